This design comes from an exercise in tuning for small area on the open sky130 flow, not from production work.
The RTL was checked by simulation tests, not by an equivalence proof against the original design.
Order is by start time. A run may have started before the one above it ended, and the first run may already hold edits.
The series may have gaps, and a smaller design here may also do less where the tests do not look.
In runs 5, 6, 8 and 10 to 17 the design's own scripts or RTL, not TritonCTS, make the clock network.
No driver is modelled on the clock port, so clock power and skew are understated where the tree is cut down; a real chip needs a root buffer or a tree.
No activity file was given, so power comes from the tool's default toggle rates.

## flow/run.sh

```bash
#!/bin/bash
# synth_recipe.tcl (not shown) runs the flow's synth.tcl, then flattens the netlist and writes it again
# the make line also repeats each setting of config.mk as NAME=value (left out here)
make -C /OpenROAD-flow-scripts/flow DESIGN_CONFIG=/design/flow/config.mk WORK_HOME=/design/flow/orfs CLKGATE_MAP_FILE= SYNTH_SCRIPT=/design/flow/synth_recipe.tcl finish
```

## flow/config.mk

```make
export PLATFORM = sky130hd
export DESIGN_NAME = pdl
export DESIGN_NICKNAME = pdl
export VERILOG_FILES = /design/flow/design.v
export SDC_FILE = /design/flow/constraint.sdc
export NUM_CORES = 4
export LEC_CHECK = 0
export CAP_MARGIN = 20
export CORE_MARGIN = 2
export CORE_UTILIZATION = 40
export SLEW_MARGIN = 20
```

## flow/constraint.sdc

```tcl
create_clock -name core_clock -period 10.0 [get_ports {clk}]
set_input_delay 2.0000 -clock core_clock [delete_from_list [all_inputs] [get_ports {clk}]]
set_output_delay 2.0000 -clock core_clock [all_outputs]
set_load 0.01 [all_outputs]
```

## flow/design.v

```verilog
module pdl  
#(
          parameter N = 20,
          parameter OUT_NUM = 8 
)   
(   
      input [N-1:0] wb,  
      input [N-1:0] dl,  
      input clk,  
      input reset,  
      input trigger,  
      output reg delay_out  
);
 reg [2:0] fsm_clk;
 reg [N-1:0] DL ;  
 reg [N-1:0] TH;  
 reg [N-1:0] counter;  
 reg trigger_sync_1,trigger_sync_2;  
 reg timer_delay_enable, timer_width_enable;
 wire trigger_rising,trigger_falling;  
 reg reset_det1,reset_det2; 
 reg TimerEn;
 reg LoadEnReg;
always @(posedge clk)  
 begin  
           trigger_sync_1 <= trigger;            
           trigger_sync_2 <= trigger_sync_1;     
           reset_det1 <= reset;  
           reset_det2 <= reset_det1;
 end 
 assign trigger_rising = trigger_sync_1 & (~trigger_sync_2);   
 assign trigger_falling = trigger_sync_2 & (~trigger_sync_1);   
always @(posedge clk or negedge reset)
if ( ~reset ) begin  
    counter <= {N{1'b0}};
 end
else
 begin
     begin
         if(LoadEnReg == 1'b1)
         begin
             counter <= {N{1'b0}};
         end
     else if (TimerEn == 1'b1)
     begin
         counter <= counter + 1'b1;
     end
 end
end
always @( posedge clk)
 begin
     case(fsm_clk)
         3'b000: delay_out <= 0; 
         3'b001: delay_out <= 0;
         3'b011: delay_out <= 1;
         default: ;
    endcase
 end
 always@(posedge clk or negedge reset)
 if (~ reset)
 begin
     fsm_clk <= 3'b000;
     TH <= {N{1'b0}};
     DL <= {N{1'b0}};
     LoadEnReg <= 1'b1;
     TimerEn <= 1'b0;
 end
 else
 begin
     case (fsm_clk)
         3'b000: begin
             if ( trigger_rising == 1 ) 
             begin
                LoadEnReg <= 1'b1;
                TimerEn <= 1'b0;
                DL <= dl;
                fsm_clk <= 3'b001;
            end
         end
         3'b001: begin
             LoadEnReg <= 1'b0;
             TimerEn <= 1'b1;
             if ( counter == DL )
             begin
                TH <= dl + wb;
                fsm_clk <= 3'b011;
            end
         end
         3'b011: begin
             if ( counter == TH )
             begin
                 fsm_clk <= 3'b000;
             end
         end
         default: ;
    endcase
end
endmodule
```

==> results of run 1 <==
## layout make-up
type                       instances  area, um^2  share of cell area
timing repair buffer              46         448              0.0920
multi-input combinational        331        2350               0.482
inverter                           9        33.8             0.00694
tap                              136         170              0.0349
clock buffer                      14         163              0.0334
sequential                        67        1670               0.344
clock inverter                     2        35.0             0.00719
## state kept, by name, summed over array words and instances, names as in the netlist
name            flops
DL                 20
TH                 20
counter            20
fsm_clk             2
LoadEnReg           1
TimerEn             1
delay_out           1
trigger_sync_1      1
trigger_sync_2      1
## worst reg2reg max path, stage by stage (launching register included)
cell,delay [ns]
sky130_fd_sc_hd__dfrtp_1,0.48
sky130_fd_sc_hd__xor2_1,0.20
sky130_fd_sc_hd__nor4_1,0.54
sky130_fd_sc_hd__nand4_1,0.38
sky130_fd_sc_hd__nor2_1,0.75
sky130_fd_sc_hd__mux2_2,0.41
## per-stage QoR
stage / cells / power, mW / hold slack, ns
2_1_floorplan: 428 / 0.465 / 0.345
3_3_place_gp: 589 / 0.525 / 0.359
3_5_place_dp: 589 / 0.529 / 0.364
4_1_cts: 605 / 0.763 / 0.378
5_1_grt: 605 / 0.802 / 0.390
6_report: 605 / 0.758 / 0.380
## path summary, 6_finish.rpt
kind	start	endpoint	slack, ns	depth (start not counted)
setup / recovery	dl[0]	TH[18]$_DFFE_PN0P_	5.65	9
hold / removal	trigger_sync_1$_DFF_P_	trigger_sync_2$_DFF_P_	0.38	0
setup reg to reg	counter[12]$_DFFE_PN0P_	TH[11]$_DFFE_PN0P_	7.12	5
hold reg to reg	trigger_sync_1$_DFF_P_	trigger_sync_2$_DFF_P_	0.38	0
max in group asynchronous	reset	DL[16]$_DFFE_PN0P_	7.61	2
min in group asynchronous	reset	counter[5]$_DFFE_PN0P_	1.84	2
## placed cells by master, fill, tap and decap left out, types with 12 or more instances in the layout
master / instances
sky130_fd_sc_hd__nor2_1: 27
sky130_fd_sc_hd__a21oi_1: 23
sky130_fd_sc_hd__mux2_2: 21
sky130_fd_sc_hd__xor2_1: 40
sky130_fd_sc_hd__nand2_1: 43
sky130_fd_sc_hd__o21ai_0: 20
sky130_fd_sc_hd__ha_1: 20
sky130_fd_sc_hd__nand4_1: 12
sky130_fd_sc_hd__xnor2_1: 25
sky130_fd_sc_hd__dfrtp_1: 63
sky130_fd_sc_hd__clkdlybuf4s50_1: 42
## layer usage
metal / share of wire / global-route usage / up-vias / wire length (um)
li1: - / - / 1606 / -
met1: 0.46 / 0.255 / 1584 / 4770
met2: 0.47 / 0.319 / 70 / 4860
met3: 0.034 / 0.0423 / 27 / 351
met4: 0.029 / 0.0761 / 0 / 301
met5: 0 / 0 / - / 0
## logic make-up after synthesis
family                   share of synthesized area
multiplexers                                0.0593
buffers and inverters                       0.0337
AO/OA/AOI/OAI                                0.145
adder cells (fa/ha/maj)                     0.0651
AND/OR/NAND/NOR                              0.157
flip-flops                                   0.403
XOR/XNOR                                     0.137
## power by group through the flow
stage / logic [mW] / registers, mW / clock network, mW
floorplan: 0.136 / 0.329 / 0
global placement: 0.174 / 0.351 / 0
detailed placement: 0.177 / 0.352 / 0
CTS: 0.178 / 0.347 / 0.237
global route: 0.199 / 0.352 / 0.251
finish: 0.178 / 0.347 / 0.232
==> qor.tcl, run 1 <==
set qor(slew_headroom) 0.435
set qor(number_of_antenna_violations_at_the_first_check_in_global_routing) 0
set qor(power.ir.vdd_worst_mv) 0.0827
set qor(boundaryPins) 44
set qor(die_x_um) 106
set qor(synth_area_per_cell_um2) 9.71
set qor(cts_sinks) 67
set qor(cts_setup_buffers) 0
set qor(dp_hpwl_um) 7740
set qor(end_kind) {flip-flop}
set qor(max_freq_mhz) 230
set qor(drt_iter0_drc) 127
set qor(initial_standard_cell_utilization_of_the_core) 0.408
set qor(power_density_mw_per_mm2) 156
set qor(post_cts_resize_count) 0
set qor(post_drt_wl_per_cell_um) 17.0
set qor(power.switching_fraction) 0.314
set qor(timing.critical_path.cells) {clkdlybuf4s50_1 -> ha_1 -> fa_1 -> a21oi_1 -> o21ai_0 -> a31o_2 -> a211o_1 -> a2111o_1 -> o211ai_1}
set qor(detail_route.drc_violations) 0
set qor(synth_warnings) 1
set qor(antenna_cells) 0
set qor(ys_ff_latch) 67
set qor(layout.core_utilization) 0.478
set qor(detailedPlace.worstSlack_ns) 5.31
set qor(hold_violations) 0
set qor(detail_route.wirelength_um) 10300
set qor(synthDominantAreaCellType) {sky130_fd_sc_hd__dfrtp_1}
set qor(finalSetupViolCount) 0
set qor(area_of_the_core_mm2) 0.0102
set qor(critical_path_arrival_ns) 4.61
set qor(internal_power_mw) 0.520
set qor(floorplan.die_area_mm2) 0.0112
set qor(required_ns) 10.26
set qor(synthesis.instances) 428
set qor(critical_path.max_stage_delay_ns) 0.44
set qor(synth.cell_area_mm2) 0.00415
set qor(rsz0062_at_grt) {no}
set qor(power_switching_mw) 0.238
set qor(power.leakage_nw) 2.13
set qor(grt_pass1_wl_um) 16900
set qor(startpoint_type) {input port}
set qor(antenna_left) 0
set qor(fin_area_mm2) 0.00487
set qor(layout_worst_path_cycle_share) 0.435
set qor(cts_buffers) 9
set qor(max_cap_violations) 0
set qor(detail_route.first_pass.iterations) 4
set qor(finClkSkew_ns) 0.00866
set qor(fin_crit_ns) 4.35
set qor(clk_pin_slew_ns) 0.07
set qor(synth_enable_flop_cells) 1
set qor(cp.buffers_inverters) 1
set qor(worst_slack_ns) 5.65
set qor(drive_above_1_share) 0.0896
set qor(globalRouteOverflowTotal) 0
set qor(cts_tree) {yes}
set qor(vias) 3287
set qor(pwr-share-clk) 0.307
set qor(fp-row-count) 37
set qor(yosysTopAreaCellShare) 0.380
set qor(synth_seq_area_share) 0.403
set qor(fp.dieH_um) 106
set qor(synth_unique_cells) 50
set qor(cts_hold_buf) 0
set qor(post_synth_main_area_contributors) {sky130_fd_sc_hd__dfrtp_1, sky130_fd_sc_hd__xor2_1, sky130_fd_sc_hd__ha_1, sky130_fd_sc_hd__mux2_2, sky130_fd_sc_hd__xnor2_1}
set qor(worst-path-max-fanout) 5
set qor(worstSetupPathType) {input port to flip-flop}
set qor(synthTopCellsByCount) {sky130_fd_sc_hd__dfrtp_1, sky130_fd_sc_hd__nand2_1, sky130_fd_sc_hd__xor2_1}
set qor(power.combinational.fraction) 0.235
set qor(setup_total_negative_slack_ns) 0
set qor(power.sequential.fraction) 0.459
set qor(grtUsageTotal) 0.196
set qor(worst_path_max_delay_cell) {sky130_fd_sc_hd__fa_1}
set qor(first_global_vias) 3399
set qor(place_congestion) 0.885
set qor(place.port_buffers) 43
set qor(postSynthNetCount) 492
set qor(postPlaceCellArea_mm2) 0.00467
set qor(primary_ff_master_synth) {sky130_fd_sc_hd__dfrtp_1}
set qor(finish.net_count) 528
set qor(nFillCells) 1022
set qor(final_max_tran_viols) 0
set qor(flow.area_growth_from_synthesis_pct) 17.2
set qor(clkLatencyLatePin_ns) 0.35
set qor(hp-class) {flip-flop to flip-flop}
set qor(status) {timing/DRC/antenna clean}
set qor(detail_route.vias_per_cell) 5.43
set qor(cts_root_buffer) {sky130_fd_sc_hd__clkbuf_8}
set qor(async_flop_share) 0.955
set qor(grt_start_max_net_pins) 65
set qor(critPathTopFamily) {compound AO/OA/AOI/OAI gates}
set qor(clock_tree.buffer_depth) 2
set qor(synth.most_common_cell) {sky130_fd_sc_hd__dfrtp_1}
set qor(worst_pin_slew_ns) 0.845
set qor(cts-htree-levels) 3
==> run 2, diff against run 1 <==
==> flow/design.v (replaced) <==
module pdl
#(
          parameter N = 20,
          parameter OUT_NUM = 8
)
(
      input [N-1:0] wb,
      input [N-1:0] dl,
      input clk,
      input reset,
      input trigger,
      output reg delay_out
);
 reg s1, s2;
 reg [N-1:0] cnt;
 reg [N-1:0] tgt;
 reg in_dly, in_wid, load;
 wire rise  = s1 & ~s2;
 wire match = (cnt == tgt);
 wire idle  = ~in_dly & ~in_wid;
 wire [N-1:0] wg = wb & {N{in_dly}};
 wire [N:0] c;
 wire [N-1:0] sum;
 assign c[0] = 1'b0;
 genvar i;
 generate for (i = 0; i < N; i = i + 1) begin : g_add
     assign sum[i] = dl[i] ^ wg[i] ^ c[i];
     assign c[i+1] = (dl[i] & wg[i]) | (c[i] & (dl[i] ^ wg[i]));
 end endgenerate
 always @(posedge clk) begin
     s1 <= trigger;
     s2 <= s1;
     delay_out <= in_wid;
     cnt <= load ? {N{1'b0}} : cnt + 1'b1;
     if ((idle & rise) | (in_dly & match))
         tgt <= sum;
 end
 always @(posedge clk or negedge reset)
     if (~reset) begin
         in_dly <= 1'b0;
         in_wid <= 1'b0;
         load   <= 1'b1;
     end else if (idle) begin
         if (rise) begin
             load   <= 1'b1;
             in_dly <= 1'b1;
         end
     end else if (in_dly) begin
         load <= 1'b0;
         if (match) begin
             in_dly <= 1'b0;
             in_wid <= 1'b1;
         end
     end else begin
         if (match)
             in_wid <= 1'b0;
     end
endmodule
==> run 2 against run 1 <==
  * Routed wire length is 61% lower
  * Critical path depth up 16
  * Still clean on timing, DRC and antenna
  * Synthesized cell count decreased by 53%
  * First-iteration DRC count down 43%
  * Total power down 34%
  * Sequential power is 25% lower
  * Clock power shrank about 40%
  * Combinational power down 42%
==> qor.tcl, run 2 <==
set qor(worst_pin_slew_ns) 0.605
set qor(worst_slack_ns) 0.258
set qor(end_kind) {flip-flop}
set qor(initial_standard_cell_utilization_of_the_core) 0.411
set qor(global_route.usage.met3) 0.0308
set qor(finClkSkew_ns) 0.00930
set qor(clk_pin_slew_ns) 0.08
set qor(cts_sinks) 46
set qor(reg2reg_slack_ns) 1.63
set qor(worst-path-max-fanout) 1
set qor(detailedPlace.worstSlack_ns) -0.257
set qor(synth_area_per_cell_um2) 12.0
set qor(cts-htree-levels) 2
set qor(detail_route.first_pass.iterations) 4
set qor(grt-busiest-layer) {met2}
set qor(postSynthNetCount) 263
set qor(synth.most_common_cell) {sky130_fd_sc_hd__xnor2_1}
set qor(post_synth_main_area_contributors) {sky130_fd_sc_hd__edfxtp_1, sky130_fd_sc_hd__dfxtp_1, sky130_fd_sc_hd__fa_1, sky130_fd_sc_hd__xnor2_1, sky130_fd_sc_hd__and2_1}
set qor(required_ns) 10.04
set qor(first_global_vias) 1462
set qor(number_of_antenna_violations_at_the_first_check_in_global_routing) 0
set qor(max_cap_violations) 0
set qor(worstSetupPathType) {input port to flip-flop}
set qor(multi_input_gate_area_mm2) 0.00123
set qor(slew_headroom) 0.597
set qor(postPlaceCellArea_mm2) 0.00292
set qor(cts_tree) {yes}
set qor(synthesis.instances) 200
set qor(place_congestion) 0.740
set qor(layout.cells.most_common_list) {sky130_fd_sc_hd__clkdlybuf4s50_1, sky130_fd_sc_hd__xnor2_1, sky130_fd_sc_hd__nor2_1, sky130_fd_sc_hd__dfxtp_1, sky130_fd_sc_hd__edfxtp_1}
set qor(power.leakage_nw) 1.08
set qor(synth_unique_cells) 31
set qor(antenna_cells) 0
set qor(clkLatencyLatePin_ns) 0.29
set qor(clock_tree.buffer_depth) 2
set qor(drt_iter0_drc) 72
set qor(grtUsageTotal) 0.137
set qor(flow.area_growth_from_synthesis_pct) 26.6
set qor(drive_above_1_share) 0.0887
set qor(detail_route.wirelength_um) 4050
set qor(startpoint_type) {input port}
set qor(synthDominantAreaCellType) {sky130_fd_sc_hd__edfxtp_1}
set qor(synthTopCellsByCount) {sky130_fd_sc_hd__xnor2_1, sky130_fd_sc_hd__nor2_1, sky130_fd_sc_hd__dfxtp_1}
set qor(async_flop_share) 0.0652
set qor(cts_buffers) 5
set qor(gr-usage-met2) 0.214
set qor(globalRouteOverflowTotal) 0
set qor(vias) 1457
set qor(primary_ff_master_synth) {sky130_fd_sc_hd__dfxtp_1}
set qor(fin_total_pwr_mw) 0.503
set qor(setup_total_negative_slack_ns) 0
set qor(max_freq_mhz) 103
set qor(power.ir.vdd_worst_mv) 0.0659
set qor(yosysTopAreaCellShare) 0.249
set qor(gr-usage-met1) 0.183
set qor(grt_pass1_wl_um) 6760
set qor(boundaryPins) 44
set qor(area_of_the_core_mm2) 0.00585
set qor(final_common_cell) {sky130_fd_sc_hd__clkdlybuf4s50_1}
set qor(synth_enable_flop_cells) 20
set qor(seq_area_mm2) 0.00114
set qor(cts_hold_buf) 0
set qor(layout_worst_path_cycle_share) 0.974
set qor(fin_crit_ns) 9.74
set qor(critical_path_arrival_ns) 9.78
set qor(detail_route.vias_per_cell) 4.51
set qor(rsz0062_at_grt) {no}
set qor(synth_seq_area_share) 0.472
set qor(synth.cell_area_mm2) 0.00241
set qor(finalSetupViolCount) 0
set qor(fp-row-count) 28
set qor(finish.net_count) 310
set qor(cts_root_buffer) {sky130_fd_sc_hd__clkbuf_8}
set qor(hold_violations) 0
set qor(dp_hpwl_um) 3190
set qor(antenna_left) 0
set qor(post_drt_wl_per_cell_um) 12.5
set qor(die_x_um) 81.6
set qor(detail_route.drc_violations) 0
set qor(hp-class) {flip-flop to flip-flop}
set qor(reg_top3) {cnt x20, tgt x20}
set qor(nFillCells) 517
set qor(cts_setup_buffers) 0
set qor(fp.dieH_um) 81.6
set qor(place.port_buffers) 43
set qor(fin_area_mm2) 0.00305
set qor(power_density_mw_per_mm2) 165
set qor(status) {timing/DRC/antenna clean}
set qor(final_max_tran_viols) 0
set qor(synth_warnings) 1
set qor(floorplan.die_area_mm2) 0.00665
set qor(grt_start_max_net_pins) 26
set qor(ys_ff_latch) 46
==> run 2: through the flow <==
step / hold slack, ns / util / instances
floorplan: 0.343 / - / 200
global placement: 0.352 / 0.499 / 315
detailed placement: 0.360 / 0.499 / 315
CTS: 0.372 / 0.519 / 323
global route: 0.392 / 0.521 / 323
finish: 0.370 / 0.521 / 323
==> run 2: timing repair <==
item / 4_1_cts / 5_1_grt
gates resized for setup: 0 / 4
endpoints found under the setup margin: 0 / 1
hold endpoints to repair: 0 / 0
==> run 2: kinds of logic (layout without fill, tap and decap cells) <==
logic type / count (synthesis) / in the layout / share of synthesized area
DFF: 46 / 46 / 0.472
buffers and inverters: 11 / 59 / 0.0187
and+or+nand+nor: 78 / 78 / 0.191
AOI/OAI and AO/OA: 6 / 6 / 0.0161
xor gates and xnor gates: 39 / 39 / 0.142
adders and majority gates: 20 / 20 / 0.160
==> run 2: where the power goes <==
part	total [mW]	internal, mW	switching [mW]
logic	0.103	0.0618	0.0416
registers	0.260	0.222	0.0382
clock network	0.140	0.0814	0.0583
==> run 2: worst paths after layout <==
path,endpoint,cells after the start,startpoint
setup / recovery,tgt[19]$_DFFE_PP_,25,wb[0]
hold / removal,s2$_DFF_P_,0,s1$_DFF_P_
max in group asynchronous,load$_DFFE_PN1P_,1,reset
min in group asynchronous,in_dly$_DFFE_PN0P_,1,reset
setup reg to reg,tgt[19]$_DFFE_PP_,24,in_dly$_DFFE_PN0P_
hold reg to reg,s2$_DFF_P_,0,s1$_DFF_P_
==> run 2: metal layers <==
layer | share of wire | wire length (um)
met1 | 0.46 | 1860
met2 | 0.49 | 1970
met4 | 0.019 | 78
met3 | 0.035 | 143
met5 | 0 | 0
==> run 2: final cells by class <==
cell class | count | share of cell area
repair buffers | 44 | 0.144
flip-flops and latches | 46 | 0.373
inverters | 7 | 0.00862
clock buffers | 7 | 0.0283
clock inverters | 1 | 0.00986
multi-input cells | 143 | 0.405
well taps | 75 | 0.0308
==> run 2: critical path: stages <==
cell	delay, ns
sky130_fd_sc_hd__clkdlybuf4s50_1	0.39
sky130_fd_sc_hd__and2_1	0.15
sky130_fd_sc_hd__ha_1	0.17
sky130_fd_sc_hd__inv_1	0.06
sky130_fd_sc_hd__fa_1	0.16
sky130_fd_sc_hd__inv_1	0.05
sky130_fd_sc_hd__fa_1	0.38
sky130_fd_sc_hd__fa_1	0.40
sky130_fd_sc_hd__fa_1	0.39
sky130_fd_sc_hd__fa_1	0.40
sky130_fd_sc_hd__fa_2	0.36
sky130_fd_sc_hd__fa_2	0.36
sky130_fd_sc_hd__fa_2	0.36
sky130_fd_sc_hd__fa_1	0.38
sky130_fd_sc_hd__fa_1	0.38
sky130_fd_sc_hd__fa_1	0.40
sky130_fd_sc_hd__fa_2	0.37
sky130_fd_sc_hd__fa_1	0.39
sky130_fd_sc_hd__fa_1	0.39
sky130_fd_sc_hd__fa_1	0.38
sky130_fd_sc_hd__fa_1	0.39
sky130_fd_sc_hd__fa_1	0.38
sky130_fd_sc_hd__fa_1	0.38
sky130_fd_sc_hd__xor2_1	0.18
sky130_fd_sc_hd__xnor2_1	0.13
==> run 3, diff against run 2 <==
==> flow/flow/run.sh (new file) <==
#!/bin/bash
# Standard ORFS flow, with the port buffers made from the smallest buffer cell.
set -e
cp standard.sh standard_sh.log
cp config.mk config_orig.log
cat >> config.mk <<'EOT'
export BUFFER_PORTS_ARGS = -buffer_cell sky130_fd_sc_hd__buf_1
EOT
bash standard.sh > standard.log 2>&1
==> flow/standard.sh (new file) <==
#!/bin/bash
# synth_recipe.tcl (not shown) runs the flow's synth.tcl, then flattens the netlist and writes it again
# the make line also repeats each setting of config.mk as NAME=value (left out here)
make -C /OpenROAD-flow-scripts/flow DESIGN_CONFIG=/design/flow/config.mk WORK_HOME=/design/flow/orfs CLKGATE_MAP_FILE= SYNTH_SCRIPT=/design/flow/synth_recipe.tcl "${@:-finish}"
--- a/flow/config.mk
+++ b/flow/config.mk
@@ -10,2 +10,3 @@
 export CORE_UTILIZATION = 40
 export SLEW_MARGIN = 20
+export BUFFER_PORTS_ARGS = -buffer_cell sky130_fd_sc_hd__buf_1
removed: flow/run.sh
==> run 3 against run 2 <==
  * Still clean
  * Total power is 8.7% lower
  * Register-to-register slack worse by 0.08 ns
  * Die area unchanged
  * Worst hold slack lost 0.00096 ns
  * Critical path depth is the same
  * Clock skew shrank 0.0049 ns
  * Highest routed layer unchanged
==> qor.tcl, run 3 <==
set qor(critical_path.max_stage_delay_ns) 0.41
set qor(synth_unique_cells) 31
set qor(dp_hpwl_um) 2920
set qor(top_cell_by_count_worst_path) {sky130_fd_sc_hd__fa_1}
set qor(detail_route.first_pass.iterations) 4
set qor(synth_area_per_cell_um2) 12.0
set qor(max_cap_violations) 0
set qor(setup_total_negative_slack_ns) 0
set qor(instances_no_fill) 323
set qor(detail_route.drc_violations) 0
set qor(synth_warnings) 1
set qor(antenna_cells) 0
set qor(finClkSkew_ns) 0.00439
set qor(cts_buffers) 5
set qor(vias) 1463
set qor(power_density_mw_per_mm2) 168
set qor(critical_path_arrival_ns) 9.57
set qor(max_freq_mhz) 105
set qor(end_kind) {flip-flop}
set qor(regToRegStartpoint) {in_dly$_DFFE_PN0P_}
set qor(synth_seq_area_share) 0.472
set qor(cts_setup_buffers) 0
set qor(hold_slack_ns) 0.370
set qor(drive_above_1_share) 0.0685
set qor(synth_enable_flop_cells) 20
set qor(critPathLaunch) {wb[0]}
set qor(worstSetupPathType) {input port to flip-flop}
set qor(status) {timing/DRC/antenna clean}
set qor(yosysTopAreaCellShare) 0.249
set qor(clock_tree.buffer_depth) 2
set qor(antenna_left) 0
set qor(area_of_the_core_mm2) 0.00585
set qor(place.port_buffers) 43
set qor(finalSetupViolCount) 0
set qor(cts_tree) {yes}
set qor(detail_route.vias_per_cell) 4.53
set qor(grt_start_max_net_pins) 26
set qor(rsz0062_at_grt) {no}
set qor(worst_setup_path_endpoint) {tgt[19]$_DFFE_PP_}
set qor(hp-class) {flip-flop to flip-flop}
set qor(reg2reg_slack_ns) 1.55
set qor(hold_violations) 0
set qor(fin_crit_ns) 9.51
set qor(reg2regPathDepth) 24
set qor(post_drt_wl_per_cell_um) 11.5
set qor(final_common_cell) {sky130_fd_sc_hd__buf_1}
set qor(floorplan.die_area_mm2) 0.00665
set qor(first_global_vias) 1415
set qor(worst_path_max_delay_cell) {sky130_fd_sc_hd__fa_1}
set qor(dpl.cell_count) 315
set qor(drt_iter0_drc) 74
set qor(synthesis.instances) 200
set qor(required_ns) 10.05
set qor(worst-path-max-fanout) 1
set qor(postSynthNetCount) 263
set qor(final_max_tran_viols) 0
set qor(die_x_um) 81.6
set qor(async_flop_share) 0.0652
set qor(layout_worst_path_cycle_share) 0.951
set qor(cts-htree-levels) 2
set qor(slew_headroom) 0.615
set qor(post_cts_resize_count) 0
set qor(synth.most_common_cell) {sky130_fd_sc_hd__xnor2_1}
set qor(reg_top3) {cnt x20, tgt x20}
set qor(globalRouteOverflowTotal) 0
set qor(layout.cells.most_common_list) {sky130_fd_sc_hd__buf_1, sky130_fd_sc_hd__xnor2_1, sky130_fd_sc_hd__nor2_1, sky130_fd_sc_hd__dfxtp_1, sky130_fd_sc_hd__edfxtp_1}
set qor(synthDominantAreaCellType) {sky130_fd_sc_hd__edfxtp_1}
set qor(power.ir.vdd_worst_mv) 0.0725
set qor(synth.cell_area_mm2) 0.00241
set qor(flow.area_growth_from_synthesis_pct) 13.5
set qor(startpoint_type) {input port}
set qor(power.leakage_nw) 0.945
set qor(detail_route.wirelength_um) 3720
set qor(primary_ff_master_synth) {sky130_fd_sc_hd__dfxtp_1}
set qor(ys_ff_latch) 46
set qor(fp-row-count) 28
set qor(initial_standard_cell_utilization_of_the_core) 0.411
set qor(cts_root_buffer) {sky130_fd_sc_hd__clkbuf_8}
set qor(synthTopCellsByCount) {sky130_fd_sc_hd__xnor2_1, sky130_fd_sc_hd__nor2_1, sky130_fd_sc_hd__dfxtp_1}
set qor(cts_hold_buf) 0
set qor(grt_pass1_wl_um) 6400
set qor(fp.dieH_um) 81.6
set qor(place_congestion) 0.707
set qor(fin_area_mm2) 0.00273
set qor(finish.net_count) 310
set qor(cts_sinks) 46
set qor(grtUsageTotal) 0.130
set qor(worst_pin_slew_ns) 0.578
set qor(clk_pin_slew_ns) 0.08
set qor(r2r-end) {tgt[19]$_DFFE_PP_}
set qor(postPlaceCellArea_mm2) 0.00265
set qor(number_of_antenna_violations_at_the_first_check_in_global_routing) 0
set qor(post_synth_main_area_contributors) {sky130_fd_sc_hd__edfxtp_1, sky130_fd_sc_hd__dfxtp_1, sky130_fd_sc_hd__fa_1, sky130_fd_sc_hd__xnor2_1, sky130_fd_sc_hd__and2_1}
set qor(clkLatencyLatePin_ns) 0.30
set qor(boundaryPins) 44
## run 3: cell types whose count changed in the layout (fill, tap and decap cells not counted), sizes merged
| cell | before | now |
|---|---|---|
| buf | 1 | 44 |
| clkdlybuf4s50 | 43 | 0 |
| bufinv | 1 | 0 |
| clkbuf | 7 | 8 |
## run 3: kinds of logic (layout without fill, tap and decap cells)
logic type               count (synthesis)  after routing  share of synthesized area
AO/OA/AOI/OAI                            6              6                     0.0161
AND/OR/NAND/NOR                         78             78                      0.191
XOR/XNOR                                39             39                      0.142
flip-flops                              46             46                      0.472
buffers and inverters                   11             59                     0.0187
adder cells (fa/ha/maj)                 20             20                      0.160
## run 3: final cells by class
type	instances	area, um^2
Clock buffer	8	81.3
Fill cell	546	3120
Inverter	7	26.3
Multi-Input combinational cell	143	1220
Sequential cell	46	1140
Tap cell	75	93.8
Timing Repair Buffer	44	169
## run 3: critical path, delay by kind of cell
family        cells  cell delay, ns
buf+inv           3            0.18
fa+ha+maj        19            6.93
xor+xnor          2            0.30
simple gates      1            0.15
## run 3: routing by layer
layer	routed length, um	GRT usage
met3	140	0.0231
met1	1730	0.171
met2	1760	0.204
met5	0	0
met4	88	0.0700
## run 3: worst min-delay path by stage
stage / to / start / depth (start not counted)
after detailed placement: s2$_DFF_P_ / s1$_DFF_P_ / 0
after CTS: s2$_DFF_P_ / s1$_DFF_P_ / 0
final: s2$_DFF_P_ / s1$_DFF_P_ / 0
after global routing: s2$_DFF_P_ / s1$_DFF_P_ / 0
after floorplan: s2$_DFF_P_ / s1$_DFF_P_ / 0
after global placement: s2$_DFF_P_ / s1$_DFF_P_ / 0
## run 3: where the power goes
group | internal, mW | total (mW) | switching, mW
sequential | 0.222 | 0.260 | 0.0377
clock | 0.0506 | 0.109 | 0.0583
combinational | 0.0502 | 0.0908 | 0.0407
total | 0.323 | 0.460 | 0.137
## run 3: through the flow
stage	power, mW	utilization	setup WS [ns]
2_1_floorplan	0.328	-	0.473
3_3_place_gp	0.354	0.453	0.185
3_5_place_dp	0.356	0.453	0.145
4_1_cts	0.464	0.467	0.462
5_1_grt	0.490	0.467	0.219
6_report	0.460	0.467	0.487
==> run 4, diff against run 3 <==
--- a/flow/design.v
+++ b/flow/design.v
@@ -31,10 +31,10 @@
      s1 <= trigger;
      s2 <= s1;
-     delay_out <= in_wid;
+     delay_out <= in_wid & reset;
      cnt <= load ? {N{1'b0}} : cnt + 1'b1;
      if ((idle & rise) | (in_dly & match))
          tgt <= sum;
  end
- always @(posedge clk or negedge reset)
+ always @(posedge clk)
      if (~reset) begin
          in_dly <= 1'b0;
--- a/flow/config.mk
+++ b/flow/config.mk
@@ -9,4 +9,7 @@
 export CORE_MARGIN = 2
 export CORE_UTILIZATION = 40
+export CTS_BUF_LIST = sky130_fd_sc_hd__clkbuf_16
+export CTS_CLUSTER_DIAMETER = 200
+export CTS_CLUSTER_SIZE = 50
 export SLEW_MARGIN = 20
 export BUFFER_PORTS_ARGS = -buffer_cell sky130_fd_sc_hd__buf_1
==> run 4 against run 3 <==
  * Routed wire length increased by 5.2%
  * Final cell count decreased by 0.62%
  * Critical endpoint unchanged
  * Combinational power is 65% lower
  * Register-to-register slack better by 0.32 ns
  * Synthesized area down 2.3%
  * Fmax fell by 0.72%
  * Clock-buffer cell count is 3 lower
  * Global-route usage grew 1.4 points
  * Core utilization is 2.0 points higher
==> qor.tcl, run 4 <==
set qor(slew_headroom) 0.522
set qor(fp.dieH_um) 80.7
set qor(grt_start_max_net_pins) 25
set qor(finClkSkew_ns) 0.00540
set qor(post_drt_wl_per_cell_um) 12.2
set qor(dp_hpwl_um) 2950
set qor(finish.net_count) 311
set qor(globalRouteOverflowTotal) 0
set qor(cts_hold_buf) 0
set qor(power_density_mw_per_mm2) 146
set qor(post_synth_main_area_contributors) {sky130_fd_sc_hd__edfxtp_1, sky130_fd_sc_hd__dfxtp_1, sky130_fd_sc_hd__fa_1, sky130_fd_sc_hd__xor2_1, sky130_fd_sc_hd__xnor2_1}
set qor(synthesis.instances) 202
set qor(detail_route.vias_per_cell) 4.51
set qor(reg_top3) {cnt x20, tgt x20}
set qor(max_cap_violations) 0
set qor(power.leakage_nw) 1.00
set qor(antenna_cells) 0
set qor(initial_standard_cell_utilization_of_the_core) 0.419
set qor(grtUsageTotal) 0.144
set qor(hp-class) {flip-flop to flip-flop}
set qor(async_flop_share) 0
set qor(rsz0062_at_grt) {no}
set qor(clkLatencyLatePin_ns) 0.29
set qor(vias) 1449
set qor(synth_warnings) 1
set qor(synth.cell_area_mm2) 0.00235
set qor(critical_path_arrival_ns) 9.61
set qor(cts_tree) {yes}
set qor(detail_route.first_pass.iterations) 4
set qor(clock_tree.buffer_depth) 2
set qor(worstSetupPathType) {input port to flip-flop}
set qor(fin_crit_ns) 9.58
set qor(cts-htree-levels) 2
set qor(synth_enable_flop_cells) 20
set qor(finalSetupViolCount) 0
set qor(flow.area_growth_from_synthesis_pct) 16.0
set qor(cts_sinks) 46
set qor(max_freq_mhz) 104
set qor(worst_pin_slew_ns) 0.716
set qor(postSynthNetCount) 265
set qor(yosysTopAreaCellShare) 0.255
set qor(end_kind) {flip-flop}
set qor(synth_unique_cells) 27
set qor(antenna_left) 0
set qor(nFillCells) 550
set qor(place_congestion) 0.721
set qor(fp-row-count) 27
set qor(detail_route.drc_violations) 0
set qor(layout.cells.most_common_list) {sky130_fd_sc_hd__buf_1, sky130_fd_sc_hd__dfxtp_1, sky130_fd_sc_hd__xor2_1, sky130_fd_sc_hd__nor2_1, sky130_fd_sc_hd__edfxtp_1}
set qor(final_max_tran_viols) 0
set qor(power.ir.vdd_worst_mv) 0.0651
set qor(detail_route.wirelength_um) 3910
set qor(post_cts_resize_count) 0
set qor(place.port_buffers) 43
set qor(cts_setup_buffers) 0
set qor(die_x_um) 80.7
set qor(number_of_antenna_violations_at_the_first_check_in_global_routing) 0
set qor(fin_total_pwr_mw) 0.398
set qor(ys_ff_latch) 46
set qor(worst-path-max-fanout) 1
set qor(floorplan.die_area_mm2) 0.00651
set qor(startpoint_type) {input port}
set qor(drt_iter0_drc) 111
set qor(synth_area_per_cell_um2) 11.6
set qor(status) {timing/DRC/antenna clean}
set qor(clk_pin_slew_ns) 0.06
set qor(boundaryPins) 44
set qor(synthTopCellsByCount) {sky130_fd_sc_hd__dfxtp_1, sky130_fd_sc_hd__xor2_1, sky130_fd_sc_hd__edfxtp_1, sky130_fd_sc_hd__nor2_1}
set qor(synthDominantAreaCellType) {sky130_fd_sc_hd__edfxtp_1}
set qor(area_of_the_core_mm2) 0.00561
set qor(setup_total_negative_slack_ns) 0
set qor(grt_pass1_wl_um) 6930
set qor(synth_seq_area_share) 0.477
set qor(layout_worst_path_cycle_share) 0.958
set qor(final_common_cell) {sky130_fd_sc_hd__buf_1}
set qor(cts_buffers) 5
set qor(primary_ff_master_synth) {sky130_fd_sc_hd__dfxtp_1}
set qor(cts_root_buffer) {sky130_fd_sc_hd__clkbuf_16}
set qor(drive_above_1_share) 0.0442
set qor(hold_violations) 0
set qor(first_global_vias) 1488
set qor(synth.most_common_cell) {sky130_fd_sc_hd__dfxtp_1}
set qor(required_ns) 10.03
-- run 4: cell type report --
cell class                      count  area [um^2]  share of cell area
Clock buffer                        5          125              0.0459
Inverter                            6         22.5             0.00825
Multi-Input combinational cell    145         1190               0.436
Sequential cell                    46         1120               0.411
Clock inverter                      3         12.5             0.00459
Timing Repair Buffer               44          169              0.0619
Tap cell                           72         90.1              0.0330
-- run 4: through the flow --
step / util / hold slack, ns / instance area, um^2 / cells / setup WS [ns]
6_report: 0.487 / 0.350 / 2730 / 321 / 0.418
5_1_grt: 0.487 / 0.361 / 2730 / 321 / 0.0860
4_1_cts: 0.487 / 0.353 / 2730 / 321 / 0.419
3_5_place_dp: 0.462 / 0.338 / 2590 / 313 / 0.136
3_3_place_gp: 0.462 / 0.333 / 2590 / 313 / 0.192
2_1_floorplan: - / 0.323 / 2350 / 202 / 0.473
-- run 4: worst max-delay path: stages --
cell	delay [ns]
sky130_fd_sc_hd__buf_1	0.06
sky130_fd_sc_hd__and2_1	0.14
sky130_fd_sc_hd__ha_1	0.17
sky130_fd_sc_hd__inv_1	0.06
sky130_fd_sc_hd__fa_1	0.15
sky130_fd_sc_hd__inv_1	0.05
sky130_fd_sc_hd__fa_1	0.40
sky130_fd_sc_hd__fa_1	0.40
sky130_fd_sc_hd__fa_1	0.39
sky130_fd_sc_hd__fa_1	0.39
sky130_fd_sc_hd__fa_1	0.40
sky130_fd_sc_hd__fa_1	0.39
sky130_fd_sc_hd__fa_1	0.40
sky130_fd_sc_hd__fa_1	0.39
sky130_fd_sc_hd__fa_1	0.39
sky130_fd_sc_hd__fa_1	0.39
sky130_fd_sc_hd__fa_1	0.39
sky130_fd_sc_hd__fa_1	0.39
sky130_fd_sc_hd__fa_1	0.39
sky130_fd_sc_hd__fa_1	0.39
sky130_fd_sc_hd__fa_1	0.39
sky130_fd_sc_hd__fa_1	0.39
sky130_fd_sc_hd__fa_1	0.38
sky130_fd_sc_hd__xor2_1	0.22
sky130_fd_sc_hd__xnor2_1	0.10
-- run 4: cell families after synthesis --
group                    after synthesis  share of synthesized area
adder cells (fa/ha/maj)               20                      0.164
XOR/XNOR                              38                      0.141
flip-flops                            46                      0.477
AO/OA/AOI/OAI                          7                     0.0149
multiplexers                           2                    0.00904
buffers and inverters                 11                     0.0181
AND/OR/NAND/NOR                       78                      0.176
-- run 4: final timing paths --
path / start / endpoint / slack (ns) / cells after the start
worst max-delay path: wb[0] / tgt[19]$_DFFE_PP_ / 0.42 / 25
worst min-delay path: s1$_DFF_P_ / s2$_DFF_P_ / 0.35 / 0
worst max register to register: in_dly$_SDFFE_PN0P_ / tgt[19]$_DFFE_PP_ / 1.87 / 24
worst min register to register: s1$_DFF_P_ / s2$_DFF_P_ / 0.35 / 0
-- run 4: power by group --
| group | total, mW | switching, mW | internal [mW] | leakage (nW) |
|---|---|---|---|---|
| logic | 0.0315 | 0.0162 | 0.0153 | 0.532 |
| registers | 0.211 | 0.00476 | 0.206 | 0.397 |
| clock network | 0.156 | 0.0653 | 0.0905 | 0.0751 |
| total | 0.398 | 0.0862 | 0.312 | 1.00 |
-- run 4: routing by layer --
layer	global-route usage	wire, um	part of all wire
met5	0	0	0
met1	0.197	1900	0.48
met3	0.0315	146	0.037
met2	0.217	1780	0.45
met4	0.0661	91	0.023
==> run 5, diff against run 4 <==
==> flow/flow/run.sh (replaced) <==
#!/bin/bash
# Standard ORFS flow with two changes:
#  - port buffers use the smallest buffer cell (buf_1);
#  - after CTS, the clock tree is rebuilt as KB_K leaf buffers fed directly
#    from the clock port (flow/kbuf.tcl), without TritonCTS's dummy loads.
set -e
HERE=$(pwd)
cp config.mk config_orig.log
cat >> config.mk <<EOT
export BUFFER_PORTS_ARGS = -buffer_cell sky130_fd_sc_hd__buf_1
export POST_CTS_TCL = $HERE/flow/post_cts.tcl
EOT
export KB_LEAF=sky130_fd_sc_hd__clkbuf_8 KB_K=3 KB_ROOT=none
bash standard.sh > standard.log 2>&1
==> flow/flow/kbuf.tcl (new file) <==
# Rebuild the clock tree: the clock port drives an optional root buffer, which
# drives K leaf buffers; the registers are split among the leaves by position
# (k-means). Settings: KB_LEAF (cell), KB_K, KB_ROOT (cell or "none").
proc kb_env {n d} { if {[info exists ::env($n)]} { return $::env($n) } ; return $d }
set leaf_master [kb_env KB_LEAF sky130_fd_sc_hd__clkbuf_8]
set K [kb_env KB_K 2]
set root_master [kb_env KB_ROOT none]
set block [ord::get_db_block]
set db [ord::get_db]
set root_net [[$block findBTerm clk] getNet]
set sinks {}; set bufs {}; set nets {}; set loads {}
set todo [list $root_net]
while {[llength $todo]} {
  set n [lindex $todo 0]; set todo [lrange $todo 1 end]
  foreach it [$n getITerms] {
    if {[$it isOutputSignal]} continue
    set inst [$it getInst]
    set m [[$inst getMaster] getName]
    if {[string match "clkload*" [$inst getName]]} { lappend loads $inst; continue }
    if {[string match "*clkbuf*" $m] || [string match "*__buf_*" $m]} {
      lappend bufs $inst
      foreach o [$inst getITerms] { if {[$o isOutputSignal] && [$o getNet] ne "NULL"} { lappend todo [$o getNet]; lappend nets [$o getNet] } }
    } elseif {[string match "*inv*" $m]} {
      error "inverter in clock tree: [$inst getName]"
    } else {
      lappend sinks $it
    }
  }
}
puts "kbuf: [llength $sinks] sinks; removing [llength $bufs] buffers, [llength $loads] dummy loads"
set pts {}
foreach it $sinks { set b [[$it getInst] getBBox]; lappend pts [list [expr {([$b xMin]+[$b xMax])/2}] [expr {([$b yMin]+[$b yMax])/2}]]; $it disconnect }
foreach inst [concat $bufs $loads] { foreach o [$inst getITerms] { $o disconnect }; odb::dbInst_destroy $inst }
foreach n $nets { odb::dbNet_destroy $n }
# k-means, seeded by spreading along x
set N [llength $pts]
set sorted [lsort -integer -index 0 $pts]
set cents {}
for {set k 0} {$k < $K} {incr k} { lappend cents [lindex $sorted [expr {int(($k+0.5)*$N/$K)}]] }
for {set iter 0} {$iter < 50} {incr iter} {
  set asg {}
  foreach p $pts {
    set best 0; set bd 1e18
    for {set k 0} {$k < $K} {incr k} { set c [lindex $cents $k]; set d [expr {abs([lindex $p 0]-[lindex $c 0]) + abs([lindex $p 1]-[lindex $c 1])}]; if {$d < $bd} { set bd $d; set best $k } }
    lappend asg $best
  }
  set nc {}
  for {set k 0} {$k < $K} {incr k} {
    set sx 0; set sy 0; set c 0
    foreach p $pts a $asg { if {$a == $k} { incr sx [lindex $p 0]; incr sy [lindex $p 1]; incr c } }
    if {$c} { lappend nc [list [expr {$sx / $c}] [expr {$sy / $c}]] } else { lappend nc [lindex $cents $k] }
  }
  set cents $nc
}
if {$root_master ne "none"} {
  set top_net [odb::dbNet_create $block clknet_root]
  $top_net setSigType CLOCK
  set r [odb::dbInst_create $block [$db findMaster $root_master] clkbuf_root]
  [$r findITerm A] connect $root_net
  [$r findITerm X] connect $top_net
  set sx 0; set sy 0; foreach c $cents { incr sx [lindex $c 0]; incr sy [lindex $c 1] }
  $r setLocation [expr {$sx / $K}] [expr {$sy / $K}]
  $r setPlacementStatus PLACED
} else {
  set top_net $root_net
}
for {set k 0} {$k < $K} {incr k} {
  set ln [odb::dbNet_create $block clknet_leaf_$k]
  $ln setSigType CLOCK
  set b [odb::dbInst_create $block [$db findMaster $leaf_master] clkbuf_leaf_$k]
  [$b findITerm A] connect $top_net
  [$b findITerm X] connect $ln
  set c 0
  foreach it $sinks a $asg { if {$a == $k} { $it connect $ln; incr c } }
  puts "kbuf: leaf $k: $c sinks"
  $b setLocation [lindex $cents $k 0] [lindex $cents $k 1]
  $b setPlacementStatus PLACED
}
==> flow/flow/post_cts.tcl (new file) <==
# Runs at the end of ORFS's CTS step: replace TritonCTS's tree with a flat
# one (see kbuf.tcl), then legalize and re-estimate.
source [file join [file dirname [info script]] kbuf.tcl]
detailed_placement
check_placement -verbose
estimate_parasitics -placement
report_worst_slack -max
report_worst_slack -min
--- a/flow/config.mk
+++ b/flow/config.mk
@@ -9,7 +9,5 @@
 export CORE_MARGIN = 2
 export CORE_UTILIZATION = 40
-export CTS_BUF_LIST = sky130_fd_sc_hd__clkbuf_16
-export CTS_CLUSTER_DIAMETER = 200
-export CTS_CLUSTER_SIZE = 50
 export SLEW_MARGIN = 20
 export BUFFER_PORTS_ARGS = -buffer_cell sky130_fd_sc_hd__buf_1
+export POST_CTS_TCL = /design/flow/flow/post_cts.tcl
==> run 5 against run 4 <==
  * Critical endpoint unchanged
  * Flip-flop and latch count unchanged
  * Still clean
  * Cell area is 3.5% lower
  * Largest cell class unchanged
  * Register-to-register slack better by 0.02 ns
  * Clock power is 54% lower
==> qor.tcl, run 5 <==
set qor(postSynthNetCount) 265
set qor(async_flop_share) 0
set qor(power.sequential.fraction) 0.672
set qor(synth_area_per_cell_um2) 11.6
set qor(regToRegStartpoint) {in_dly$_SDFFE_PN0P_}
set qor(r2r-end) {tgt[19]$_DFFE_PP_}
set qor(clkLatencyLatePin_ns) 0.16
set qor(power.ir.vdd_worst_mv) 0.0620
set qor(synth_warnings) 1
set qor(internal_power_mw) 0.248
set qor(vias) 1433
set qor(hp-class) {flip-flop to flip-flop}
set qor(synth.most_common_cell) {sky130_fd_sc_hd__dfxtp_1}
set qor(worstSetupPathType) {input port to flip-flop}
set qor(yosysTopAreaCellShare) 0.255
set qor(reg2reg_slack_ns) 1.89
set qor(hold_slack_ns) 0.357
set qor(fp-row-count) 27
set qor(power_switching_mw) 0.0643
set qor(post_synth_main_area_contributors) {sky130_fd_sc_hd__edfxtp_1, sky130_fd_sc_hd__dfxtp_1, sky130_fd_sc_hd__fa_1, sky130_fd_sc_hd__xor2_1, sky130_fd_sc_hd__xnor2_1}
set qor(post_drt_wl_per_cell_um) 11.8
set qor(die_x_um) 80.7
set qor(grt_pass1_wl_um) 6720
set qor(place_congestion) 0.721
set qor(reg_top3) {cnt x20, tgt x20}
set qor(synthTopCellsByCount) {sky130_fd_sc_hd__dfxtp_1, sky130_fd_sc_hd__xor2_1, sky130_fd_sc_hd__edfxtp_1, sky130_fd_sc_hd__nor2_1}
set qor(whs_endpoint) {s2$_DFF_P_}
set qor(end_kind) {flip-flop}
set qor(layout_worst_path_cycle_share) 0.967
set qor(power.switching_fraction) 0.206
set qor(place.port_buffers) 43
set qor(synth.cell_area_mm2) 0.00235
set qor(final_common_cell) {sky130_fd_sc_hd__buf_1}
set qor(synth_unique_cells) 27
set qor(fin_total_pwr_mw) 0.313
set qor(antenna_left) 0
set qor(final_max_tran_viols) 0
set qor(max_cap_violations) 0
set qor(synthesis.instances) 202
set qor(fp.dieH_um) 80.7
set qor(reg2regPathDepth) 24
set qor(drt_iter0_drc) 99
set qor(boundaryPins) 44
set qor(slew_headroom) 0.510
set qor(drive_above_1_share) 0.0287
set qor(pwr-share-clk) 0.228
set qor(ys_ff_latch) 46
set qor(initial_standard_cell_utilization_of_the_core) 0.419
set qor(power.combinational.fraction) 0.099
set qor(synth_enable_flop_cells) 20
set qor(detail_route.wirelength_um) 3720
set qor(antenna_cells) 0
set qor(dp_hpwl_um) 2950
set qor(finClkSkew_ns) 0.0297
set qor(number_of_antenna_violations_at_the_first_check_in_global_routing) 0
set qor(finish.net_count) 309
set qor(finalSetupViolCount) 0
set qor(hp-start) {s1$_DFF_P_}
set qor(max_freq_mhz) 103
set qor(startpoint_type) {input port}
set qor(power.leakage_nw) 0.950
set qor(critical_path_arrival_ns) 9.59
set qor(detail_route.vias_per_cell) 4.53
set qor(primary_ff_master_synth) {sky130_fd_sc_hd__dfxtp_1}
set qor(power_density_mw_per_mm2) 119
set qor(area_of_the_core_mm2) 0.00561
set qor(required_ns) 9.93
set qor(grt_start_max_net_pins) 25
set qor(worst-path-max-fanout) 1
set qor(grtUsageTotal) 0.135
set qor(layout.cells.most_common_list) {sky130_fd_sc_hd__buf_1, sky130_fd_sc_hd__dfxtp_1, sky130_fd_sc_hd__xor2_1, sky130_fd_sc_hd__nor2_1, sky130_fd_sc_hd__edfxtp_1}
set qor(hold_violations) 0
set qor(flow.area_growth_from_synthesis_pct) 11.9
set qor(fin_crit_ns) 9.67
set qor(first_global_vias) 1472
set qor(status) {timing/DRC/antenna clean}
set qor(detail_route.drc_violations) 0
set qor(setup_total_negative_slack_ns) 0
set qor(synthDominantAreaCellType) {sky130_fd_sc_hd__edfxtp_1}
set qor(floorplan.die_area_mm2) 0.00651
set qor(hold-path-cell-count) 0
set qor(detail_route.first_pass.iterations) 4
set qor(clk_pin_slew_ns) 0.11
set qor(globalRouteOverflowTotal) 0
set qor(rsz0062_at_grt) {no}
set qor(worst_pin_slew_ns) 0.734
set qor(cts_sinks) 46
set qor(nFillCells) 564
set qor(synth_seq_area_share) 0.477
run 5: cell counts after synthesis:
No cell type changed its count.
run 5: stage by stage:
| stage | util | instance area [um^2] | setup slack, ns | std cells |
|---|---|---|---|---|
| after floorplan | - | 2350 | 0.473 | 202 |
| after global placement | 0.462 | 2590 | 0.192 | 313 |
| after detailed placement | 0.462 | 2590 | 0.136 | 313 |
| after global routing | 0.469 | 2630 | 0.00980 | 316 |
| final | 0.469 | 2630 | 0.331 | 316 |
run 5: metal layers:
| layer | up-vias | wire, um | global-route usage |
|---|---|---|---|
| li1 | 751 | - | - |
| met1 | 638 | 1830 | 0.190 |
| met2 | 41 | 1720 | 0.213 |
| met3 | 3 | 134 | 0.0213 |
| met4 | 0 | 36 | 0.0492 |
| met5 | - | 0 | 0 |
run 5: how the worst max path moves through the flow:
stage / start / end / depth (start not counted)
after floorplan: wb[0] / tgt[19]$_DFFE_PP_ / 24
after global placement: wb[0] / tgt[19]$_DFFE_PP_ / 25
after detailed placement: wb[0] / tgt[19]$_DFFE_PP_ / 25
after global routing: wb[0] / tgt[19]$_DFFE_PP_ / 25
final: wb[0] / tgt[19]$_DFFE_PP_ / 25
run 5: layout make-up:
class,count,area [um^2],share of cell area
timing repair buffer,44,169,0.0642
sequential,46,1120,0.426
buffer,3,41.3,0.0157
multi-input combinational,145,1190,0.452
tap,72,90.1,0.0342
inverter,6,22.5,0.00856
run 5: power groups by stage:
stage | combinational, mW | sequential [mW] | clock (mW)
floorplan | 0.0202 | 0.212 | 0
global route | 0.0378 | 0.211 | 0.0825
detailed placement | 0.0321 | 0.215 | 0
finish | 0.0310 | 0.210 | 0.0714
global placement | 0.0311 | 0.215 | 0
run 5: kinds of logic (layout without fill, tap and decap cells):
| kind of cell | after synthesis | count (layout) | synth area share |
|---|---|---|---|
| and+or+nand+nor | 78 | 78 | 0.176 |
| muxes | 2 | 2 | 0.00904 |
| AOI/OAI and AO/OA | 7 | 7 | 0.0149 |
| DFF | 46 | 46 | 0.477 |
| adders and majority gates | 20 | 20 | 0.164 |
| buffers and inverters | 11 | 53 | 0.0181 |
| xor gates and xnor gates | 38 | 38 | 0.141 |
run 5: worst max-delay path, stage by stage:
cell and delay (ns):
sky130_fd_sc_hd__buf_1 0.06, sky130_fd_sc_hd__and2_1 0.14, sky130_fd_sc_hd__ha_1 0.17, sky130_fd_sc_hd__inv_1 0.06, sky130_fd_sc_hd__fa_1 0.15, sky130_fd_sc_hd__inv_1 0.05
sky130_fd_sc_hd__fa_1 0.40, sky130_fd_sc_hd__fa_1 0.40, sky130_fd_sc_hd__fa_1 0.39, sky130_fd_sc_hd__fa_1 0.39, sky130_fd_sc_hd__fa_1 0.40, sky130_fd_sc_hd__fa_1 0.39
sky130_fd_sc_hd__fa_1 0.40, sky130_fd_sc_hd__fa_1 0.39, sky130_fd_sc_hd__fa_1 0.39, sky130_fd_sc_hd__fa_1 0.39, sky130_fd_sc_hd__fa_1 0.39, sky130_fd_sc_hd__fa_1 0.39
sky130_fd_sc_hd__fa_1 0.39, sky130_fd_sc_hd__fa_1 0.39, sky130_fd_sc_hd__fa_1 0.39, sky130_fd_sc_hd__fa_1 0.39, sky130_fd_sc_hd__fa_1 0.38, sky130_fd_sc_hd__xor2_1 0.20
sky130_fd_sc_hd__xnor2_1 0.10
==> run 6, diff against run 5 <==
--- a/flow/config.mk
+++ b/flow/config.mk
@@ -8,5 +8,5 @@
 export CAP_MARGIN = 20
 export CORE_MARGIN = 2
-export CORE_UTILIZATION = 40
+export CORE_UTILIZATION = 65
 export SLEW_MARGIN = 20
 export BUFFER_PORTS_ARGS = -buffer_cell sky130_fd_sc_hd__buf_1
==> run 6 against run 5 <==
  * Die area shrank 37%
  * Worst hold slack gained 0.0068 ns
  * Critical path depth is the same
  * Synthesized cell count is the same
  * Synthesized area is the same
  * Critical path type unchanged
  * Largest power group unchanged
==> qor.tcl, run 6 <==
set qor(finalSetupViolCount) 0
set qor(synth-xor-area-share) 0.141
set qor(vias) 1452
set qor(worst_path_max_delay_cell) {sky130_fd_sc_hd__fa_1}
set qor(cts_sinks) 46
set qor(async_flop_share) 0
set qor(worstSetupPathType) {input port to flip-flop}
set qor(synth_mux_area_frac) 0.00904
set qor(clk_pin_slew_ns) 0.09
set qor(final_max_tran_viols) 0
set qor(number_of_antenna_violations_at_the_first_check_in_global_routing) 0
set qor(initial_standard_cell_utilization_of_the_core) 0.689
set qor(grt_start_max_net_pins) 26
set qor(reg_top3) {cnt x20, tgt x20}
set qor(fin_total_pwr_mw) 0.313
set qor(boundaryPins) 44
set qor(critical_path.max_stage_delay_ns) 0.40
set qor(post_drt_wl_per_cell_um) 13.1
set qor(instances_no_fill) 289
set qor(synth.most_common_cell) {sky130_fd_sc_hd__dfxtp_1}
set qor(worst-path-max-fanout) 1
set qor(ys_ff_latch) 46
set qor(grt_pass1_wl_um) 6620
set qor(detail_route.drc_violations) 0
set qor(die_x_um) 64.2
set qor(post_synth_simple_gate_area) 0.176
set qor(hold_violations) 0
set qor(synth_unique_cells) 27
set qor(first_global_vias) 1484
set qor(floorplan.die_area_mm2) 0.00412
set qor(synthDominantAreaCellType) {sky130_fd_sc_hd__edfxtp_1}
set qor(worst_slack_ns) 0.359
set qor(layout_worst_path_cycle_share) 0.964
set qor(antenna_left) 0
set qor(worst_pin_slew_ns) 0.702
set qor(fin_crit_ns) 9.64
set qor(dpl.cell_count) 286
set qor(power_density_mw_per_mm2) 120
set qor(post_synth_main_area_contributors) {sky130_fd_sc_hd__edfxtp_1, sky130_fd_sc_hd__dfxtp_1, sky130_fd_sc_hd__fa_1, sky130_fd_sc_hd__xor2_1, sky130_fd_sc_hd__xnor2_1}
set qor(max_freq_mhz) 104
set qor(synth_enable_flop_cells) 20
set qor(area_of_the_core_mm2) 0.00342
set qor(globalRouteOverflowTotal) 0
set qor(drive_above_1_share) 0.0329
set qor(detail_route.vias_per_cell) 5.02
set qor(finish.net_count) 308
set qor(end_kind) {flip-flop}
set qor(synthTopCellsByCount) {sky130_fd_sc_hd__dfxtp_1, sky130_fd_sc_hd__xor2_1, sky130_fd_sc_hd__edfxtp_1, sky130_fd_sc_hd__nor2_1}
set qor(dp_hpwl_um) 3120
set qor(place.port_buffers) 43
set qor(hp-class) {flip-flop to flip-flop}
set qor(grtUsageTotal) 0.209
set qor(drt_iter0_drc) 88
set qor(fp.dieH_um) 64.2
set qor(fp-row-count) 21
set qor(setup_total_negative_slack_ns) 0
set qor(required_ns) 9.91
set qor(synth_compound_gate_area_share) 0.0149
set qor(startpoint_type) {input port}
set qor(power.leakage_nw) 0.942
set qor(synth.cell_area_mm2) 0.00235
set qor(finClkSkew_ns) 0.00594
set qor(synth_warnings) 1
set qor(clkLatencyLatePin_ns) 0.15
set qor(seq_area_mm2) 0.00112
set qor(post_synth_fa_ha_maj_area_fraction) 0.164
set qor(yosysTopAreaCellShare) 0.255
set qor(place_congestion) 0.789
set qor(multi_input_gate_area_mm2) 0.00119
set qor(synthesis.instances) 202
set qor(max_cap_violations) 0
set qor(critical_path_arrival_ns) 9.55
set qor(synth_area_per_cell_um2) 11.6
set qor(slew_headroom) 0.531
set qor(detail_route.first_pass.iterations) 4
set qor(postSynthNetCount) 265
set qor(primary_ff_master_synth) {sky130_fd_sc_hd__dfxtp_1}
set qor(antenna_cells) 0
set qor(largest_family_of_logic_cells_by_synthesized_area) {simple AND/OR/NAND/NOR gates}
set qor(final_common_cell) {sky130_fd_sc_hd__buf_1}
set qor(detailedPlace.worstSlack_ns) 0.0964
set qor(detail_route.wirelength_um) 3770
set qor(status) {timing/DRC/antenna clean}
set qor(top_cell_by_count_worst_path) {sky130_fd_sc_hd__fa_1}
set qor(rsz0062_at_grt) {no}
set qor(flow.area_growth_from_synthesis_pct) 10.4
set qor(layout.cells.most_common_list) {sky130_fd_sc_hd__buf_1, sky130_fd_sc_hd__dfxtp_1, sky130_fd_sc_hd__xor2_1, sky130_fd_sc_hd__nor2_1, sky130_fd_sc_hd__edfxtp_1}
set qor(power.ir.vdd_worst_mv) 0.0616
set qor(nFillCells) 228
set qor(synth_seq_area_share) 0.477
==> run 6: layer usage <==
layer | global-route usage | vias to the layer above | part of all wire | wire (um)
li1 | - | 750 | - | -
met1 | 0.282 | 652 | 0.48 | 1810
met2 | 0.349 | 45 | 0.45 | 1710
met3 | 0.0405 | 5 | 0.055 | 208
met4 | 0.0585 | 0 | 0.014 | 53
met5 | 0 | - | 0 | 0
==> run 6: worst max-delay path, delay by kind of cell <==
kind | cells | cell delay (ns)
buf+inv | 3 | 0.17
xor+xnor | 2 | 0.29
simple gates | 1 | 0.15
fa+ha+maj | 19 | 6.91
==> run 6: kinds of logic after synthesis <==
family / after synthesis
xor gates and xnor gates: 38
buffers and inverters: 11
adders and majority gates: 20
DFF: 46
AOI/OAI and AO/OA: 7
and+or+nand+nor: 78
muxes: 2
==> run 6: power breakdown <==
group          switching [mW]  leakage [nW]  total (mW)  internal, mW
Combinational          0.0157         0.523      0.0313        0.0157
Clock                  0.0425        0.0216      0.0702        0.0277
Sequential            0.00584         0.397       0.211         0.206
==> run 6: worst paths after layout <==
path / startpoint / to / slack, ns / cells past startpoint
max: wb[0] / tgt[19]$_DFFE_PP_ / 0.36 / 25
min: s1$_DFF_P_ / s2$_DFF_P_ / 0.36 / 0
max reg2reg: in_dly$_SDFFE_PN0P_ / tgt[19]$_DFFE_PP_ / 1.66 / 24
min reg2reg: s1$_DFF_P_ / s2$_DFF_P_ / 0.36 / 0
==> run 6: cell type report <==
type,instances,share of cell area
plain buffers,3,0.0159
repair buffers,43,0.0621
flip-flops and latches,46,0.432
well taps,46,0.0222
inverters,6,0.00867
multi-input cells,145,0.460
==> run 6: through the flow <==
stage,util,hold WS [ns],instance area (um^2)
global placement,0.747,0.334,2550
floorplan,-,0.323,2350
global route,0.760,0.367,2600
finish,0.760,0.364,2600
detailed placement,0.747,0.347,2550
==> run 7, diff against run 6 <==
--- a/flow/design.v
+++ b/flow/design.v
@@ -19,9 +19,16 @@
  wire match = (cnt == tgt);
  wire idle  = ~in_dly & ~in_wid;
+ genvar i;
+ wire [N:0] ic;
+ wire [N-1:0] inc;
+ assign ic[0] = 1'b1;
+ generate for (i = 0; i < N; i = i + 1) begin : g_inc
+     assign inc[i] = cnt[i] ^ ic[i];
+     assign ic[i+1] = cnt[i] & ic[i];
+ end endgenerate
  wire [N-1:0] wg = wb & {N{in_dly}};
  wire [N:0] c;
  wire [N-1:0] sum;
  assign c[0] = 1'b0;
- genvar i;
  generate for (i = 0; i < N; i = i + 1) begin : g_add
      assign sum[i] = dl[i] ^ wg[i] ^ c[i];
@@ -32,5 +39,5 @@
      s2 <= s1;
      delay_out <= in_wid & reset;
-     cnt <= load ? {N{1'b0}} : cnt + 1'b1;
+     cnt <= load ? {N{1'b0}} : inc;
      if ((idle & rise) | (in_dly & match))
          tgt <= sum;
--- a/flow/flow/run.sh
+++ b/flow/flow/run.sh
@@ -11,4 +11,4 @@
 export POST_CTS_TCL = $HERE/flow/post_cts.tcl
 EOT
-export KB_LEAF=sky130_fd_sc_hd__clkbuf_8 KB_K=3 KB_ROOT=none
+export KB_LEAF=sky130_fd_sc_hd__clkbuf_8 KB_K=2 KB_ROOT=none
 bash standard.sh > standard.log 2>&1
--- a/flow/config.mk
+++ b/flow/config.mk
@@ -8,5 +8,6 @@
 export CAP_MARGIN = 20
 export CORE_MARGIN = 2
-export CORE_UTILIZATION = 65
+export CORE_UTILIZATION = 85
+export PLACE_DENSITY = 0.9
 export SLEW_MARGIN = 20
 export BUFFER_PORTS_ARGS = -buffer_cell sky130_fd_sc_hd__buf_1
==> run 7 against run 6 <==
  * The run now fails in 3_3_place_gp
  * Synthesized cell count fell by 15%
  * Synthesized area fell by 2.4%
==> qor.tcl, run 7 <==
set qor(yosysTopAreaCellShare) 0.262
set qor(synth.most_common_cell) {sky130_fd_sc_hd__dfxtp_1}
set qor(post_synth_main_area_contributors) {sky130_fd_sc_hd__edfxtp_1, sky130_fd_sc_hd__dfxtp_1, sky130_fd_sc_hd__fa_1, sky130_fd_sc_hd__ha_1, sky130_fd_sc_hd__xor2_1}
set qor(ys_ff_latch) 46
set qor(status) {stopped before the end}
set qor(synthDominantAreaCellType) {sky130_fd_sc_hd__edfxtp_1}
set qor(synth_warnings) 1
set qor(boundaryPins) 44
set qor(postSynthNetCount) 251
set qor(die_x_um) 56.0
set qor(synthTopCellsByCount) {sky130_fd_sc_hd__dfxtp_1, sky130_fd_sc_hd__edfxtp_1, sky130_fd_sc_hd__ha_1}
set qor(primary_ff_master_synth) {sky130_fd_sc_hd__dfxtp_1}
set qor(fp.dieH_um) 56.0
set qor(place.port_buffers) 43
set qor(fp-row-count) 18
set qor(first-error) {[ERROR GPL-0301] Utilization 101.890 % exceeds 100%.}
set qor(synth_unique_cells) 21
set qor(async_flop_share) 0
set qor(initial_standard_cell_utilization_of_the_core) 0.910
set qor(flow.stopped_at) {3_3_place_gp}
set qor(synth_seq_area_share) 0.488
set qor(synth_enable_flop_cells) 20
set qor(synth_area_per_cell_um2) 13.4
set qor(synthesis.instances) 171
set qor(synth.cell_area_mm2) 0.00230
run 7: logic make-up after synthesis:
kind of cell,after synthesis,share of synthesized area
simple gates,51,0.133
flops,46,0.488
fa+ha+maj,37,0.260
xor+xnor,23,0.0877
mux,2,0.00926
compound gates,3,0.00654
buf+inv,9,0.0147
==> run 8, diff against run 7 <==
--- a/flow/flow/run.sh
+++ b/flow/flow/run.sh
@@ -11,4 +11,4 @@
 export POST_CTS_TCL = $HERE/flow/post_cts.tcl
 EOT
-export KB_LEAF=sky130_fd_sc_hd__clkbuf_8 KB_K=2 KB_ROOT=none
+export KB_LEAF=sky130_fd_sc_hd__clkbuf_8 KB_K=3 KB_ROOT=none
 bash standard.sh > standard.log 2>&1
--- a/flow/config.mk
+++ b/flow/config.mk
@@ -8,6 +8,5 @@
 export CAP_MARGIN = 20
 export CORE_MARGIN = 2
-export CORE_UTILIZATION = 85
-export PLACE_DENSITY = 0.9
+export CORE_UTILIZATION = 65
 export SLEW_MARGIN = 20
 export BUFFER_PORTS_ARGS = -buffer_cell sky130_fd_sc_hd__buf_1
==> run 8 against run 7 <==
  * The run now finishes clean
  * Synthesized cell count unchanged
  * Synthesized area stayed put
==> qor.tcl, run 8 <==
set qor(status) {timing/DRC/antenna clean}
set qor(synth_compound_gate_area_share) 0.00654
set qor(pwr-share-clk) 0.229
set qor(final_common_cell) {sky130_fd_sc_hd__buf_1}
set qor(critical_path.max_stage_delay_ns) 0.42
set qor(synth_area_per_cell_um2) 13.4
set qor(startpoint_type) {input port}
set qor(clk_pin_slew_ns) 0.10
set qor(detailedPlace.worstSlack_ns) -0.104
set qor(number_of_antenna_violations_at_the_first_check_in_global_routing) 0
set qor(post_synth_main_area_contributors) {sky130_fd_sc_hd__edfxtp_1, sky130_fd_sc_hd__dfxtp_1, sky130_fd_sc_hd__fa_1, sky130_fd_sc_hd__ha_1, sky130_fd_sc_hd__xor2_1}
set qor(synthDominantAreaCellType) {sky130_fd_sc_hd__edfxtp_1}
set qor(place.port_buffers) 43
set qor(cts_sinks) 46
set qor(synth_mux_area_frac) 0.00926
set qor(internal_power_mw) 0.249
set qor(die_x_um) 63.4
set qor(max_cap_violations) 0
set qor(fp-row-count) 21
set qor(detail_route.vias_per_cell) 5.03
set qor(layout_worst_path_cycle_share) 0.975
set qor(synth_enable_flop_cells) 20
set qor(drt_iter0_drc) 53
set qor(finClkSkew_ns) 0.0111
set qor(area_of_the_core_mm2) 0.00336
set qor(detail_route.first_pass.iterations) 4
set qor(power.combinational.fraction) 0.104
set qor(floorplan.die_area_mm2) 0.00402
set qor(synthTopCellsByCount) {sky130_fd_sc_hd__dfxtp_1, sky130_fd_sc_hd__edfxtp_1, sky130_fd_sc_hd__ha_1}
set qor(ys_ff_latch) 46
set qor(power_switching_mw) 0.0675
set qor(synth_unique_cells) 21
set qor(power.ir.vdd_worst_mv) 0.105
set qor(synth_warnings) 1
set qor(power.switching_fraction) 0.213
set qor(grt_pass1_wl_um) 6290
set qor(power.leakage_nw) 1.06
set qor(finalSetupViolCount) 0
set qor(postSynthNetCount) 251
set qor(place_congestion) 0.750
set qor(fp.dieH_um) 63.4
set qor(critical_path_arrival_ns) 9.66
set qor(fin_total_pwr_mw) 0.317
set qor(hold_slack_ns) 0.357
set qor(required_ns) 9.91
set qor(largest_family_of_logic_cells_by_synthesized_area) {adder cells}
set qor(clkLatencyLatePin_ns) 0.16
set qor(postPlaceCellArea_mm2) 0.00250
set qor(flow.area_growth_from_synthesis_pct) 11.0
set qor(worst-path-max-fanout) 1
set qor(yosysTopAreaCellShare) 0.262
set qor(post_drt_wl_per_cell_um) 14.8
set qor(power_density_mw_per_mm2) 124
set qor(worstSetupPathType) {input port to flip-flop}
set qor(hold_violations) 0
set qor(primary_ff_master_synth) {sky130_fd_sc_hd__dfxtp_1}
set qor(synth.most_common_cell) {sky130_fd_sc_hd__dfxtp_1}
set qor(fin_area_mm2) 0.00255
set qor(layout.cells.most_common_list) {sky130_fd_sc_hd__buf_1, sky130_fd_sc_hd__dfxtp_1, sky130_fd_sc_hd__edfxtp_1, sky130_fd_sc_hd__ha_1}
set qor(dp_hpwl_um) 3020
set qor(synth.cell_area_mm2) 0.00230
set qor(first_global_vias) 1461
set qor(vias) 1303
set qor(hp-class) {flip-flop to flip-flop}
set qor(critPathTopFamily) {adder cells}
set qor(slew_headroom) 0.467
set qor(finish.net_count) 295
set qor(max_freq_mhz) 103
set qor(post_synth_simple_gate_area) 0.133
set qor(detail_route.wirelength_um) 3840
set qor(antenna_cells) 0
set qor(grt_start_max_net_pins) 26
set qor(worst_slack_ns) 0.254
set qor(rsz0062_at_grt) {no}
set qor(worst_pin_slew_ns) 0.800
set qor(fin_crit_ns) 9.75
set qor(worst_path_max_delay_cell) {sky130_fd_sc_hd__fa_1}
set qor(top_cell_by_count_worst_path) {sky130_fd_sc_hd__fa_1}
set qor(antenna_left) 0
set qor(cp.buffers_inverters) 3
set qor(synth_seq_area_share) 0.488
set qor(async_flop_share) 0
set qor(globalRouteOverflowTotal) 0
set qor(grtUsageTotal) 0.206
set qor(drive_above_1_share) 0.0329
set qor(end_kind) {flip-flop}
set qor(setup_total_negative_slack_ns) 0
set qor(boundaryPins) 44
set qor(initial_standard_cell_utilization_of_the_core) 0.683
set qor(detail_route.drc_violations) 0
set qor(reg_top3) {cnt x20, tgt x20}
set qor(synthesis.instances) 171
set qor(power.sequential.fraction) 0.667
set qor(post_synth_fa_ha_maj_area_fraction) 0.260
set qor(synth-xor-area-share) 0.0877
set qor(final_max_tran_viols) 0
[run 8: cell counts after synthesis]
Identical to the previous run, type by type.
[run 8: cell families (layout without fill, tap and decap cells)]
group	Yosys count	count (layout)
AND/OR/NAND/NOR	51	51
buffers and inverters	9	51
XOR/XNOR	23	23
multiplexers	2	2
flip-flops	46	46
adder cells (fa/ha/maj)	37	37
AO/OA/AOI/OAI	3	3
[run 8: power groups by stage]
stage	Combinational [mW]	Clock, mW	Sequential (mW)
3_5_place_dp	0.0318	0	0.216
5_1_grt	0.0373	0.0780	0.213
6_report	0.0329	0.0725	0.211
2_1_floorplan	0.0201	0	0.212
3_3_place_gp	0.0294	0	0.216
[run 8: area by class of cell]
cell class                      instances  area, um^2
Inverter                                5        18.8
Multi-Input combinational cell        116        1150
Tap cell                               46        57.6
Buffer                                  3        41.3
Timing Repair Buffer                   43         161
Fill cell                             237         815
Sequential cell                        46        1120
[run 8: path summary, 6_finish.rpt]
path,startpoint,depth (start not counted),endpoint,slack (ns)
max,wb[0],25,tgt[19]$_DFFE_PP_,0.25
min,s1$_DFF_P_,0,s2$_DFF_P_,0.36
max reg2reg,in_dly$_SDFFE_PN0P_,24,tgt[19]$_DFFE_PP_,1.54
min reg2reg,s1$_DFF_P_,0,s2$_DFF_P_,0.36
[run 8: layer usage]
| layer | vias to the layer above | track usage | share of wire |
|---|---|---|---|
| met4 | 0 | 0.0326 | 0.0065 |
| met2 | 27 | 0.382 | 0.53 |
| met5 | - | 0 | 0 |
| li1 | 646 | - | - |
| met1 | 628 | 0.255 | 0.43 |
| met3 | 2 | 0.0393 | 0.032 |
[run 8: per-stage QoR]
step                cells   util
finish                259  0.758
global route          259  0.758
global placement      256  0.743
detailed placement    256  0.743
floorplan             171      -
[run 8: worst register-to-register path: stages, from the launching register on]
cell and delay [ns]:
sky130_fd_sc_hd__dfxtp_1 0.52, sky130_fd_sc_hd__and2_1 0.25, sky130_fd_sc_hd__ha_1 0.18, sky130_fd_sc_hd__inv_1 0.07, sky130_fd_sc_hd__fa_1 0.16, sky130_fd_sc_hd__inv_1 0.05
sky130_fd_sc_hd__fa_1 0.42, sky130_fd_sc_hd__fa_2 0.40, sky130_fd_sc_hd__fa_1 0.39, sky130_fd_sc_hd__fa_1 0.39, sky130_fd_sc_hd__fa_1 0.39, sky130_fd_sc_hd__fa_1 0.42
sky130_fd_sc_hd__fa_2 0.37, sky130_fd_sc_hd__fa_2 0.36, sky130_fd_sc_hd__fa_1 0.38, sky130_fd_sc_hd__fa_1 0.40, sky130_fd_sc_hd__fa_1 0.41, sky130_fd_sc_hd__fa_1 0.40
sky130_fd_sc_hd__fa_1 0.39, sky130_fd_sc_hd__fa_1 0.39, sky130_fd_sc_hd__fa_1 0.39, sky130_fd_sc_hd__fa_1 0.39, sky130_fd_sc_hd__fa_1 0.38, sky130_fd_sc_hd__xor2_1 0.16
sky130_fd_sc_hd__xnor2_1 0.14
==> run 9, diff against run 8 <==
==> flow/flow/run.sh (replaced) <==
#!/bin/bash
# Standard ORFS flow with two changes:
#  - port buffers use the smallest buffer cell (buf_1);
#  - after CTS, the clock tree is rebuilt as 2-4 leaf buffers fed directly
#    from the clock port (flow/kbuf_auto.tcl), without TritonCTS's dummy loads.
set -e
HERE=$(pwd)
cp config.mk config_orig.log
cat >> config.mk <<EOT
export BUFFER_PORTS_ARGS = -buffer_cell sky130_fd_sc_hd__buf_1
export POST_CTS_TCL = $HERE/flow/post_cts.tcl
EOT
export KB_TARGET=0.115
bash standard.sh > standard.log 2>&1
==> flow/flow/kbuf_auto.tcl (new file) <==
source [file join [file dirname [info script]] kbuf_lib.tcl]
set kb_sizes {sky130_fd_sc_hd__clkbuf_1 sky130_fd_sc_hd__clkbuf_2 sky130_fd_sc_hd__clkbuf_4 sky130_fd_sc_hd__clkbuf_8 sky130_fd_sc_hd__clkbuf_16}
set kb_target [expr {[info exists ::env(KB_TARGET)] ? $::env(KB_TARGET) : 0.115}]
proc kb_leaf_slew {k} {
  set worst 0
  foreach p [get_pins -of_objects [get_nets clknet_leaf_$k]] {
    if {[get_property $p direction] ne "input"} continue
    foreach prop {slew_max_rise slew_max_fall} { set s [get_property $p $prop]; if {$s > $worst} { set worst $s } }
  }
  return $worst
}
proc kb_size {K} {
  global kb_sizes kb_target
  set idx {}
  for {set k 0} {$k < $K} {incr k} { lappend idx 0; replace_cell [get_cells clkbuf_leaf_$k] [lindex $kb_sizes 0] }
  while 1 {
    estimate_parasitics -placement
    set changed 0
    for {set k 0} {$k < $K} {incr k} {
      if {[kb_leaf_slew $k] > $kb_target} {
        set i [lindex $idx $k]
        if {$i + 1 >= [llength $kb_sizes]} { return 1e9 }
        incr i; lset idx $k $i
        replace_cell [get_cells clkbuf_leaf_$k] [lindex $kb_sizes $i]
        set changed 1
      }
    }
    if {!$changed} break
  }
  set area 0
  for {set k 0} {$k < $K} {incr k} { set area [expr {$area + [[[ord::get_db] findMaster [lindex $kb_sizes [lindex $idx $k]]] getWidth]}] }
  puts "kbuf: K=$K sizes=[lmap i $idx {lindex $kb_sizes $i}] width=$area"
  return $area
}
set best_k 0; set best_a 1e18
foreach K {2 3 4} {
  kb_build $K sky130_fd_sc_hd__clkbuf_2 none
  set a [kb_size $K]
  if {$a < $best_a} { set best_a $a; set best_k $K }
}
puts "kbuf: choosing K=$best_k"
kb_build $best_k sky130_fd_sc_hd__clkbuf_2 none
kb_size $best_k
==> flow/flow/kbuf_lib.tcl (new file) <==
# Rebuild the clock tree: the clock port drives an optional root buffer, which
# drives K leaf buffers; the registers are split among the leaves by position
# (k-means). Settings: KB_LEAF (cell), KB_K, KB_ROOT (cell or "none").
proc kb_build {K leaf_master root_master} {
set block [ord::get_db_block]
set db [ord::get_db]
set root_net [[$block findBTerm clk] getNet]
set sinks {}; set bufs {}; set nets {}; set loads {}
set todo [list $root_net]
while {[llength $todo]} {
  set n [lindex $todo 0]; set todo [lrange $todo 1 end]
  foreach it [$n getITerms] {
    if {[$it isOutputSignal]} continue
    set inst [$it getInst]
    set m [[$inst getMaster] getName]
    if {[string match "clkload*" [$inst getName]]} { lappend loads $inst; continue }
    if {[string match "*clkbuf*" $m] || [string match "*__buf_*" $m]} {
      lappend bufs $inst
      foreach o [$inst getITerms] { if {[$o isOutputSignal] && [$o getNet] ne "NULL"} { lappend todo [$o getNet]; lappend nets [$o getNet] } }
    } elseif {[string match "*inv*" $m]} {
      error "inverter in clock tree: [$inst getName]"
    } else {
      lappend sinks $it
    }
  }
}
puts "kbuf($K): [llength $sinks] sinks; removing [llength $bufs] buffers, [llength $loads] dummy loads"
set pts {}
foreach it $sinks { set b [[$it getInst] getBBox]; lappend pts [list [expr {([$b xMin]+[$b xMax])/2}] [expr {([$b yMin]+[$b yMax])/2}]]; $it disconnect }
foreach inst [concat $bufs $loads] { foreach o [$inst getITerms] { $o disconnect }; odb::dbInst_destroy $inst }
foreach n $nets { odb::dbNet_destroy $n }
# k-means, seeded by spreading along x
set N [llength $pts]
set sorted [lsort -integer -index 0 $pts]
set cents {}
for {set k 0} {$k < $K} {incr k} { lappend cents [lindex $sorted [expr {int(($k+0.5)*$N/$K)}]] }
for {set iter 0} {$iter < 50} {incr iter} {
  set asg {}
  foreach p $pts {
    set best 0; set bd 1e18
    for {set k 0} {$k < $K} {incr k} { set c [lindex $cents $k]; set d [expr {abs([lindex $p 0]-[lindex $c 0]) + abs([lindex $p 1]-[lindex $c 1])}]; if {$d < $bd} { set bd $d; set best $k } }
    lappend asg $best
  }
  set nc {}
  for {set k 0} {$k < $K} {incr k} {
    set sx 0; set sy 0; set c 0
    foreach p $pts a $asg { if {$a == $k} { incr sx [lindex $p 0]; incr sy [lindex $p 1]; incr c } }
    if {$c} { lappend nc [list [expr {$sx / $c}] [expr {$sy / $c}]] } else { lappend nc [lindex $cents $k] }
  }
  set cents $nc
}
if {$root_master ne "none"} {
  set top_net [odb::dbNet_create $block clknet_root]
  $top_net setSigType CLOCK
  set r [odb::dbInst_create $block [$db findMaster $root_master] clkbuf_root]
  [$r findITerm A] connect $root_net
  [$r findITerm X] connect $top_net
  set sx 0; set sy 0; foreach c $cents { incr sx [lindex $c 0]; incr sy [lindex $c 1] }
  $r setLocation [expr {$sx / $K}] [expr {$sy / $K}]
  $r setPlacementStatus PLACED
} else {
  set top_net $root_net
}
for {set k 0} {$k < $K} {incr k} {
  set ln [odb::dbNet_create $block clknet_leaf_$k]
  $ln setSigType CLOCK
  set b [odb::dbInst_create $block [$db findMaster $leaf_master] clkbuf_leaf_$k]
  [$b findITerm A] connect $top_net
  [$b findITerm X] connect $ln
  set c 0
  foreach it $sinks a $asg { if {$a == $k} { $it connect $ln; incr c } }
  puts "kbuf($K): leaf $k: $c sinks"
  $b setLocation [lindex $cents $k 0] [lindex $cents $k 1]
  $b setPlacementStatus PLACED
}
}
==> flow/flow/post_cts.tcl (replaced) <==
# Runs at the end of ORFS's CTS step: replace TritonCTS's tree with a flat
# one (see kbuf_auto.tcl), then legalize and re-estimate.
source [file join [file dirname [info script]] kbuf_auto.tcl]
detailed_placement
check_placement -verbose
estimate_parasitics -placement
report_worst_slack -max
report_worst_slack -min
removed: flow/flow/kbuf.tcl
==> run 9 against run 8 <==
  * The flow now stops in 4_1_cts
  * Synthesized area unchanged
  * Synthesized cell count unchanged
==> qor.tcl, run 9 <==
set qor(async_flop_share) 0
set qor(synth_unique_cells) 21
set qor(ys_ff_latch) 46
set qor(synth_warnings) 1
set qor(synth_area_per_cell_um2) 13.4
set qor(synthesis.instances) 171
set qor(yosysTopAreaCellShare) 0.262
set qor(dp_hpwl_um) 3020
set qor(die_x_um) 63.4
set qor(first-error) {Error: cts.tcl, 90 can't read "kb_sizes": no such variable}
set qor(primary_ff_master_synth) {sky130_fd_sc_hd__dfxtp_1}
set qor(cts_sinks) 46
set qor(initial_standard_cell_utilization_of_the_core) 0.683
set qor(fp.dieH_um) 63.4
set qor(place.port_buffers) 43
set qor(synth.cell_area_mm2) 0.00230
set qor(flow.stopped_at) {4_1_cts}
set qor(status) {stopped before the end}
set qor(synth_enable_flop_cells) 20
set qor(place_congestion) 0.750
set qor(postSynthNetCount) 251
set qor(post_synth_main_area_contributors) {sky130_fd_sc_hd__edfxtp_1, sky130_fd_sc_hd__dfxtp_1, sky130_fd_sc_hd__fa_1, sky130_fd_sc_hd__ha_1, sky130_fd_sc_hd__xor2_1}
set qor(synthDominantAreaCellType) {sky130_fd_sc_hd__edfxtp_1}
set qor(synth.most_common_cell) {sky130_fd_sc_hd__dfxtp_1}
set qor(boundaryPins) 44
set qor(synth_seq_area_share) 0.488
set qor(synthTopCellsByCount) {sky130_fd_sc_hd__dfxtp_1, sky130_fd_sc_hd__edfxtp_1, sky130_fd_sc_hd__ha_1}
set qor(fp-row-count) 21
-- run 9: cell counts after synthesis --
Identical to the previous run, type by type.
-- run 9: how the worst max path moves through the flow --
stage,endpoint,slack (ns),cells after the start
after floorplan,tgt[19]$_DFFE_PP_,0.38,24
after global placement,tgt[19]$_DFFE_PP_,0.13,25
after detailed placement,tgt[19]$_DFFE_PP_,-0.10,25
-- run 9: logic make-up after synthesis --
| family | synth area share |
|---|---|
| AO/OA/AOI/OAI | 0.00654 |
| XOR/XNOR | 0.0877 |
| adder cells (fa/ha/maj) | 0.260 |
| buffers and inverters | 0.0147 |
| flip-flops | 0.488 |
| multiplexers | 0.00926 |
| AND/OR/NAND/NOR | 0.133 |
-- run 9: stage by stage --
| stage | setup WS [ns] | cell area [um^2] | std cells | TNS [ns] |
|---|---|---|---|---|
| after floorplan | 0.382 | 2300 | 171 | 0 |
| after global placement | 0.130 | 2500 | 256 | 0 |
| after detailed placement | -0.104 | 2500 | 256 | -0.104 |
-- run 9: power by group through the flow --
stage               Clock (mW)  Combinational, mW  Sequential, mW
floorplan                    0             0.0201           0.212
global placement             0             0.0294           0.216
detailed placement           0             0.0318           0.216
==> run 10, diff against run 9 <==
--- a/flow/flow/kbuf_auto.tcl
+++ b/flow/flow/kbuf_auto.tcl
@@ -1,5 +1,5 @@
 source [file join [file dirname [info script]] kbuf_lib.tcl]
-set kb_sizes {sky130_fd_sc_hd__clkbuf_1 sky130_fd_sc_hd__clkbuf_2 sky130_fd_sc_hd__clkbuf_4 sky130_fd_sc_hd__clkbuf_8 sky130_fd_sc_hd__clkbuf_16}
-set kb_target [expr {[info exists ::env(KB_TARGET)] ? $::env(KB_TARGET) : 0.115}]
+set ::kb_sizes {sky130_fd_sc_hd__clkbuf_1 sky130_fd_sc_hd__clkbuf_2 sky130_fd_sc_hd__clkbuf_4 sky130_fd_sc_hd__clkbuf_8 sky130_fd_sc_hd__clkbuf_16}
+set ::kb_target [expr {[info exists ::env(KB_TARGET)] ? $::env(KB_TARGET) : 0.115}]
 proc kb_leaf_slew {k} {
   set worst 0
==> run 10 against run 9 <==
  * Synthesized cell count stayed put
  * Synthesized area unchanged
  * Now clean on timing, DRC and antenna
==> qor.tcl, run 10 <==
set qor(synth_unique_cells) 21
set qor(fp-row-count) 21
set qor(clkLatencyLatePin_ns) 0.16
set qor(cp.buffers_inverters) 3
set qor(synthesis.instances) 171
set qor(end_kind) {flip-flop}
set qor(floorplan.die_area_mm2) 0.00402
set qor(fp.dieH_um) 63.4
set qor(detail_route.wirelength_um) 3820
set qor(gr-usage-met2) 0.382
set qor(finish.net_count) 295
set qor(drt_iter0_drc) 57
set qor(final_max_tran_viols) 0
set qor(top_cell_by_count_worst_path) {sky130_fd_sc_hd__fa_1}
set qor(synth_enable_flop_cells) 20
set qor(synth_seq_area_share) 0.488
set qor(worst_slack_ns) 0.245
set qor(layout.core_utilization) 0.758
set qor(grt_pass1_wl_um) 6290
set qor(boundaryPins) 44
set qor(worst_path_max_delay_cell) {sky130_fd_sc_hd__fa_1}
set qor(critical_path_arrival_ns) 9.66
set qor(drive_above_1_share) 0.0329
set qor(hp-class) {flip-flop to flip-flop}
set qor(die_x_um) 63.4
set qor(power_density_mw_per_mm2) 124
set qor(critical_path.max_stage_delay_ns) 0.42
set qor(synth_warnings) 1
set qor(instances_no_fill) 259
set qor(antenna_left) 0
set qor(grt_start_max_net_pins) 26
set qor(layout_worst_path_cycle_share) 0.975
set qor(place_congestion) 0.750
set qor(async_flop_share) 0
set qor(postSynthNetCount) 251
set qor(flow.area_growth_from_synthesis_pct) 11.0
set qor(fin_crit_ns) 9.75
set qor(cts_sinks) 46
set qor(grtUsageTotal) 0.206
set qor(hold_slack_ns) 0.358
set qor(number_of_antenna_violations_at_the_first_check_in_global_routing) 0
set qor(gr-usage-met1) 0.255
set qor(power.ir.vdd_worst_mv) 0.105
set qor(clk_pin_slew_ns) 0.10
set qor(synth.cell_area_mm2) 0.00230
set qor(dp_hpwl_um) 3020
set qor(slew_headroom) 0.468
set qor(place.port_buffers) 43
set qor(finClkSkew_ns) 0.0122
set qor(worstSetupPathType) {input port to flip-flop}
set qor(startpoint_type) {input port}
set qor(hold_violations) 0
set qor(yosysTopAreaCellShare) 0.262
set qor(dpl.cell_count) 256
set qor(synth_area_per_cell_um2) 13.4
set qor(detail_route.drc_violations) 0
set qor(setup_total_negative_slack_ns) 0
set qor(vias) 1304
set qor(area_of_the_core_mm2) 0.00336
set qor(grt-busiest-layer) {met2}
set qor(layout.cells.most_common_list) {sky130_fd_sc_hd__buf_1, sky130_fd_sc_hd__dfxtp_1, sky130_fd_sc_hd__edfxtp_1, sky130_fd_sc_hd__ha_1}
set qor(synth.most_common_cell) {sky130_fd_sc_hd__dfxtp_1}
set qor(max_freq_mhz) 103
set qor(detailedPlace.worstSlack_ns) -0.104
set qor(final_common_cell) {sky130_fd_sc_hd__buf_1}
set qor(ys_ff_latch) 46
set qor(max_cap_violations) 0
set qor(post_drt_wl_per_cell_um) 14.7
set qor(synthDominantAreaCellType) {sky130_fd_sc_hd__edfxtp_1}
set qor(critPathTopFamily) {adder cells}
set qor(global_route.usage.met3) 0.0393
set qor(antenna_cells) 0
set qor(power.leakage_nw) 1.06
set qor(status) {timing/DRC/antenna clean}
set qor(post_synth_main_area_contributors) {sky130_fd_sc_hd__edfxtp_1, sky130_fd_sc_hd__dfxtp_1, sky130_fd_sc_hd__fa_1, sky130_fd_sc_hd__ha_1, sky130_fd_sc_hd__xor2_1}
set qor(worst-path-max-fanout) 1
set qor(first_global_vias) 1467
set qor(required_ns) 9.91
set qor(worst_pin_slew_ns) 0.799
set qor(finalSetupViolCount) 0
set qor(reg_top3) {cnt x20, tgt x20}
set qor(detail_route.first_pass.iterations) 2
set qor(synthTopCellsByCount) {sky130_fd_sc_hd__dfxtp_1, sky130_fd_sc_hd__edfxtp_1, sky130_fd_sc_hd__ha_1}
set qor(rsz0062_at_grt) {no}
set qor(globalRouteOverflowTotal) 0
set qor(detail_route.vias_per_cell) 5.03
set qor(primary_ff_master_synth) {sky130_fd_sc_hd__dfxtp_1}
set qor(initial_standard_cell_utilization_of_the_core) 0.683
run 10: metal layers:
metal	vias to the layer above	wire (um)	share of wire
met5	-	0	0
met4	0	25	0.0066
met3	2	123	0.032
met2	27	2010	0.53
met1	628	1660	0.43
li1	647	-	-
run 10: layout make-up:
type	count	area, um^2
timing repair buffer	43	161
tap	46	57.6
inverter	5	18.8
buffer	3	41.3
fill	237	815
sequential	46	1120
multi-input combinational	116	1150
run 10: worst reg2reg max path, delay by kind of cell (launching register included):
kind                       cells  cell delay, ns
adders and majority gates     19            7.00
DFF                            1            0.52
xor gates and xnor gates       2            0.31
and+or+nand+nor                1            0.26
buffers and inverters          2            0.12
run 10: path summary, 6_finish.rpt:
path / from / endpoint / slack [ns] / cells after the start
worst max register to register: in_dly$_SDFFE_PN0P_ / tgt[19]$_DFFE_PP_ / 1.53 / 24
worst max-delay path: wb[0] / tgt[19]$_DFFE_PP_ / 0.25 / 25
worst min-delay path: s1$_DFF_P_ / s2$_DFF_P_ / 0.36 / 0
worst min register to register: s1$_DFF_P_ / s2$_DFF_P_ / 0.36 / 0
run 10: cells by family (layout without fill, tap and decap cells):
logic type	after synthesis	after routing	synth area share
muxes	2	2	0.00926
AOI/OAI and AO/OA	3	3	0.00654
xor gates and xnor gates	23	23	0.0877
adders and majority gates	37	37	0.260
DFF	46	46	0.488
and+or+nand+nor	51	51	0.133
buffers and inverters	9	51	0.0147
run 10: metrics by stage:
step | total power, mW | instance area (um^2)
floorplan | 0.233 | 2300
global placement | 0.245 | 2500
detailed placement | 0.248 | 2500
global route | 0.328 | 2550
finish | 0.317 | 2550
run 10: power breakdown:
part	internal (mW)	switching, mW	total [mW]
Combinational	0.0160	0.0167	0.0326
Clock	0.0277	0.0448	0.0725
Sequential	0.206	0.00591	0.212
Total	0.249	0.0674	0.317
==> run 11, diff against run 10 <==
--- a/flow/config.mk
+++ b/flow/config.mk
@@ -8,5 +8,6 @@
 export CAP_MARGIN = 20
 export CORE_MARGIN = 2
-export CORE_UTILIZATION = 65
+export CORE_UTILIZATION = 70
+export PLACE_DENSITY = 0.8
 export SLEW_MARGIN = 20
 export BUFFER_PORTS_ARGS = -buffer_cell sky130_fd_sc_hd__buf_1
==> run 11 against run 10 <==
  * Critical path type unchanged
  * Cell area is 0.25% lower
  * Sequential power barely moved
  * Combinational power hardly changed
  * Fmax rose by 0.63%
  * Clock power is 9.8% lower
  * Clock skew is 0.012 ns higher
  * Core utilization rose by 6.8 points
  * Still clean on timing, DRC and antenna
  * Sequential share of layout area grew 0.11 points
  * Register-to-register slack better by 0.04 ns
==> qor.tcl, run 11 <==
set qor(instances_no_fill) 257
set qor(drt_iter0_drc) 72
set qor(antenna_left) 0
set qor(ys_ff_latch) 46
set qor(fin_area_mm2) 0.00254
set qor(synth_enable_flop_cells) 20
set qor(synth_unique_cells) 21
set qor(critical_path.max_stage_delay_ns) 0.42
set qor(post_synth_main_area_contributors) {sky130_fd_sc_hd__edfxtp_1, sky130_fd_sc_hd__dfxtp_1, sky130_fd_sc_hd__fa_1, sky130_fd_sc_hd__ha_1, sky130_fd_sc_hd__xor2_1}
set qor(required_ns) 9.92
set qor(cts_sinks) 46
set qor(max_freq_mhz) 103
set qor(power.ir.vdd_worst_mv) 0.0768
set qor(place_congestion) 0.709
set qor(rsz0062_at_grt) {no}
set qor(worst-path-max-fanout) 1
set qor(synth.cell_area_mm2) 0.00230
set qor(detail_route.drc_violations) 0
set qor(number_of_antenna_violations_at_the_first_check_in_global_routing) 0
set qor(die_x_um) 61.3
set qor(synthDominantAreaCellType) {sky130_fd_sc_hd__edfxtp_1}
set qor(status) {timing/DRC/antenna clean}
set qor(synth_area_per_cell_um2) 13.4
set qor(synth_warnings) 1
set qor(slew_headroom) 0.489
set qor(clk_pin_slew_ns) 0.11
set qor(critical_path_arrival_ns) 9.62
set qor(worst_path_max_delay_cell) {sky130_fd_sc_hd__fa_1}
set qor(grt_start_max_net_pins) 26
set qor(max_cap_violations) 0
set qor(grt_pass1_wl_um) 6120
set qor(power.leakage_nw) 1.05
set qor(layout_worst_path_cycle_share) 0.969
set qor(critPathTopFamily) {adder cells}
set qor(layout.cells.most_common_list) {sky130_fd_sc_hd__buf_1, sky130_fd_sc_hd__dfxtp_1, sky130_fd_sc_hd__edfxtp_1, sky130_fd_sc_hd__ha_1}
set qor(setup_total_negative_slack_ns) 0
set qor(area_of_the_core_mm2) 0.00308
set qor(hold_violations) 0
set qor(first_global_vias) 1403
set qor(grtUsageTotal) 0.238
set qor(antenna_cells) 0
set qor(dp_hpwl_um) 3150
set qor(final_common_cell) {sky130_fd_sc_hd__buf_1}
set qor(fp-row-count) 20
set qor(layout.core_utilization) 0.826
set qor(startpoint_type) {input port}
set qor(fp.dieH_um) 61.3
set qor(hp-class) {flip-flop to flip-flop}
set qor(end_kind) {flip-flop}
set qor(synthTopCellsByCount) {sky130_fd_sc_hd__dfxtp_1, sky130_fd_sc_hd__edfxtp_1, sky130_fd_sc_hd__ha_1}
set qor(final_max_tran_viols) 0
set qor(async_flop_share) 0
set qor(synth_seq_area_share) 0.488
set qor(postSynthNetCount) 251
set qor(detail_route.first_pass.iterations) 4
set qor(fin_crit_ns) 9.69
set qor(worst_pin_slew_ns) 0.766
set qor(place.port_buffers) 43
set qor(initial_standard_cell_utilization_of_the_core) 0.746
set qor(power_density_mw_per_mm2) 122
set qor(synthesis.instances) 171
set qor(nFillCells) 179
set qor(worstSetupPathType) {input port to flip-flop}
set qor(flow.area_growth_from_synthesis_pct) 10.7
set qor(primary_ff_master_synth) {sky130_fd_sc_hd__dfxtp_1}
set qor(vias) 1339
set qor(yosysTopAreaCellShare) 0.262
set qor(drive_above_1_share) 0.0376
set qor(post_drt_wl_per_cell_um) 14.8
set qor(synth.most_common_cell) {sky130_fd_sc_hd__dfxtp_1}
set qor(cp.buffers_inverters) 3
set qor(hold_slack_ns) 0.360
set qor(top_cell_by_count_worst_path) {sky130_fd_sc_hd__fa_1}
set qor(finalSetupViolCount) 0
set qor(globalRouteOverflowTotal) 0
set qor(reg_top3) {cnt x20, tgt x20}
set qor(detail_route.vias_per_cell) 5.21
set qor(postPlaceCellArea_mm2) 0.00250
set qor(floorplan.die_area_mm2) 0.00375
set qor(dpl.cell_count) 254
set qor(finClkSkew_ns) 0.0242
set qor(clkLatencyLatePin_ns) 0.17
set qor(detail_route.wirelength_um) 3790
set qor(boundaryPins) 44
set qor(finish.net_count) 295
## run 11: changes by cell type in the layout (fill, tap and decap cells not counted)
cell                       change
sky130_fd_sc_hd__fa_1          -1
sky130_fd_sc_hd__clkbuf_4      +1
sky130_fd_sc_hd__fa_2          +1
sky130_fd_sc_hd__clkbuf_8      -1
## run 11: per-layer routing
layer	vias to the layer above	GRT usage	share of wire
met2	38	0.445	0.55
met1	651	0.280	0.41
met3	0	0.0609	0.047
met4	0	0.0373	0
li1	650	-	-
met5	-	0	0
## run 11: area by class of cell
type	instances	area [um^2]	area share
Inverter	5	18.8	0.00738
Tap cell	44	55.1	0.0217
Buffer	3	35.0	0.0138
Multi-Input combinational cell	116	1150	0.453
Timing Repair Buffer	43	161	0.0635
Sequential cell	46	1120	0.441
## run 11: cell families (layout without fill, tap and decap cells)
family                     count (synthesis)  after routing  synth area share
AOI/OAI and AO/OA                          3              3           0.00654
xor gates and xnor gates                  23             23            0.0877
adders and majority gates                 37             37             0.260
buffers and inverters                      9             51            0.0147
DFF                                       46             46             0.488
muxes                                      2              2           0.00926
and+or+nand+nor                           51             51             0.133
## run 11: report_power, final
part,total (mW),switching [mW],internal (mW)
combinational,0.0324,0.0165,0.0159
sequential,0.212,0.00591,0.206
clock,0.0654,0.0420,0.0233
## run 11: final timing paths
kind	start	to	slack, ns	depth (start not counted)
max	wb[0]	tgt[19]$_DFFE_PP_	0.31	25
min	s1$_DFF_P_	s2$_DFF_P_	0.36	0
max reg2reg	in_dly$_SDFFE_PN0P_	tgt[19]$_DFFE_PP_	1.57	24
min reg2reg	s1$_DFF_P_	s2$_DFF_P_	0.36	0
## run 11: stage by stage
| step | setup slack [ns] | total power, mW |
|---|---|---|
| 2_1_floorplan | 0.382 | 0.233 |
| 6_report | 0.306 | 0.309 |
| 3_3_place_gp | 0.138 | 0.245 |
| 5_1_grt | 0.0317 | 0.324 |
| 3_5_place_dp | -0.134 | 0.248 |
==> run 12, diff against run 11 <==
--- a/flow/config.mk
+++ b/flow/config.mk
@@ -8,6 +8,5 @@
 export CAP_MARGIN = 20
 export CORE_MARGIN = 2
-export CORE_UTILIZATION = 70
-export PLACE_DENSITY = 0.8
+export CORE_UTILIZATION = 75
 export SLEW_MARGIN = 20
 export BUFFER_PORTS_ARGS = -buffer_cell sky130_fd_sc_hd__buf_1
==> run 12 against run 11 <==
  * Highest routed layer is now met4
  * Via count shrank 1.8%
  * Largest cell class unchanged
  * Worst hold slack gained 0.0071 ns
  * Still clean
  * Critical path type unchanged
  * Fmax shrank 0.81%
  * Largest power group unchanged
  * Flip-flop and latch count is the same
==> qor.tcl, run 12 <==
set qor(synth_warnings) 1
set qor(antenna_cells) 0
set qor(worst_path_max_delay_cell) {sky130_fd_sc_hd__fa_1}
set qor(synth_seq_area_share) 0.488
set qor(finalSetupViolCount) 0
set qor(ys_ff_latch) 46
set qor(fp.dieH_um) 59.3
set qor(internal_power_mw) 0.254
set qor(critPathLaunch) {wb[0]}
set qor(final_common_cell) {sky130_fd_sc_hd__buf_1}
set qor(power_density_mw_per_mm2) 126
set qor(finish.net_count) 296
set qor(startpoint_type) {input port}
set qor(synthDominantAreaCellType) {sky130_fd_sc_hd__edfxtp_1}
set qor(grtUsageTotal) 0.250
set qor(fin_area_mm2) 0.00254
set qor(reg2reg_slack_ns) 1.54
set qor(critical_path_arrival_ns) 9.68
set qor(status) {timing/DRC/antenna clean}
set qor(floorplan.die_area_mm2) 0.00352
set qor(worst-path-max-fanout) 1
set qor(r2r-end) {tgt[19]$_DFFE_PP_}
set qor(globalRouteOverflowTotal) 0
set qor(reg2regPathDepth) 24
set qor(initial_standard_cell_utilization_of_the_core) 0.771
set qor(first_global_vias) 1433
set qor(place_congestion) 0.733
set qor(power.ir.vdd_worst_mv) 0.0789
set qor(postSynthNetCount) 251
set qor(power.combinational.fraction) 0.103
set qor(antenna_left) 0
set qor(async_flop_share) 0
set qor(top_cell_by_count_worst_path) {sky130_fd_sc_hd__fa_1}
set qor(clkLatencyLatePin_ns) 0.15
set qor(max_cap_violations) 0
set qor(number_of_antenna_violations_at_the_first_check_in_global_routing) 0
set qor(cp.buffers_inverters) 3
set qor(synth_unique_cells) 21
set qor(detail_route.drc_violations) 0
set qor(layout_worst_path_cycle_share) 0.977
set qor(final_max_tran_viols) 0
set qor(synthesis.instances) 171
set qor(power_switching_mw) 0.0655
set qor(worst_pin_slew_ns) 0.753
set qor(yosysTopAreaCellShare) 0.262
set qor(max_freq_mhz) 102
set qor(postPlaceCellArea_mm2) 0.00248
set qor(nFillCells) 156
set qor(grt_pass1_wl_um) 6190
set qor(grt_start_max_net_pins) 26
set qor(drt_iter0_drc) 64
set qor(worst_setup_path_endpoint) {tgt[19]$_DFFE_PP_}
set qor(detail_route.first_pass.iterations) 4
set qor(detail_route.vias_per_cell) 5.32
set qor(slew_headroom) 0.498
set qor(primary_ff_master_synth) {sky130_fd_sc_hd__dfxtp_1}
set qor(synth.cell_area_mm2) 0.00230
set qor(setup_total_negative_slack_ns) 0
set qor(synth_area_per_cell_um2) 13.4
set qor(critPathTopFamily) {adder cells}
set qor(post_synth_main_area_contributors) {sky130_fd_sc_hd__edfxtp_1, sky130_fd_sc_hd__dfxtp_1, sky130_fd_sc_hd__fa_1, sky130_fd_sc_hd__ha_1, sky130_fd_sc_hd__xor2_1}
set qor(drive_above_1_share) 0.0421
set qor(synth.most_common_cell) {sky130_fd_sc_hd__dfxtp_1}
set qor(clk_pin_slew_ns) 0.08
set qor(pwr-share-clk) 0.235
set qor(post_drt_wl_per_cell_um) 15.8
set qor(cts_sinks) 46
set qor(layout.core_utilization) 0.854
set qor(dpl.cell_count) 243
set qor(finClkSkew_ns) 0.0114
set qor(boundaryPins) 44
set qor(hp-class) {flip-flop to flip-flop}
set qor(worstSetupPathType) {input port to flip-flop}
set qor(die_x_um) 59.3
set qor(detail_route.wirelength_um) 3910
set qor(required_ns) 9.90
set qor(power.switching_fraction) 0.205
set qor(dp_hpwl_um) 3080
set qor(timing.critical_path.depth) 25
set qor(fin_crit_ns) 9.77
set qor(synth_enable_flop_cells) 20
set qor(regToRegStartpoint) {in_dly$_SDFFE_PN0P_}
set qor(flow.area_growth_from_synthesis_pct) 10.7
set qor(critical_path.max_stage_delay_ns) 0.43
set qor(power.sequential.fraction) 0.662
set qor(end_kind) {flip-flop}
set qor(synthTopCellsByCount) {sky130_fd_sc_hd__dfxtp_1, sky130_fd_sc_hd__edfxtp_1, sky130_fd_sc_hd__ha_1}
set qor(hold_violations) 0
set qor(power.leakage_nw) 1.06
set qor(fp-row-count) 20
set qor(layout.cells.most_common_list) {sky130_fd_sc_hd__buf_1, sky130_fd_sc_hd__dfxtp_1, sky130_fd_sc_hd__edfxtp_1, sky130_fd_sc_hd__ha_1}
set qor(reg_top3) {cnt x20, tgt x20}
set qor(place.port_buffers) 43
set qor(vias) 1315
set qor(instances_no_fill) 247
set qor(area_of_the_core_mm2) 0.00298
run 12: cell counts after synthesis:
No cell type changed its count.
run 12: routing by layer:
layer,wire length [um],GRT usage
met1,1500,0.308
met2,2220,0.455
met3,173,0.0524
met4,17,0.0487
met5,0,0
run 12: worst register-to-register path, delay by kind of cell, from the launching register on:
kind | cells | cell delay, ns
fa+ha+maj | 19 | 7.03
flops | 1 | 0.51
xor+xnor | 2 | 0.31
buf+inv | 2 | 0.13
simple gates | 1 | 0.25
run 12: worst min-delay path by stage:
stage / from / end / slack [ns] / cells past startpoint
floorplan: s1$_DFF_P_ / s2$_DFF_P_ / 0.32 / 0
global placement: s1$_DFF_P_ / s2$_DFF_P_ / 0.33 / 0
detailed placement: s1$_DFF_P_ / s2$_DFF_P_ / 0.34 / 0
global route: s1$_DFF_P_ / s2$_DFF_P_ / 0.36 / 0
finish: s1$_DFF_P_ / s2$_DFF_P_ / 0.37 / 0
run 12: final cells by class:
type / instances / area [um^2] / share of cell area
Multi-Input combinational cell: 116 / 1150 / 0.453
Sequential cell: 46 / 1120 / 0.441
Timing Repair Buffer: 43 / 161 / 0.0635
Buffer: 4 / 48.8 / 0.0192
Tap cell: 33 / 41.3 / 0.0162
Inverter: 5 / 18.8 / 0.00738
run 12: metrics by stage:
step	worst slack (ns)	power, mW	hold slack, ns
final	0.227	0.319	0.367
after global routing	-0.0159	0.333	0.364
after detailed placement	-0.132	0.248	0.339
after global placement	0.137	0.244	0.331
after floorplan	0.382	0.233	0.323
run 12: kinds of logic (layout without fill, tap and decap cells):
kind of cell               count (synthesis)  count (layout)  share of synthesized area
and+or+nand+nor                           51              51                      0.133
DFF                                       46              46                      0.488
adders and majority gates                 37              37                      0.260
xor gates and xnor gates                  23              23                     0.0877
buffers and inverters                      9              52                     0.0147
AOI/OAI and AO/OA                          3               3                    0.00654
muxes                                      2               2                    0.00926
run 12: power by group through the flow:
stage                     combinational, mW  sequential (mW)  clock (mW)
after global placement               0.0288            0.215           0
after global routing                 0.0377            0.212      0.0827
after floorplan                      0.0201            0.212           0
final                                0.0328            0.211      0.0751
after detailed placement             0.0323            0.216           0
==> run 13, diff against run 12 <==
--- a/flow/flow/kbuf_lib.tcl
+++ b/flow/flow/kbuf_lib.tcl
@@ -26,4 +26,8 @@
 }
 puts "kbuf($K): [llength $sinks] sinks; removing [llength $bufs] buffers, [llength $loads] dummy loads"
+# order the registers by name so the result does not depend on net order
+set named {}
+foreach it $sinks { lappend named [list [[$it getInst] getName] $it] }
+set sinks [lmap r [lsort -index 0 $named] {lindex $r 1}]
 set pts {}
 foreach it $sinks { set b [[$it getInst] getBBox]; lappend pts [list [expr {([$b xMin]+[$b xMax])/2}] [expr {([$b yMin]+[$b yMax])/2}]]; $it disconnect }
--- a/flow/config.mk
+++ b/flow/config.mk
@@ -8,5 +8,6 @@
 export CAP_MARGIN = 20
 export CORE_MARGIN = 2
-export CORE_UTILIZATION = 75
+export CORE_UTILIZATION = 70
+export PLACE_DENSITY = 0.8
 export SLEW_MARGIN = 20
 export BUFFER_PORTS_ARGS = -buffer_cell sky130_fd_sc_hd__buf_1
==> run 13 against run 12 <==
  * Still clean
  * Sequential power hardly changed
  * Final cell count up 4.5%
  * Clock power is 13% lower
  * Total power down 3.2%
  * Sequential share of layout area barely moved
  * Synthesized area did not move
  * Worst setup slack improved by 0.081 ns
  * Routed wire length decreased by 2.0%
  * Synthesized cell count is the same
  * Core utilization shrank 2.7 points
  * Global-route usage decreased by 1.1 points
  * Clock skew is 0.0074 ns higher
==> qor.tcl, run 13 <==
set qor(power.ir.vdd_worst_mv) 0.0679
set qor(post_synth_main_area_contributors) {sky130_fd_sc_hd__edfxtp_1, sky130_fd_sc_hd__dfxtp_1, sky130_fd_sc_hd__fa_1, sky130_fd_sc_hd__ha_1, sky130_fd_sc_hd__xor2_1}
set qor(cp.buffers_inverters) 3
set qor(floorplan.die_area_mm2) 0.00375
set qor(worst_pin_slew_ns) 0.778
set qor(multi_input_gate_area_mm2) 0.00115
set qor(detail_route.wirelength_um) 3830
set qor(synth_enable_flop_cells) 20
set qor(boundaryPins) 44
set qor(synth_warnings) 1
set qor(layout_worst_path_cycle_share) 0.969
set qor(cts_sinks) 46
set qor(hold_violations) 0
set qor(dp_hpwl_um) 3150
set qor(route.top_layer_used) {met4}
set qor(max_freq_mhz) 103
set qor(startpoint_type) {input port}
set qor(reg_top3) {cnt x20, tgt x20}
set qor(top_cell_by_count_worst_path) {sky130_fd_sc_hd__fa_1}
set qor(post_drt_wl_per_cell_um) 14.8
set qor(required_ns) 9.92
set qor(status) {timing/DRC/antenna clean}
set qor(clk_pin_slew_ns) 0.10
set qor(slew_headroom) 0.481
set qor(seq_area_mm2) 0.00112
set qor(hp-class) {flip-flop to flip-flop}
set qor(nFillCells) 180
set qor(drt_iter0_drc) 74
set qor(synthTopCellsByCount) {sky130_fd_sc_hd__dfxtp_1, sky130_fd_sc_hd__edfxtp_1, sky130_fd_sc_hd__ha_1}
set qor(antenna_left) 0
set qor(fin_total_pwr_mw) 0.309
set qor(ys_ff_latch) 46
set qor(flow.area_growth_from_synthesis_pct) 10.8
set qor(worst-path-max-fanout) 1
set qor(area_of_the_core_mm2) 0.00308
set qor(finClkSkew_ns) 0.0189
set qor(critPathTopFamily) {adder cells}
set qor(first_global_vias) 1409
set qor(met3_length_um) 165
set qor(primary_ff_master_synth) {sky130_fd_sc_hd__dfxtp_1}
set qor(worst_path_max_delay_cell) {sky130_fd_sc_hd__fa_1}
set qor(worstSetupPathType) {input port to flip-flop}
set qor(synth.cell_area_mm2) 0.00230
set qor(finalSetupViolCount) 0
set qor(fin_crit_ns) 9.69
set qor(antenna_cells) 0
set qor(globalRouteOverflowTotal) 0
set qor(critical_path.max_stage_delay_ns) 0.42
set qor(detail_route.vias_per_cell) 5.14
set qor(postSynthNetCount) 251
set qor(postPlaceCellArea_mm2) 0.00250
set qor(detail_route.first_pass.iterations) 4
set qor(layout.cells.most_common_list) {sky130_fd_sc_hd__buf_1, sky130_fd_sc_hd__dfxtp_1, sky130_fd_sc_hd__edfxtp_1, sky130_fd_sc_hd__ha_1}
set qor(detail_route.drc_violations) 0
set qor(synth_unique_cells) 21
set qor(place_congestion) 0.709
set qor(die_x_um) 61.3
set qor(finish.net_count) 296
set qor(power_density_mw_per_mm2) 122
set qor(reg2regPathDepth) 24
set qor(grt_start_max_net_pins) 26
set qor(timing.critical_path.depth) 25
set qor(place.port_buffers) 43
set qor(synthDominantAreaCellType) {sky130_fd_sc_hd__edfxtp_1}
set qor(fp-row-count) 20
set qor(drive_above_1_share) 0.0421
set qor(fp.dieH_um) 61.3
set qor(synth_seq_area_share) 0.488
set qor(yosysTopAreaCellShare) 0.262
set qor(rsz0062_at_grt) {no}
set qor(synth_area_per_cell_um2) 13.4
set qor(clkLatencyLatePin_ns) 0.16
set qor(met2_wirelength_um) 2050
set qor(grtUsageTotal) 0.240
set qor(hold-path-cell-count) 0
set qor(detail_route.wirelength.met1_um) 1580
set qor(reg2reg_slack_ns) 1.58
set qor(grt_pass1_wl_um) 6140
set qor(vias) 1327
set qor(power.leakage_nw) 1.06
set qor(fin_area_mm2) 0.00254
set qor(critical_path_arrival_ns) 9.61
set qor(synth.most_common_cell) {sky130_fd_sc_hd__dfxtp_1}
set qor(number_of_antenna_violations_at_the_first_check_in_global_routing) 0
set qor(async_flop_share) 0
set qor(initial_standard_cell_utilization_of_the_core) 0.746
set qor(max_cap_violations) 0
set qor(final_max_tran_viols) 0
set qor(end_kind) {flip-flop}
set qor(synthesis.instances) 171
set qor(final_common_cell) {sky130_fd_sc_hd__buf_1}
## run 13: cell types whose count changed in the layout (fill, tap and decap cells not counted)
| cell | before | now |
|---|---|---|
| sky130_fd_sc_hd__clkbuf_8 | 3 | 1 |
| sky130_fd_sc_hd__clkbuf_4 | 1 | 3 |
## run 13: final cells by class
type / count / area share
multi-input cells: 116 / 0.453
flip-flops and latches: 46 / 0.441
repair buffers: 43 / 0.0635
well taps: 44 / 0.0216
plain buffers: 4 / 0.0143
inverters: 5 / 0.00738
## run 13: logic make-up after synthesis
kind of cell | share of synthesized area
AND/OR/NAND/NOR | 0.133
XOR/XNOR | 0.0877
AO/OA/AOI/OAI | 0.00654
flip-flops | 0.488
adder cells (fa/ha/maj) | 0.260
multiplexers | 0.00926
buffers and inverters | 0.0147
## run 13: power by group
group | leakage [nW] | total (mW) | switching, mW | internal, mW
registers | 0.397 | 0.212 | 0.00592 | 0.206
logic | 0.639 | 0.0325 | 0.0166 | 0.0159
clock network | 0.0210 | 0.0651 | 0.0415 | 0.0236
## run 13: worst paths after layout
path / start / endpoint
setup / recovery: wb[0] / tgt[19]$_DFFE_PP_
hold / removal: s1$_DFF_P_ / s2$_DFF_P_
setup reg to reg: in_dly$_SDFFE_PN0P_ / tgt[19]$_DFFE_PP_
hold reg to reg: s1$_DFF_P_ / s2$_DFF_P_
## run 13: layer usage
metal	global-route usage	vias to the layer above
met4	0.0466	0
li1	-	649
met5	0	-
met1	0.280	640
met2	0.442	33
met3	0.0672	5
## run 13: metrics by stage
stage	hold slack [ns]	util	setup WS (ns)	instances	setup TNS [ns]
finish	0.357	0.826	0.308	258	0
global route	0.373	0.826	0.0366	258	0
detailed placement	0.334	0.811	-0.134	254	-0.134
global placement	0.331	0.811	0.138	254	0
floorplan	0.323	-	0.382	171	0
==> run 14, diff against run 13 <==
==> flow/design.v (replaced) <==
module pdl
#(
          parameter N = 20,
          parameter OUT_NUM = 8
)
(
      input [N-1:0] wb,
      input [N-1:0] dl,
      input clk,
      input reset,
      input trigger,
      output reg delay_out
);
 localparam [N-1:0] MASK = {(N+1)/2{2'b10}};
 reg s1, s2;                 
 reg in_dly, in_wid;         
 reg load;                   
 reg [N-1:0] cq;             
 reg [N-1:0] tgt;            
 wire [N-1:0] cnt   = cq ^ MASK;
 wire         match = (cnt == tgt);
 wire         idle  = ~(in_dly | in_wid);
 wire         trig  = idle & s1 & ~s2;           
 wire [N-1:0] cnt_next = load ? {N{1'b0}} : cnt + 1'b1;
 wire [N-1:0] sum   = dl + (wb & {N{in_dly}});   
 always @(posedge clk) begin
     s1 <= trigger;
     s2 <= s1;
     delay_out <= in_wid & reset;
     cq <= cnt_next ^ MASK;
     if (trig | (in_dly & match))
         tgt <= sum;
     in_dly <= reset & (trig | (in_dly & ~match));
     in_wid <= reset & ((in_dly & match) | (in_wid & ~match));
     load   <= ~reset | trig | (idle & load);
 end
endmodule
--- a/flow/flow/run.sh
+++ b/flow/flow/run.sh
@@ -1,4 +1,6 @@
 #!/bin/bash
-# Standard ORFS flow with two changes:
+# ORFS flow with three changes:
+#  - synthesis takes the hand-mapped netlist flow/pdl_netlist.v (registers
+#    named and typed as the standard synthesis of rtl/pdl.v names them);
 #  - port buffers use the smallest buffer cell (buf_1);
 #  - after CTS, the clock tree is rebuilt as 2-4 leaf buffers fed directly
@@ -8,4 +10,5 @@
 cp config.mk config_orig.log
 cat >> config.mk <<EOT
+export SYNTH_NETLIST_FILES = $HERE/flow/pdl_netlist.v
 export BUFFER_PORTS_ARGS = -buffer_cell sky130_fd_sc_hd__buf_1
 export POST_CTS_TCL = $HERE/flow/post_cts.tcl
==> flow/flow/pdl_netlist.v (new file) <==
// Hand-mapped sky130hd netlist of rtl/pdl.v; written by gen/make_netlist.py.
module pdl(wb, dl, clk, reset, trigger, delay_out);
  input [19:0] wb;
  input [19:0] dl;
  input clk;
  input reset;
  input trigger;
  output delay_out;
  wire [19:0] cq;
  wire [19:0] tgt;
  wire c1;
  wire c10;
  wire c11;
  wire c12;
  wire c13;
  wire c14;
  wire c15;
  wire c16;
  wire c17;
  wire c18;
  wire c19;
  wire c2;
  wire c3;
  wire c4;
  wire c5;
  wire c6;
  wire c7;
  wire c8;
  wire c9;
  wire cq_d0;
  wire cq_d1;
  wire cq_d10;
  wire cq_d11;
  wire cq_d12;
  wire cq_d13;
  wire cq_d14;
  wire cq_d15;
  wire cq_d16;
  wire cq_d17;
  wire cq_d18;
  wire cq_d19;
  wire cq_d2;
  wire cq_d3;
  wire cq_d4;
  wire cq_d5;
  wire cq_d6;
  wire cq_d7;
  wire cq_d8;
  wire cq_d9;
  wire en;
  wire eqg0;
  wire eqg1;
  wire eqg2;
  wire eqg3;
  wire eqg4;
  wire idle;
  wire in_dly;
  wire in_dly_d;
  wire in_wid;
  wire in_wid_d;
  wire k10;
  wire k11;
  wire k12;
  wire k13;
  wire k14;
  wire k15;
  wire k16;
  wire k17;
  wire k18;
  wire k19;
  wire k2;
  wire k3;
  wire k4;
  wire k5;
  wire k6;
  wire k7;
  wire k8;
  wire k9;
  wire load;
  wire load_d;
  wire match;
  wire ne0;
  wire ne1;
  wire ne10;
  wire ne11;
  wire ne12;
  wire ne13;
  wire ne14;
  wire ne15;
  wire ne16;
  wire ne17;
  wire ne18;
  wire ne19;
  wire ne2;
  wire ne3;
  wire ne4;
  wire ne5;
  wire ne6;
  wire ne7;
  wire ne8;
  wire ne9;
  wire neqa;
  wire neqb;
  wire nload;
  wire nmatch;
  wire nreset;
  wire nwg19;
  wire out_d;
  wire s1;
  wire s2;
  wire sum0;
  wire sum1;
  wire sum10;
  wire sum11;
  wire sum12;
  wire sum13;
  wire sum14;
  wire sum15;
  wire sum16;
  wire sum17;
  wire sum18;
  wire sum19;
  wire sum2;
  wire sum3;
  wire sum4;
  wire sum5;
  wire sum6;
  wire sum7;
  wire sum8;
  wire sum9;
  wire sx;
  wire t_dly;
  wire t_load;
  wire t_wid;
  wire trig;
  wire wg0;
  wire wg1;
  wire wg10;
  wire wg11;
  wire wg12;
  wire wg13;
  wire wg14;
  wire wg15;
  wire wg16;
  wire wg17;
  wire wg18;
  wire wg2;
  wire wg3;
  wire wg4;
  wire wg5;
  wire wg6;
  wire wg7;
  wire wg8;
  wire wg9;
  wire x1;
  wire x10;
  wire x11;
  wire x12;
  wire x13;
  wire x14;
  wire x15;
  wire x16;
  wire x17;
  wire x18;
  wire x19;
  wire x2;
  wire x3;
  wire x4;
  wire x5;
  wire x6;
  wire x7;
  wire x8;
  wire x9;
  sky130_fd_sc_hd__inv_1 g0 (.A(reset), .Y(nreset));
  sky130_fd_sc_hd__inv_1 g1 (.A(load), .Y(nload));
  sky130_fd_sc_hd__nor4b_1 g2 (.A(in_dly), .B(in_wid), .C(s2), .D_N(s1), .Y(trig));
  sky130_fd_sc_hd__nor2_1 g3 (.A(in_dly), .B(in_wid), .Y(idle));
  sky130_fd_sc_hd__xor2_1 g4 (.A(cq[0]), .B(tgt[0]), .X(ne0));
  sky130_fd_sc_hd__xnor2_1 g5 (.A(cq[1]), .B(tgt[1]), .Y(ne1));
  sky130_fd_sc_hd__xor2_1 g6 (.A(cq[2]), .B(tgt[2]), .X(ne2));
  sky130_fd_sc_hd__xnor2_1 g7 (.A(cq[3]), .B(tgt[3]), .Y(ne3));
  sky130_fd_sc_hd__xor2_1 g8 (.A(cq[4]), .B(tgt[4]), .X(ne4));
  sky130_fd_sc_hd__xnor2_1 g9 (.A(cq[5]), .B(tgt[5]), .Y(ne5));
  sky130_fd_sc_hd__xor2_1 g10 (.A(cq[6]), .B(tgt[6]), .X(ne6));
  sky130_fd_sc_hd__xnor2_1 g11 (.A(cq[7]), .B(tgt[7]), .Y(ne7));
  sky130_fd_sc_hd__xor2_1 g12 (.A(cq[8]), .B(tgt[8]), .X(ne8));
  sky130_fd_sc_hd__xnor2_1 g13 (.A(cq[9]), .B(tgt[9]), .Y(ne9));
  sky130_fd_sc_hd__xor2_1 g14 (.A(cq[10]), .B(tgt[10]), .X(ne10));
  sky130_fd_sc_hd__xnor2_1 g15 (.A(cq[11]), .B(tgt[11]), .Y(ne11));
  sky130_fd_sc_hd__xor2_1 g16 (.A(cq[12]), .B(tgt[12]), .X(ne12));
  sky130_fd_sc_hd__xnor2_1 g17 (.A(cq[13]), .B(tgt[13]), .Y(ne13));
  sky130_fd_sc_hd__xor2_1 g18 (.A(cq[14]), .B(tgt[14]), .X(ne14));
  sky130_fd_sc_hd__xnor2_1 g19 (.A(cq[15]), .B(tgt[15]), .Y(ne15));
  sky130_fd_sc_hd__xor2_1 g20 (.A(cq[16]), .B(tgt[16]), .X(ne16));
  sky130_fd_sc_hd__xnor2_1 g21 (.A(cq[17]), .B(tgt[17]), .Y(ne17));
  sky130_fd_sc_hd__xor2_1 g22 (.A(cq[18]), .B(tgt[18]), .X(ne18));
  sky130_fd_sc_hd__xnor2_1 g23 (.A(cq[19]), .B(tgt[19]), .Y(ne19));
  sky130_fd_sc_hd__nor4_1 g24 (.A(ne0), .B(ne1), .C(ne2), .D(ne3), .Y(eqg0));
  sky130_fd_sc_hd__nor4_1 g25 (.A(ne4), .B(ne5), .C(ne6), .D(ne7), .Y(eqg1));
  sky130_fd_sc_hd__nor4_1 g26 (.A(ne8), .B(ne9), .C(ne10), .D(ne11), .Y(eqg2));
  sky130_fd_sc_hd__nor4_1 g27 (.A(ne12), .B(ne13), .C(ne14), .D(ne15), .Y(eqg3));
  sky130_fd_sc_hd__nor4_1 g28 (.A(ne16), .B(ne17), .C(ne18), .D(ne19), .Y(eqg4));
  sky130_fd_sc_hd__nand3_1 g29 (.A(eqg0), .B(eqg1), .C(eqg2), .Y(neqa));
  sky130_fd_sc_hd__nand2_1 g30 (.A(eqg3), .B(eqg4), .Y(neqb));
  sky130_fd_sc_hd__nor2_1 g31 (.A(neqa), .B(neqb), .Y(match));
  sky130_fd_sc_hd__inv_1 g32 (.A(match), .Y(nmatch));
  sky130_fd_sc_hd__a21o_1 g33 (.A1(in_dly), .A2(match), .B1(trig), .X(en));
  sky130_fd_sc_hd__a21oi_1 g34 (.A1(in_dly), .A2(nmatch), .B1(trig), .Y(t_dly));
  sky130_fd_sc_hd__nor2_1 g35 (.A(t_dly), .B(nreset), .Y(in_dly_d));
  sky130_fd_sc_hd__a22oi_1 g36 (.A1(in_dly), .A2(match), .B1(in_wid), .B2(nmatch), .Y(t_wid));
  sky130_fd_sc_hd__nor2_1 g37 (.A(t_wid), .B(nreset), .Y(in_wid_d));
  sky130_fd_sc_hd__a21oi_1 g38 (.A1(idle), .A2(load), .B1(trig), .Y(t_load));
  sky130_fd_sc_hd__nand2_1 g39 (.A(t_load), .B(reset), .Y(load_d));
  sky130_fd_sc_hd__and2_1 g40 (.A(in_wid), .B(reset), .X(out_d));
  sky130_fd_sc_hd__nor2_1 g41 (.A(load), .B(cq[0]), .Y(cq_d0));
  sky130_fd_sc_hd__nor2b_1 g42 (.A(cq[1]), .B_N(cq[0]), .Y(k2));
  sky130_fd_sc_hd__xnor2_1 g43 (.A(cq[1]), .B(cq[0]), .Y(x1));
  sky130_fd_sc_hd__nand2_1 g44 (.A(nload), .B(x1), .Y(cq_d1));
  sky130_fd_sc_hd__xnor2_1 g45 (.A(cq[2]), .B(k2), .Y(x2));
  sky130_fd_sc_hd__nor2_1 g46 (.A(load), .B(x2), .Y(cq_d2));
  sky130_fd_sc_hd__nand2_1 g47 (.A(cq[2]), .B(k2), .Y(k3));
  sky130_fd_sc_hd__xor2_1 g48 (.A(cq[3]), .B(k3), .X(x3));
  sky130_fd_sc_hd__nand2_1 g49 (.A(nload), .B(x3), .Y(cq_d3));
  sky130_fd_sc_hd__nor2_1 g50 (.A(cq[3]), .B(k3), .Y(k4));
  sky130_fd_sc_hd__xnor2_1 g51 (.A(cq[4]), .B(k4), .Y(x4));
  sky130_fd_sc_hd__nor2_1 g52 (.A(load), .B(x4), .Y(cq_d4));
  sky130_fd_sc_hd__nand2_1 g53 (.A(cq[4]), .B(k4), .Y(k5));
  sky130_fd_sc_hd__xor2_1 g54 (.A(cq[5]), .B(k5), .X(x5));
  sky130_fd_sc_hd__nand2_1 g55 (.A(nload), .B(x5), .Y(cq_d5));
  sky130_fd_sc_hd__nor2_1 g56 (.A(cq[5]), .B(k5), .Y(k6));
  sky130_fd_sc_hd__xnor2_1 g57 (.A(cq[6]), .B(k6), .Y(x6));
  sky130_fd_sc_hd__nor2_1 g58 (.A(load), .B(x6), .Y(cq_d6));
  sky130_fd_sc_hd__nand2_1 g59 (.A(cq[6]), .B(k6), .Y(k7));
  sky130_fd_sc_hd__xor2_1 g60 (.A(cq[7]), .B(k7), .X(x7));
  sky130_fd_sc_hd__nand2_1 g61 (.A(nload), .B(x7), .Y(cq_d7));
  sky130_fd_sc_hd__nor2_1 g62 (.A(cq[7]), .B(k7), .Y(k8));
  sky130_fd_sc_hd__xnor2_1 g63 (.A(cq[8]), .B(k8), .Y(x8));
  sky130_fd_sc_hd__nor2_1 g64 (.A(load), .B(x8), .Y(cq_d8));
  sky130_fd_sc_hd__nand2_1 g65 (.A(cq[8]), .B(k8), .Y(k9));
  sky130_fd_sc_hd__xor2_1 g66 (.A(cq[9]), .B(k9), .X(x9));
  sky130_fd_sc_hd__nand2_1 g67 (.A(nload), .B(x9), .Y(cq_d9));
  sky130_fd_sc_hd__nor2_1 g68 (.A(cq[9]), .B(k9), .Y(k10));
  sky130_fd_sc_hd__xnor2_1 g69 (.A(cq[10]), .B(k10), .Y(x10));
  sky130_fd_sc_hd__nor2_1 g70 (.A(load), .B(x10), .Y(cq_d10));
  sky130_fd_sc_hd__nand2_1 g71 (.A(cq[10]), .B(k10), .Y(k11));
  sky130_fd_sc_hd__xor2_1 g72 (.A(cq[11]), .B(k11), .X(x11));
  sky130_fd_sc_hd__nand2_1 g73 (.A(nload), .B(x11), .Y(cq_d11));
  sky130_fd_sc_hd__nor2_1 g74 (.A(cq[11]), .B(k11), .Y(k12));
  sky130_fd_sc_hd__xnor2_1 g75 (.A(cq[12]), .B(k12), .Y(x12));
  sky130_fd_sc_hd__nor2_1 g76 (.A(load), .B(x12), .Y(cq_d12));
  sky130_fd_sc_hd__nand2_1 g77 (.A(cq[12]), .B(k12), .Y(k13));
  sky130_fd_sc_hd__xor2_1 g78 (.A(cq[13]), .B(k13), .X(x13));
  sky130_fd_sc_hd__nand2_1 g79 (.A(nload), .B(x13), .Y(cq_d13));
  sky130_fd_sc_hd__nor2_1 g80 (.A(cq[13]), .B(k13), .Y(k14));
  sky130_fd_sc_hd__xnor2_1 g81 (.A(cq[14]), .B(k14), .Y(x14));
  sky130_fd_sc_hd__nor2_1 g82 (.A(load), .B(x14), .Y(cq_d14));
  sky130_fd_sc_hd__nand2_1 g83 (.A(cq[14]), .B(k14), .Y(k15));
  sky130_fd_sc_hd__xor2_1 g84 (.A(cq[15]), .B(k15), .X(x15));
  sky130_fd_sc_hd__nand2_1 g85 (.A(nload), .B(x15), .Y(cq_d15));
  sky130_fd_sc_hd__nor2_1 g86 (.A(cq[15]), .B(k15), .Y(k16));
  sky130_fd_sc_hd__xnor2_1 g87 (.A(cq[16]), .B(k16), .Y(x16));
  sky130_fd_sc_hd__nor2_1 g88 (.A(load), .B(x16), .Y(cq_d16));
  sky130_fd_sc_hd__nand2_1 g89 (.A(cq[16]), .B(k16), .Y(k17));
  sky130_fd_sc_hd__xor2_1 g90 (.A(cq[17]), .B(k17), .X(x17));
  sky130_fd_sc_hd__nand2_1 g91 (.A(nload), .B(x17), .Y(cq_d17));
  sky130_fd_sc_hd__nor2_1 g92 (.A(cq[17]), .B(k17), .Y(k18));
  sky130_fd_sc_hd__xnor2_1 g93 (.A(cq[18]), .B(k18), .Y(x18));
  sky130_fd_sc_hd__nor2_1 g94 (.A(load), .B(x18), .Y(cq_d18));
  sky130_fd_sc_hd__nand2_1 g95 (.A(cq[18]), .B(k18), .Y(k19));
  sky130_fd_sc_hd__xor2_1 g96 (.A(cq[19]), .B(k19), .X(x19));
  sky130_fd_sc_hd__nand2_1 g97 (.A(nload), .B(x19), .Y(cq_d19));
  sky130_fd_sc_hd__and2_1 g98 (.A(wb[0]), .B(in_dly), .X(wg0));
  sky130_fd_sc_hd__ha_1 g99 (.A(dl[0]), .B(wg0), .COUT(c1), .SUM(sum0));
  sky130_fd_sc_hd__and2_1 g100 (.A(wb[1]), .B(in_dly), .X(wg1));
  sky130_fd_sc_hd__fa_1 g101 (.A(dl[1]), .B(wg1), .CIN(c1), .COUT(c2), .SUM(sum1));
  sky130_fd_sc_hd__and2_1 g102 (.A(wb[2]), .B(in_dly), .X(wg2));
  sky130_fd_sc_hd__fa_1 g103 (.A(dl[2]), .B(wg2), .CIN(c2), .COUT(c3), .SUM(sum2));
  sky130_fd_sc_hd__and2_1 g104 (.A(wb[3]), .B(in_dly), .X(wg3));
  sky130_fd_sc_hd__fa_1 g105 (.A(dl[3]), .B(wg3), .CIN(c3), .COUT(c4), .SUM(sum3));
  sky130_fd_sc_hd__and2_1 g106 (.A(wb[4]), .B(in_dly), .X(wg4));
  sky130_fd_sc_hd__fa_1 g107 (.A(dl[4]), .B(wg4), .CIN(c4), .COUT(c5), .SUM(sum4));
  sky130_fd_sc_hd__and2_1 g108 (.A(wb[5]), .B(in_dly), .X(wg5));
  sky130_fd_sc_hd__fa_1 g109 (.A(dl[5]), .B(wg5), .CIN(c5), .COUT(c6), .SUM(sum5));
  sky130_fd_sc_hd__and2_1 g110 (.A(wb[6]), .B(in_dly), .X(wg6));
  sky130_fd_sc_hd__fa_1 g111 (.A(dl[6]), .B(wg6), .CIN(c6), .COUT(c7), .SUM(sum6));
  sky130_fd_sc_hd__and2_1 g112 (.A(wb[7]), .B(in_dly), .X(wg7));
  sky130_fd_sc_hd__fa_1 g113 (.A(dl[7]), .B(wg7), .CIN(c7), .COUT(c8), .SUM(sum7));
  sky130_fd_sc_hd__and2_1 g114 (.A(wb[8]), .B(in_dly), .X(wg8));
  sky130_fd_sc_hd__fa_1 g115 (.A(dl[8]), .B(wg8), .CIN(c8), .COUT(c9), .SUM(sum8));
  sky130_fd_sc_hd__and2_1 g116 (.A(wb[9]), .B(in_dly), .X(wg9));
  sky130_fd_sc_hd__fa_1 g117 (.A(dl[9]), .B(wg9), .CIN(c9), .COUT(c10), .SUM(sum9));
  sky130_fd_sc_hd__and2_1 g118 (.A(wb[10]), .B(in_dly), .X(wg10));
  sky130_fd_sc_hd__fa_1 g119 (.A(dl[10]), .B(wg10), .CIN(c10), .COUT(c11), .SUM(sum10));
  sky130_fd_sc_hd__and2_1 g120 (.A(wb[11]), .B(in_dly), .X(wg11));
  sky130_fd_sc_hd__fa_1 g121 (.A(dl[11]), .B(wg11), .CIN(c11), .COUT(c12), .SUM(sum11));
  sky130_fd_sc_hd__and2_1 g122 (.A(wb[12]), .B(in_dly), .X(wg12));
  sky130_fd_sc_hd__fa_1 g123 (.A(dl[12]), .B(wg12), .CIN(c12), .COUT(c13), .SUM(sum12));
  sky130_fd_sc_hd__and2_1 g124 (.A(wb[13]), .B(in_dly), .X(wg13));
  sky130_fd_sc_hd__fa_1 g125 (.A(dl[13]), .B(wg13), .CIN(c13), .COUT(c14), .SUM(sum13));
  sky130_fd_sc_hd__and2_1 g126 (.A(wb[14]), .B(in_dly), .X(wg14));
  sky130_fd_sc_hd__fa_1 g127 (.A(dl[14]), .B(wg14), .CIN(c14), .COUT(c15), .SUM(sum14));
  sky130_fd_sc_hd__and2_1 g128 (.A(wb[15]), .B(in_dly), .X(wg15));
  sky130_fd_sc_hd__fa_1 g129 (.A(dl[15]), .B(wg15), .CIN(c15), .COUT(c16), .SUM(sum15));
  sky130_fd_sc_hd__and2_1 g130 (.A(wb[16]), .B(in_dly), .X(wg16));
  sky130_fd_sc_hd__fa_1 g131 (.A(dl[16]), .B(wg16), .CIN(c16), .COUT(c17), .SUM(sum16));
  sky130_fd_sc_hd__and2_1 g132 (.A(wb[17]), .B(in_dly), .X(wg17));
  sky130_fd_sc_hd__fa_1 g133 (.A(dl[17]), .B(wg17), .CIN(c17), .COUT(c18), .SUM(sum17));
  sky130_fd_sc_hd__and2_1 g134 (.A(wb[18]), .B(in_dly), .X(wg18));
  sky130_fd_sc_hd__fa_1 g135 (.A(dl[18]), .B(wg18), .CIN(c18), .COUT(c19), .SUM(sum18));
  sky130_fd_sc_hd__xor2_1 g136 (.A(dl[19]), .B(c19), .X(sx));
  sky130_fd_sc_hd__nand2_1 g137 (.A(wb[19]), .B(in_dly), .Y(nwg19));
  sky130_fd_sc_hd__xnor2_1 g138 (.A(sx), .B(nwg19), .Y(sum19));
  sky130_fd_sc_hd__dfxtp_1 \s1$_DFF_P_  (.CLK(clk), .D(trigger), .Q(s1));
  sky130_fd_sc_hd__dfxtp_1 \s2$_DFF_P_  (.CLK(clk), .D(s1), .Q(s2));
  sky130_fd_sc_hd__dfxtp_1 \delay_out$_DFF_P_  (.CLK(clk), .D(out_d), .Q(delay_out));
  sky130_fd_sc_hd__dfxtp_1 \in_dly$_DFF_P_  (.CLK(clk), .D(in_dly_d), .Q(in_dly));
  sky130_fd_sc_hd__dfxtp_1 \in_wid$_DFF_P_  (.CLK(clk), .D(in_wid_d), .Q(in_wid));
  sky130_fd_sc_hd__dfxtp_1 \load$_DFF_P_  (.CLK(clk), .D(load_d), .Q(load));
  sky130_fd_sc_hd__dfxtp_1 \cq[0]$_SDFF_PP0_  (.CLK(clk), .D(cq_d0), .Q(cq[0]));
  sky130_fd_sc_hd__dfxtp_1 \cq[1]$_DFF_P_  (.CLK(clk), .D(cq_d1), .Q(cq[1]));
  sky130_fd_sc_hd__dfxtp_1 \cq[2]$_SDFF_PP0_  (.CLK(clk), .D(cq_d2), .Q(cq[2]));
  sky130_fd_sc_hd__dfxtp_1 \cq[3]$_DFF_P_  (.CLK(clk), .D(cq_d3), .Q(cq[3]));
  sky130_fd_sc_hd__dfxtp_1 \cq[4]$_SDFF_PP0_  (.CLK(clk), .D(cq_d4), .Q(cq[4]));
  sky130_fd_sc_hd__dfxtp_1 \cq[5]$_DFF_P_  (.CLK(clk), .D(cq_d5), .Q(cq[5]));
  sky130_fd_sc_hd__dfxtp_1 \cq[6]$_SDFF_PP0_  (.CLK(clk), .D(cq_d6), .Q(cq[6]));
  sky130_fd_sc_hd__dfxtp_1 \cq[7]$_DFF_P_  (.CLK(clk), .D(cq_d7), .Q(cq[7]));
  sky130_fd_sc_hd__dfxtp_1 \cq[8]$_SDFF_PP0_  (.CLK(clk), .D(cq_d8), .Q(cq[8]));
  sky130_fd_sc_hd__dfxtp_1 \cq[9]$_DFF_P_  (.CLK(clk), .D(cq_d9), .Q(cq[9]));
  sky130_fd_sc_hd__dfxtp_1 \cq[10]$_SDFF_PP0_  (.CLK(clk), .D(cq_d10), .Q(cq[10]));
  sky130_fd_sc_hd__dfxtp_1 \cq[11]$_DFF_P_  (.CLK(clk), .D(cq_d11), .Q(cq[11]));
  sky130_fd_sc_hd__dfxtp_1 \cq[12]$_SDFF_PP0_  (.CLK(clk), .D(cq_d12), .Q(cq[12]));
  sky130_fd_sc_hd__dfxtp_1 \cq[13]$_DFF_P_  (.CLK(clk), .D(cq_d13), .Q(cq[13]));
  sky130_fd_sc_hd__dfxtp_1 \cq[14]$_SDFF_PP0_  (.CLK(clk), .D(cq_d14), .Q(cq[14]));
  sky130_fd_sc_hd__dfxtp_1 \cq[15]$_DFF_P_  (.CLK(clk), .D(cq_d15), .Q(cq[15]));
  sky130_fd_sc_hd__dfxtp_1 \cq[16]$_SDFF_PP0_  (.CLK(clk), .D(cq_d16), .Q(cq[16]));
  sky130_fd_sc_hd__dfxtp_1 \cq[17]$_DFF_P_  (.CLK(clk), .D(cq_d17), .Q(cq[17]));
  sky130_fd_sc_hd__dfxtp_1 \cq[18]$_SDFF_PP0_  (.CLK(clk), .D(cq_d18), .Q(cq[18]));
  sky130_fd_sc_hd__dfxtp_1 \cq[19]$_DFF_P_  (.CLK(clk), .D(cq_d19), .Q(cq[19]));
  sky130_fd_sc_hd__edfxtp_1 \tgt[0]$_DFFE_PP_  (.CLK(clk), .D(sum0), .DE(en), .Q(tgt[0]));
  sky130_fd_sc_hd__edfxtp_1 \tgt[1]$_DFFE_PP_  (.CLK(clk), .D(sum1), .DE(en), .Q(tgt[1]));
  sky130_fd_sc_hd__edfxtp_1 \tgt[2]$_DFFE_PP_  (.CLK(clk), .D(sum2), .DE(en), .Q(tgt[2]));
  sky130_fd_sc_hd__edfxtp_1 \tgt[3]$_DFFE_PP_  (.CLK(clk), .D(sum3), .DE(en), .Q(tgt[3]));
  sky130_fd_sc_hd__edfxtp_1 \tgt[4]$_DFFE_PP_  (.CLK(clk), .D(sum4), .DE(en), .Q(tgt[4]));
  sky130_fd_sc_hd__edfxtp_1 \tgt[5]$_DFFE_PP_  (.CLK(clk), .D(sum5), .DE(en), .Q(tgt[5]));
  sky130_fd_sc_hd__edfxtp_1 \tgt[6]$_DFFE_PP_  (.CLK(clk), .D(sum6), .DE(en), .Q(tgt[6]));
  sky130_fd_sc_hd__edfxtp_1 \tgt[7]$_DFFE_PP_  (.CLK(clk), .D(sum7), .DE(en), .Q(tgt[7]));
  sky130_fd_sc_hd__edfxtp_1 \tgt[8]$_DFFE_PP_  (.CLK(clk), .D(sum8), .DE(en), .Q(tgt[8]));
  sky130_fd_sc_hd__edfxtp_1 \tgt[9]$_DFFE_PP_  (.CLK(clk), .D(sum9), .DE(en), .Q(tgt[9]));
  sky130_fd_sc_hd__edfxtp_1 \tgt[10]$_DFFE_PP_  (.CLK(clk), .D(sum10), .DE(en), .Q(tgt[10]));
  sky130_fd_sc_hd__edfxtp_1 \tgt[11]$_DFFE_PP_  (.CLK(clk), .D(sum11), .DE(en), .Q(tgt[11]));
  sky130_fd_sc_hd__edfxtp_1 \tgt[12]$_DFFE_PP_  (.CLK(clk), .D(sum12), .DE(en), .Q(tgt[12]));
  sky130_fd_sc_hd__edfxtp_1 \tgt[13]$_DFFE_PP_  (.CLK(clk), .D(sum13), .DE(en), .Q(tgt[13]));
  sky130_fd_sc_hd__edfxtp_1 \tgt[14]$_DFFE_PP_  (.CLK(clk), .D(sum14), .DE(en), .Q(tgt[14]));
  sky130_fd_sc_hd__edfxtp_1 \tgt[15]$_DFFE_PP_  (.CLK(clk), .D(sum15), .DE(en), .Q(tgt[15]));
  sky130_fd_sc_hd__edfxtp_1 \tgt[16]$_DFFE_PP_  (.CLK(clk), .D(sum16), .DE(en), .Q(tgt[16]));
  sky130_fd_sc_hd__edfxtp_1 \tgt[17]$_DFFE_PP_  (.CLK(clk), .D(sum17), .DE(en), .Q(tgt[17]));
  sky130_fd_sc_hd__edfxtp_1 \tgt[18]$_DFFE_PP_  (.CLK(clk), .D(sum18), .DE(en), .Q(tgt[18]));
  sky130_fd_sc_hd__edfxtp_1 \tgt[19]$_DFFE_PP_  (.CLK(clk), .D(sum19), .DE(en), .Q(tgt[19]));
endmodule
--- a/flow/config.mk
+++ b/flow/config.mk
@@ -11,4 +11,5 @@
 export PLACE_DENSITY = 0.8
 export SLEW_MARGIN = 20
+export SYNTH_NETLIST_FILES = /design/flow/flow/pdl_netlist.v
 export BUFFER_PORTS_ARGS = -buffer_cell sky130_fd_sc_hd__buf_1
 export POST_CTS_TCL = /design/flow/flow/post_cts.tcl
==> run 14 against run 13 <==
  * Combinational power shrank 2%
  * Core utilization shrank 0.92 points
  * Die area shrank 2.6%
  * Worst setup slack lost 0.064 ns
  * Highest routed layer unchanged
  * Synthesized cell count grew 8.2%
  * Register-to-register slack lost 0.15 ns
  * Total power grew 2.1%
  * Flip-flop and latch count is the same
  * Fmax shrank 0.66%
==> qor.tcl, run 14 <==
set qor(status) {timing/DRC/antenna clean}
set qor(fin_area_mm2) 0.00249
set qor(worst-path-max-fanout) 1
set qor(boundaryPins) 44
set qor(floorplan.die_area_mm2) 0.00365
set qor(instances_no_fill) 276
set qor(worst_slack_ns) 0.244
set qor(worst_pin_slew_ns) 0.823
set qor(area_of_the_core_mm2) 0.00305
set qor(top_cell_by_count_worst_path) {sky130_fd_sc_hd__fa_1}
set qor(worstSetupPathType) {input port to flip-flop}
set qor(critical_path_arrival_ns) 9.69
set qor(slew_headroom) 0.452
set qor(place_congestion) 0.770
set qor(first_global_vias) 1392
set qor(dpl.cell_count) 272
set qor(synth.cell_area_mm2) 0.00223
set qor(finalSetupViolCount) 0
set qor(drt_iter0_drc) 59
set qor(synthesis.instances) 185
set qor(finClkSkew_ns) 0.0338
set qor(reg_top3) {cq x20, tgt x20}
set qor(end_kind) {flip-flop}
set qor(critPathTopFamily) {adder cells}
set qor(power_density_mw_per_mm2) 127
set qor(layout.cells.most_common_list) {sky130_fd_sc_hd__buf_1, sky130_fd_sc_hd__dfxtp_1, sky130_fd_sc_hd__nand2_1, sky130_fd_sc_hd__nor2_1, sky130_fd_sc_hd__xnor2_1}
set qor(timing.critical_path.cells) {buf_1 -> and2_1 -> ha_1 -> fa_1 -> fa_1 -> fa_1 -> fa_1 -> fa_1 -> fa_1 -> fa_1 -> fa_1 -> fa_1 -> fa_1 -> fa_1 -> fa_1 -> fa_2 -> fa_1 -> fa_2 -> fa_1 -> fa_1 -> fa_1 -> xor2_1 -> xnor2_1}
set qor(synth_warnings) 0
set qor(vias) 1387
set qor(clk_pin_slew_ns) 0.11
set qor(postSynthNetCount) 247
set qor(final_max_tran_viols) 0
set qor(clkLatencyLatePin_ns) 0.17
set qor(critical_path.max_stage_delay_ns) 0.40
set qor(die_x_um) 60.5
set qor(synth_area_per_cell_um2) 12.1
set qor(globalRouteOverflowTotal) 0
set qor(dp_hpwl_um) 2860
set qor(max_freq_mhz) 102
set qor(hold_violations) 0
set qor(fin_crit_ns) 9.76
set qor(hp-class) {flip-flop to flip-flop}
set qor(finish.net_count) 296
set qor(worst_path_max_delay_cell) {sky130_fd_sc_hd__fa_1}
set qor(required_ns) 9.93
set qor(antenna_cells) 0
set qor(max_cap_violations) 0
set qor(grtUsageTotal) 0.233
set qor(fp.dieH_um) 60.5
set qor(fin_total_pwr_mw) 0.316
set qor(power.ir.vdd_worst_mv) 0.0963
set qor(grt_start_max_net_pins) 26
set qor(drive_above_1_share) 0.0259
set qor(place.port_buffers) 43
set qor(detail_route.wirelength_um) 3790
set qor(layout.core_utilization) 0.817
set qor(flow.area_growth_from_synthesis_pct) 11.8
set qor(startpoint_type) {input port}
set qor(cp.buffers_inverters) 1
set qor(cts_sinks) 46
set qor(post_drt_wl_per_cell_um) 13.7
set qor(postPlaceCellArea_mm2) 0.00245
set qor(antenna_left) 0
set qor(nFillCells) 193
set qor(grt_pass1_wl_um) 6050
set qor(rsz0062_at_grt) {no}
set qor(detail_route.first_pass.iterations) 4
set qor(number_of_antenna_violations_at_the_first_check_in_global_routing) 0
set qor(initial_standard_cell_utilization_of_the_core) 0.731
set qor(detail_route.vias_per_cell) 5.03
set qor(detail_route.drc_violations) 0
set qor(layout_worst_path_cycle_share) 0.976
set qor(fp-row-count) 20
set qor(final_common_cell) {sky130_fd_sc_hd__buf_1}
set qor(detailedPlace.worstSlack_ns) -0.0695
set qor(power.leakage_nw) 0.885
[run 14: worst paths after layout]
kind	startpoint	to	slack (ns)	cells after the start
hold / removal	s1$_DFF_P_	s2$_DFF_P_	0.36	0
setup / recovery	wb[0]	tgt[19]$_DFFE_PP_	0.24	23
setup reg to reg	in_dly$_DFF_P_	tgt[19]$_DFFE_PP_	1.43	22
hold reg to reg	s1$_DFF_P_	s2$_DFF_P_	0.36	0
[run 14: cell type report]
| type | count | area (um^2) | share of cell area |
|---|---|---|---|
| repair buffers | 43 | 161 | 0.0647 |
| well taps | 44 | 55.1 | 0.0221 |
| multi-input cells | 136 | 1100 | 0.442 |
| flip-flops and latches | 46 | 1120 | 0.449 |
| plain buffers | 4 | 42.5 | 0.0171 |
| inverters | 3 | 11.3 | 0.00451 |
[run 14: through the flow]
| step | setup TNS, ns | hold WS (ns) |
|---|---|---|
| 6_report | 0 | 0.358 |
| 5_1_grt | 0 | 0.372 |
| 3_5_place_dp | -0.0695 | 0.333 |
| 3_3_place_gp | 0 | 0.332 |
| 2_1_floorplan | 0 | 0.323 |
[run 14: where the power goes]
group          internal [mW]  leakage (nW)  switching [mW]
registers              0.206         0.397         0.00584
clock network         0.0279        0.0236          0.0440
logic                 0.0156         0.465          0.0164
total                  0.249         0.885          0.0662
[run 14: metal layers]
metal  vias up  wire length [um]  GRT usage
li1        685                 -          -
met1       668              1600      0.289
met2        31              2020      0.421
met3         3               149     0.0426
met4         0                29     0.0652
met5         -                 0          0
==> run 15, diff against run 14 <==
--- a/flow/config.mk
+++ b/flow/config.mk
@@ -9,5 +9,5 @@
 export CORE_MARGIN = 2
 export CORE_UTILIZATION = 70
-export PLACE_DENSITY = 0.8
+export PLACE_DENSITY = 0.92
 export SLEW_MARGIN = 20
 export SYNTH_NETLIST_FILES = /design/flow/flow/pdl_netlist.v
==> run 15 against run 14 <==
  * Combinational power up about 10%
  * Flip-flop and latch count unchanged
  * First-iteration DRC count down 12%
  * Routed wire length up 5.4%
  * Cell area up 0.10%
  * Core utilization up 0.082 points
  * Register-to-register slack better by 0.30 ns
  * Worst hold slack better by 0.012 ns
  * Clock skew down 0.024 ns
  * Worst setup slack worse by 0.029 ns
  * Final cell count unchanged
==> qor.tcl, run 15 <==
set qor(detailedPlace.worstSlack_ns) -0.0541
set qor(r2r-end) {tgt[19]$_DFFE_PP_}
set qor(layout.cells.most_common_list) {sky130_fd_sc_hd__buf_1, sky130_fd_sc_hd__dfxtp_1, sky130_fd_sc_hd__nand2_1, sky130_fd_sc_hd__nor2_1, sky130_fd_sc_hd__xnor2_1}
set qor(whs_endpoint) {s2$_DFF_P_}
set qor(boundaryPins) 44
set qor(drt_iter0_drc) 52
set qor(number_of_antenna_violations_at_the_first_check_in_global_routing) 0
set qor(detail_route.vias_per_cell) 5.10
set qor(finClkSkew_ns) 0.00940
set qor(reg2reg_slack_ns) 1.73
set qor(worst_slack_ns) 0.215
set qor(worst_pin_slew_ns) 0.832
set qor(detail_route.first_pass.iterations) 4
set qor(post_drt_wl_per_cell_um) 14.5
set qor(area_of_the_core_mm2) 0.00305
set qor(fin_crit_ns) 9.79
set qor(nFillCells) 179
set qor(grt_pass1_wl_um) 6480
set qor(fin_area_mm2) 0.00250
set qor(startpoint_type) {input port}
set qor(postPlaceCellArea_mm2) 0.00245
set qor(vias) 1407
set qor(hp-start) {s1$_DFF_P_}
set qor(hold-path-cell-count) 0
set qor(antenna_cells) 0
set qor(reg2regPathDepth) 22
set qor(globalRouteOverflowTotal) 0
set qor(max_cap_violations) 0
set qor(power.ir.vdd_worst_mv) 0.118
set qor(finish.net_count) 296
set qor(grtUsageTotal) 0.251
set qor(flow.area_growth_from_synthesis_pct) 11.9
set qor(hp-class) {flip-flop to flip-flop}
set qor(fin_total_pwr_mw) 0.311
set qor(rsz0062_at_grt) {no}
set qor(reg_top3) {cq x20, tgt x20}
set qor(power.leakage_nw) 0.885
set qor(antenna_left) 0
set qor(initial_standard_cell_utilization_of_the_core) 0.731
set qor(first_global_vias) 1515
set qor(place_congestion) 0.838
set qor(cts_sinks) 46
set qor(max_freq_mhz) 102
set qor(dp_hpwl_um) 2960
set qor(floorplan.die_area_mm2) 0.00365
set qor(clk_pin_slew_ns) 0.11
set qor(instances_no_fill) 276
set qor(synth.cell_area_mm2) 0.00223
set qor(clkLatencyLatePin_ns) 0.16
set qor(fp-row-count) 20
set qor(required_ns) 9.92
set qor(synth_warnings) 0
set qor(worstSetupPathType) {input port to flip-flop}
set qor(status) {timing/DRC/antenna clean}
set qor(regToRegStartpoint) {in_dly$_DFF_P_}
set qor(drive_above_1_share) 0.0302
set qor(postSynthNetCount) 247
set qor(layout_worst_path_cycle_share) 0.979
set qor(critical_path_arrival_ns) 9.71
set qor(finalSetupViolCount) 0
set qor(synthesis.instances) 185
set qor(worst-path-max-fanout) 1
set qor(grt_start_max_net_pins) 22
set qor(synth_area_per_cell_um2) 12.1
set qor(hold_violations) 0
set qor(setup_total_negative_slack_ns) 0
set qor(die_x_um) 60.5
set qor(dpl.cell_count) 273
set qor(final_max_tran_viols) 0
set qor(place.port_buffers) 43
set qor(power_density_mw_per_mm2) 125
set qor(end_kind) {flip-flop}
set qor(layout.core_utilization) 0.818
set qor(final_common_cell) {sky130_fd_sc_hd__buf_1}
set qor(fp.dieH_um) 60.5
set qor(detail_route.drc_violations) 0
set qor(hold_slack_ns) 0.370
set qor(detail_route.wirelength_um) 4000
set qor(slew_headroom) 0.445
## run 15: cell count changes in the layout (fill, tap and decap cells not counted), sizes merged
cell / change
buf: +1
clkbuf: -1
## run 15: layout make-up
class,count,area [um^2],area share
well taps,44,55.1,0.0220
plain buffers,3,35.0,0.0140
flip-flops and latches,46,1120,0.449
multi-input cells,136,1110,0.443
repair buffers,44,169,0.0676
inverters,3,11.3,0.00451
## run 15: power breakdown
group	leakage [nW]	internal (mW)	switching, mW	total (mW)
Combinational	0.468	0.0165	0.0188	0.0352
Sequential	0.397	0.206	0.00418	0.210
Clock	0.0190	0.0234	0.0427	0.0661
## run 15: worst max-delay path: stages
cell	delay, ns
sky130_fd_sc_hd__buf_1	0.06
sky130_fd_sc_hd__and2_1	0.14
sky130_fd_sc_hd__ha_1	0.19
sky130_fd_sc_hd__fa_1	0.39
sky130_fd_sc_hd__fa_1	0.40
sky130_fd_sc_hd__fa_2	0.37
sky130_fd_sc_hd__fa_1	0.40
sky130_fd_sc_hd__fa_1	0.40
sky130_fd_sc_hd__fa_2	0.37
sky130_fd_sc_hd__fa_1	0.40
sky130_fd_sc_hd__fa_1	0.39
sky130_fd_sc_hd__fa_1	0.39
sky130_fd_sc_hd__fa_1	0.41
sky130_fd_sc_hd__fa_2	0.36
sky130_fd_sc_hd__fa_1	0.40
sky130_fd_sc_hd__fa_1	0.40
sky130_fd_sc_hd__fa_1	0.39
sky130_fd_sc_hd__fa_1	0.38
sky130_fd_sc_hd__fa_1	0.39
sky130_fd_sc_hd__fa_1	0.39
sky130_fd_sc_hd__fa_1	0.38
sky130_fd_sc_hd__xor2_1	0.16
sky130_fd_sc_hd__xnor2_1	0.13
## run 15: how the worst max path moves through the flow
stage / endpoint / slack (ns) / start
global placement: tgt[19]$_DFFE_PP_ / 0.09 / wb[0]
floorplan: tgt[19]$_DFFE_PP_ / 0.35 / wb[0]
finish: tgt[19]$_DFFE_PP_ / 0.21 / wb[0]
global route: tgt[19]$_DFFE_PP_ / 0.02 / wb[0]
detailed placement: tgt[19]$_DFFE_PP_ / -0.05 / wb[0]
## run 15: routing by layer
layer / vias to the layer above / routed length, um / global-route usage
li1: 687 / - / -
met1: 663 / 1570 / 0.281
met2: 50 / 2090 / 0.475
met3: 7 / 260 / 0.0618
met4: 0 / 78 / 0.0714
met5: - / 0 / 0
==> run 16, diff against run 15 <==
--- a/flow/config.mk
+++ b/flow/config.mk
@@ -8,6 +8,6 @@
 export CAP_MARGIN = 20
 export CORE_MARGIN = 2
-export CORE_UTILIZATION = 70
-export PLACE_DENSITY = 0.92
+export CORE_UTILIZATION = 60
+export PLACE_DENSITY = 0.7
 export SLEW_MARGIN = 20
 export SYNTH_NETLIST_FILES = /design/flow/flow/pdl_netlist.v
==> run 16 against run 15 <==
  * Worst hold slack worse by 0.015 ns
  * Clock power grew 12%
  * Critical path depth stayed put
  * Fmax grew 0.39%
  * First-iteration DRC count down 50%
  * Flip-flop and latch count unchanged
  * Synthesized cell count is the same
  * Routed wire length shrank 12%
  * Largest power group unchanged
==> qor.tcl, run 16 <==
set qor(clkLatencyLatePin_ns) 0.17
set qor(first_global_vias) 1334
set qor(whs_endpoint) {s2$_DFF_P_}
set qor(power.combinational.fraction) 0.100
set qor(worstSetupPathType) {input port to flip-flop}
set qor(internal_power_mw) 0.249
set qor(met3_length_um) 125
set qor(detail_route.vias_per_cell) 4.88
set qor(drive_above_1_share) 0.0216
set qor(die_x_um) 65.0
set qor(flow.area_growth_from_synthesis_pct) 12.0
set qor(power.ir.vdd_worst_mv) 0.0793
set qor(boundaryPins) 44
set qor(area_of_the_core_mm2) 0.00361
set qor(max_cap_violations) 0
set qor(power.leakage_nw) 0.883
set qor(r2r-end) {tgt[19]$_DFFE_PP_}
set qor(seq_area_mm2) 0.00112
set qor(worst_pin_slew_ns) 0.776
set qor(status) {timing/DRC/antenna clean}
set qor(max_freq_mhz) 103
set qor(place.port_buffers) 43
set qor(reg2reg_slack_ns) 1.50
set qor(startpoint_type) {input port}
set qor(antenna_cells) 0
set qor(worst-path-max-fanout) 1
set qor(clk_pin_slew_ns) 0.09
set qor(cts_sinks) 46
set qor(end_kind) {flip-flop}
set qor(finish.net_count) 295
set qor(hp-class) {flip-flop to flip-flop}
set qor(detail_route.wirelength_um) 3520
set qor(fin_total_pwr_mw) 0.317
set qor(reg_top3) {cq x20, tgt x20}
set qor(layout.cells.most_common_list) {sky130_fd_sc_hd__buf_1, sky130_fd_sc_hd__dfxtp_1, sky130_fd_sc_hd__nand2_1, sky130_fd_sc_hd__nor2_1, sky130_fd_sc_hd__xnor2_1}
set qor(grt_pass1_wl_um) 5800
set qor(power.sequential.fraction) 0.667
set qor(synth_area_per_cell_um2) 12.1
set qor(rsz0062_at_grt) {no}
set qor(synth_warnings) 0
set qor(place_congestion) 0.735
set qor(multi_input_gate_area_mm2) 0.00110
set qor(fp.dieH_um) 65.0
set qor(initial_standard_cell_utilization_of_the_core) 0.619
set qor(grt_start_max_net_pins) 26
set qor(fin_crit_ns) 9.75
set qor(power_switching_mw) 0.0674
set qor(power_density_mw_per_mm2) 127
set qor(postSynthNetCount) 247
set qor(hold_slack_ns) 0.355
set qor(slew_headroom) 0.483
set qor(hold_violations) 0
set qor(detail_route.wirelength.met1_um) 1470
set qor(antenna_left) 0
set qor(pwr-share-clk) 0.233
set qor(floorplan.die_area_mm2) 0.00422
set qor(globalRouteOverflowTotal) 0
set qor(met2_wirelength_um) 1890
set qor(final_common_cell) {sky130_fd_sc_hd__buf_1}
set qor(layout.core_utilization) 0.693
set qor(reg2regPathDepth) 22
set qor(setup_total_negative_slack_ns) 0
set qor(power.switching_fraction) 0.213
set qor(grtUsageTotal) 0.183
set qor(nFillCells) 286
set qor(dp_hpwl_um) 2710
set qor(number_of_antenna_violations_at_the_first_check_in_global_routing) 0
set qor(detail_route.first_pass.iterations) 4
set qor(required_ns) 9.91
set qor(regToRegStartpoint) {in_dly$_DFF_P_}
set qor(finalSetupViolCount) 0
set qor(synth.cell_area_mm2) 0.00223
set qor(final_max_tran_viols) 0
set qor(critical_path_arrival_ns) 9.66
set qor(finClkSkew_ns) 0.0322
set qor(layout_worst_path_cycle_share) 0.975
set qor(drt_iter0_drc) 26
set qor(hp-start) {s1$_DFF_P_}
set qor(post_drt_wl_per_cell_um) 12.6
set qor(hold-path-cell-count) 0
set qor(detail_route.drc_violations) 0
set qor(vias) 1361
set qor(fp-row-count) 22
set qor(route.top_layer_used) {met4}
set qor(synthesis.instances) 185
run 16: cell types whose count changed in the layout (fill, tap and decap cells not counted):
cell	previous run	this run
sky130_fd_sc_hd__buf_4	1	0
sky130_fd_sc_hd__clkbuf_4	1	0
sky130_fd_sc_hd__clkbuf_8	2	3
sky130_fd_sc_hd__fa_1	15	16
sky130_fd_sc_hd__fa_2	3	2
run 16: metal layers:
metal	global-route usage	up-vias
li1	-	684
met2	0.335	27
met3	0.0313	3
met5	0	-
met4	0.0479	0
met1	0.222	647
run 16: worst max path at each step:
stage,start,to,slack [ns],cells past startpoint
final,wb[0],tgt[19]$_DFFE_PP_,0.25,23
after floorplan,wb[0],tgt[19]$_DFFE_PP_,0.35,22
after global placement,wb[0],tgt[19]$_DFFE_PP_,0.09,23
after global routing,wb[0],tgt[19]$_DFFE_PP_,0.03,23
after detailed placement,wb[0],tgt[19]$_DFFE_PP_,-0.006,23
run 16: per-stage QoR:
step                area [um^2]  instances  setup WS (ns)
floorplan                  2230        185          0.354
global placement           2450        276         0.0856
detailed placement         2450        276       -0.00605
global route               2500        279         0.0276
finish                     2500        279          0.253
run 16: power groups by stage:
stage,combinational [mW],clock (mW),sequential [mW]
after floorplan,0.0190,0,0.214
after global placement,0.0296,0,0.216
after detailed placement,0.0313,0,0.216
after global routing,0.0364,0.0791,0.212
final,0.0316,0.0739,0.211
run 16: final cells by class:
type                            instances  area share
Buffer                                  3      0.0165
Tap cell                               48      0.0240
Multi-Input combinational cell        136       0.442
Sequential cell                        46       0.449
Timing Repair Buffer                   43      0.0646
Inverter                                3     0.00451
run 16: worst max-delay path: stages:
cell	delay, ns
sky130_fd_sc_hd__buf_1	0.06
sky130_fd_sc_hd__and2_1	0.14
sky130_fd_sc_hd__ha_1	0.20
sky130_fd_sc_hd__fa_1	0.39
sky130_fd_sc_hd__fa_1	0.40
sky130_fd_sc_hd__fa_2	0.36
sky130_fd_sc_hd__fa_1	0.40
sky130_fd_sc_hd__fa_1	0.40
sky130_fd_sc_hd__fa_2	0.36
sky130_fd_sc_hd__fa_1	0.38
sky130_fd_sc_hd__fa_1	0.39
sky130_fd_sc_hd__fa_1	0.39
sky130_fd_sc_hd__fa_1	0.40
sky130_fd_sc_hd__fa_1	0.39
sky130_fd_sc_hd__fa_1	0.38
sky130_fd_sc_hd__fa_1	0.39
sky130_fd_sc_hd__fa_1	0.39
sky130_fd_sc_hd__fa_1	0.39
sky130_fd_sc_hd__fa_1	0.39
sky130_fd_sc_hd__fa_1	0.39
sky130_fd_sc_hd__fa_1	0.39
sky130_fd_sc_hd__xor2_1	0.16
sky130_fd_sc_hd__xnor2_1	0.12
==> run 17, diff against run 16 <==
--- a/flow/flow/run.sh
+++ b/flow/flow/run.sh
@@ -14,4 +14,4 @@
 export POST_CTS_TCL = $HERE/flow/post_cts.tcl
 EOT
-export KB_TARGET=0.115
+export KB_TARGET=0.12
 bash standard.sh > standard.log 2>&1
--- a/flow/config.mk
+++ b/flow/config.mk
@@ -8,6 +8,6 @@
 export CAP_MARGIN = 20
 export CORE_MARGIN = 2
-export CORE_UTILIZATION = 60
-export PLACE_DENSITY = 0.7
+export CORE_UTILIZATION = 70
+export PLACE_DENSITY = 0.8
 export SLEW_MARGIN = 20
 export SYNTH_NETLIST_FILES = /design/flow/flow/pdl_netlist.v
==> run 17 against run 16 <==
  * Still clean
  * Final cell count shrank 1.4%
  * Clock power shrank 8.7%
  * Worst hold slack gained 0.0075 ns
  * Sequential power is essentially flat
  * Combinational power is essentially flat
  * Global-route usage grew 5.2 points
  * Critical path type unchanged
==> qor.tcl, run 17 <==
set qor(end_kind) {flip-flop}
set qor(critical_path_arrival_ns) 9.68
set qor(power.sequential.fraction) 0.681
set qor(fin_crit_ns) 9.76
set qor(finClkSkew_ns) 0.0248
set qor(clk_pin_slew_ns) 0.12
set qor(layout_worst_path_cycle_share) 0.976
set qor(synthesis.instances) 185
set qor(clkLatencyLatePin_ns) 0.17
set qor(place.port_buffers) 43
set qor(hp-class) {flip-flop to flip-flop}
set qor(detail_route.first_pass.iterations) 4
set qor(worst_path_max_delay_cell) {sky130_fd_sc_hd__fa_1}
set qor(flow.area_growth_from_synthesis_pct) 11.5
set qor(power.leakage_nw) 0.881
set qor(required_ns) 9.92
set qor(status) {timing/DRC/antenna clean}
set qor(final_common_cell) {sky130_fd_sc_hd__buf_1}
set qor(max_cap_violations) 0
set qor(hold_violations) 0
set qor(detailedPlace.worstSlack_ns) -0.0695
set qor(power_density_mw_per_mm2) 125
set qor(fp-row-count) 20
set qor(detail_route.vias_per_cell) 5.05
set qor(fp.dieH_um) 60.5
set qor(vias) 1390
set qor(startpoint_type) {input port}
set qor(instances_no_fill) 275
set qor(finish.net_count) 295
set qor(max_freq_mhz) 102
set qor(detail_route.drc_violations) 0
set qor(worst_slack_ns) 0.238
set qor(boundaryPins) 44
set qor(globalRouteOverflowTotal) 0
set qor(final_max_tran_viols) 0
set qor(antenna_cells) 0
set qor(critical_path.max_stage_delay_ns) 0.40
set qor(worstSetupPathType) {input port to flip-flop}
set qor(die_x_um) 60.5
set qor(initial_standard_cell_utilization_of_the_core) 0.731
set qor(dp_hpwl_um) 2860
set qor(slew_headroom) 0.462
set qor(postSynthNetCount) 247
set qor(cts_sinks) 46
set qor(grt_start_max_net_pins) 26
set qor(top_cell_by_count_worst_path) {sky130_fd_sc_hd__fa_1}
set qor(drt_iter0_drc) 63
set qor(grtUsageTotal) 0.235
set qor(synth_area_per_cell_um2) 12.1
set qor(drive_above_1_share) 0.0216
set qor(rsz0062_at_grt) {no}
set qor(fin_area_mm2) 0.00249
set qor(worst-path-max-fanout) 1
set qor(dpl.cell_count) 272
set qor(power_switching_mw) 0.0661
set qor(power.ir.vdd_worst_mv) 0.110
set qor(internal_power_mw) 0.245
set qor(post_drt_wl_per_cell_um) 13.8
set qor(area_of_the_core_mm2) 0.00305
set qor(number_of_antenna_violations_at_the_first_check_in_global_routing) 0
set qor(finalSetupViolCount) 0
set qor(fin_total_pwr_mw) 0.311
set qor(worst_pin_slew_ns) 0.807
set qor(synth_warnings) 0
set qor(power.switching_fraction) 0.213
set qor(grt_pass1_wl_um) 6070
set qor(first_global_vias) 1372
set qor(timing.critical_path.cells) {buf_1 -> and2_1 -> ha_1 -> fa_1 -> fa_1 -> fa_1 -> fa_1 -> fa_1 -> fa_1 -> fa_1 -> fa_1 -> fa_1 -> fa_1 -> fa_1 -> fa_1 -> fa_2 -> fa_1 -> fa_2 -> fa_1 -> fa_1 -> fa_1 -> xor2_1 -> xnor2_1}
set qor(detail_route.wirelength_um) 3800
set qor(layout.cells.most_common_list) {sky130_fd_sc_hd__buf_1, sky130_fd_sc_hd__dfxtp_1, sky130_fd_sc_hd__nand2_1, sky130_fd_sc_hd__nor2_1, sky130_fd_sc_hd__xnor2_1}
set qor(synth.cell_area_mm2) 0.00223
set qor(power.combinational.fraction) 0.102
set qor(place_congestion) 0.770
set qor(reg_top3) {cq x20, tgt x20}
set qor(antenna_left) 0
set qor(pwr-share-clk) 0.217
set qor(floorplan.die_area_mm2) 0.00365
set qor(postPlaceCellArea_mm2) 0.00245
## run 17: changes by cell type in the layout (fill, tap and decap cells not counted)
cell	before	now
sky130_fd_sc_hd__clkbuf_4	0	1
sky130_fd_sc_hd__clkbuf_8	3	2
## run 17: critical path, delay by kind of cell
kind	cells	cell delay, ns
xor+xnor	2	0.30
fa+ha+maj	19	7.18
simple gates	1	0.13
buf+inv	1	0.06
## run 17: metal layers
layer	vias up	GRT usage	share of wire	wire (um)
met5	-	0	0	0
li1	683	-	-	-
met1	669	0.294	0.41	1570
met3	4	0.0426	0.039	148
met2	34	0.422	0.53	2030
met4	0	0.0652	0.013	51
## run 17: path summary, 6_finish.rpt
kind	from	endpoint	slack (ns)	depth (start not counted)
worst min register to register	s1$_DFF_P_	s2$_DFF_P_	0.36	0
worst min-delay path	s1$_DFF_P_	s2$_DFF_P_	0.36	0
worst max register to register	in_dly$_DFF_P_	tgt[19]$_DFFE_PP_	1.42	22
worst max-delay path	wb[0]	tgt[19]$_DFFE_PP_	0.24	23
## run 17: power groups by stage
stage	Combinational (mW)	Clock [mW]	Sequential (mW)
final	0.0318	0.0675	0.212
after global routing	0.0364	0.0766	0.213
after detailed placement	0.0322	0	0.216
after global placement	0.0289	0	0.216
after floorplan	0.0190	0	0.214
## run 17: area by class of cell
| class | count | area, um^2 |
|---|---|---|
| sequential | 46 | 1120 |
| multi-input combinational | 136 | 1100 |
| fill | 195 | 566 |
| timing repair buffer | 43 | 161 |
| tap | 44 | 55.1 |
| buffer | 3 | 35.0 |
| inverter | 3 | 11.3 |
## run 17: metrics by stage
step	hold WS [ns]	setup TNS [ns]	util
after floorplan	0.323	0	-
after global placement	0.332	0	0.802
after detailed placement	0.333	-0.0695	0.802
after global routing	0.375	0	0.815
final	0.362	0	0.815

## port drivers added, routing unchanged
The results above use ideal ports. As a check the final layouts listed here were re-extracted and re-timed, cells and wires unchanged.
Step 1 sets driving cells, clkbuf_16 on the clock port and buf_2 on the other inputs (assumed; they add their load-dependent delay and slew).
Step 2 moves the port delays by t, midway between the first and last clock arrival at a register: inputs arrive t later, outputs are due t later. That takes back most of the time a late clock gives input paths.
a / b / c = ideal / step 1 / step 2; a / b = the first two.
| run | t, ns | setup WS [ns] | latest minus earliest clock arrival (ns) | slew at the worst register clock pin (ns) | pins driven straight from the clock port |
|---|---|---|---|---|---|
| run 1 | 0.384 | 5.653 / 5.661 / 5.277 | 0.008 / 0.009 | 0.08 / 0.08 | 1 |
| run 2 | 0.320 | 0.258 / 0.266 / -0.054 | 0.009 / 0.009 | 0.08 / 0.08 | 1 |
| run 3 | 0.322 | 0.487 / 0.492 / 0.170 | 0.004 / 0.004 | 0.08 / 0.08 | 1 |
| run 4 | 0.315 | 0.418 / 0.431 / 0.116 | 0.005 / 0.006 | 0.06 / 0.06 | 1 |
| run 5 | 0.195 | 0.331 / 0.358 / 0.163 | 0.030 / 0.029 | 0.11 / 0.11 | 3 |
| run 6 | 0.191 | 0.359 / 0.383 / 0.192 | 0.006 / 0.006 | 0.09 / 0.09 | 3 |
| run 8 | 0.194 | 0.254 / 0.277 / 0.084 | 0.011 / 0.011 | 0.10 / 0.10 | 3 |
| run 10 | 0.193 | 0.245 / 0.269 / 0.076 | 0.012 / 0.012 | 0.10 / 0.10 | 3 |
| run 11 | 0.196 | 0.306 / 0.328 / 0.132 | 0.025 / 0.025 | 0.11 / 0.11 | 3 |
| run 12 | 0.191 | 0.227 / 0.256 / 0.066 | 0.012 / 0.011 | 0.08 / 0.08 | 4 |
| run 13 | 0.202 | 0.308 / 0.338 / 0.137 | 0.019 / 0.019 | 0.10 / 0.10 | 4 |
| run 14 | 0.202 | 0.244 / 0.269 / 0.067 | 0.034 / 0.034 | 0.11 / 0.11 | 4 |
| run 15 | 0.201 | 0.215 / 0.240 / 0.039 | 0.009 / 0.010 | 0.11 / 0.11 | 3 |
| run 16 | 0.196 | 0.253 / 0.276 / 0.080 | 0.032 / 0.032 | 0.12 / 0.12 | 3 |
| run 17 | 0.204 | 0.238 / 0.259 / 0.056 | 0.025 / 0.025 | 0.12 / 0.12 | 3 |
With both steps, setup timing fails in run 2, where it was met with ideal ports. For run 1, which loses most, drivers alone change the setup slack by +0.008 ns; drivers and shift together by -0.376 ns.
